This is an optimization exercise on Yosys and OpenROAD, whose aim is small area, not a production implementation.
Where RTL was checked, it was by simulation tests only, not by an equivalence proof against the original.
The runs stand in the order in which they began. Some may have run side by side, so a run need not build on the results above it, and the first need not be the original design.
Not every run is shown, and edits may drop behaviour that the tests do not exercise.
Function not checked in run 4: the RTL went through the layout flow alone.
The clock cells of runs 11 to 18 come from the design's own scripts or RTL, not from TritonCTS.
The clock input has no modelled driver; a real chip could not lean on it and would need a root buffer or a full tree.

<file path="flow/config.mk">
export PLATFORM = sky130hd
export DESIGN_NAME = CounterUD
export DESIGN_NICKNAME = CounterUD
export VERILOG_FILES = /design/flow/design.v
export SDC_FILE = /design/flow/constraint.sdc
export NUM_CORES = 4
export LEC_CHECK = 0
export CAP_MARGIN = 20
export CORE_MARGIN = 2
export CORE_UTILIZATION = 40
export SLEW_MARGIN = 20
</file>
<file path="flow/design.v">
`timescale 1ns / 1ps
module chia8xung
#(parameter N= 30, M = 20000000) 
( input wire clk,reset,
 output wire [7:0]q );
reg [N-1:0] r_reg01H,r_reg1H,r_reg10H,r_reg100H,r_reg1000H,r_reg10000H,r_reg100000H,r_reg1000000H;
wire [N-1:0] 
r_next01H,r_next1H,r_next10H,r_next100H,r_next1000H,r_next10000H,r_next100000H,r_next1000000H;
always @(posedge clk,posedge reset)
if (reset)
begin
r_reg01H<=0;
r_reg1H<=0;
r_reg10H<=0;
r_reg100H<=0;
r_reg1000H<=0;
r_reg10000H<=0;
r_reg100000H<=0;
r_reg1000000H<=0;
end
else begin
r_reg01H<=r_next01H;
r_reg1H<=r_next1H;
r_reg10H<=r_next10H;
r_reg100H<=r_next100H;
r_reg1000H<=r_next1000H;
r_reg10000H<=r_next10000H;
r_reg100000H<=r_next100000H;
r_reg1000000H<=r_next1000000H; end
assign r_next01H = (r_reg01H==M)?0:r_reg01H + 1;
assign r_next1H = (r_reg1H==M/10)?0:r_reg1H + 1;
assign r_next10H = (r_reg10H==M/100)?0:r_reg10H + 1;
assign r_next100H = (r_reg100H==M/1000)?0:r_reg100H + 1;
assign r_next1000H = (r_reg1000H==M/10000)?0:r_reg1000H + 1;
assign r_next10000H = (r_reg10000H==M/100000)?0:r_reg10000H + 1;
assign r_next100000H = (r_reg100000H==M/1000000)?0:r_reg100000H + 1;
assign r_next1000000H = (r_reg1000000H==M/10000000)?0:r_reg1000000H + 1;
assign q[7]=(r_reg01H<M/2)?0:1;
assign q[6]=(r_reg1H<M/20)?0:1;
assign q[5]=(r_reg10H<M/200)?0:1;
assign q[4]=(r_reg100H<M/2000)?0:1;
assign q[3]=(r_reg1000H<M/20000)?0:1;
assign q[2]=(r_reg10000H<M/200000)?0:1;
assign q[1]=(r_reg100000H<M/2000000)?0:1;
assign q[0]=(r_reg1000000H<M/20000000)?0:1;
endmodule
`timescale 1ns / 1ps
module mux8to1(
input [7:0] d,
input [2:0] s,
input wire En,
output reg y);
always @(d, s, En)
if (En == 1)
case (s)
3'b000: y = d[0];
3'b001: y = d[1];
3'b010: y = d[2];
3'b011: y = d[3];
3'b100: y = d[4];
3'b101: y = d[5];
3'b110: y = d[6];
3'b111: y = d[7];
endcase
else y = 0;
endmodule
`timescale 1ns / 1ps
module dem8bit
#(parameter N= 8)
(input wire clk,reset,tick,ud,
output wire [7:0]q );
reg [N-1:0] r_reg;
reg t_prev;
wire [N-1:0] r_next;
always @(posedge clk, posedge reset) 
if (reset)
begin
r_reg<=0;
t_prev<=0;
end
else 
begin
t_prev<=tick;
if (tick & ~t_prev)
r_reg<=r_next;
end
assign r_next = (ud==0)?r_reg + 1:r_reg - 1;
assign q=r_reg;
endmodule
`timescale 1ns / 1ps
module CounterUD(
input wire clk, reset, En,
input wire [2:0] SW,
input wire UD,
output wire [7:0]LED,
output wire [7:0]Dao );
wire [7:0]f;
wire clk_o;
chia8xung a1 (clk, reset, f) ;
mux8to1 a2(f,SW,En,clk_o);
dem8bit a3 (clk,reset,clk_o,UD,LED);
assign Dao = ~LED;
endmodule
</file>
<file path="flow/run.sh">
#!/bin/bash
# synth_recipe.tcl (not shown) runs the flow's synth.tcl, then flattens the netlist and writes it again
# the make line also repeats each setting of config.mk as NAME=value (left out here)
make -C /OpenROAD-flow-scripts/flow DESIGN_CONFIG=/design/flow/config.mk WORK_HOME=/design/flow/orfs CLKGATE_MAP_FILE= SYNTH_SCRIPT=/design/flow/synth_recipe.tcl finish
</file>
<file path="flow/constraint.sdc">
create_clock -name core_clock -period 10.0 [get_ports {clk}]
set_input_delay 2.0000 -clock core_clock [delete_from_list [all_inputs] [get_ports {clk}]]
set_output_delay 2.0000 -clock core_clock [all_outputs]
set_load 0.01 [all_outputs]
</file>
==> run_results.csv, run 1 <==
group,metric,value,unit
worst_setup_path,cp.required,10.42,ns
cts,cts_tree,"yes",
route,viasPerCell,5.10,
timing,worst_slack,6.14,ns
placed_design,dp_hpwl,14800,um
worst_hold_path,worstHoldPathType,"reg2reg",
timing,finalHoldViolCount,0,
global_routing,grt_pass1_wl,38000,um
route,drt-initial-drc-count,445,
floorplanning,die_y,176,um
global_routing,gr-usage-all-layers,14.5,%
route,dr_total_vias,8147,
cells_and_area,drive_above_1_share,5.56,%
timing,slew_headroom,34.7,%
global_routing,grt-ovfl-total,0,
timing,layout_min_cycle_time,3.86,ns
synthesis,synth_top_area_share,52.5,%
worst_setup_path,crit_path_start,"SW[0]",
timing,worstMarginPinSlew,0.979,ns
worst_setup_path,crit_fanout,14,
cts,clockBufferDepth,3,
cts,cts-root-buf,"clkbuf_16",
cts,post_cts_resized,0,
cts,numCtsBuffers,29,
placed_design,portBuffers,22,
global_routing,busiest_layer,"met2",
run_status,outcome,"complete, no violations",
global_routing,grt_use_met1,20.1,%
cells_and_area,final_net_count,1217,
synthesis,synth_area,11900,um2
flow_run,maxCapViolCount,0,
floorplanning,die_area,31000,um2
synthesis,synthTopCellsByArea,"dfrtp_1, xnor2_1, xor2_1",
floorplanning,start_util,40.3,%
global_routing,grt_max_degree,141,
synthesis,async_reset_ff_share,100,%
synthesis,yosysUniqueCellTypes,54,
timing,rsz0062_at_grt,"false",
worst_setup_path,critical-path-max-stage-delay,0.71,ns
worst_hold_path,hp-start,"a1.r_reg10H[29]$_DFF_PP0_",
timing,period_share,38.6,%
floorplanning,io_pins,23,
worst_setup_path,r2r-end,"a3.r_reg[7]$_DFFE_PP0P_",
synthesis,ys_seq_area_share,52.5,%
cts,htree_levels,1,
worst_setup_path,r2r_cells,7,
cts,path_clk_slew,0.06,ns
global_routing,met2_usage,23.7,%
floorplanning,design.core.area,29400,um2
worst_setup_path,end_kind,"register",
timing,fmax,259,MHz
synthesis,syn_area_per_cell,10.4,um2
worst_setup_path,r2r-start,"a1.r_reg1H[13]$_DFF_PP0_",
cells_and_area,area_growth,14.2,%
cells_and_area,post-route-util,46.1,%
cts,hold_buffers,0,
cts,worstSkewPairLatency,0.54,ns
timing,setup_violations,0,
synthesis,syn_nets,1170,
global_routing,grt_pass1_vias,7982,
timing,slew_viol_final,0,
worst_setup_path,worst_setup_path_start_kind,"primary input",
worst_setup_path,criticalPathCategory,"in2reg",
cts,cts_sinks,249,
route,wl_per_cell,13.6,um
worst_setup_path,r2r_slack,7.43,ns
synthesis,ys_warn_count,3,
worst_setup_path,worstPathCellList,"clkdlybuf4s50_1, or4b_2, o41ai_1, nor4_1, o311ai_4, nor2_1, xnor2_1",
route,drc,0,
route,ant_nets,0,
timing,fin_skew,0.0173,ns
worst_setup_path,cp_slowest_cell,"or4b_2",
worst_hold_path,min_to,"a1.r_reg10H[29]$_DFF_PP0_",
floorplanning,die_x,176,um
synthesis,synth-edff-count,0,
worst_hold_path,hold_depth,1,
global_routing,grt_use_met3,2.67,%
floorplanning,num_rows,63,
worst_setup_path,critPathArrivalTime,4.28,ns
global_routing,antenna_found_initial,1,
synthesis,synth_seq_cells,249,
route,routed_wl,21700,um
synthesis,syn_inst,1139,
synthesis,synthFlopType,"dfrtp_1",
synthesis,post-synth-top-area-cell,"dfrtp_1",
route,dr.pass1.iters,5,
cts,postCtsSetupBuffers,0,
timing,tns,0,ns
placed_design,place.gp.congestion,0.774,
placed_design,post-place-ws,5.56,ns
metal layers:
metal	vias to the layer above	wire length [um]	share of wire, %
li1	4038	-	-
met3	27	853	3.9
met2	85	9740	45
met4	0	292	1.3
met5	-	0	0
met1	3997	10800	50
cells by family (layout without fill, tap and decap cells):
logic type	Yosys count	count (layout)	synth area share, %
XOR/XNOR	229	229	16.9
AO/OA/AOI/OAI	42	42	2.47
AND/OR/NAND/NOR	539	539	23.6
adder cells (fa/ha/maj)	24	24	2.60
buffers and inverters	56	123	1.90
flip-flops	249	249	52.5
other	0	1	0
through the flow:
step	std cells	area, um2	hold slack [ns]
after CTS	1596	13500	0.470
after global placement	1545	12600	0.460
after floorplan	1139	11900	0.443
final	1597	13500	0.469
after global routing	1596	13500	0.480
after detailed placement	1545	12600	0.459
worst max-delay path: cells and delay by family:
family,cells,cell delay [ns]
buf+inv,1,0.61
xor+xnor,1,0.15
simple gates,3,0.98
compound gates,2,0.54
worst max path at each step:
stage | to | slack, ns | depth (start not counted)
detailed placement | a3.r_reg[7]$_DFFE_PP0P_ | 5.56 | 7
global route | a3.r_reg[7]$_DFFE_PP0P_ | 5.94 | 7
CTS | a3.r_reg[7]$_DFFE_PP0P_ | 6.13 | 7
finish | a3.r_reg[7]$_DFFE_PP0P_ | 6.14 | 7
global placement | a3.r_reg[7]$_DFFE_PP0P_ | 5.69 | 9
floorplan | a1.r_reg01H[0]$_DFF_PP0_ | 1.16 | 1
cell usage after synthesis (2+ instances only):
cell       count
or3_1          6
a21o_1         2
nor4_1        41
nor2b_1        8
inv_1         44
nand3_1      108
and3_1        39
a211oi_1       3
nand2_1       91
nor3_1        28
and2_1         4
o21ai_1        6
xor2_1        72
xnor2_1      157
o41ai_1        2
nand2b_1       3
or4_1          5
o211ai_1       4
ha_1          23
o21ai_0        9
nor2_1       121
dfrtp_1      249
nor4b_1        3
buf_2          2
o31a_1         2
clkbuf_1       7
nand4bb_1      2
nand4b_1       5
nand4_1       48
and4_1        15
a21oi_1        7
cells in the final DEF (no fill, tap or decap), types with 39 or more instances in the layout:
cell type / netlist / routed
nand3_1: 108 / 108
xor2_1: 72 / 72
nor4_1: 41 / 39
nand2_1: 91 / 91
nand4_1: 48 / 48
xnor2_1: 157 / 157
dfrtp_1: 249 / 249
inv_1: 44 / 43
and3_1: 39 / 39
nor2_1: 121 / 121
cell type report:
class                      count  area [um2]
sequential                   249        6230
inverter                      44         173
tap                          390         488
multi-input combinational    834        5410
antenna                        1        2.50
fill                        2751       15900
clock buffer                  40         837
timing repair buffer          28         265
clock inverter                11         134
Power of run 1 is not shown: the default activity estimate is doubtful for this run.
==> inputs of run 2 (changes only) <==
==> flow/design.v (replaced) <==
module CounterUD(
input wire clk, reset, En,
input wire [2:0] SW,
input wire UD,
output wire [7:0] LED,
output wire [7:0] Dao );
reg ca, cb;  
reg [2:0] r7;
reg [6:0] r67;
reg [9:0] r667;
reg [12:0] r6667;
reg [16:0] r66667;
reg [19:0] r666667;
reg [19:0] r952381;
reg [7:1] fr;
reg p;
reg [7:0] cnt;
wire fb7 = ~(r7[2] ^ r7[1]);
wire e67 = (r67 == 7'd55);
wire fb67 = ~(r67[6] ^ r67[0]) ^ e67;
wire e667 = (r667 == 10'd587);
wire fb667 = ~(r667[9] ^ r667[6]) ^ e667;
wire e6667 = (r6667 == 13'd4920);
wire fb6667 = ~(r6667[12] ^ r6667[0] ^ r6667[1] ^ r6667[4]) ^ e6667;
wire e66667 = (r66667 == 17'd56286);
wire fb66667 = ~(r66667[16] ^ r66667[2]) ^ e66667;
wire e666667 = (r666667 == 20'd344611);
wire fb666667 = ~(r666667[19] ^ r666667[16]) ^ e666667;
wire e952381 = (r952381 == 20'd126811);
wire fb952381 = ~(r952381[19] ^ r952381[2]) ^ e952381;
wire set1 = ~ca & (r7 == 3'd3);
wire clr1 = cb & (r7 == 3'd4);
wire set2 = ~ca & (r67 == 7'd11);
wire clr2 = cb & e67;
wire set3 = ~ca & (r667 == 10'd594);
wire clr3 = cb & e667;
wire set4 = ~ca & (r6667 == 13'd8101);
wire clr4 = cb & e6667;
wire set5 = ~ca & (r66667 == 17'd40949);
wire clr5 = cb & e66667;
wire set6 = ~ca & (r666667 == 20'd485048);
wire clr6 = cb & e666667;
wire set7 = ~ca & (r7 == 3'd3) & (r952381 == 20'd704423);
wire clr7 = cb & (r7 == 3'd4) & e952381;
wire [7:0] f = {fr, ca};
wire s = En & f[SW];
always @(posedge clk, posedge reset)
if (reset) begin
  ca <= 1'b0; cb <= 1'b0;
  r7 <= 3'd0;
  r67 <= 7'd111;
  r667 <= 10'd150;
  r6667 <= 13'd1648;
  r66667 <= 17'd112573;
  r666667 <= 20'd689223;
  r952381 <= 20'd253622;
  fr <= 7'd0; p <= 1'b0; cnt <= 8'd0;
end else begin
  ca <= ~cb; cb <= ca & ~cb;
  r7 <= {r7[1:0], fb7};
  r67 <= {r67[5:0], fb67};
  r667 <= {r667[8:0], fb667};
  r6667 <= {r6667[11:0], fb6667};
  r66667 <= {r66667[15:0], fb66667};
  r666667 <= {r666667[18:0], fb666667};
  r952381 <= {r952381[18:0], fb952381};
  fr[1] <= set1 | (fr[1] & ~clr1);
  fr[2] <= set2 | (fr[2] & ~clr2);
  fr[3] <= set3 | (fr[3] & ~clr3);
  fr[4] <= set4 | (fr[4] & ~clr4);
  fr[5] <= set5 | (fr[5] & ~clr5);
  fr[6] <= set6 | (fr[6] & ~clr6);
  fr[7] <= set7 | (fr[7] & ~clr7);
  p <= s;
  if (s & ~p) cnt <= UD ? cnt - 8'd1 : cnt + 8'd1;
end
assign LED = cnt;
assign Dao = ~cnt;
endmodule
==> run_results.csv, run 2 <==
group,metric,value,unit
timing,fin_skew,0.0125,ns
synthesis,synthTopCellsByArea,"dfrtp_1, dfstp_2, ha_1",
global_routing,grt-ovfl-total,0,
cts,htree_levels,3,
global_routing,grt_pass1_wl,10300,um
floorplanning,num_rows,35,
synthesis,synth-edff-count,0,
timing,hold-worst-slack,0.366,ns
cells_and_area,num_antenna_cells,0,
synthesis,synth_area,3810,um2
synthesis,synth_top_area_share,38.8,%
floorplanning,die_area,10300,um2
cts,hold_buffers,0,
cts,path_clk_slew,0.11,ns
worst_setup_path,cp.required,10.27,ns
route,dr.pass1.iters,4,
route,drt-initial-drc-count,90,
cells_and_area,layout.cells.non_filler,429,
run_status,outcome,"complete, no violations",
synthesis,ys_warn_count,1,
worst_setup_path,crit_fanout,7,
timing,slew_viol_final,0,
global_routing,grt_max_degree,66,
floorplanning,design.core.area,9240,um2
timing,finalHoldViolCount,0,
route,ant_nets,0,
cells_and_area,fillCellCount,814,
synthesis,syn_inst,262,
cells_and_area,reg_top3,"r666667 x20, r952381 x20, r66667 x17",
global_routing,gr-usage-all-layers,13.0,%
synthesis,syn_area_per_cell,14.5,um2
timing,tns,0,ns
cts,worstSkewPairLatency,0.37,ns
cts,cts_sinks,108,
cts,numCtsBuffers,9,
timing,period_share,37.9,%
route,viasPerCell,4.87,
worst_setup_path,critPathArrivalTime,4.06,ns
synthesis,async_reset_ff_share,100,%
cells_and_area,drive_above_1_share,23.3,%
worst_setup_path,criticalPathCategory,"in2reg",
cells_and_area,design_area,4390,um2
floorplanning,die_x,102,um
route,drc,0,
synthesis,netlist_top_cells_count,"dfrtp_1, dfstp_2, nand2_1, nor2_1, o21ai_0",
worst_hold_path,worstHoldPathType,"reg2reg",
global_routing,grt_pass1_vias,2139,
cells_and_area,final_net_count,309,
synthesis,ys_seq_area_share,72.6,%
cts,cts_tree,"yes",
floorplanning,die_y,102,um
floorplanning,io_pins,23,
synthesis,syn_nets,276,
placed_design,place.gp.congestion,0.734,
placed_design,place_area,4190,um2
route,wl_per_cell,13.7,um
synthesis,post-synth-top-area-cell,"dfrtp_1",
placed_design,portBuffers,22,
cells_and_area,layout_common_cells,"dfrtp_1, dfstp_2, clkdlybuf4s50_1, nand2_1",
flow_run,maxCapViolCount,0,
route,dr_total_vias,2089,
floorplanning,start_util,41.2,%
cts,clockBufferDepth,2,
synthesis,yosysUniqueCellTypes,44,
route,routed_wl,5880,um
cts,postCtsSetupBuffers,0,
cells_and_area,area_growth,15.2,%
worst_setup_path,end_kind,"register",
timing,worstMarginPinSlew,0.777,ns
cts,cts-root-buf,"clkbuf_8",
timing,setup_violations,0,
global_routing,antenna_found_initial,0,
synthesis,yosys.cell_count.top_type,"dfrtp_1",
cts,post_cts_resized,0,
timing,fmax,264,MHz
timing,slew_headroom,47.9,%
timing,layout_min_cycle_time,3.79,ns
cells_and_area,layout_commonest_cell,"dfrtp_1",
placed_design,dp_hpwl,3980,um
timing,rsz0062_at_grt,"false",
synthesis,synth_seq_cells,108,
worst_setup_path,worst_setup_path_start_kind,"primary input",
placed_design,dp_cells,413,
synthesis,synthFlopType,"dfrtp_1",
## run 2: changes by cell type in the layout (fill, tap and decap cells not counted), sizes merged, moves of 37 or more
cell	before	now
dfstp	0	49
xor2	72	4
nor4	41	2
xnor2	157	7
nor2	121	14
nand2	91	15
and3	39	2
nand3	108	7
dfrtp	249	59
nand4	49	4
## run 2: logic make-up after synthesis
logic type                 after synthesis  share of synthesized area [%]
AOI/OAI and AO/OA                       34                           5.39
xor gates and xnor gates                11                           2.53
adders and majority gates                7                           2.50
buffers and inverters                   14                           1.58
DFF                                    108                           72.6
muxes                                    5                           2.17
and+or+nand+nor                         83                           13.2
## run 2: critical path, cell delays in order
cell             delay, ns
clkdlybuf4s50_1       0.65
inv_1                 0.15
fa_1                  0.47
nand2b_1              0.18
a21oi_1               0.18
o21a_1                0.14
o21ai_0               0.07
a31o_2                0.23
## run 2: layout make-up
type	instances	area [um2]	share of cell area [%]
Sequential cell	108	2760	63.0
Tap cell	129	161	3.68
Clock inverter	7	76.3	1.74
Timing Repair Buffer	23	228	5.19
Inverter	13	51.3	1.17
Multi-Input combinational cell	140	983	22.4
Clock buffer	9	124	2.82
## run 2: per-layer routing
metal	vias to the layer above	global-route usage, %	wire [um]
li1	994	-	-
met1	1063	18.3	2890
met2	25	19.0	2720
met3	7	4.83	224
met4	0	3.85	47
met5	-	0	0
## run 2: worst paths after layout
check,startpoint,end,cells past startpoint,slack (ns)
max in group asynchronous,reset,r6667[3]$_DFF_PP0_,3,6.80
max,UD,cnt[6]$_DFFE_PP0P_,8,6.21
max reg2reg,ca$_DFF_PP0_,cnt[7]$_DFFE_PP0P_,5,8.04
min reg2reg,r66667[15]$_DFF_PP1_,r66667[16]$_DFF_PP1_,0,0.37
min in group asynchronous,reset,r952381[13]$_DFF_PP0_,2,2.03
min,r66667[15]$_DFF_PP1_,r66667[16]$_DFF_PP1_,0,0.37
## run 2: metrics by stage
stage	setup slack, ns	utilization [%]
finish	6.21	47.5
global route	6.07	47.5
CTS	6.22	47.5
detailed placement	5.81	45.3
global placement	5.83	45.3
floorplan	5.24	-
Power of run 2 is not shown: the default activity estimate is doubtful for this run.
==> inputs of run 3 (changes only) <==
==> flow/design.v (replaced) <==
module CounterUD(
input wire clk, reset, En,
input wire [2:0] SW,
input wire UD,
output wire [7:0] LED,
output wire [7:0] Dao );
reg ca, cb;  
reg [2:0] r1;  
reg [6:0] r2;  
reg [9:0] r3;  
reg [12:0] r4;  
reg [16:0] r5;  
reg [19:0] r6;  
reg [19:0] r7;  
reg [7:1] fr;
reg p;
reg [7:0] cnt;
wire fb1 = ~(r1[2] ^ r1[1]);
wire e2 = ((r2 & 7'd101) == 7'd4);
wire e3 = ((r3 & 10'd863) == 10'd73);
wire e4 = ((r4 & 13'd8179) == 13'd7218);
wire e5 = ((r5 & 17'd98259) == 17'd18688);
wire e6 = ((r6 & 20'd491503) == 20'd279595);
wire e7 = ((r7 & 20'd1048559) == 20'd57610);
wire set1 = ~ca & ((r1 & 3'd1) == 3'd1);
wire clr1 = cb & ((r1 & 3'd7) == 3'd4);
wire set2 = ~ca & ((r2 & 7'd25) == 7'd1);
wire clr2 = cb & e2;
wire set3 = ~ca & ((r3 & 10'd821) == 10'd0);
wire clr3 = cb & e3;
wire set4 = ~ca & ((r4 & 13'd7918) == 13'd4236);
wire clr4 = cb & e4;
wire set5 = ~ca & ((r5 & 17'd40446) == 17'd38914);
wire clr5 = cb & e5;
wire set6 = ~ca & ((r6 & 20'd786382) == 20'd60166);
wire clr6 = cb & e6;
wire set7 = ~ca & ((r1 & 3'd3) == 3'd3) & ((r7 & 20'd753591) == 20'd218117);
wire clr7 = cb & e7 & ((r1 & 3'd5) == 3'd4);
wire [7:0] f = {fr, ca};
wire s = En & f[SW];
always @(posedge clk, posedge reset)
if (reset) begin
  ca <= 1'b0; cb <= 1'b0;
  r1 <= 3'd0;
  r2 <= 7'd9;
  r3 <= 10'd18;
  r4 <= 13'd4196;
  r5 <= 17'd70160;
  r6 <= 20'd559188;
  r7 <= 20'd49684;
  fr <= 7'd0; p <= 1'b0; cnt <= 8'd0;
end else begin
  ca <= ~cb; cb <= ca & ~cb;
  r1 <= {r1[1:0], fb1};
  r2 <= {r2[5], r2[4], r2[3], r2[2], r2[1], r2[0], (r2[6] ^ r2[5]) ^ e2};
  r3 <= {r3[8], r3[7], r3[6] ^ e3, r3[5], r3[4], r3[3], r3[2], r3[1], r3[0], ~(r3[9] ^ r3[6])};
  r4 <= {r4[11], r4[10] ^ e4, r4[9], r4[8], r4[7], r4[6], r4[5], r4[4], r4[3], r4[2], r4[1], r4[0], ~(r4[12] ^ r4[2])};
  r5 <= {r5[15], r5[14] ^ e5, r5[13], r5[12], r5[11], r5[10], r5[9], r5[8], r5[7], r5[6], r5[5], r5[4], r5[3], r5[2], r5[1], r5[0], (r5[16] ^ r5[2])};
  r6 <= {r6[18], r6[17], r6[16], r6[15], r6[14], r6[13], r6[12], r6[11], r6[10], r6[9], r6[8], r6[7], r6[6], r6[5], r6[4], r6[3], r6[2], r6[1], r6[0] ^ e6, ~(r6[19] ^ r6[2])};
  r7 <= {r7[18], r7[17], r7[16], r7[15] ^ e7, r7[14], r7[13], r7[12], r7[11], r7[10], r7[9], r7[8], r7[7], r7[6], r7[5], r7[4], r7[3], r7[2], r7[1], r7[0], (r7[19] ^ r7[2])};
  fr[1] <= set1 | (fr[1] & ~clr1);
  fr[2] <= set2 | (fr[2] & ~clr2);
  fr[3] <= set3 | (fr[3] & ~clr3);
  fr[4] <= set4 | (fr[4] & ~clr4);
  fr[5] <= set5 | (fr[5] & ~clr5);
  fr[6] <= set6 | (fr[6] & ~clr6);
  fr[7] <= set7 | (fr[7] & ~clr7);
  p <= s;
  if (s & ~p) cnt <= UD ? cnt - 8'd1 : cnt + 8'd1;
end
assign LED = cnt;
assign Dao = ~cnt;
endmodule
==> run_results.csv, run 3 <==
group,metric,value,unit
worst_setup_path,criticalPathCategory,"in2reg",
placed_design,dp_cells,380,
route,ant_nets,0,
route,wl_met1,2870,um
worst_hold_path,min_to,"r2[2]$_DFF_PP0_",
cells_and_area,layout_common_cells,"dfrtp_1, dfstp_2, clkdlybuf4s50_1, inv_1, nand2_1",
route,wl_per_cell,14.7,um
cells_and_area,layout_commonest_cell,"dfrtp_1",
timing,worstMarginPinSlew,0.726,ns
worst_hold_path,worstHoldPathType,"reg2reg",
route,dr.max_layer_used,"met4",
global_routing,gr-usage-all-layers,13.3,%
worst_setup_path,worstPathCellList,"clkdlybuf4s50_1, inv_1, fa_1, nand2b_1, a21oi_1, o21a_1, o21ai_0, a31o_2",
cells_and_area,design_area,4280,um2
cells_and_area,reg_top3,"r6 x20, r7 x20, r5 x17",
synthesis,ys_warn_count,1,
floorplanning,num_rows,35,
cts,post_cts_resized,0,
synthesis,synth_seq_cells,108,
placed_design,place_area,4070,um2
cts,hold_buffers,0,
worst_setup_path,critPathArrivalTime,4.08,ns
cells_and_area,layout.cells.non_filler,396,
worst_setup_path,r2r-end,"cnt[7]$_DFFE_PP0P_",
placed_design,dp_hpwl,3970,um
floorplanning,io_pins,23,
worst_setup_path,r2r-start,"ca$_DFF_PP0_",
global_routing,grt_max_degree,84,
synthesis,syn_inst,247,
synthesis,synth_top_area_share,57.4,%
placed_design,portBuffers,22,
route,drt-initial-drc-count,55,
global_routing,grt-ovfl-total,0,
timing,finalHoldViolCount,0,
synthesis,syn_area_per_cell,15.0,um2
cts,htree_levels,3,
run_status,outcome,"complete, no violations",
global_routing,grt_pass1_wl,10400,um
timing,layout_min_cycle_time,3.83,ns
worst_setup_path,r2r_cells,5,
cells_and_area,num_antenna_cells,0,
cts,cts_tree,"yes",
timing,slew_headroom,51.3,%
synthesis,yosysUniqueCellTypes,44,
cts,cts-root-buf,"clkbuf_8",
floorplanning,design.core.area,9110,um2
route,wl_met2,2670,um
synthesis,syn_nets,262,
placed_design,place.gp.congestion,0.739,
cts,cts_sinks,108,
synthesis,synthFlopType,"dfrtp_1",
route,dr_total_vias,1990,
global_routing,grt_pass1_vias,2056,
timing,fin_skew,0.00581,ns
cts,worstSkewPairLatency,0.36,ns
floorplanning,die_y,100,um
flow_run,maxCapViolCount,0,
synthesis,synthTopCellsByArea,"dfrtp_1, dfstp_2, ha_1",
cells_and_area,drive_above_1_share,15.1,%
worst_setup_path,end_kind,"register",
synthesis,yosys.cell_count.top_type,"dfrtp_1",
timing,slew_viol_final,0,
cts,numCtsBuffers,9,
worst_setup_path,r2r_slack,8.02,ns
worst_setup_path,cp_slowest_cell,"clkdlybuf4s50_1",
synthesis,netlist_top_cells_count,"dfrtp_1, dfstp_2, inv_1, nand2_1, o21ai_0",
cells_and_area,area_growth,15.6,%
timing,period_share,38.3,%
synthesis,async_reset_ff_share,100,%
route,dr.pass1.iters,4,
synthesis,synth_area,3710,um2
cells_and_area,final_net_count,295,
cts,clockBufferDepth,2,
worst_hold_path,hold_depth,0,
route,routed_wl,5810,um
floorplanning,start_util,40.7,%
worst_setup_path,worst_setup_path_start_kind,"primary input",
worst_hold_path,hp-start,"r2[1]$_DFF_PP0_",
timing,fmax,261,MHz
cells_and_area,fillCellCount,786,
synthesis,ys_seq_area_share,73.7,%
global_routing,antenna_found_initial,0,
worst_setup_path,cp.required,10.26,ns
timing,rsz0062_at_grt,"false",
worst_setup_path,critical-path-max-stage-delay,0.63,ns
timing,setup_violations,0,
route,viasPerCell,5.03,
route,wl_met3,201,um
timing,tns,0,ns
route,drc,0,
cts,postCtsSetupBuffers,0,
floorplanning,die_x,100,um
synthesis,synth-edff-count,0,
synthesis,post-synth-top-area-cell,"dfrtp_1",
worst_setup_path,crit_fanout,7,
floorplanning,die_area,10100,um2
cts,path_clk_slew,0.10,ns
[run 3: cell count changes in the layout (fill, tap and decap cells not counted), sizes merged, moves of 3 or more]
cell    before  now
nand4b       4    1
dfrtp       59   85
inv         14   20
nand2       15   12
o21ai       15   11
nor4b        4    7
nor4         2    5
nor2        14    6
and2         0    3
dfstp       49   23
clkinv       4    1
[run 3: worst max-delay path: cells and delay by family]
family | cells | cell delay (ns)
buf+inv | 2 | 0.77
compound gates | 4 | 0.63
simple gates | 1 | 0.18
fa+ha+maj | 1 | 0.48
[run 3: cell type report]
type	count	area, um2	area share, %
Clock inverter	7	91.3	2.13
Tap cell	111	139	3.24
Sequential cell	108	2730	63.8
Timing Repair Buffer	23	231	5.40
Multi-Input combinational cell	122	905	21.1
Clock buffer	9	124	2.89
Inverter	16	62.6	1.46
[run 3: cell families (layout without fill, tap and decap cells)]
kind of cell    count (synthesis)  count (layout)  synth area share (%)
flops                         108             108                  73.7
simple gates                   67              67                  11.4
compound gates                 32              32                  5.57
buf+inv                        17              55                  1.92
xor+xnor                       11              11                  2.60
fa+ha+maj                       8               8                  2.90
mux                             4               4                  1.96
[run 3: worst max-delay path by stage]
stage                from            endpoint  slack [ns]
finish                 UD  cnt[6]$_DFFE_PP0P_        6.17
global route           UD  cnt[6]$_DFFE_PP0P_        6.05
CTS                    UD  cnt[6]$_DFFE_PP0P_        6.19
detailed placement     UD  cnt[6]$_DFFE_PP0P_        5.80
global placement       UD  cnt[6]$_DFFE_PP0P_        5.89
floorplan           reset        ca$_DFF_PP0_        5.19
[run 3: metrics by stage]
step | setup slack [ns] | hold WS [ns] | util (%)
after floorplan | 5.19 | 0.331 | -
after global placement | 5.89 | 0.335 | 44.6
after detailed placement | 5.80 | 0.337 | 44.6
after CTS | 6.19 | 0.367 | 47.0
after global routing | 6.05 | 0.371 | 47.0
final | 6.17 | 0.360 | 47.0
[run 3: layer usage]
layer  vias to the layer above  global-route usage [%]
li1                        940                       -
met1                      1011                    19.1
met2                        32                    19.5
met3                         7                    3.83
met4                         0                    4.43
met5                         -                       0
Power of run 3 is not shown: the default activity estimate is doubtful for this run.
==> inputs of run 4 (changes only) <==
--- a/flow/design.v
+++ b/flow/design.v
@@ -39,4 +39,11 @@
 wire [7:0] f = {fr, ca};
 wire s = En & f[SW];
+wire [7:0] x = cnt ^ {8{UD}};
+wire [7:0] tg;
+assign tg[0] = s & ~p;
+genvar i;
+generate for (i = 1; i < 8; i = i + 1) begin : g_tg
+  assign tg[i] = tg[i-1] & x[i-1];
+end endgenerate
 always @(posedge clk, posedge reset)
 if (reset) begin
@@ -67,5 +74,5 @@
   fr[7] <= set7 | (fr[7] & ~clr7);
   p <= s;
-  if (s & ~p) cnt <= UD ? cnt - 8'd1 : cnt + 8'd1;
+  cnt <= cnt ^ tg;
 end
 assign LED = cnt;
==> flow/flow/run.sh (new file) <==
#!/bin/bash
# Standard ORFS layout (standard.sh), with two changes that only affect buffer choice:
# port buffers use buf_1 and CTS uses clkbuf_8 without dummy loads.
set -euo pipefail
export BUFFER_PORTS_ARGS="-buffer_cell sky130_fd_sc_hd__buf_1"
export CTS_ARGS="-sink_clustering_enable -repair_clock_nets -dont_use_dummy_load -buf_list sky130_fd_sc_hd__clkbuf_8"
bash standard.sh finish > run_standard.log 2>&1
==> flow/standard.sh (new file) <==
#!/bin/bash
# synth_recipe.tcl (not shown) runs the flow's synth.tcl, then flattens the netlist and writes it again
# the make line also repeats each setting of config.mk as NAME=value (left out here)
make -C /OpenROAD-flow-scripts/flow DESIGN_CONFIG=/design/flow/config.mk WORK_HOME=/design/flow/orfs CLKGATE_MAP_FILE= SYNTH_SCRIPT=/design/flow/synth_recipe.tcl "${@:-finish}"
removed: flow/run.sh
==> run_results.csv, run 4 <==
group,metric,value,unit
cells_and_area,regArea,2730,um2
placed_design,portBuffers,22,
timing,slew_viol_final,0,
synthesis,synth_compound_area_share,4.09,%
cts,htree_levels,3,
global_routing,grt_pass1_vias,1913,
cells_and_area,layout_commonest_cell,"dfrtp_1",
worst_setup_path,worstSetupPathDepth,2,
route,dr_total_vias,1876,
cells_and_area,drive_above_1_share,16.5,%
worst_setup_path,critPathBufInv,2,
timing,worstMarginPinSlew,0.793,ns
worst_setup_path,crit_family,"flip-flops",
synthesis,synth_seq_cells,108,
synthesis,post-synth-top-area-cell,"dfrtp_1",
timing,layout_min_cycle_time,3.10,ns
worst_setup_path,worstPathCellList,"inv_1, buf_1",
synthesis,netlist_top_cells_count,"dfrtp_1, dfstp_2, xnor2_1, inv_1",
synthesis,syn_inst,237,
route,routed_wl,5630,um
worst_setup_path,r2r_cells,4,
synthesis,synth-edff-count,0,
worst_hold_path,hold_depth,0,
global_routing,grt_max_degree,69,
floorplanning,die_y,99.8,um
cts,clockBufferDepth,2,
timing,worst_slack,6.90,ns
synthesis,synthFlopType,"dfrtp_1",
timing,fmax,323,MHz
global_routing,grt_pass1_wl,9740,um
route,dr.pass1.iters,5,
timing,rsz0062_at_grt,"false",
worst_setup_path,cp.required,8.00,ns
timing,slew_headroom,47.1,%
cts,hold_buffers,0,
placed_design,place.gp.congestion,0.736,
cells_and_area,num_antenna_cells,0,
synthesis,synth_top_family_by_area,"simple AND/OR/NAND/NOR gates",
cells_and_area,reg_top3,"r6 x20, r7 x20, r5 x17",
cts,post_cts_resized,0,
route,viasPerCell,5.00,
floorplanning,num_rows,34,
worst_setup_path,end_kind,"primary output",
floorplanning,die_area,9950,um2
flow_run,maxCapViolCount,0,
synthesis,synth_area,3670,um2
synthesis,yosys.cell_count.top_type,"dfrtp_1",
route,drt-initial-drc-count,63,
cts,worstSkewPairLatency,0.36,ns
floorplanning,die_x,99.8,um
floorplanning,io_pins,23,
cells_and_area,area_growth,9.08,%
floorplanning,start_util,41.6,%
synthesis,ys_warn_count,1,
timing,finalHoldViolCount,0,
worst_setup_path,criticalPathCategory,"reg2out",
cells_and_area,layout_common_cells,"dfrtp_1, dfstp_2, buf_1, xnor2_1, inv_1",
synthesis,async_reset_ff_share,100,%
cts,cts_tree,"yes",
cts,path_clk_slew,0.09,ns
worst_setup_path,worst_setup_path_start_kind,"register",
global_routing,antenna_found_initial,0,
worst_setup_path,cp_slowest_cell,"dfrtp_1",
cells_and_area,final_net_count,277,
timing,period_share,31.0,%
route,drc,0,
synthesis,yosysUniqueCellTypes,42,
floorplanning,design.core.area,8810,um2
placed_design,dp_hpwl,3720,um
synthesis,ys_seq_area_share,74.5,%
worst_setup_path,critical-path-max-stage-delay,0.46,ns
placed_design,post-place-ws,6.56,ns
route,wl_per_cell,15.0,um
timing,setup_violations,0,
synthesis,synth_mux_area_share,1.16,%
synthesis,synthXorXnorAreaFrac,4.06,%
worst_setup_path,crit_fanout,7,
cts,cts-root-buf,"clkbuf_8",
synthesis,synth_top_area_share,58.0,%
timing,tns,0,ns
synthesis,synthAdderAreaFrac,0.341,%
synthesis,syn_area_per_cell,15.5,um2
route,ant_nets,0,
global_routing,grt-ovfl-total,0,
synthesis,syn_nets,245,
cts,postCtsSetupBuffers,0,
cts,numCtsBuffers,9,
cells_and_area,fillCellCount,782,
worst_hold_path,worstHoldPathType,"reg2reg",
cells_and_area,multi_input_area,865,um2
timing,fin_skew,0.0290,ns
worst_setup_path,critPathArrivalTime,1.10,ns
global_routing,gr-usage-all-layers,12.7,%
cts,cts_sinks,108,
run_status,outcome,"complete, no violations",
synthesis,synthTopCellsByArea,"dfrtp_1, dfstp_2, xnor2_1",
synthesis,synthSimpleGateAreaFrac,13.9,%
-- run 4: cell type report --
cell class	count	area share (%)
flip-flops and latches	108	68.3
multi-input cells	113	21.6
well taps	108	3.38
clock buffers	9	3.10
repair buffers	23	2.25
inverters	14	1.38
-- run 4: per-stage QoR --
| stage | instances | area, um2 | hold slack, ns | util [%] |
|---|---|---|---|---|
| after global routing | 375 | 4000 | 0.348 | 45.4 |
| after detailed placement | 366 | 3880 | 0.336 | 44.0 |
| after CTS | 375 | 4000 | 0.332 | 45.4 |
| after global placement | 366 | 3880 | 0.334 | 44.0 |
| final | 375 | 4000 | 0.337 | 45.4 |
| after floorplan | 237 | 3670 | 0.331 | - |
-- run 4: final timing paths --
path                                        from                to  slack (ns)
worst max register to register      ca$_DFF_PP0_  cnt[7]$_DFF_PP0_        8.35
worst min register to register   r3[7]$_DFF_PP0_   r3[8]$_DFF_PP0_        0.34
max in group asynchronous                  reset   r6[7]$_DFF_PP0_        7.14
worst min-delay path             r3[7]$_DFF_PP0_   r3[8]$_DFF_PP0_        0.34
worst max-delay path            cnt[0]$_DFF_PP0_            Dao[0]        6.90
min in group asynchronous                  reset   r1[0]$_DFF_PP0_        1.65
-- run 4: cell families after synthesis --
family | after synthesis
DFF | 108
buffers and inverters | 16
muxes | 4
adders and majority gates | 1
AOI/OAI and AO/OA | 19
xor gates and xnor gates | 17
and+or+nand+nor | 72
-- run 4: per-layer routing --
layer  part of all wire (%)  track usage (%)
met4                    1.7             5.69
met2                     41             16.1
met3                    4.1             4.08
met1                     54             19.8
met5                      0                0
Power of run 4 is not shown: the default activity estimate is doubtful for this run.
==> inputs of run 5 (changes only) <==
--- a/flow/design.v
+++ b/flow/design.v
@@ -60,10 +60,10 @@
   ca <= ~cb; cb <= ca & ~cb;
   r1 <= {r1[1:0], fb1};
-  r2 <= {r2[5], r2[4], r2[3], r2[2], r2[1], r2[0], (r2[6] ^ r2[5]) ^ e2};
-  r3 <= {r3[8], r3[7], r3[6] ^ e3, r3[5], r3[4], r3[3], r3[2], r3[1], r3[0], ~(r3[9] ^ r3[6])};
-  r4 <= {r4[11], r4[10] ^ e4, r4[9], r4[8], r4[7], r4[6], r4[5], r4[4], r4[3], r4[2], r4[1], r4[0], ~(r4[12] ^ r4[2])};
-  r5 <= {r5[15], r5[14] ^ e5, r5[13], r5[12], r5[11], r5[10], r5[9], r5[8], r5[7], r5[6], r5[5], r5[4], r5[3], r5[2], r5[1], r5[0], (r5[16] ^ r5[2])};
-  r6 <= {r6[18], r6[17], r6[16], r6[15], r6[14], r6[13], r6[12], r6[11], r6[10], r6[9], r6[8], r6[7], r6[6], r6[5], r6[4], r6[3], r6[2], r6[1], r6[0] ^ e6, ~(r6[19] ^ r6[2])};
-  r7 <= {r7[18], r7[17], r7[16], r7[15] ^ e7, r7[14], r7[13], r7[12], r7[11], r7[10], r7[9], r7[8], r7[7], r7[6], r7[5], r7[4], r7[3], r7[2], r7[1], r7[0], (r7[19] ^ r7[2])};
+  r2 <= {r2[5], r2[4], r2[3], r2[2], r2[1], r2[0], ((r2[6] ^ r2[5]) | e2)};
+  r3 <= {r3[8], r3[7], (r3[6] & ~e3), r3[5], r3[4], r3[3], r3[2], r3[1], r3[0], ~(r3[9] ^ r3[6])};
+  r4 <= {r4[11], (r4[10] & ~e4), r4[9], r4[8], r4[7], r4[6], r4[5], r4[4], r4[3], r4[2], r4[1], r4[0], ~(r4[12] ^ r4[2])};
+  r5 <= {r5[15], (r5[14] & ~e5), r5[13], r5[12], r5[11], r5[10], r5[9], r5[8], r5[7], r5[6], r5[5], r5[4], r5[3], r5[2], r5[1], r5[0], (r5[16] ^ r5[2])};
+  r6 <= {r6[18], r6[17], r6[16], r6[15], r6[14], r6[13], r6[12], r6[11], r6[10], r6[9], r6[8], r6[7], r6[6], r6[5], r6[4], r6[3], r6[2], r6[1], (r6[0] & ~e6), ~(r6[19] ^ r6[2])};
+  r7 <= {r7[18], r7[17], r7[16], (r7[15] & ~e7), r7[14], r7[13], r7[12], r7[11], r7[10], r7[9], r7[8], r7[7], r7[6], r7[5], r7[4], r7[3], r7[2], r7[1], r7[0], (r7[19] ^ r7[2])};
   fr[1] <= set1 | (fr[1] & ~clr1);
   fr[2] <= set2 | (fr[2] & ~clr2);
==> run_results.csv, run 5 <==
group,metric,value,unit
synthesis,post-synth-top-area-cell,"dfrtp_1",
cells_and_area,design_area,3970,um2
cts,numCtsBuffers,9,
floorplanning,start_util,41.6,%
synthesis,synthFlopType,"dfrtp_1",
worst_hold_path,worstHoldPathType,"reg2reg",
cells_and_area,area_growth,9.03,%
placed_design,dp_cells,367,
cts,post_cts_resized,0,
global_routing,grt_max_degree,84,
timing,finalHoldViolCount,0,
timing,layout_min_cycle_time,3.23,ns
synthesis,synth_top_area_share,58.4,%
worst_setup_path,worst_setup_path_start_kind,"primary input",
cts,cts_tree,"yes",
route,drc,0,
synthesis,synth_seq_cells,108,
timing,fin_skew,0.0309,ns
route,viasPerCell,4.91,
timing,rsz0062_at_grt,"false",
global_routing,antenna_found_initial,0,
timing,fmax,310,MHz
floorplanning,die_y,99.5,um
placed_design,place_area,3850,um2
worst_setup_path,crit_fanout,9,
route,wl_per_cell,14.9,um
synthesis,synthAdderAreaFrac,0.343,%
placed_design,post-place-ws,6.43,ns
floorplanning,design.core.area,8760,um2
floorplanning,die_x,99.5,um
worst_setup_path,end_kind,"register",
cts,clockBufferDepth,2,
timing,worst_slack,6.77,ns
placed_design,place.gp.congestion,0.740,
synthesis,syn_nets,246,
global_routing,grt_pass1_wl,9390,um
timing,tns,0,ns
route,routed_wl,5610,um
timing,setup_violations,0,
synthesis,synthSimpleGateAreaFrac,13.6,%
floorplanning,num_rows,34,
timing,period_share,32.3,%
cells_and_area,reg_top3,"r6 x20, r7 x20, r5 x17",
worst_setup_path,criticalPathCategory,"in2reg",
timing,slew_viol_final,0,
synthesis,synthXorXnorAreaFrac,3.84,%
cells_and_area,final_net_count,278,
cells_and_area,num_antenna_cells,0,
synthesis,synth-edff-count,0,
synthesis,yosys.cell_count.top_type,"dfrtp_1",
route,dr_total_vias,1846,
worst_setup_path,critPathArrivalTime,3.45,ns
cts,path_clk_slew,0.10,ns
global_routing,grt_pass1_vias,1894,
synthesis,ys_seq_area_share,74.9,%
synthesis,async_reset_ff_share,100,%
cts,hold_buffers,0,
timing,worstMarginPinSlew,0.972,ns
cts,worstSkewPairLatency,0.35,ns
synthesis,netlist_top_cells_count,"dfrtp_1, dfstp_2, xnor2_1, inv_1",
worst_setup_path,cp.required,10.22,ns
floorplanning,io_pins,23,
cells_and_area,drive_above_1_share,16.0,%
synthesis,syn_area_per_cell,15.3,um2
global_routing,grt-ovfl-total,0,
flow_run,maxCapViolCount,0,
synthesis,synth_compound_area_share,4.19,%
run_status,outcome,"complete, no violations",
synthesis,ys_warn_count,1,
cells_and_area,layout.cells.non_filler,376,
cts,postCtsSetupBuffers,0,
placed_design,dp_hpwl,3760,um
synthesis,syn_inst,238,
synthesis,synthTopCellsByArea,"dfrtp_1, dfstp_2, xnor2_1",
cts,htree_levels,3,
synthesis,synth_mux_area_share,1.17,%
cells_and_area,layout_commonest_cell,"dfrtp_1",
cts,cts-root-buf,"clkbuf_8",
synthesis,yosysUniqueCellTypes,41,
placed_design,portBuffers,22,
cells_and_area,layout_common_cells,"dfrtp_1, dfstp_2, buf_1, xnor2_1, inv_1",
timing,slew_headroom,35.2,%
route,dr.pass1.iters,4,
floorplanning,die_area,9890,um2
synthesis,synth_area,3640,um2
global_routing,gr-usage-all-layers,12.3,%
route,ant_nets,0,
cts,cts_sinks,108,
synthesis,synth_top_family_by_area,"simple AND/OR/NAND/NOR gates",
route,drt-initial-drc-count,75,
## run 5: changes by cell type after synthesis, sizes merged, moves of 3 or more
cell,before,now
nand4b,1,4
nand3,3,8
nor4,10,7
o21ai,5,8
nor4b,9,6
## run 5: critical path, stage by stage
cell	delay (ns)
buf_1	0.29
or3b_2	0.47
o21ai_0	0.08
or4b_1	0.46
xnor2_1	0.14
## run 5: area by class of cell
type | instances | area, um2
clock buffer | 9 | 124
fill | 771 | 4790
inverter | 13 | 51.3
multi-input combinational | 115 | 842
sequential | 108 | 2730
tap | 108 | 135
timing repair buffer | 23 | 90.1
## run 5: per-layer routing
layer  up-vias  GRT usage (%)  routed length [um]
li1        895              -                   -
met1       917           18.0                2890
met2        27           17.5                2470
met3         7           3.79                 174
met4         0           4.11                  75
met5         -              0                   0
## run 5: stage by stage
stage               hold slack [ns]  utilization [%]
finish                        0.353             45.3
global placement              0.337             43.9
global route                  0.365             45.3
detailed placement            0.339             43.9
floorplan                     0.331                -
CTS                           0.358             45.3
## run 5: path summary, 6_finish.rpt
path / startpoint / slack [ns] / cells after the start / to
min reg2reg: r2[4]$_DFF_PP0_ / 0.35 / 0 / r2[5]$_DFF_PP0_
min in group asynchronous: reset / 1.59 / 2 / r7[7]$_DFF_PP0_
min: r2[4]$_DFF_PP0_ / 0.35 / 0 / r2[5]$_DFF_PP0_
max: UD / 6.77 / 5 / cnt[2]$_DFF_PP0_
max in group asynchronous: reset / 7.11 / 3 / r6[0]$_DFF_PP0_
max reg2reg: ca$_DFF_PP0_ / 8.17 / 4 / cnt[2]$_DFF_PP0_
## run 5: kinds of logic (layout without fill, tap and decap cells)
kind of cell    Yosys count  in the layout
compound gates           19             19
simple gates             75             75
flops                   108            108
fa+ha+maj                 1              1
mux                       4              4
xor+xnor                 16             16
buf+inv                  15             45
Power of run 5 is not shown: the default activity estimate is doubtful for this run.
==> inputs of run 6 (changes only) <==
==> flow/flow/run.sh (replaced) <==
#!/bin/bash
# Standard ORFS layout (standard.sh), with two changes that only affect buffer choice:
# port buffers use buf_1 and CTS uses clkbuf_8 without dummy loads.
set -euo pipefail
export BUFFER_PORTS_ARGS="-buffer_cell sky130_fd_sc_hd__buf_1"
export CTS_ARGS="-sink_clustering_enable -repair_clock_nets -dont_use_dummy_load -buf_list sky130_fd_sc_hd__clkbuf_16 -sink_clustering_size 100 -sink_clustering_max_diameter 500"
bash standard.sh finish > run_standard.log 2>&1
==> run_results.csv, run 6 <==
group,metric,value,unit
synthesis,synth_mux_area_share,1.17,%
route,dr_total_vias,1847,
floorplanning,die_y,99.5,um
global_routing,grt_max_degree,84,
worst_setup_path,r2r_slack,8.19,ns
floorplanning,design.core.area,8760,um2
cells_and_area,layout_common_cells,"dfrtp_1, dfstp_2, buf_1, xnor2_1, inv_1",
worst_setup_path,critPathArrivalTime,3.46,ns
worst_setup_path,end_kind,"register",
cts,htree_levels,3,
synthesis,synth_area,3640,um2
timing,worstMarginPinSlew,0.978,ns
cts,clockBufferDepth,2,
route,drt-initial-drc-count,62,
route,routed_wl,5730,um
worst_setup_path,r2r_cells,4,
cts,post_cts_resized,0,
timing,period_share,32.5,%
timing,layout_min_cycle_time,3.25,ns
placed_design,place.gp.congestion,0.740,
worst_hold_path,worstHoldPathType,"reg2reg",
timing,slew_viol_final,0,
cts,cts_tree,"yes",
placed_design,portBuffers,22,
synthesis,yosys.cell_count.top_type,"dfrtp_1",
cts,path_clk_slew,0.07,ns
global_routing,grt_use_met3,4.22,%
synthesis,synthFlopType,"dfrtp_1",
cells_and_area,drive_above_1_share,16.0,%
worst_setup_path,crit_path_start,"UD",
cells_and_area,fillCellCount,764,
worst_setup_path,crit_end,"cnt[2]$_DFF_PP0_",
timing,slew_headroom,34.8,%
worst_setup_path,worst_setup_path_start_kind,"primary input",
timing,fin_skew,0.0198,ns
global_routing,grt_use_met1,18.3,%
synthesis,ys_warn_count,1,
floorplanning,io_pins,23,
timing,rsz0062_at_grt,"false",
cts,hold_buffers,0,
worst_setup_path,cp_slowest_cell,"or3b_2",
route,drc,0,
run_status,outcome,"complete, no violations",
placed_design,post-place-ws,6.43,ns
global_routing,grt-ovfl-total,0,
timing,fmax,307,MHz
cts,postCtsSetupBuffers,0,
cts,worstSkewPairLatency,0.34,ns
cells_and_area,final_net_count,278,
route,dr.pass1.iters,4,
global_routing,antenna_found_initial,0,
cells_and_area,num_antenna_cells,0,
floorplanning,die_area,9890,um2
route,viasPerCell,4.91,
worst_setup_path,r2r-start,"ca$_DFF_PP0_",
synthesis,synth_seq_cells,108,
worst_setup_path,critPathBufInv,1,
synthesis,synthSimpleGateAreaFrac,13.6,%
synthesis,syn_area_per_cell,15.3,um2
floorplanning,start_util,41.6,%
synthesis,post-synth-top-area-cell,"dfrtp_1",
route,ant_nets,0,
global_routing,grt_pass1_vias,1910,
worst_setup_path,cp.required,10.21,ns
worst_setup_path,worstSetupPathDepth,5,
flow_run,maxCapViolCount,0,
global_routing,busiest_layer,"met1",
synthesis,synth_top_area_share,58.4,%
floorplanning,num_rows,34,
cells_and_area,reg_top3,"r6 x20, r7 x20, r5 x17",
timing,finalHoldViolCount,0,
cts,cts_sinks,108,
worst_setup_path,criticalPathCategory,"in2reg",
cts,numCtsBuffers,9,
worst_setup_path,worstPathCellList,"buf_1, or3b_2, o21ai_0, or4b_1, xnor2_1",
worst_setup_path,r2r-end,"cnt[2]$_DFF_PP0_",
route,wl_per_cell,15.2,um
cts,cts-root-buf,"clkbuf_16",
cells_and_area,layout_commonest_cell,"dfrtp_1",
synthesis,synthXorXnorAreaFrac,3.84,%
floorplanning,die_x,99.5,um
synthesis,synth_compound_area_share,4.19,%
placed_design,dp_hpwl,3760,um
synthesis,synthAdderAreaFrac,0.343,%
timing,setup_violations,0,
synthesis,synth-edff-count,0,
timing,worst_slack,6.75,ns
worst_setup_path,crit_family,"simple AND/OR/NAND/NOR gates",
synthesis,synthTopCellsByArea,"dfrtp_1, dfstp_2, xnor2_1",
synthesis,ys_seq_area_share,74.9,%
synthesis,syn_nets,246,
global_routing,met2_usage,17.7,%
synthesis,async_reset_ff_share,100,%
worst_setup_path,crit_fanout,9,
synthesis,syn_inst,238,
global_routing,grt_pass1_wl,9560,um
synthesis,synth_top_family_by_area,"simple AND/OR/NAND/NOR gates",
cells_and_area,post-route-util,46.5,%
synthesis,yosysUniqueCellTypes,41,
global_routing,gr-usage-all-layers,12.6,%
worst_setup_path,critical-path-max-stage-delay,0.48,ns
cells_and_area,area_growth,11.8,%
synthesis,netlist_top_cells_count,"dfrtp_1, dfstp_2, xnor2_1, inv_1",
timing,tns,0,ns
## run 6: cell counts after synthesis
Identical to the previous run, type by type.
## run 6: cell families after synthesis
| logic type | after synthesis |
|---|---|
| AOI/OAI and AO/OA | 19 |
| xor gates and xnor gates | 16 |
| adders and majority gates | 1 |
| buffers and inverters | 15 |
| muxes | 4 |
| DFF | 108 |
| and+or+nand+nor | 75 |
## run 6: worst min-delay path by stage
| stage | startpoint | to | slack, ns | cells after the start |
|---|---|---|---|---|
| after floorplan | r2[1]$_DFF_PP0_ | r2[2]$_DFF_PP0_ | 0.33 | 0 |
| after global placement | r2[1]$_DFF_PP0_ | r2[2]$_DFF_PP0_ | 0.34 | 0 |
| after detailed placement | r3[7]$_DFF_PP0_ | r3[8]$_DFF_PP0_ | 0.34 | 0 |
| after CTS | r2[1]$_DFF_PP0_ | r2[2]$_DFF_PP0_ | 0.36 | 0 |
| after global routing | r2[1]$_DFF_PP0_ | r2[2]$_DFF_PP0_ | 0.37 | 0 |
| final | r2[1]$_DFF_PP0_ | r2[2]$_DFF_PP0_ | 0.36 | 0 |
## run 6: metal layers
layer  vias up  share of wire (%)  routed length [um]
li1        893                  -                   -
met1       920                 52                3010
met2        24                 43                2470
met3        10                2.9                 168
met4         0                1.5                  87
met5         -                  0                   0
## run 6: area by class of cell
cell class	count	area (um2)	share of cell area [%]
sequential	108	2730	67.0
inverter	13	51.3	1.26
multi-input combinational	115	842	20.7
timing repair buffer	23	90.1	2.21
clock buffer	9	225	5.53
tap	108	135	3.32
## run 6: through the flow
| stage | hold WS [ns] | instances | instance area, um2 |
|---|---|---|---|
| after floorplan | 0.331 | 238 | 3640 |
| after global placement | 0.337 | 367 | 3850 |
| after detailed placement | 0.339 | 367 | 3850 |
| after CTS | 0.361 | 376 | 4080 |
| after global routing | 0.370 | 376 | 4080 |
| final | 0.358 | 376 | 4080 |
Power of run 6 is not shown: the default activity estimate is doubtful for this run.
==> inputs of run 7 (changes only) <==
==> flow/flow/run.sh (replaced) <==
#!/bin/bash
# Standard ORFS layout (standard.sh), with two changes that only affect buffer choice:
# port buffers use buf_1 and CTS uses clkbuf_8 without dummy loads.
set -euo pipefail
export BUFFER_PORTS_ARGS="-buffer_cell sky130_fd_sc_hd__buf_1"
export CTS_ARGS="-sink_clustering_enable -repair_clock_nets -dont_use_dummy_load -buf_list sky130_fd_sc_hd__clkbuf_8 -sink_clustering_size 30 -sink_clustering_max_diameter 300"
bash standard.sh finish > run_standard.log 2>&1
==> run_results.csv, run 7 <==
group,metric,value,unit
run_status,outcome,"complete, no violations",
synthesis,syn_area_per_cell,15.3,um2
timing,fmax,310,MHz
global_routing,grt_pass1_wl,9390,um
route,dr.pass1.iters,4,
synthesis,yosys.cell_count.top_type,"dfrtp_1",
synthesis,synth_top_area_share,58.4,%
timing,layout_min_cycle_time,3.23,ns
timing,fin_skew,0.0309,ns
cts,postCtsSetupBuffers,0,
synthesis,yosysUniqueCellTypes,41,
synthesis,async_reset_ff_share,100,%
global_routing,grt-ovfl-total,0,
timing,slew_headroom,35.2,%
cts,hold_buffers,0,
worst_setup_path,end_kind,"register",
worst_setup_path,critical-path-max-stage-delay,0.47,ns
cells_and_area,design_area,3970,um2
global_routing,grt_pass1_vias,1894,
cts,cts_tree,"yes",
synthesis,synthTopCellsByArea,"dfrtp_1, dfstp_2, xnor2_1",
worst_setup_path,worstPathCellList,"buf_1, or3b_2, o21ai_0, or4b_1, xnor2_1",
global_routing,antenna_found_initial,0,
timing,slew_viol_final,0,
synthesis,synth-edff-count,0,
worst_setup_path,crit_family,"simple AND/OR/NAND/NOR gates",
synthesis,syn_inst,238,
synthesis,netlist_top_cells_count,"dfrtp_1, dfstp_2, xnor2_1, inv_1",
cts,cts-root-buf,"clkbuf_8",
timing,tns,0,ns
synthesis,ys_seq_area_share,74.9,%
cells_and_area,area_growth,9.03,%
cts,cts_sinks,108,
route,viasPerCell,4.91,
timing,period_share,32.3,%
flow_run,maxCapViolCount,0,
floorplanning,die_x,99.5,um
floorplanning,die_area,9890,um2
cells_and_area,num_antenna_cells,0,
timing,worstMarginPinSlew,0.972,ns
placed_design,dp_hpwl,3760,um
cells_and_area,final_net_count,278,
cells_and_area,layout_common_cells,"dfrtp_1, dfstp_2, buf_1, xnor2_1, inv_1",
worst_setup_path,crit_fanout,9,
synthesis,ys_warn_count,1,
global_routing,gr-usage-all-layers,12.3,%
synthesis,syn_nets,246,
placed_design,portBuffers,22,
worst_setup_path,cp_slowest_cell,"or3b_2",
cts,worstSkewPairLatency,0.35,ns
worst_setup_path,crit_path_start,"UD",
worst_hold_path,worstHoldPathType,"reg2reg",
placed_design,post-place-ws,6.43,ns
cells_and_area,drive_above_1_share,16.0,%
worst_setup_path,cp.required,10.22,ns
placed_design,place_area,3850,um2
route,drt-initial-drc-count,75,
worst_setup_path,critPathArrivalTime,3.45,ns
synthesis,synth_area,3640,um2
floorplanning,num_rows,34,
synthesis,synth_seq_cells,108,
timing,finalHoldViolCount,0,
placed_design,place.gp.congestion,0.740,
timing,rsz0062_at_grt,"false",
floorplanning,io_pins,23,
floorplanning,die_y,99.5,um
route,ant_nets,0,
cts,path_clk_slew,0.10,ns
worst_setup_path,worst_setup_path_start_kind,"primary input",
floorplanning,start_util,41.6,%
cells_and_area,reg_top3,"r6 x20, r7 x20, r5 x17",
route,routed_wl,5610,um
synthesis,synthFlopType,"dfrtp_1",
worst_setup_path,critPathBufInv,1,
cts,post_cts_resized,0,
cells_and_area,layout_commonest_cell,"dfrtp_1",
timing,setup_violations,0,
worst_setup_path,r2r-start,"ca$_DFF_PP0_",
route,dr_total_vias,1846,
cts,htree_levels,3,
floorplanning,design.core.area,8760,um2
synthesis,post-synth-top-area-cell,"dfrtp_1",
timing,worst_slack,6.77,ns
worst_hold_path,hp-start,"r2[4]$_DFF_PP0_",
route,wl_per_cell,14.9,um
global_routing,grt_max_degree,84,
route,drc,0,
cts,numCtsBuffers,9,
worst_setup_path,criticalPathCategory,"in2reg",
cts,clockBufferDepth,2,
[run 7: cells by family (layout without fill, tap and decap cells)]
kind of cell    after synthesis  in the layout  synth area share [%]
simple gates                 75             75                  13.6
fa+ha+maj                     1              1                 0.343
mux                           4              4                  1.17
buf+inv                      15             45                  1.96
flops                       108            108                  74.9
xor+xnor                     16             16                  3.84
compound gates               19             19                  4.19
[run 7: path summary, 6_finish.rpt]
check	depth (start not counted)	to	slack, ns
worst max-delay path	5	cnt[2]$_DFF_PP0_	6.77
worst min-delay path	0	r2[5]$_DFF_PP0_	0.35
worst max register to register	4	cnt[2]$_DFF_PP0_	8.17
worst min register to register	0	r2[5]$_DFF_PP0_	0.35
max in group asynchronous	3	r6[0]$_DFF_PP0_	7.11
min in group asynchronous	2	r7[7]$_DFF_PP0_	1.59
[run 7: layer usage]
| metal | vias to the layer above | share of wire (%) | track usage [%] |
|---|---|---|---|
| li1 | 895 | - | - |
| met1 | 917 | 52 | 18.0 |
| met2 | 27 | 44 | 17.5 |
| met3 | 7 | 3.1 | 3.79 |
| met4 | 0 | 1.3 | 4.11 |
| met5 | - | 0 | 0 |
[run 7: metrics by stage]
stage | utilization [%] | cells | hold slack, ns
2_1_floorplan | - | 238 | 0.331
3_3_place_gp | 43.9 | 367 | 0.337
5_1_grt | 45.3 | 376 | 0.365
6_report | 45.3 | 376 | 0.353
4_1_cts | 45.3 | 376 | 0.358
3_5_place_dp | 43.9 | 367 | 0.339
[run 7: layout make-up]
class	count	area, um2
fill	771	4790
multi-input combinational	115	842
sequential	108	2730
tap	108	135
inverter	13	51.3
clock buffer	9	124
timing repair buffer	23	90.1
Power of run 7 is not shown: the default activity estimate is doubtful for this run.
==> inputs of run 8 (changes only) <==
==> flow/flow/run.sh (replaced) <==
#!/bin/bash
# Standard ORFS layout (standard.sh) with changes that only affect cell sizes and buffer choice:
# combinational cells downsized after synthesis (the later repair steps upsize where needed),
# port buffers use buf_1, and CTS uses clkbuf_8 without dummy loads.
set -euo pipefail
export BUFFER_PORTS_ARGS="-buffer_cell sky130_fd_sc_hd__buf_1"
export CTS_ARGS="-sink_clustering_enable -repair_clock_nets -dont_use_dummy_load -buf_list sky130_fd_sc_hd__clkbuf_8"
bash standard.sh synth > run_synth.log 2>&1
DOWNSIZE_ODB=orfs/results/sky130hd/CounterUD/base/1_synth.odb openroad -no_init -exit flow/downsize.tcl > run_downsize.log 2>&1
bash standard.sh finish > run_finish.log 2>&1
==> flow/flow/downsize.tcl (new file) <==
# Swap every combinational cell of the synthesized netlist to the smallest cell with the
# same function (same base name, other drive strength); registers and buffers are left alone.
set odb $::env(DOWNSIZE_ODB)
read_db $odb
set db [ord::get_db]
set block [ord::get_db_block]
set best [dict create]
foreach lib [$db getLibs] {
  foreach m [$lib getMasters] {
    set n [$m getName]
    if {[regexp {^(sky130_fd_sc_hd__[a-z0-9]+)_([0-9]+)$} $n -> base drive]} {
      set a [expr {[$m getWidth] * [$m getHeight]}]
      if {![dict exists $best $base] || $a < [lindex [dict get $best $base] 1]} {
        dict set best $base [list $m $a]
      }
    }
  }
}
set n 0
foreach inst [$block getInsts] {
  set m [$inst getMaster]
  set name [$m getName]
  if {![regexp {^(sky130_fd_sc_hd__[a-z0-9]+)_([0-9]+)$} $name -> base drive]} { continue }
  if {[regexp {__(df|dl|sdf|buf|clkbuf|inv|clkinv|conb|tap)} $name]} { continue }
  set nm [lindex [dict get $best $base] 0]
  if {[$nm getName] ne $name && [expr {[$nm getWidth]*[$nm getHeight]}] < [expr {[$m getWidth]*[$m getHeight]}]} {
    puts "downsize [$inst getName] $name -> [$nm getName]"
    $inst swapMaster $nm
    incr n
  }
}
puts "downsized $n cells"
write_db $odb
==> run_results.csv, run 8 <==
group,metric,value,unit
synthesis,yosysUniqueCellTypes,41,
synthesis,ys_seq_area_share,74.9,%
synthesis,synthXorXnorAreaFrac,3.84,%
timing,slew_viol_final,0,
cts,worstSkewPairLatency,0.36,ns
route,routed_wl,5460,um
floorplanning,die_y,99.1,um
timing,rsz0062_at_grt,"false",
synthesis,ys_area,3640,um2
global_routing,grt-ovfl-total,0,
cts,hold_buffers,0,
synthesis,synth_area,3610,um2
route,viasPerCell,5.02,
global_routing,grt_pass1_wl,9520,um
cells_and_area,drive_above_1_share,13.8,%
synthesis,syn_inst,238,
cells_and_area,reg_top3,"r6 x20, r7 x20, r5 x17",
worst_setup_path,r2r-end,"cnt[7]$_DFF_PP0_",
synthesis,synthTopCellsByArea,"dfrtp_1, dfstp_2, xnor2_1",
worst_setup_path,r2r-start,"cnt[1]$_DFF_PP0_",
worst_setup_path,r2r_cells,4,
flow_run,maxCapViolCount,0,
placed_design,place.gp.congestion,0.772,
global_routing,gr-usage-all-layers,12.5,%
worst_setup_path,crit_end,"cnt[7]$_DFF_PP0_",
cts,post_cts_resized,0,
synthesis,synthFlopType,"dfrtp_1",
cts,cts-root-buf,"clkbuf_8",
placed_design,dp_hpwl,3550,um
worst_setup_path,criticalPathCategory,"in2reg",
worst_setup_path,crit_fanout,9,
floorplanning,die_area,9810,um2
synthesis,synthAdderAreaFrac,0.343,%
route,dr.pass1.iters,4,
placed_design,portBuffers,22,
cells_and_area,layout_common_cells,"dfrtp_1, dfstp_2, buf_1, xnor2_1, inv_1",
worst_setup_path,worst_setup_path_start_kind,"primary input",
timing,setup_violations,0,
cells_and_area,num_antenna_cells,0,
worst_hold_path,worstHoldPathType,"reg2reg",
worst_setup_path,r2r_slack,8.11,ns
worst_setup_path,critPathArrivalTime,3.64,ns
floorplanning,die_x,99.1,um
synthesis,post-synth-top-area-cell,"dfrtp_1",
timing,fin_skew,0.0312,ns
route,drc,0,
synthesis,synth_mux_area_share,1.17,%
cells_and_area,layout_commonest_cell,"dfrtp_1",
route,drt-initial-drc-count,82,
floorplanning,io_pins,23,
route,wl_per_cell,14.5,um
cells_and_area,post-route-util,45.0,%
cts,clockBufferDepth,2,
worst_setup_path,end_kind,"register",
floorplanning,start_util,41.2,%
cts,cts_sinks,108,
timing,fmax,297,MHz
cts,htree_levels,3,
cts,postCtsSetupBuffers,0,
timing,worst_slack,6.63,ns
cts,numCtsBuffers,9,
synthesis,synth_compound_area_share,4.19,%
floorplanning,design.core.area,8760,um2
synthesis,synthSimpleGateAreaFrac,13.6,%
synthesis,ys_warn_count,1,
worst_setup_path,cp.required,10.27,ns
cts,path_clk_slew,0.09,ns
floorplanning,num_rows,34,
synthesis,syn_nets,246,
cells_and_area,final_net_count,278,
global_routing,grt_max_degree,90,
timing,hold-worst-slack,0.357,ns
global_routing,antenna_found_initial,0,
synthesis,syn_area_per_cell,15.2,um2
synthesis,synth_seq_cells,108,
route,ant_nets,0,
cts,cts_tree,"yes",
synthesis,netlist_top_cells_count,"dfrtp_1, dfstp_2, xnor2_1, inv_1",
synthesis,synth-edff-count,0,
timing,slew_headroom,48.0,%
synthesis,synth_top_family_by_area,"simple AND/OR/NAND/NOR gates",
timing,worstMarginPinSlew,0.780,ns
synthesis,async_reset_ff_share,100,%
route,dr_total_vias,1889,
run_status,outcome,"complete, no violations",
worst_setup_path,crit_path_start,"UD",
synthesis,synth_top_area_share,58.4,%
placed_design,post-place-ws,6.29,ns
global_routing,grt_pass1_vias,1933,
timing,tns,0,ns
synthesis,yosys.cell_count.top_type,"dfrtp_1",
cells_and_area,area_growth,9.21,%
timing,finalHoldViolCount,0,
timing,layout_min_cycle_time,3.37,ns
timing,period_share,33.7,%
==> run 8: cell counts after synthesis <==
No cell type changed its count.
==> run 8: per-stage QoR <==
stage | area [um2] | std cells
after floorplan | 3610 | 238
after global placement | 3820 | 367
after detailed placement | 3820 | 367
after CTS | 3940 | 376
after global routing | 3950 | 376
final | 3950 | 376
==> run 8: logic make-up (layout without fill, tap and decap cells) <==
group                      Yosys count  in the layout
DFF                                108            108
xor gates and xnor gates            16             16
muxes                                4              4
AOI/OAI and AO/OA                   19             19
and+or+nand+nor                     75             75
adders and majority gates            1              1
buffers and inverters               15             45
==> run 8: area by class of cell <==
type	count	area [um2]
multi-input cells	115	812
clock buffers	9	124
fillers	779	4820
inverters	13	51.3
flip-flops and latches	108	2730
repair buffers	23	93.8
well taps	108	135
==> run 8: critical path: stages <==
cell and delay (ns):
buf_1 0.30, nor4b_1 0.40, a22oi_1 0.23, a2111oi_0 0.53, xnor2_1 0.17
==> run 8: worst min-delay path by stage <==
stage,endpoint,depth (start not counted),slack [ns],startpoint
floorplan,r2[2]$_DFF_PP0_,0,0.33,r2[1]$_DFF_PP0_
global placement,r3[8]$_DFF_PP0_,0,0.33,r3[7]$_DFF_PP0_
detailed placement,r3[8]$_DFF_PP0_,0,0.34,r3[7]$_DFF_PP0_
CTS,r2[2]$_DFF_PP0_,0,0.36,r2[1]$_DFF_PP0_
global route,r2[2]$_DFF_PP0_,0,0.37,r2[1]$_DFF_PP0_
finish,r2[2]$_DFF_PP0_,0,0.36,r2[1]$_DFF_PP0_
==> run 8: metal layers <==
| layer | vias to the layer above | track usage, % | wire, um |
|---|---|---|---|
| li1 | 893 | - | - |
| met4 | 0 | 3.79 | 68 |
| met5 | - | 0 | 0 |
| met3 | 7 | 4.47 | 213 |
| met2 | 31 | 17.3 | 2330 |
| met1 | 958 | 18.6 | 2840 |
Power of run 8 is not shown: the default activity estimate is doubtful for this run.
==> inputs of run 9 (changes only) <==
--- a/flow/design.v
+++ b/flow/design.v
@@ -39,11 +39,16 @@
 wire [7:0] f = {fr, ca};
 wire s = En & f[SW];
-wire [7:0] x = cnt ^ {8{UD}};
-wire [7:0] tg;
-assign tg[0] = s & ~p;
+wire [7:0] nx;
+wire [7:0] c;  
+assign c[0] = s & ~p;
 genvar i;
-generate for (i = 1; i < 8; i = i + 1) begin : g_tg
-  assign tg[i] = tg[i-1] & x[i-1];
+generate for (i = 0; i < 7; i = i + 1) begin : g_ud
+  if (i % 2 == 0) begin : g_even
+    ud_even u (.ci(c[i]), .q(cnt[i]), .ud(UD), .co(c[i+1]), .qn(nx[i]));
+  end else begin : g_odd
+    ud_odd u (.ci(c[i]), .q(cnt[i]), .ud(UD), .co(c[i+1]), .qn(nx[i]));
+  end
 end endgenerate
+ud_last u7 (.ci(c[7]), .q(cnt[7]), .qn(nx[7]));
 always @(posedge clk, posedge reset)
 if (reset) begin
@@ -74,7 +79,18 @@
   fr[7] <= set7 | (fr[7] & ~clr7);
   p <= s;
-  cnt <= cnt ^ tg;
+  cnt <= nx;
 end
 assign LED = cnt;
 assign Dao = ~cnt;
 endmodule
+module ud_even(input wire ci, q, ud, output wire co, qn);
+assign co = ~(ci & (q ^ ud));
+assign qn = q ^ ci;
+endmodule
+module ud_odd(input wire ci, q, ud, output wire co, qn);
+assign co = ~(ci | ~(q ^ ud));
+assign qn = ~(q ^ ci);
+endmodule
+module ud_last(input wire ci, q, output wire qn);
+assign qn = ~(q ^ ci);
+endmodule
--- a/flow/config.mk
+++ b/flow/config.mk
@@ -10,2 +10,4 @@
 export CORE_UTILIZATION = 40
 export SLEW_MARGIN = 20
+export SYNTH_HIERARCHICAL = 1
+export SYNTH_MINIMUM_KEEP_SIZE = 0
==> run_results.csv, run 9 <==
group,metric,value,unit
worst_setup_path,criticalPathCategory,"in2reg",
global_routing,grt_max_degree,56,
timing,fin_skew,0.0192,ns
global_routing,grt-ovfl-total,0,
synthesis,synthTopCellsByArea,"dfrtp_1, dfstp_2, xnor2_1",
timing,worstMarginPinSlew,0.651,ns
floorplanning,die_x,97.5,um
route,wl_met1,2710,um
timing,rsz0062_at_grt,"false",
global_routing,antenna_found_initial,0,
cts,cts_sinks,108,
worst_setup_path,cp_slowest_cell,"mux4_2",
run_status,outcome,"complete, no violations",
synthesis,async_reset_ff_share,100,%
floorplanning,die_area,9500,um2
route,dr.pass1.iters,4,
worst_hold_path,worstHoldPathType,"reg2reg",
cells_and_area,layout_common_cells,"dfrtp_1, dfstp_2, buf_1, inv_1, xnor2_1",
route,wl_met2,2290,um
synthesis,syn_inst,217,
worst_setup_path,worstPathCellList,"buf_1, mux4_2, mux2i_1, nor2b_1, nor2b_1, nand2_1, nor2_1, nand2_1, nor2_1, nand2_1, nor2_1, nand2_1, xnor2_1",
worst_setup_path,critPathArrivalTime,3.95,ns
worst_hold_path,hp-start,"r3[7]$_DFF_PP0_",
placed_design,portBuffers,22,
cells_and_area,reg_top3,"r6 x20, r7 x20, r5 x17",
synthesis,yosysUniqueCellTypes,31,
worst_setup_path,r2r_slack,7.57,ns
worst_setup_path,critPathBufInv,1,
synthesis,syn_area_per_cell,16.1,um2
floorplanning,io_pins,23,
worst_setup_path,crit_family,"simple AND/OR/NAND/NOR gates",
route,dr_total_vias,1714,
global_routing,grt_pass1_vias,1746,
cts,post_cts_resized,0,
route,viasPerCell,4.80,
placed_design,place_area,3720,um2
route,ant_nets,0,
worst_setup_path,crit_fanout,2,
synthesis,synth-edff-count,0,
worst_setup_path,cp.required,10.24,ns
synthesis,ys_seq_area_share,77.9,%
worst_hold_path,min_to,"r3[8]$_DFF_PP0_",
floorplanning,die_y,97.5,um
cells_and_area,area_growth,10.1,%
route,dr.max_layer_used,"met4",
floorplanning,design.core.area,8590,um2
cts,path_clk_slew,0.08,ns
cts,hold_buffers,0,
timing,tns,0,ns
cts,clockBufferDepth,2,
cts,cts-root-buf,"clkbuf_8",
synthesis,synth_top_area_share,60.7,%
worst_setup_path,worst_setup_path_start_kind,"primary input",
route,wl_met3,255,um
placed_design,place.gp.congestion,0.706,
global_routing,grt_pass1_wl,9290,um
synthesis,yosys.cell_count.top_type,"dfrtp_1",
cells_and_area,drive_above_1_share,14.5,%
flow_run,maxCapViolCount,0,
route,drc,0,
synthesis,syn_nets,225,
synthesis,ys_area,3510,um2
floorplanning,start_util,40.7,%
worst_setup_path,r2r-end,"cnt[7]$_DFF_PP0_",
timing,period_share,37.2,%
timing,slew_headroom,56.6,%
route,routed_wl,5310,um
timing,setup_violations,0,
worst_setup_path,r2r-start,"ca$_DFF_PP0_",
timing,finalHoldViolCount,0,
worst_hold_path,hold_depth,0,
synthesis,ys_warn_count,7,
worst_setup_path,end_kind,"register",
cts,worstSkewPairLatency,0.36,ns
floorplanning,num_rows,34,
timing,layout_min_cycle_time,3.72,ns
route,wl_per_cell,14.9,um
timing,fmax,269,MHz
cts,numCtsBuffers,9,
cells_and_area,final_net_count,259,
synthesis,synth_seq_cells,108,
cells_and_area,design_area,3840,um2
timing,slew_viol_final,0,
worst_setup_path,critical-path-max-stage-delay,0.33,ns
worst_setup_path,path_common_cell,"nand2_1",
synthesis,netlist_top_cells_count,"dfrtp_1, dfstp_2, inv_1, xnor2_1, xor2_1",
placed_design,dp_hpwl,3550,um
synthesis,synthFlopType,"dfrtp_1",
global_routing,gr-usage-all-layers,12.5,%
cells_and_area,layout_commonest_cell,"dfrtp_1",
cts,htree_levels,3,
worst_setup_path,r2r_cells,12,
cts,cts_tree,"yes",
cts,postCtsSetupBuffers,0,
cells_and_area,num_antenna_cells,0,
cells_and_area,fillCellCount,779,
synthesis,post-synth-top-area-cell,"dfrtp_1",
route,drt-initial-drc-count,84,
synthesis,synth_area,3490,um2
==> run 9: changes by cell type in the layout (fill, tap and decap cells not counted), sizes merged, moves of 2 or more <==
| cell | delta |
|---|---|
| nand3 | -3 |
| xnor2 | -3 |
| nor4bb | +2 |
| xor2 | +8 |
| mux4 | +2 |
| o21ai | -2 |
| nor4 | -4 |
| nand4 | +2 |
| o31ai | +2 |
| nor3 | -3 |
| mux2 | -2 |
| o21a | +2 |
| nand4b | -2 |
==> run 9: worst max path at each step <==
| stage | startpoint | to | slack [ns] | cells past startpoint |
|---|---|---|---|---|
| detailed placement | SW[0] | cnt[7]$_DFF_PP0_ | 5.89 | 13 |
| floorplan | reset | ca$_DFF_PP0_ | 5.19 | 1 |
| global route | SW[0] | cnt[7]$_DFF_PP0_ | 6.00 | 13 |
| global placement | SW[0] | cnt[7]$_DFF_PP0_ | 5.97 | 13 |
| finish | SW[0] | cnt[7]$_DFF_PP0_ | 6.28 | 13 |
| CTS | SW[0] | cnt[7]$_DFF_PP0_ | 6.27 | 13 |
==> run 9: cells by family (layout without fill, tap and decap cells) <==
kind of cell / after synthesis / in the layout / share of synthesized area, %
compound gates: 15 / 15 / 3.21
flops: 108 / 108 / 77.9
fa+ha+maj: 1 / 1 / 0.357
mux: 3 / 3 / 1.57
xor+xnor: 21 / 21 / 5.25
buf+inv: 13 / 45 / 1.39
simple gates: 56 / 56 / 10.3
==> run 9: worst register-to-register path, stage by stage, from the launching register on <==
cell and delay, ns:
dfrtp_1 0.54, mux4_2 0.29, mux2i_1 0.06, nor2b_1 0.15, nor2b_1 0.21, nand2_1 0.12
nor2_1 0.19, nand2_1 0.11, nor2_1 0.18, nand2_1 0.10, nor2_1 0.17, nand2_1 0.09
xnor2_1 0.12
==> run 9: layout make-up <==
| cell class | count | area, um2 | share of cell area (%) |
|---|---|---|---|
| flip-flops and latches | 108 | 2730 | 71.0 |
| multi-input cells | 96 | 713 | 18.5 |
| well taps | 108 | 135 | 3.51 |
| clock buffers | 9 | 124 | 3.22 |
| repair buffers | 23 | 90.1 | 2.34 |
| inverters | 13 | 51.3 | 1.33 |
==> run 9: routing by layer <==
metal / global-route usage [%] / vias up
li1: - / 810
met1: 19.3 / 869
met2: 16.6 / 28
met3: 5.11 / 7
met4: 3.21 / 0
met5: 0 / -
==> run 9: modules after synthesis, one instance, submodules excluded <==
module	copies in the design	flip-flops and latches	area, um2
CounterUD	1	108	3350
ud_even	4	0	21.3
ud_last	1	0	8.76
ud_odd	3	0	21.3
==> run 9: stage by stage <==
step / worst slack, ns / instances / utilization (%) / hold WS (ns)
floorplan: 5.19 / 217 / - / 0.331
global placement: 5.97 / 348 / 43.3 / 0.333
detailed placement: 5.89 / 348 / 43.3 / 0.337
CTS: 6.27 / 357 / 44.7 / 0.357
global route: 6.00 / 357 / 44.7 / 0.372
finish: 6.28 / 357 / 44.7 / 0.352
Power of run 9 is not shown: the default activity estimate is doubtful for this run.
==> inputs of run 10 (changes only) <==
--- a/flow/config.mk
+++ b/flow/config.mk
@@ -8,5 +8,5 @@
 export CAP_MARGIN = 20
 export CORE_MARGIN = 2
-export CORE_UTILIZATION = 40
+export CORE_UTILIZATION = 65
 export SLEW_MARGIN = 20
 export SYNTH_HIERARCHICAL = 1
==> run_results.csv, run 10 <==
group,metric,value,unit
run_status,outcome,"complete, no violations",
synthesis,syn_inst,217,
cells_and_area,drive_above_1_share,14.5,%
timing,tns,0,ns
cts,postCtsSetupBuffers,0,
worst_setup_path,worst_setup_path_start_kind,"primary input",
worst_hold_path,hold_depth,0,
cells_and_area,regArea,2730,um2
route,viasPerCell,5.58,
floorplanning,design.core.area,5140,um2
worst_hold_path,worstHoldPathType,"reg2reg",
floorplanning,num_rows,26,
cts,numCtsBuffers,9,
placed_design,dp_hpwl,3580,um
synthesis,ys_seq_area_share,77.9,%
synthesis,synthTopCellsByArea,"dfrtp_1, dfstp_2, xnor2_1",
timing,setup_violations,0,
floorplanning,die_y,77.3,um
worst_setup_path,worstSetupPathDepth,13,
synthesis,synth_top_area_share,60.7,%
worst_setup_path,r2r-start,"ca$_DFF_PP0_",
worst_setup_path,criticalPathCategory,"in2reg",
global_routing,grt-ovfl-total,0,
floorplanning,die_x,77.3,um
floorplanning,die_area,5980,um2
route,drc,0,
timing,rsz0062_at_grt,"false",
worst_setup_path,r2r_cells,12,
synthesis,netlist_top_cells_count,"dfrtp_1, dfstp_2, inv_1, xnor2_1, xor2_1",
cells_and_area,area_growth,8.70,%
global_routing,gr-usage-all-layers,20.7,%
cells_and_area,design_area,3800,um2
synthesis,synth-edff-count,0,
cts,path_clk_slew,0.07,ns
cts,hold_buffers,0,
synthesis,async_reset_ff_share,100,%
global_routing,grt_pass1_wl,9320,um
route,ant_nets,0,
worst_setup_path,crit_family,"simple AND/OR/NAND/NOR gates",
cts,cts_tree,"yes",
worst_setup_path,end_kind,"register",
route,dr_total_vias,1781,
timing,worstMarginPinSlew,0.810,ns
timing,fmax,271,MHz
synthesis,yosys.cell_count.top_type,"dfrtp_1",
cells_and_area,layout_commonest_cell,"dfrtp_1",
worst_setup_path,r2r-end,"cnt[7]$_DFF_PP0_",
cts,post_cts_resized,0,
worst_setup_path,critPathArrivalTime,3.93,ns
worst_setup_path,cp_slowest_cell,"mux4_2",
synthesis,yosysUniqueCellTypes,31,
placed_design,portBuffers,22,
worst_setup_path,cp.required,10.23,ns
timing,slew_viol_final,0,
synthesis,ys_area,3510,um2
worst_setup_path,crit_fanout,2,
worst_setup_path,crit_end,"cnt[7]$_DFF_PP0_",
timing,slew_headroom,46.0,%
route,wl_per_cell,16.6,um
cells_and_area,reg_top3,"r6 x20, r7 x20, r5 x17",
route,dr.pass1.iters,4,
worst_setup_path,path_common_cell,"nand2_1",
worst_setup_path,critPathBufInv,1,
flow_run,maxCapViolCount,0,
synthesis,ys_warn_count,7,
placed_design,place.gp.congestion,0.790,
global_routing,antenna_found_initial,0,
cts,htree_levels,3,
cells_and_area,fillCellCount,353,
synthesis,syn_area_per_cell,16.1,um2
timing,fin_skew,0.0230,ns
worst_setup_path,crit_path_start,"SW[0]",
synthesis,syn_nets,225,
cts,cts_sinks,108,
floorplanning,io_pins,23,
synthesis,synth_seq_cells,108,
worst_setup_path,r2r_slack,7.57,ns
cells_and_area,num_antenna_cells,0,
timing,period_share,37.0,%
cts,worstSkewPairLatency,0.36,ns
worst_setup_path,worstPathCellList,"buf_1, mux4_2, mux2i_1, nor2b_1, nor2b_1, nand2_1, nor2_1, nand2_1, nor2_1, nand2_1, nor2_1, nand2_1, xnor2_1",
cells_and_area,layout_common_cells,"dfrtp_1, dfstp_2, buf_1, inv_1, xnor2_1",
synthesis,synthFlopType,"dfrtp_1",
route,drt-initial-drc-count,86,
worst_setup_path,critical-path-max-stage-delay,0.33,ns
timing,finalHoldViolCount,0,
global_routing,grt_max_degree,73,
global_routing,grt_pass1_vias,1892,
synthesis,post-synth-top-area-cell,"dfrtp_1",
timing,layout_min_cycle_time,3.70,ns
floorplanning,start_util,68.0,%
synthesis,synth_area,3490,um2
route,routed_wl,5290,um
cts,clockBufferDepth,2,
placed_design,place_area,3670,um2
cells_and_area,final_net_count,259,
cts,cts-root-buf,"clkbuf_8",
cells_and_area,post-route-util,73.9,%
cells_and_area,multi_input_area,713,um2
## run 10: cell counts after synthesis
Identical to the previous run, type by type.
## run 10: how the worst min path moves through the flow
stage | startpoint | slack [ns] | endpoint
final | r3[7]$_DFF_PP0_ | 0.35 | r3[8]$_DFF_PP0_
after global routing | r5[15]$_DFF_PP0_ | 0.36 | r5[16]$_DFF_PP1_
after CTS | r3[7]$_DFF_PP0_ | 0.36 | r3[8]$_DFF_PP0_
after detailed placement | r2[1]$_DFF_PP0_ | 0.34 | r2[2]$_DFF_PP0_
after global placement | r2[1]$_DFF_PP0_ | 0.34 | r2[2]$_DFF_PP0_
after floorplan | r2[1]$_DFF_PP0_ | 0.33 | r2[2]$_DFF_PP0_
## run 10: routing by layer
metal	global-route usage, %	wire (um)
met1	29.5	2430
met2	31.2	2580
met3	7.53	211
met4	5.36	65
met5	0	0
## run 10: layout make-up
type,count,area share (%)
Sequential cell,108,71.9
Multi-Input combinational cell,96,18.8
Clock buffer,9,3.26
Inverter,13,1.35
Timing Repair Buffer,23,2.37
Tap cell,70,2.31
## run 10: metrics by stage
step / hold slack [ns] / worst slack (ns) / std cells
2_1_floorplan: 0.331 / 5.19 / 217
3_3_place_gp: 0.337 / 6.01 / 310
3_5_place_dp: 0.343 / 5.92 / 310
4_1_cts: 0.356 / 6.29 / 319
5_1_grt: 0.364 / 6.10 / 319
6_report: 0.353 / 6.30 / 319
## run 10: kinds of logic (layout without fill, tap and decap cells)
group / after synthesis / in the layout / share of synthesized area, %
AOI/OAI and AO/OA: 15 / 15 / 3.21
xor gates and xnor gates: 21 / 21 / 5.25
adders and majority gates: 1 / 1 / 0.357
buffers and inverters: 13 / 45 / 1.39
DFF: 108 / 108 / 77.9
muxes: 3 / 3 / 1.57
and+or+nand+nor: 56 / 56 / 10.3
## run 10: modules after synthesis (local to each module, per instance)
module     cells  flip-flops and latches
CounterUD    195                     108
ud_last        1                       0
ud_odd         3                       0
ud_even        3                       0
Power of run 10 is not shown: the default activity estimate is doubtful for this run.
==> inputs of run 11 (changes only) <==
==> flow/design.v (replaced) <==
module CounterUD(
input wire clk, reset, En,
input wire [2:0] SW,
input wire UD,
output wire [7:0] LED,
output wire [7:0] Dao );
reg ca, cb;  
reg [2:0] r1;  
reg [6:0] r2;  
reg [9:0] r3;  
reg [12:0] r4;  
reg [16:0] r5;  
reg [19:0] r6;  
reg [19:0] r7;  
reg [7:1] fr;
reg p;
reg [7:0] cnt;
wire fb1 = ~(r1[2] ^ r1[1]);
wire e2 = ((r2 & 7'd115) == 7'd16);
wire e3 = ((r3 & 10'd943) == 10'd41);
wire e4 = ((r4 & 13'd8183) == 13'd1362);
wire e5 = ((r5 & 17'd128957) == 17'd16385);
wire e6 = ((r6 & 20'd491503) == 20'd279595);
wire e7 = ((r7 & 20'd1015807) == 20'd791585);
wire set1 = ~ca & ((r1 & 3'd1) == 3'd1);
wire clr1 = cb & ((r1 & 3'd7) == 3'd4);
wire set2 = ~ca & ((r2 & 7'd100) == 7'd4);
wire clr2 = cb & e2;
wire set3 = ~ca & ((r3 & 10'd415) == 10'd267);
wire clr3 = cb & e3;
wire set4 = ~ca & ((r4 & 13'd6775) == 13'd530);
wire clr4 = cb & e4;
wire set5 = ~ca & ((r5 & 17'd16363) == 17'd1);
wire clr5 = cb & e5;
wire set6 = ~ca & ((r6 & 20'd783867) == 20'd57651);
wire clr6 = cb & e6;
wire set7 = ~ca & ((r1 & 3'd3) == 3'd3) & ((r7 & 20'd1046491) == 20'd275457);
wire clr7 = cb & e7 & ((r1 & 3'd5) == 3'd4);
wire [7:0] f = {fr, ca};
wire s = En & f[SW];
wire [7:0] nx;
wire [7:0] c;  
assign c[0] = s & ~p;
genvar i;
generate for (i = 0; i < 7; i = i + 1) begin : g_ud
  if (i % 2 == 0) begin : g_even
    ud_even u (.ci(c[i]), .q(cnt[i]), .ud(UD), .co(c[i+1]), .qn(nx[i]));
  end else begin : g_odd
    ud_odd u (.ci(c[i]), .q(cnt[i]), .ud(UD), .co(c[i+1]), .qn(nx[i]));
  end
end endgenerate
ud_last u7 (.ci(c[7]), .q(cnt[7]), .qn(nx[7]));
always @(posedge clk, posedge reset)
if (reset) begin
  ca <= 1'b0; cb <= 1'b0;
  r1 <= 3'd0;
  r2 <= 7'd36;
  r3 <= 10'd66;
  r4 <= 13'd2736;
  r5 <= 17'd36996;
  r6 <= 20'd559188;
  r7 <= 20'd75843;
  fr <= 7'd0; p <= 1'b0; cnt <= 8'd0;
end else begin
  ca <= ~cb; cb <= ca & ~cb;
  r1 <= {r1[1:0], fb1};
  r2 <= {r2[5], r2[4], r2[3], r2[2], (r2[1] | e2), r2[0], (r2[6] ^ r2[5])};
  r3 <= {r3[8], r3[7], r3[6], r3[5], r3[4], (r3[3] & ~e3), r3[2], r3[1], r3[0], (r3[9] ^ r3[8])};
  r4 <= {r4[11], r4[10], r4[9], r4[8], r4[7], r4[6], r4[5], r4[4], r4[3], r4[2], (r4[1] & ~e4), r4[0], ~(r4[12] ^ r4[3])};
  r5 <= {r5[15], r5[14], r5[13], r5[12], r5[11], r5[10], r5[9], r5[8], r5[7], r5[6], r5[5], r5[4], r5[3], r5[2], r5[1], (r5[0] & ~e5), (r5[16] ^ r5[2])};
  r6 <= {r6[18], r6[17], r6[16], r6[15], r6[14], r6[13], r6[12], r6[11], r6[10], r6[9], r6[8], r6[7], r6[6], r6[5], r6[4], r6[3], r6[2], r6[1], (r6[0] & ~e6), ~(r6[19] ^ r6[2])};
  r7 <= {(r7[18] & ~e7), r7[17], r7[16], r7[15], r7[14], r7[13], r7[12], r7[11], r7[10], r7[9], r7[8], r7[7], r7[6], r7[5], r7[4], r7[3], r7[2], r7[1], r7[0], (r7[19] ^ r7[16])};
  fr[1] <= set1 | (fr[1] & ~clr1);
  fr[2] <= set2 | (fr[2] & ~clr2);
  fr[3] <= set3 | (fr[3] & ~clr3);
  fr[4] <= set4 | (fr[4] & ~clr4);
  fr[5] <= set5 | (fr[5] & ~clr5);
  fr[6] <= set6 | (fr[6] & ~clr6);
  fr[7] <= set7 | (fr[7] & ~clr7);
  p <= s;
  cnt <= nx;
end
assign LED = cnt;
assign Dao = ~cnt;
endmodule
module ud_even(input wire ci, q, ud, output wire co, qn);
assign co = ~(ci & (q ^ ud));
assign qn = q ^ ci;
endmodule
module ud_odd(input wire ci, q, ud, output wire co, qn);
assign co = ~(ci | ~(q ^ ud));
assign qn = ~(q ^ ci);
endmodule
module ud_last(input wire ci, q, output wire qn);
assign qn = ~(q ^ ci);
endmodule
==> flow/flow/run.sh (replaced) <==
#!/bin/bash
# Standard ORFS layout (standard.sh) with changes that only affect cell sizes and buffers:
# - combinational cells downsized after synthesis (later repair steps upsize where needed),
# - port buffers are buf_1,
# - CTS without dummy loads; its tree is then replaced by four leaf buffers driven from the
#   clock port (reclock_step.tcl), one per group of nearby registers.
set -euo pipefail
R=orfs/results/$FLOW_PLATFORM/CounterUD/base
export BUFFER_PORTS_ARGS="-buffer_cell sky130_fd_sc_hd__buf_1"
export CTS_ARGS="-sink_clustering_enable -repair_clock_nets -dont_use_dummy_load -buf_list sky130_fd_sc_hd__clkbuf_8"
bash standard.sh synth > run_synth.log 2>&1
DOWNSIZE_ODB=$R/1_synth.odb openroad -no_init -exit flow/downsize.tcl > run_downsize.log 2>&1
bash standard.sh cts > run_cts.log 2>&1
RECLOCK_ODB=$R/4_cts.odb RECLOCK_SDC=$R/4_cts.sdc RECLOCK_K=4 RECLOCK_BUF=sky130_fd_sc_hd__clkbuf_8 \
  RECLOCK_SIZES="sky130_fd_sc_hd__clkbuf_8 sky130_fd_sc_hd__clkbuf_16" RECLOCK_SLEW=0.105 \
  openroad -no_init -exit flow/reclock_step.tcl > run_reclock.log 2>&1
bash standard.sh finish > run_finish.log 2>&1
==> flow/flow/reclock.tcl (new file) <==
# Rebuild the clock tree that CTS made as K leaf buffers driven straight from the clock port.
# Sinks are split into K groups by k-means on their locations; each buffer sits at its
# group's centroid and is legalized by detailed placement.
set K $::env(RECLOCK_K)
set bufname $::env(RECLOCK_BUF)
set block [ord::get_db_block]
set db [ord::get_db]
set bt [$block findBTerm clk]
set clknet [$bt getNet]
set master [$db findMaster $bufname]
# walk the tree from the port: collect buffers and register clock pins
set sinks {}
set bufs {}
set front [list $clknet]
while {[llength $front]} {
  set net [lindex $front 0]; set front [lrange $front 1 end]
  foreach it [$net getITerms] {
    if {[$it isOutputSignal]} { continue }
    set inst [$it getInst]
    set mn [[$inst getMaster] getName]
    if {[string match *clkbuf* $mn] || [string match *clkinv* $mn] || [string match *__buf_* $mn]} {
      if {[string match *clkinv* $mn]} { error "inverter in clock tree" }
      lappend bufs $inst
      foreach o [$inst getITerms] { if {[$o isOutputSignal] && [$o getNet] ne "NULL"} { lappend front [$o getNet] } }
    } else {
      lappend sinks $it
    }
  }
}
puts "reclock: [llength $bufs] old buffers, [llength $sinks] sinks"
# sink locations
set pts {}
foreach it $sinks {
  set b [[$it getInst] getBBox]
  lappend pts [list [expr {([$b xMin]+[$b xMax])/2}] [expr {([$b yMin]+[$b yMax])/2}]]
}
# k-means, seeded along x sorted order
set n [llength $pts]
set sorted [lsort -real -index 0 $pts]
set cent {}
for {set k 0} {$k < $K} {incr k} { lappend cent [lindex $sorted [expr {int(($k+0.5)*$n/$K)}]] }
for {set iter 0} {$iter < 50} {incr iter} {
  set asg {}
  foreach p $pts {
    set bk 0; set bd 1e30
    for {set k 0} {$k < $K} {incr k} {
      set c [lindex $cent $k]
      set d [expr {abs([lindex $p 0]-[lindex $c 0]) + abs([lindex $p 1]-[lindex $c 1])}]
      if {$d < $bd} { set bd $d; set bk $k }
    }
    lappend asg $bk
  }
  set nc {}
  for {set k 0} {$k < $K} {incr k} {
    set sx 0; set sy 0; set cnt 0
    foreach p $pts a $asg { if {$a == $k} { set sx [expr {$sx+[lindex $p 0]}]; set sy [expr {$sy+[lindex $p 1]}]; incr cnt } }
    if {$cnt} { lappend nc [list [expr {$sx/$cnt}] [expr {$sy/$cnt}]] } else { lappend nc [lindex $cent $k] }
  }
  set cent $nc
}
# remove the old tree
foreach it $sinks { $it disconnect }
foreach inst $bufs {
  foreach o [$inst getITerms] {
    set nn [$o getNet]
    if {$nn ne "NULL" && [$o isOutputSignal]} { $o disconnect; odb::dbNet_destroy $nn } else { $o disconnect }
  }
  odb::dbInst_destroy $inst
}
# new leaf buffers
for {set k 0} {$k < $K} {incr k} {
  set inst [odb::dbInst_create $block $master "clkleaf_$k"]
  set net [odb::dbNet_create $block "clkleaf_net_$k"]
  $net setSigType CLOCK
  foreach it [$inst getITerms] {
    set mt [[$it getMTerm] getName]
    if {$mt eq "A"} { $it connect $clknet } elseif {$mt eq "X"} { $it connect $net }
  }
  set c [lindex $cent $k]
  $inst setLocation [expr {int([lindex $c 0])}] [expr {int([lindex $c 1])}]
  $inst setPlacementStatus PLACED
  set cnt 0
  foreach it $sinks a $asg { if {$a == $k} { $it connect $net; incr cnt } }
  puts "reclock: leaf $k at $c drives $cnt sinks"
}
==> flow/flow/reclock_step.tcl (new file) <==
# Replace the clock tree CTS built with RECLOCK_K leaf buffers driven straight from the clock
# port (k-means groups of registers, each buffer sized to keep clock-pin slew low), then
# legalize. Runs between ORFS's cts and global route steps.
set plat $::env(FLOW_HOME)/platforms/$::env(FLOW_PLATFORM)
read_liberty $plat/lib/sky130_fd_sc_hd__tt_025C_1v80.lib
read_db $::env(RECLOCK_ODB)
read_sdc $::env(RECLOCK_SDC)
source $plat/setRC.tcl
source [file dirname [info script]]/reclock.tcl
detailed_placement
estimate_parasitics -placement
source [file dirname [info script]]/sizeleaf.tcl
detailed_placement
check_placement -verbose
set_propagated_clock [all_clocks]
estimate_parasitics -placement
report_clock_skew
report_worst_slack -min
report_worst_slack -max
write_db $::env(RECLOCK_ODB)
==> flow/flow/sizeleaf.tcl (new file) <==
# After reclock.tcl: size each leaf buffer to the smallest of RECLOCK_SIZES whose sinks'
# clock slew stays under RECLOCK_SLEW (ns), by placement parasitics.
set_propagated_clock [all_clocks]
set sizes $::env(RECLOCK_SIZES)
set target $::env(RECLOCK_SLEW)
proc leaf_slew {k} {
  set net [[ord::get_db_block] findNet "clkleaf_net_$k"]
  set ms 0
  foreach it [$net getITerms] {
    if {[$it isOutputSignal]} { continue }
    set pin [get_pins [[$it getInst] getName]/[[$it getMTerm] getName]]
    foreach p {slew_max_rise slew_max_fall} { set s [get_property $pin $p]; if {$s > $ms} {set ms $s} }
  }
  return $ms
}
for {set k 0} {$k < $::env(RECLOCK_K)} {incr k} {
  set inst [[ord::get_db_block] findInst "clkleaf_$k"]
  foreach sz $sizes {
    replace_cell [get_cells clkleaf_$k] $sz
    estimate_parasitics -placement
    set s [leaf_slew $k]
    puts "reclock: leaf $k $sz slew $s"
    if {$s <= $target} { break }
  }
}
--- a/flow/config.mk
+++ b/flow/config.mk
@@ -8,5 +8,5 @@
 export CAP_MARGIN = 20
 export CORE_MARGIN = 2
-export CORE_UTILIZATION = 65
+export CORE_UTILIZATION = 55
 export SLEW_MARGIN = 20
 export SYNTH_HIERARCHICAL = 1
==> run_results.csv, run 11 <==
group,metric,value,unit
run_status,outcome,"complete, no violations",
floorplanning,design.core.area,6240,um2
timing,worstMarginPinSlew,0.782,ns
worst_hold_path,hp-start,"r2[3]$_DFF_PP0_",
synthesis,netlist_top_cells_count,"dfrtp_1, dfstp_2, inv_1, xor2_1",
placed_design,place.gp.congestion,0.784,
route,ant_nets,0,
worst_setup_path,critPathArrivalTime,3.93,ns
flow_run,maxCapViolCount,0,
synthesis,syn_area_per_cell,16.3,um2
synthesis,synth_top_area_share,59.6,%
timing,slew_viol_final,0,
route,viasPerCell,5.23,
worst_setup_path,r2r-end,"cnt[7]$_DFF_PP0_",
synthesis,synthAdderAreaFrac,0.359,%
global_routing,grt_pass1_wl,8710,um
worst_setup_path,worst_setup_path_start_kind,"primary input",
synthesis,syn_nets,222,
worst_setup_path,r2r-start,"ca$_DFF_PP0_",
global_routing,grt_use_met1,23.6,%
floorplanning,start_util,55.9,%
worst_setup_path,cp.required,10.05,ns
synthesis,post-synth-top-area-cell,"dfrtp_1",
global_routing,antenna_found_initial,0,
cells_and_area,layout_common_cells,"dfrtp_1, dfstp_2, buf_1, inv_1, xor2_1",
global_routing,grt_max_degree,93,
placed_design,portBuffers,22,
cells_and_area,layout_commonest_cell,"dfrtp_1",
floorplanning,die_y,83.6,um
cts,path_clk_slew,0.09,ns
timing,period_share,38.8,%
synthesis,synthSimpleGateAreaFrac,10.5,%
synthesis,syn_inst,214,
global_routing,met2_usage,23.9,%
synthesis,synth_compound_area_share,2.33,%
global_routing,gr-usage-all-layers,15.9,%
route,drt-initial-drc-count,70,
global_routing,grt_use_met3,4.55,%
synthesis,synth_mux_area_share,1.58,%
timing,finalHoldViolCount,0,
cells_and_area,regArea,2730,um2
worst_setup_path,criticalPathCategory,"in2reg",
worst_setup_path,r2r_slack,7.57,ns
synthesis,synthXorXnorAreaFrac,5.27,%
synthesis,synth_top_family_by_area,"simple AND/OR/NAND/NOR gates",
global_routing,grt-ovfl-total,0,
cts,cts_sinks,108,
cells_and_area,num_antenna_cells,0,
worst_hold_path,hold_depth,0,
cells_and_area,fillCellCount,490,
floorplanning,num_rows,29,
synthesis,ys_warn_count,7,
timing,setup_violations,0,
worst_hold_path,min_to,"r2[4]$_DFF_PP0_",
cells_and_area,final_net_count,251,
timing,layout_min_cycle_time,3.88,ns
global_routing,grt_pass1_vias,1707,
route,drc,0,
synthesis,async_reset_ff_share,100,%
worst_setup_path,r2r_cells,12,
route,routed_wl,5070,um
worst_hold_path,worstHoldPathType,"reg2reg",
cells_and_area,reg_top3,"r6 x20, r7 x20, r5 x17",
worst_setup_path,end_kind,"register",
route,dr.pass1.iters,4,
floorplanning,die_x,83.6,um
synthesis,yosys.cell_count.top_type,"dfrtp_1",
timing,fmax,258,MHz
floorplanning,die_area,6990,um2
worst_setup_path,crit_fanout,2,
cells_and_area,multi_input_area,701,um2
synthesis,synth_area,3490,um2
route,dr_total_vias,1664,
synthesis,yosysUniqueCellTypes,37,
synthesis,synth-edff-count,0,
timing,hold-worst-slack,0.362,ns
cells_and_area,area_growth,8.40,%
timing,fin_skew,0.0121,ns
timing,rsz0062_at_grt,"false",
route,wl_per_cell,15.9,um
cells_and_area,drive_above_1_share,14.5,%
synthesis,synthTopCellsByArea,"dfrtp_1, dfstp_2, xor2_1",
cts,post_cts_resized,0,
cts,worstSkewPairLatency,0.16,ns
synthesis,synthFlopType,"dfrtp_1",
cts,postCtsSetupBuffers,0,
placed_design,dp_hpwl,3360,um
timing,tns,0,ns
synthesis,ys_seq_area_share,78.4,%
timing,slew_headroom,47.9,%
cts,hold_buffers,0,
synthesis,synth_seq_cells,108,
floorplanning,io_pins,23,
global_routing,busiest_layer,"met2",
==> run 11: Yosys stat by module (local to each module, per instance) <==
module / flops+latches / cell area, um2
ud_odd: 0 / 21.3
ud_even: 0 / 21.3
CounterUD: 108 / 3330
ud_last: 0 / 8.76
==> run 11: worst max path at each step <==
stage               start          endpoint  slack (ns)  cells after the start
global route        SW[0]  cnt[7]$_DFF_PP0_        5.80                     13
finish              SW[0]  cnt[7]$_DFF_PP0_        6.12                     13
CTS                 SW[0]  cnt[7]$_DFF_PP0_        6.26                     13
detailed placement  SW[0]  cnt[7]$_DFF_PP0_        5.89                     13
floorplan           reset      ca$_DFF_PP0_        5.20                      1
global placement    SW[0]  cnt[7]$_DFF_PP0_        5.94                     13
==> run 11: layout make-up <==
class / instances / area share (%)
repair buffers: 23 / 2.48
well taps: 77 / 2.55
plain buffers: 4 / 2.65
multi-input cells: 92 / 18.5
flip-flops and latches: 108 / 72.3
inverters: 14 / 1.46
==> run 11: routing by layer <==
metal  share of wire (%)  vias to the layer above
met5                   0                        -
met3                 2.8                        4
li1                    -                      782
met1                  49                      862
met4                 1.0                        0
met2                  48                       16
==> run 11: logic make-up after synthesis <==
family	after synthesis
DFF	108
and+or+nand+nor	57
xor gates and xnor gates	21
buffers and inverters	14
AOI/OAI and AO/OA	10
muxes	3
adders and majority gates	1
==> run 11: critical path: stages <==
cell and delay [ns]:
buf_1 0.11, mux4_2 0.33, mux2i_1 0.07, nor2b_1 0.14
nor2b_1 0.21, nand2_1 0.12, nor2_1 0.17, nand2_1 0.11
nor2_1 0.17, nand2_1 0.10, nor2_1 0.17, nand2_1 0.09
xnor2_1 0.13
==> run 11: metrics by stage <==
step	cells	setup slack [ns]	instance area [um2]	utilization, %
global route	318	5.80	3780	60.6
floorplan	214	5.20	3490	-
finish	318	6.12	3780	60.6
global placement	314	5.94	3680	58.9
CTS	323	6.26	3800	60.9
detailed placement	314	5.89	3680	58.9
Power of run 11 is not shown: the default activity estimate is doubtful for this run.
==> inputs of run 12 (changes only) <==
--- a/flow/design.v
+++ b/flow/design.v
@@ -18,22 +18,22 @@
 wire fb1 = ~(r1[2] ^ r1[1]);
 wire e2 = ((r2 & 7'd115) == 7'd16);
-wire e3 = ((r3 & 10'd943) == 10'd41);
-wire e4 = ((r4 & 13'd8183) == 13'd1362);
+wire e3 = ((r3 & 10'd863) == 10'd73);
+wire e4 = ((r4 & 13'd8187) == 13'd681);
 wire e5 = ((r5 & 17'd128957) == 17'd16385);
-wire e6 = ((r6 & 20'd491503) == 20'd279595);
-wire e7 = ((r7 & 20'd1015807) == 20'd791585);
+wire e6 = ((r6 & 20'd983037) == 20'd567400);
+wire e7 = ((r7 & 20'd1040383) == 20'd984328);
 wire set1 = ~ca & ((r1 & 3'd1) == 3'd1);
 wire clr1 = cb & ((r1 & 3'd7) == 3'd4);
 wire set2 = ~ca & ((r2 & 7'd100) == 7'd4);
 wire clr2 = cb & e2;
-wire set3 = ~ca & ((r3 & 10'd415) == 10'd267);
+wire set3 = ~ca & ((r3 & 10'd821) == 10'd0);
 wire clr3 = cb & e3;
-wire set4 = ~ca & ((r4 & 13'd6775) == 13'd530);
+wire set4 = ~ca & ((r4 & 13'd7483) == 13'd265);
 wire clr4 = cb & e4;
 wire set5 = ~ca & ((r5 & 17'd16363) == 17'd1);
 wire clr5 = cb & e5;
-wire set6 = ~ca & ((r6 & 20'd783867) == 20'd57651);
+wire set6 = ~ca & ((r6 & 20'd704383) == 20'd557420);
 wire clr6 = cb & e6;
-wire set7 = ~ca & ((r1 & 3'd3) == 3'd3) & ((r7 & 20'd1046491) == 20'd275457);
+wire set7 = ~ca & ((r1 & 3'd3) == 3'd3) & ((r7 & 20'd1048054) == 20'd855296);
 wire clr7 = cb & e7 & ((r1 & 3'd5) == 3'd4);
 wire [7:0] f = {fr, ca};
@@ -56,9 +56,9 @@
   r1 <= 3'd0;
   r2 <= 7'd36;
-  r3 <= 10'd66;
-  r4 <= 13'd2736;
+  r3 <= 10'd18;
+  r4 <= 13'd1368;
   r5 <= 17'd36996;
-  r6 <= 20'd559188;
-  r7 <= 20'd75843;
+  r6 <= 20'd213200;
+  r7 <= 20'd805392;
   fr <= 7'd0; p <= 1'b0; cnt <= 8'd0;
 end else begin
@@ -66,9 +66,9 @@
   r1 <= {r1[1:0], fb1};
   r2 <= {r2[5], r2[4], r2[3], r2[2], (r2[1] | e2), r2[0], (r2[6] ^ r2[5])};
-  r3 <= {r3[8], r3[7], r3[6], r3[5], r3[4], (r3[3] & ~e3), r3[2], r3[1], r3[0], (r3[9] ^ r3[8])};
-  r4 <= {r4[11], r4[10], r4[9], r4[8], r4[7], r4[6], r4[5], r4[4], r4[3], r4[2], (r4[1] & ~e4), r4[0], ~(r4[12] ^ r4[3])};
+  r3 <= {r3[8], r3[7], (r3[6] & ~e3), r3[5], r3[4], r3[3], r3[2], r3[1], r3[0], ~(r3[9] ^ r3[6])};
+  r4 <= {r4[11], r4[10], r4[9], r4[8], r4[7], r4[6], r4[5], r4[4], r4[3], r4[2], r4[1], (r4[0] & ~e4), ~(r4[12] ^ r4[3])};
   r5 <= {r5[15], r5[14], r5[13], r5[12], r5[11], r5[10], r5[9], r5[8], r5[7], r5[6], r5[5], r5[4], r5[3], r5[2], r5[1], (r5[0] & ~e5), (r5[16] ^ r5[2])};
-  r6 <= {r6[18], r6[17], r6[16], r6[15], r6[14], r6[13], r6[12], r6[11], r6[10], r6[9], r6[8], r6[7], r6[6], r6[5], r6[4], r6[3], r6[2], r6[1], (r6[0] & ~e6), ~(r6[19] ^ r6[2])};
-  r7 <= {(r7[18] & ~e7), r7[17], r7[16], r7[15], r7[14], r7[13], r7[12], r7[11], r7[10], r7[9], r7[8], r7[7], r7[6], r7[5], r7[4], r7[3], r7[2], r7[1], r7[0], (r7[19] ^ r7[16])};
+  r6 <= {r6[18], r6[17], r6[16], r6[15], r6[14], r6[13], r6[12], (r6[11] & ~e6), r6[10], r6[9], r6[8], r6[7], r6[6], r6[5], r6[4], r6[3], r6[2], r6[1], r6[0], ~(r6[19] ^ r6[0])};
+  r7 <= {r7[18], r7[17], (r7[16] & ~e7), r7[15], r7[14], r7[13], r7[12], r7[11], r7[10], r7[9], r7[8], r7[7], r7[6], r7[5], r7[4], r7[3], r7[2], r7[1], r7[0], (r7[19] ^ r7[16])};
   fr[1] <= set1 | (fr[1] & ~clr1);
   fr[2] <= set2 | (fr[2] & ~clr2);
==> run_results.csv, run 12 <==
group,metric,value,unit
run_status,outcome,"complete, no violations",
global_routing,grt_pass1_vias,1764,
worst_setup_path,end_kind,"register",
worst_setup_path,r2r_cells,12,
route,viasPerCell,5.37,
placed_design,dp_hpwl,3310,um
route,drt-initial-drc-count,117,
cts,postCtsSetupBuffers,0,
placed_design,place.gp.congestion,0.786,
timing,setup_violations,0,
cts,post_cts_resized,0,
worst_setup_path,r2r-end,"cnt[7]$_DFF_PP0_",
floorplanning,die_x,83.4,um
synthesis,syn_inst,212,
route,dr_total_vias,1685,
floorplanning,start_util,57.9,%
synthesis,syn_nets,219,
synthesis,async_reset_ff_share,100,%
timing,fmax,255,MHz
placed_design,place_area,3650,um2
worst_setup_path,worst_setup_path_start_kind,"primary input",
cells_and_area,drive_above_1_share,14.6,%
worst_hold_path,hold_depth,0,
route,wl_per_cell,16.2,um
synthesis,synth_seq_cells,108,
worst_setup_path,crit_fanout,2,
timing,slew_headroom,46.0,%
route,ant_nets,0,
cts,hold_buffers,0,
worst_setup_path,cp_slowest_cell,"mux4_2",
worst_hold_path,hp-start,"r5[8]$_DFF_PP0_",
synthesis,netlist_top_cells_count,"dfrtp_1, dfstp_2, nor2_1",
cts,cts_sinks,108,
worst_setup_path,path_common_cell,"nand2_1",
timing,worstMarginPinSlew,0.810,ns
worst_setup_path,critical-path-max-stage-delay,0.34,ns
floorplanning,die_y,83.4,um
synthesis,syn_area_per_cell,16.3,um2
cells_and_area,regArea,2730,um2
cells_and_area,fillCellCount,446,
worst_setup_path,r2r_slack,7.52,ns
worst_setup_path,worstPathCellList,"buf_1, mux4_2, mux2i_1, nor2b_1, nor2b_1, nand2_1, nor2_1, nand2_1, nor2_1, nand2_1, nor2_1, nand2_1, xnor2_1",
cells_and_area,design_area,3760,um2
floorplanning,design.core.area,5990,um2
synthesis,synthTopCellsByArea,"dfrtp_1, dfstp_2, xnor2_1",
synthesis,synth_area,3470,um2
global_routing,grt-ovfl-total,0,
timing,fin_skew,0.0248,ns
cells_and_area,area_growth,8.38,%
floorplanning,io_pins,23,
global_routing,grt_pass1_wl,8750,um
synthesis,synth-edff-count,0,
timing,tns,0,ns
worst_setup_path,criticalPathCategory,"in2reg",
floorplanning,num_rows,28,
placed_design,post-place-ws,5.87,ns
cts,path_clk_slew,0.11,ns
timing,rsz0062_at_grt,"false",
cells_and_area,final_net_count,248,
worst_setup_path,r2r-start,"ca$_DFF_PP0_",
worst_hold_path,min_to,"r5[9]$_DFF_PP0_",
cells_and_area,multi_input_area,691,um2
route,dr.pass1.iters,3,
floorplanning,die_area,6950,um2
timing,finalHoldViolCount,0,
global_routing,antenna_found_initial,0,
synthesis,synthFlopType,"dfrtp_1",
synthesis,yosys.cell_count.top_type,"dfrtp_1",
synthesis,yosysUniqueCellTypes,38,
cells_and_area,num_antenna_cells,0,
timing,layout_min_cycle_time,3.93,ns
synthesis,ys_area,3480,um2
cells_and_area,layout_common_cells,"dfrtp_1, dfstp_2, buf_1, nor2_1",
flow_run,maxCapViolCount,0,
cts,worstSkewPairLatency,0.17,ns
timing,period_share,39.3,%
synthesis,ys_seq_area_share,78.6,%
cells_and_area,reg_top3,"r6 x20, r7 x20, r5 x17",
worst_setup_path,critPathArrivalTime,3.99,ns
synthesis,ys_warn_count,7,
worst_setup_path,cp.required,10.07,ns
timing,slew_viol_final,0,
synthesis,synth_top_area_share,59.7,%
global_routing,gr-usage-all-layers,16.0,%
timing,worst_slack,6.07,ns
timing,hold-worst-slack,0.359,ns
cells_and_area,layout_commonest_cell,"dfrtp_1",
worst_setup_path,crit_path_start,"SW[0]",
placed_design,portBuffers,22,
route,routed_wl,5100,um
synthesis,post-synth-top-area-cell,"dfrtp_1",
global_routing,grt_max_degree,96,
route,drc,0,
worst_hold_path,worstHoldPathType,"reg2reg",
==> run 12: layout make-up <==
cell class | count | area share, %
multi-input cells | 93 | 18.4
plain buffers | 4 | 2.66
repair buffers | 23 | 2.50
inverters | 11 | 1.17
well taps | 75 | 2.50
flip-flops and latches | 108 | 72.8
==> run 12: worst max path at each step <==
stage	to	slack, ns	depth (start not counted)
after detailed placement	cnt[7]$_DFF_PP0_	5.87	13
after CTS	cnt[7]$_DFF_PP0_	6.23	13
after global routing	cnt[7]$_DFF_PP0_	5.84	13
final	cnt[7]$_DFF_PP0_	6.07	13
after floorplan	ca$_DFF_PP0_	5.20	1
after global placement	cnt[7]$_DFF_PP0_	6.01	13
==> run 12: through the flow <==
| stage | std cells | utilization, % |
|---|---|---|
| 2_1_floorplan | 212 | - |
| 3_3_place_gp | 310 | 61.0 |
| 3_5_place_dp | 310 | 61.0 |
| 4_1_cts | 319 | 63.0 |
| 5_1_grt | 314 | 62.7 |
| 6_report | 314 | 62.7 |
==> run 12: critical path: cells and delay by family <==
family	cells	cell delay, ns
and+or+nand+nor	9	1.33
muxes	2	0.41
xor gates and xnor gates	1	0.13
buffers and inverters	1	0.11
==> run 12: kinds of logic after synthesis <==
family	after synthesis	synth area share, %
XOR/XNOR	22	5.54
flip-flops	108	78.6
multiplexers	3	1.58
AND/OR/NAND/NOR	55	9.93
AO/OA/AOI/OAI	13	3.13
buffers and inverters	11	1.19
==> run 12: modules after synthesis, one instance, submodules excluded <==
module,area [um2],flops+latches,times used,cells
ud_odd,21.3,0,3,3
ud_last,8.76,0,1,1
ud_even,21.3,0,4,3
CounterUD,3320,108,1,190
==> run 12: layer usage <==
metal | track usage, % | share of wire [%] | routed length [um]
met5 | 0 | 0 | 0
met1 | 24.0 | 51 | 2580
met3 | 3.88 | 3.4 | 172
met4 | 5.37 | 2.0 | 100
met2 | 23.4 | 44 | 2240
Power of run 12 is not shown: the default activity estimate is doubtful for this run.
==> inputs of run 13 (changes only) <==
==> flow/design.v: back to that of run 11 <==
--- a/flow/config.mk
+++ b/flow/config.mk
@@ -6,8 +6,8 @@
 export NUM_CORES = 4
 export LEC_CHECK = 0
-export CAP_MARGIN = 20
+export CAP_MARGIN = 5
 export CORE_MARGIN = 2
 export CORE_UTILIZATION = 55
-export SLEW_MARGIN = 20
+export SLEW_MARGIN = 5
 export SYNTH_HIERARCHICAL = 1
 export SYNTH_MINIMUM_KEEP_SIZE = 0
==> run_results.csv, run 13 <==
group,metric,value,unit
global_routing,grt_pass1_vias,1707,
route,routed_wl,5080,um
worst_setup_path,critical-path-max-stage-delay,0.33,ns
timing,slew_viol_final,0,
worst_setup_path,end_kind,"register",
worst_setup_path,cp_slowest_cell,"mux4_2",
placed_design,place_area,3680,um2
floorplanning,start_util,55.9,%
route,dr.max_layer_used,"met4",
route,wl_met3,141,um
timing,tns,0,ns
route,wl_met2,2420,um
cts,cts_sinks,108,
floorplanning,die_x,83.6,um
synthesis,yosysUniqueCellTypes,37,
cells_and_area,num_antenna_cells,0,
worst_setup_path,crit_path_start,"SW[0]",
timing,hold-worst-slack,0.362,ns
synthesis,syn_area_per_cell,16.3,um2
cts,worstSkewPairLatency,0.16,ns
synthesis,syn_inst,214,
cells_and_area,drive_above_1_share,14.5,%
cells_and_area,design_area,3780,um2
route,wl_met1,2470,um
cts,postCtsSetupBuffers,0,
route,viasPerCell,5.23,
synthesis,synth_area,3490,um2
placed_design,portBuffers,22,
worst_setup_path,critPathBufInv,1,
floorplanning,die_y,83.6,um
worst_hold_path,worstHoldPathType,"reg2reg",
synthesis,synthFlopType,"dfrtp_1",
timing,fmax,258,MHz
cts,post_cts_resized,0,
worst_setup_path,r2r-start,"ca$_DFF_PP0_",
worst_setup_path,path_common_cell,"nand2_1",
synthesis,synth_top_area_share,59.6,%
worst_setup_path,crit_fanout,2,
global_routing,antenna_found_initial,0,
synthesis,synth-edff-count,0,
worst_setup_path,crit_end,"cnt[7]$_DFF_PP0_",
run_status,outcome,"complete, no violations",
route,drt-initial-drc-count,70,
timing,slew_headroom,27.4,%
cells_and_area,reg_top3,"r6 x20, r7 x20, r5 x17",
floorplanning,num_rows,29,
synthesis,synth_seq_cells,108,
worst_setup_path,worstPathCellList,"buf_1, mux4_2, mux2i_1, nor2b_1, nor2b_1, nand2_1, nor2_1, nand2_1, nor2_1, nand2_1, nor2_1, nand2_1, xnor2_1",
timing,fin_skew,0.0121,ns
timing,finalHoldViolCount,0,
timing,setup_violations,0,
route,dr.pass1.iters,4,
floorplanning,die_area,6990,um2
synthesis,synthTopCellsByArea,"dfrtp_1, dfstp_2, xor2_1",
global_routing,grt_pass1_wl,8710,um
cells_and_area,final_net_count,251,
placed_design,place.gp.congestion,0.784,
cells_and_area,layout_common_cells,"dfrtp_1, dfstp_2, buf_1, inv_1, xor2_1",
global_routing,grt-ovfl-total,0,
cts,path_clk_slew,0.09,ns
worst_setup_path,worstSetupPathDepth,13,
floorplanning,io_pins,23,
synthesis,async_reset_ff_share,100,%
global_routing,grt_max_degree,93,
route,ant_nets,0,
timing,worstMarginPinSlew,1.09,ns
timing,rsz0062_at_grt,"false",
worst_setup_path,worst_setup_path_start_kind,"primary input",
worst_setup_path,r2r_cells,12,
synthesis,ys_seq_area_share,78.4,%
synthesis,yosys.cell_count.top_type,"dfrtp_1",
timing,period_share,38.8,%
worst_setup_path,r2r-end,"cnt[7]$_DFF_PP0_",
worst_setup_path,cp.required,10.05,ns
route,wl_per_cell,16.0,um
worst_setup_path,critPathArrivalTime,3.93,ns
route,drc,0,
synthesis,netlist_top_cells_count,"dfrtp_1, dfstp_2, inv_1, xor2_1",
synthesis,post-synth-top-area-cell,"dfrtp_1",
cells_and_area,layout_commonest_cell,"dfrtp_1",
timing,layout_min_cycle_time,3.88,ns
synthesis,syn_nets,222,
cells_and_area,area_growth,8.29,%
floorplanning,design.core.area,6240,um2
flow_run,maxCapViolCount,0,
route,dr_total_vias,1663,
worst_setup_path,r2r_slack,7.57,ns
global_routing,gr-usage-all-layers,15.9,%
worst_setup_path,criticalPathCategory,"in2reg",
worst_setup_path,crit_family,"simple AND/OR/NAND/NOR gates",
placed_design,dp_hpwl,3360,um
cts,hold_buffers,0,
synthesis,ys_warn_count,7,
run 13: cell types whose count changed after synthesis, moves of 2 or more:
cell       change
nor4b_1        +2
nor2_1         -5
nand4bb_1      +3
nor4_1         +2
inv_1          +3
o41ai_1        -2
run 13: area by class of cell:
type,instances,area [um2]
sequential,108,2730
multi-input combinational,92,701
fill,489,2460
tap,77,96.3
timing repair buffer,23,90.1
buffer,4,100
inverter,14,55.1
run 13: worst min-delay path by stage:
stage | from | endpoint | slack [ns] | cells past startpoint
2_1_floorplan | r2[3]$_DFF_PP0_ | r2[4]$_DFF_PP0_ | 0.33 | 0
3_3_place_gp | r2[3]$_DFF_PP0_ | r2[4]$_DFF_PP0_ | 0.34 | 0
3_5_place_dp | r2[3]$_DFF_PP0_ | r2[4]$_DFF_PP0_ | 0.34 | 0
4_1_cts | r2[3]$_DFF_PP0_ | r2[4]$_DFF_PP0_ | 0.36 | 0
5_1_grt | r7[0]$_DFF_PP1_ | r7[1]$_DFF_PP1_ | 0.38 | 0
6_report | r2[3]$_DFF_PP0_ | r2[4]$_DFF_PP0_ | 0.36 | 0
run 13: layer usage:
metal	vias to the layer above	GRT usage, %
met2	16	23.9
met5	-	0
met4	0	3.52
met3	4	4.55
li1	782	-
met1	861	23.6
run 13: metrics by stage:
stage	cells	utilization [%]	worst slack [ns]
floorplan	214	-	5.20
global placement	314	58.9	5.94
detailed placement	314	58.9	5.89
CTS	323	60.9	6.26
global route	318	60.5	5.80
finish	318	60.5	6.12
run 13: cells by family after synthesis:
family          Yosys count  synth area share (%)
fa+ha+maj                 1                 0.359
compound gates           10                  2.33
buf+inv                  14                  1.51
mux                       3                  1.58
xor+xnor                 21                  5.27
simple gates             57                  10.5
flops                   108                  78.4
run 13: modules after synthesis (local to each module, per instance):
module     cells inside  times used  area [um2]
ud_even               3           4        21.3
CounterUD           192           1        3330
ud_last               1           1        8.76
ud_odd                3           3        21.3
Power of run 13 is not shown: the default activity estimate is doubtful for this run.
==> inputs of run 14 (changes only) <==
==> flow/design.v: back to that of run 12 <==
==> run_results.csv, run 14 <==
group,metric,value,unit
cts,path_clk_slew,0.11,ns
worst_setup_path,worst_setup_path_start_kind,"primary input",
timing,tns,0,ns
cells_and_area,area_growth,8.27,%
flow_run,maxCapViolCount,0,
worst_setup_path,r2r_slack,7.52,ns
placed_design,dp_hpwl,3310,um
synthesis,synthFlopType,"dfrtp_1",
worst_setup_path,criticalPathCategory,"in2reg",
worst_setup_path,r2r-start,"ca$_DFF_PP0_",
global_routing,grt_pass1_vias,1764,
floorplanning,io_pins,23,
synthesis,synthTopCellsByArea,"dfrtp_1, dfstp_2, xnor2_1",
placed_design,dp_cells,310,
floorplanning,start_util,57.9,%
floorplanning,die_x,83.4,um
global_routing,grt_max_degree,96,
synthesis,yosys.cell_count.top_type,"dfrtp_1",
timing,hold-worst-slack,0.359,ns
placed_design,post-place-ws,5.87,ns
cells_and_area,layout_common_cells,"dfrtp_1, dfstp_2, buf_1, nor2_1",
run_status,outcome,"complete, no violations",
route,dr.pass1.iters,3,
worst_setup_path,crit_fanout,2,
synthesis,ys_warn_count,7,
route,drc,0,
cells_and_area,reg_top3,"r6 x20, r7 x20, r5 x17",
synthesis,synth-edff-count,0,
route,wl_per_cell,16.3,um
cts,post_cts_resized,0,
route,drt-initial-drc-count,113,
cells_and_area,drive_above_1_share,14.6,%
synthesis,synth_seq_cells,108,
worst_setup_path,critPathArrivalTime,3.99,ns
synthesis,yosysUniqueCellTypes,38,
synthesis,syn_nets,219,
timing,rsz0062_at_grt,"false",
timing,layout_min_cycle_time,3.93,ns
synthesis,syn_inst,212,
timing,worstMarginPinSlew,1.13,ns
worst_hold_path,min_to,"r5[9]$_DFF_PP0_",
cts,hold_buffers,0,
cells_and_area,layout.cells.non_filler,314,
synthesis,async_reset_ff_share,100,%
global_routing,grt_pass1_wl,8750,um
worst_hold_path,hp-start,"r5[8]$_DFF_PP0_",
cts,cts_sinks,108,
cts,worstSkewPairLatency,0.17,ns
route,dr_total_vias,1688,
floorplanning,num_rows,28,
cells_and_area,layout_commonest_cell,"dfrtp_1",
cells_and_area,num_antenna_cells,0,
floorplanning,design.core.area,5990,um2
synthesis,synth_area,3470,um2
cells_and_area,final_net_count,248,
route,routed_wl,5110,um
synthesis,syn_area_per_cell,16.3,um2
synthesis,netlist_top_cells_count,"dfrtp_1, dfstp_2, nor2_1",
route,viasPerCell,5.38,
global_routing,gr-usage-all-layers,16.0,%
worst_hold_path,worstHoldPathType,"reg2reg",
route,ant_nets,0,
floorplanning,die_y,83.4,um
timing,slew_viol_final,0,
timing,slew_headroom,24.9,%
worst_setup_path,r2r-end,"cnt[7]$_DFF_PP0_",
placed_design,portBuffers,22,
placed_design,place.gp.congestion,0.786,
worst_hold_path,hold_depth,0,
timing,setup_violations,0,
timing,worst_slack,6.07,ns
timing,fmax,255,MHz
worst_setup_path,r2r_cells,12,
synthesis,ys_area,3480,um2
global_routing,antenna_found_initial,0,
cts,postCtsSetupBuffers,0,
floorplanning,die_area,6950,um2
timing,fin_skew,0.0248,ns
timing,period_share,39.3,%
timing,finalHoldViolCount,0,
worst_setup_path,end_kind,"register",
worst_setup_path,cp.required,10.07,ns
global_routing,grt-ovfl-total,0,
synthesis,synth_top_area_share,59.7,%
synthesis,post-synth-top-area-cell,"dfrtp_1",
synthesis,ys_seq_area_share,78.6,%
## run 14: cell types whose count changed in the layout (fill, tap and decap cells not counted), moves of 2 or more
cell	change
nand4bb_1	-3
nor4b_1	-2
nor2_1	+5
o41ai_1	+2
inv_1	-3
## run 14: how the worst max path moves through the flow
stage | from | to | slack (ns) | cells past startpoint
6_report | SW[0] | cnt[7]$_DFF_PP0_ | 6.07 | 13
5_1_grt | SW[0] | cnt[7]$_DFF_PP0_ | 5.84 | 13
4_1_cts | SW[0] | cnt[7]$_DFF_PP0_ | 6.23 | 13
3_5_place_dp | SW[0] | cnt[7]$_DFF_PP0_ | 5.87 | 13
3_3_place_gp | SW[0] | cnt[7]$_DFF_PP0_ | 6.01 | 13
2_1_floorplan | reset | ca$_DFF_PP0_ | 5.20 | 1
## run 14: critical path: stages
cell and delay, ns:
buf_1 0.11, mux4_2 0.34, mux2i_1 0.07, nor2b_1 0.13, nor2b_1 0.21, nand2_1 0.11
nor2_1 0.19, nand2_1 0.11, nor2_1 0.19, nand2_1 0.11, nor2_1 0.19, nand2_1 0.09
xnor2_1 0.13
## run 14: routing by layer
layer	up-vias	GRT usage (%)	wire (um)
li1	772	-	-
met1	879	24.0	2590
met4	0	5.37	100
met5	-	0	0
met2	28	23.4	2240
met3	9	3.88	172
## run 14: per-stage QoR
step / utilization [%] / instance area (um2)
final: 62.6 / 3750
after global routing: 62.6 / 3750
after CTS: 63.0 / 3780
after detailed placement: 61.0 / 3650
after global placement: 61.0 / 3650
after floorplan: - / 3470
## run 14: per-module statistics from Yosys (local to each module, per instance)
module | flops+latches | area (um2) | cells
CounterUD | 108 | 3320 | 190
ud_last | 0 | 8.76 | 1
ud_even | 0 | 21.3 | 3
ud_odd | 0 | 21.3 | 3
## run 14: kinds of logic after synthesis
group	count (synthesis)	synth area share (%)
flip-flops	108	78.6
AND/OR/NAND/NOR	55	9.93
XOR/XNOR	22	5.54
AO/OA/AOI/OAI	13	3.13
buffers and inverters	11	1.19
multiplexers	3	1.58
## run 14: cell type report
cell class | instances | area (um2)
flip-flops and latches | 108 | 2730
inverters | 11 | 43.8
plain buffers | 4 | 100
multi-input cells | 93 | 691
fillers | 448 | 2240
repair buffers | 23 | 90.1
well taps | 75 | 93.8
Power of run 14 is not shown: the default activity estimate is doubtful for this run.
==> inputs of run 15 (changes only) <==
--- a/flow/flow/run.sh
+++ b/flow/flow/run.sh
@@ -4,5 +4,6 @@
 # - port buffers are buf_1,
 # - CTS without dummy loads; its tree is then replaced by four leaf buffers driven from the
-#   clock port (reclock_step.tcl), one per group of nearby registers.
+#   clock port (reclock_step.tcl), one per group of nearby registers (one group kept
+#   small so a smaller buffer can drive it).
 set -euo pipefail
 R=orfs/results/$FLOW_PLATFORM/CounterUD/base
@@ -12,5 +13,5 @@
 DOWNSIZE_ODB=$R/1_synth.odb openroad -no_init -exit flow/downsize.tcl > run_downsize.log 2>&1
 bash standard.sh cts > run_cts.log 2>&1
-RECLOCK_ODB=$R/4_cts.odb RECLOCK_SDC=$R/4_cts.sdc RECLOCK_K=4 RECLOCK_BUF=sky130_fd_sc_hd__clkbuf_8 \
+RECLOCK_ODB=$R/4_cts.odb RECLOCK_SDC=$R/4_cts.sdc RECLOCK_K=4 RECLOCK_SMALL=18 RECLOCK_BUF=sky130_fd_sc_hd__clkbuf_8 \
   RECLOCK_SIZES="sky130_fd_sc_hd__clkbuf_8 sky130_fd_sc_hd__clkbuf_16" RECLOCK_SLEW=0.105 \
   openroad -no_init -exit flow/reclock_step.tcl > run_reclock.log 2>&1
--- a/flow/flow/reclock.tcl
+++ b/flow/flow/reclock.tcl
@@ -59,4 +59,37 @@
   set cent $nc
 }
+# optionally shrink the smallest group to RECLOCK_SMALL sinks (so a smaller buffer can drive it),
+# moving its farthest sinks to the nearest other group
+if {[info exists ::env(RECLOCK_SMALL)] && $K > 1} {
+  set small $::env(RECLOCK_SMALL)
+  set cnts {}
+  for {set k 0} {$k < $K} {incr k} { lappend cnts [llength [lsearch -all -exact $asg $k]] }
+  set ks [lsearch -exact $cnts [tcl::mathfunc::min {*}$cnts]]
+  set c [lindex $cent $ks]
+  while {[llength [lsearch -all -exact $asg $ks]] > $small} {
+    set far -1; set fd -1
+    foreach i [lsearch -all -exact $asg $ks] {
+      set p [lindex $pts $i]
+      set d [expr {abs([lindex $p 0]-[lindex $c 0]) + abs([lindex $p 1]-[lindex $c 1])}]
+      if {$d > $fd} { set fd $d; set far $i }
+    }
+    set p [lindex $pts $far]; set bk -1; set bd 1e30
+    for {set k 0} {$k < $K} {incr k} {
+      if {$k == $ks} { continue }
+      set cc [lindex $cent $k]
+      set d [expr {abs([lindex $p 0]-[lindex $cc 0]) + abs([lindex $p 1]-[lindex $cc 1])}]
+      if {$d < $bd} { set bd $d; set bk $k }
+    }
+    lset asg $far $bk
+  }
+  # recompute centroids
+  set nc {}
+  for {set k 0} {$k < $K} {incr k} {
+    set sx 0; set sy 0; set cnt 0
+    foreach p $pts a $asg { if {$a == $k} { set sx [expr {$sx+[lindex $p 0]}]; set sy [expr {$sy+[lindex $p 1]}]; incr cnt } }
+    if {$cnt} { lappend nc [list [expr {$sx/$cnt}] [expr {$sy/$cnt}]] } else { lappend nc [lindex $cent $k] }
+  }
+  set cent $nc
+}
 # remove the old tree
 foreach it $sinks { $it disconnect }
==> run_results.csv, run 15 <==
group,metric,value,unit
synthesis,synth-edff-count,0,
timing,period_share,39.1,%
timing,layout_min_cycle_time,3.91,ns
cells_and_area,reg_top3,"r6 x20, r7 x20, r5 x17",
synthesis,synth_area,3470,um2
cells_and_area,drive_above_1_share,14.6,%
synthesis,ys_seq_area_share,78.6,%
timing,slew_headroom,25.0,%
floorplanning,die_y,83.4,um
cells_and_area,area_growth,7.94,%
timing,tns,0,ns
worst_setup_path,crit_family,"simple AND/OR/NAND/NOR gates",
worst_setup_path,cp.required,10.08,ns
synthesis,synthFlopType,"dfrtp_1",
timing,finalHoldViolCount,0,
cells_and_area,num_antenna_cells,0,
timing,setup_violations,0,
worst_setup_path,end_kind,"register",
global_routing,grt-ovfl-total,0,
global_routing,grt_max_degree,96,
cts,path_clk_slew,0.12,ns
worst_setup_path,critPathBufInv,1,
global_routing,antenna_found_initial,0,
worst_setup_path,worst_setup_path_start_kind,"primary input",
synthesis,synth_top_area_share,59.7,%
worst_setup_path,path_common_cell,"nand2_1",
route,ant_nets,0,
cts,worstSkewPairLatency,0.17,ns
worst_setup_path,cp_slowest_cell,"mux4_2",
floorplanning,die_area,6950,um2
route,routed_wl,5050,um
placed_design,place.gp.congestion,0.786,
timing,fin_skew,0.0226,ns
cells_and_area,post-route-util,62.4,%
synthesis,synth_seq_cells,108,
cts,postCtsSetupBuffers,0,
timing,slew_viol_final,0,
route,wl_per_cell,16.1,um
global_routing,gr-usage-all-layers,16.1,%
worst_setup_path,criticalPathCategory,"in2reg",
synthesis,async_reset_ff_share,100,%
cts,cts_sinks,108,
cells_and_area,layout_common_cells,"dfrtp_1, dfstp_2, buf_1, nor2_1",
synthesis,post-synth-top-area-cell,"dfrtp_1",
worst_setup_path,critPathArrivalTime,3.99,ns
synthesis,yosysUniqueCellTypes,38,
synthesis,ys_area,3480,um2
placed_design,dp_hpwl,3310,um
flow_run,maxCapViolCount,0,
route,wl_met2,2220,um
floorplanning,io_pins,23,
route,dr_total_vias,1697,
synthesis,ys_warn_count,7,
synthesis,syn_area_per_cell,16.3,um2
placed_design,portBuffers,22,
route,wl_met3,172,um
timing,rsz0062_at_grt,"false",
worst_hold_path,worstHoldPathType,"reg2reg",
route,dr.pass1.iters,3,
synthesis,syn_nets,219,
route,drc,0,
global_routing,grt_pass1_wl,8750,um
synthesis,netlist_top_cells_count,"dfrtp_1, dfstp_2, nor2_1",
floorplanning,die_x,83.4,um
floorplanning,num_rows,28,
floorplanning,design.core.area,5990,um2
route,viasPerCell,5.40,
synthesis,syn_inst,212,
worst_setup_path,critical-path-max-stage-delay,0.34,ns
cells_and_area,layout_commonest_cell,"dfrtp_1",
timing,worstMarginPinSlew,1.13,ns
floorplanning,start_util,57.9,%
route,wl_met1,2550,um
cells_and_area,final_net_count,248,
worst_setup_path,crit_fanout,2,
synthesis,yosys.cell_count.top_type,"dfrtp_1",
worst_setup_path,worstPathCellList,"buf_1, mux4_2, mux2i_1, nor2b_1, nor2b_1, nand2_1, nor2_1, nand2_1, nor2_1, nand2_1, nor2_1, nand2_1, xnor2_1",
run_status,outcome,"complete, no violations",
synthesis,synthTopCellsByArea,"dfrtp_1, dfstp_2, xnor2_1",
timing,fmax,255,MHz
cts,post_cts_resized,0,
route,dr.max_layer_used,"met4",
global_routing,grt_pass1_vias,1751,
route,drt-initial-drc-count,121,
cts,hold_buffers,0,
run 15: cell counts after synthesis:
Identical to the previous run, type by type.
run 15: worst paths after layout:
path / slack [ns] / to / depth (start not counted) / start
setup / recovery: 6.09 / cnt[7]$_DFF_PP0_ / 13 / SW[0]
hold reg to reg: 0.34 / r6[17]$_DFF_PP1_ / 0 / r6[16]$_DFF_PP1_
min in group asynchronous: 1.73 / r7[16]$_DFF_PP0_ / 2 / reset
hold / removal: 0.34 / r6[17]$_DFF_PP1_ / 0 / r6[16]$_DFF_PP1_
max in group asynchronous: 6.93 / r1[1]$_DFF_PP0_ / 3 / reset
setup reg to reg: 7.52 / cnt[7]$_DFF_PP0_ / 12 / ca$_DFF_PP0_
run 15: routing by layer:
layer,global-route usage [%],up-vias
li1,-,771
met1,24.6,890
met2,22.9,27
met3,3.88,9
met4,5.37,0
met5,0,-
run 15: worst reg2reg max path: stages, from the launching register on:
cell and delay [ns]:
dfrtp_1 0.55, mux4_2 0.30, mux2i_1 0.07, nor2b_1 0.13
nor2b_1 0.21, nand2_1 0.11, nor2_1 0.19, nand2_1 0.11
nor2_1 0.19, nand2_1 0.11, nor2_1 0.19, nand2_1 0.09
xnor2_1 0.13
run 15: area by class of cell:
type,count,area (um2)
Sequential cell,108,2730
Multi-Input combinational cell,93,691
Buffer,4,88.8
Fill cell,451,2250
Tap cell,75,93.8
Inverter,11,43.8
Timing Repair Buffer,23,90.1
run 15: Yosys stat by module, one instance, submodules excluded:
module / cell area, um2 / cells
ud_odd: 21.3 / 3
ud_even: 21.3 / 3
CounterUD: 3320 / 190
ud_last: 8.76 / 1
run 15: logic make-up (layout without fill, tap and decap cells):
group / Yosys count / in the layout / share of synthesized area [%]
AND/OR/NAND/NOR: 55 / 55 / 9.93
buffers and inverters: 11 / 38 / 1.19
multiplexers: 3 / 3 / 1.58
XOR/XNOR: 22 / 22 / 5.54
AO/OA/AOI/OAI: 13 / 13 / 3.13
flip-flops: 108 / 108 / 78.6
run 15: per-stage QoR:
step           worst slack, ns  area (um2)  std cells  hold slack (ns)
2_1_floorplan             5.20        3470        212            0.331
3_3_place_gp              6.01        3650        310            0.334
3_5_place_dp              5.87        3650        310            0.336
4_1_cts                   6.23        3780        319            0.344
5_1_grt                   5.85        3740        314            0.349
6_report                  6.09        3740        314            0.339
Power of run 15 is not shown: the default activity estimate is doubtful for this run.
==> inputs of run 16 (changes only) <==
--- a/flow/flow/run.sh
+++ b/flow/flow/run.sh
@@ -13,5 +13,5 @@
 DOWNSIZE_ODB=$R/1_synth.odb openroad -no_init -exit flow/downsize.tcl > run_downsize.log 2>&1
 bash standard.sh cts > run_cts.log 2>&1
-RECLOCK_ODB=$R/4_cts.odb RECLOCK_SDC=$R/4_cts.sdc RECLOCK_K=4 RECLOCK_SMALL=18 RECLOCK_BUF=sky130_fd_sc_hd__clkbuf_8 \
+RECLOCK_ODB=$R/4_cts.odb RECLOCK_SDC=$R/4_cts.sdc RECLOCK_K=4 RECLOCK_SMALL=18 RECLOCK_CAP=31 RECLOCK_BUF=sky130_fd_sc_hd__clkbuf_8 \
   RECLOCK_SIZES="sky130_fd_sc_hd__clkbuf_8 sky130_fd_sc_hd__clkbuf_16" RECLOCK_SLEW=0.105 \
   openroad -no_init -exit flow/reclock_step.tcl > run_reclock.log 2>&1
--- a/flow/flow/reclock.tcl
+++ b/flow/flow/reclock.tcl
@@ -77,4 +77,5 @@
     for {set k 0} {$k < $K} {incr k} {
       if {$k == $ks} { continue }
+      if {[llength [lsearch -all -exact $asg $k]] >= $::env(RECLOCK_CAP)} { continue }
       set cc [lindex $cent $k]
       set d [expr {abs([lindex $p 0]-[lindex $cc 0]) + abs([lindex $p 1]-[lindex $cc 1])}]
==> run_results.csv, run 16 <==
group,metric,value,unit
worst_setup_path,critPathArrivalTime,4.00,ns
synthesis,async_reset_ff_share,100,%
cts,worstSkewPairLatency,0.17,ns
worst_hold_path,worstHoldPathType,"reg2reg",
worst_setup_path,worst_setup_path_start_kind,"primary input",
synthesis,syn_nets,219,
route,routed_wl,5100,um
cells_and_area,layout.cells.non_filler,314,
synthesis,yosysUniqueCellTypes,38,
route,wl_per_cell,16.3,um
synthesis,synth_top_area_share,59.7,%
placed_design,dp_cells,310,
timing,setup_violations,0,
placed_design,place.gp.congestion,0.786,
cells_and_area,layout_common_cells,"dfrtp_1, dfstp_2, buf_1, nor2_1",
synthesis,synth_top_family_by_area,"simple AND/OR/NAND/NOR gates",
global_routing,grt_pass1_vias,1742,
floorplanning,start_util,57.9,%
global_routing,grt_max_degree,96,
synthesis,synthTopCellsByArea,"dfrtp_1, dfstp_2, xnor2_1",
timing,rsz0062_at_grt,"false",
synthesis,syn_inst,212,
cells_and_area,drive_above_1_share,14.6,%
global_routing,grt-ovfl-total,0,
worst_setup_path,crit_fanout,2,
global_routing,grt_pass1_wl,8770,um
floorplanning,num_rows,28,
cells_and_area,num_antenna_cells,0,
timing,period_share,39.3,%
synthesis,synth_seq_cells,108,
cts,postCtsSetupBuffers,0,
synthesis,synthFlopType,"dfrtp_1",
placed_design,post-place-ws,5.87,ns
synthesis,synth-edff-count,0,
worst_setup_path,cp.required,10.07,ns
timing,tns,0,ns
synthesis,synth_area,3470,um2
synthesis,synth_compound_area_share,3.13,%
synthesis,ys_seq_area_share,78.6,%
cells_and_area,layout_commonest_cell,"dfrtp_1",
route,drc,0,
timing,slew_viol_final,0,
synthesis,netlist_top_cells_count,"dfrtp_1, dfstp_2, nor2_1",
route,dr.pass1.iters,3,
timing,fin_skew,0.0173,ns
floorplanning,die_y,83.4,um
synthesis,ys_area,3480,um2
synthesis,post-synth-top-area-cell,"dfrtp_1",
cts,path_clk_slew,0.11,ns
global_routing,grt_use_met1,25.0,%
global_routing,gr-usage-all-layers,16.1,%
global_routing,grt_use_met3,2.68,%
timing,worst_slack,6.07,ns
timing,finalHoldViolCount,0,
timing,layout_min_cycle_time,3.93,ns
timing,fmax,255,MHz
timing,worstMarginPinSlew,1.12,ns
route,ant_nets,0,
floorplanning,io_pins,23,
placed_design,dp_hpwl,3310,um
synthesis,synthXorXnorAreaFrac,5.54,%
global_routing,met2_usage,22.9,%
placed_design,portBuffers,22,
cts,cts_sinks,108,
floorplanning,design.core.area,5990,um2
flow_run,maxCapViolCount,0,
synthesis,syn_area_per_cell,16.3,um2
worst_setup_path,criticalPathCategory,"in2reg",
synthesis,ys_warn_count,7,
global_routing,busiest_layer,"met1",
route,drt-initial-drc-count,106,
cells_and_area,area_growth,7.94,%
route,dr_total_vias,1693,
route,viasPerCell,5.39,
floorplanning,die_area,6950,um2
timing,slew_headroom,25.2,%
worst_setup_path,end_kind,"register",
synthesis,synthSimpleGateAreaFrac,9.93,%
synthesis,synthAdderAreaFrac,0,%
cts,hold_buffers,0,
synthesis,synth_mux_area_share,1.58,%
global_routing,antenna_found_initial,0,
synthesis,yosys.cell_count.top_type,"dfrtp_1",
run_status,outcome,"complete, no violations",
cts,post_cts_resized,0,
cells_and_area,final_net_count,248,
floorplanning,die_x,83.4,um
cells_and_area,reg_top3,"r6 x20, r7 x20, r5 x17",
run 16: cell counts after synthesis:
Identical to the previous run, type by type.
run 16: per-module statistics from Yosys, one instance, submodules excluded:
module / cells inside / flip-flops and latches
ud_even: 3 / 0
CounterUD: 190 / 108
ud_odd: 3 / 0
ud_last: 1 / 0
run 16: cells by family after synthesis:
logic type / Yosys count
compound gates: 13
buf+inv: 11
simple gates: 55
xor+xnor: 22
mux: 3
flops: 108
run 16: stage by stage:
stage / instance area, um2 / hold WS (ns) / util (%)
detailed placement: 3650 / 0.336 / 61.0
global placement: 3650 / 0.334 / 61.0
CTS: 3780 / 0.344 / 63.0
floorplan: 3470 / 0.331 / -
finish: 3740 / 0.348 / 62.4
global route: 3740 / 0.358 / 62.4
run 16: per-layer routing:
metal	share of wire (%)	vias to the layer above
li1	-	770
met1	50	885
met2	45	27
met3	2.8	11
met4	2.3	0
met5	0	-
run 16: area by class of cell:
cell class                 count  area [um2]
timing repair buffer          23        90.1
tap                           75        93.8
inverter                      11        43.8
fill                         451        2250
buffer                         4        88.8
multi-input combinational     93         691
sequential                   108        2730
run 16: final timing paths:
kind | startpoint | slack [ns] | cells past startpoint | end
worst max-delay path | SW[0] | 6.07 | 13 | cnt[7]$_DFF_PP0_
worst min-delay path | r6[16]$_DFF_PP1_ | 0.35 | 0 | r6[17]$_DFF_PP1_
worst max register to register | ca$_DFF_PP0_ | 7.51 | 12 | cnt[7]$_DFF_PP0_
worst min register to register | r6[16]$_DFF_PP1_ | 0.35 | 0 | r6[17]$_DFF_PP1_
max in group asynchronous | reset | 6.95 | 3 | r4[1]$_DFF_PP0_
min in group asynchronous | reset | 1.71 | 2 | r7[16]$_DFF_PP0_
run 16: critical path: stages:
cell and delay [ns]:
buf_1 0.11, mux4_2 0.34, mux2i_1 0.07, nor2b_1 0.14
nor2b_1 0.21, nand2_1 0.11, nor2_1 0.19, nand2_1 0.11
nor2_1 0.19, nand2_1 0.11, nor2_1 0.19, nand2_1 0.09
xnor2_1 0.13
Power of run 16 is not shown: the default activity estimate is doubtful for this run.
==> inputs of run 17 (changes only) <==
--- a/flow/flow/run.sh
+++ b/flow/flow/run.sh
@@ -13,5 +13,5 @@
 DOWNSIZE_ODB=$R/1_synth.odb openroad -no_init -exit flow/downsize.tcl > run_downsize.log 2>&1
 bash standard.sh cts > run_cts.log 2>&1
-RECLOCK_ODB=$R/4_cts.odb RECLOCK_SDC=$R/4_cts.sdc RECLOCK_K=4 RECLOCK_SMALL=18 RECLOCK_CAP=31 RECLOCK_BUF=sky130_fd_sc_hd__clkbuf_8 \
+RECLOCK_ODB=$R/4_cts.odb RECLOCK_SDC=$R/4_cts.sdc RECLOCK_K=4 RECLOCK_SMALL=20 RECLOCK_NSMALL=2 RECLOCK_CAP=34 RECLOCK_BUF=sky130_fd_sc_hd__clkbuf_8 \
   RECLOCK_SIZES="sky130_fd_sc_hd__clkbuf_8 sky130_fd_sc_hd__clkbuf_16" RECLOCK_SLEW=0.105 \
   openroad -no_init -exit flow/reclock_step.tcl > run_reclock.log 2>&1
--- a/flow/flow/reclock.tcl
+++ b/flow/flow/reclock.tcl
@@ -61,9 +61,15 @@
 # optionally shrink the smallest group to RECLOCK_SMALL sinks (so a smaller buffer can drive it),
 # moving its farthest sinks to the nearest other group
+set nsmall [expr {[info exists ::env(RECLOCK_NSMALL)] ? $::env(RECLOCK_NSMALL) : 1}]
+set shrunk {}
+for {set si 0} {$si < $nsmall} {incr si} {
 if {[info exists ::env(RECLOCK_SMALL)] && $K > 1} {
   set small $::env(RECLOCK_SMALL)
   set cnts {}
-  for {set k 0} {$k < $K} {incr k} { lappend cnts [llength [lsearch -all -exact $asg $k]] }
+  for {set k 0} {$k < $K} {incr k} {
+    if {[lsearch -exact $shrunk $k] >= 0} { lappend cnts 1000000 } else { lappend cnts [llength [lsearch -all -exact $asg $k]] }
+  }
   set ks [lsearch -exact $cnts [tcl::mathfunc::min {*}$cnts]]
+  lappend shrunk $ks
   set c [lindex $cent $ks]
   while {[llength [lsearch -all -exact $asg $ks]] > $small} {
@@ -76,5 +82,5 @@
     set p [lindex $pts $far]; set bk -1; set bd 1e30
     for {set k 0} {$k < $K} {incr k} {
-      if {$k == $ks} { continue }
+      if {[lsearch -exact $shrunk $k] >= 0} { continue }
       if {[llength [lsearch -all -exact $asg $k]] >= $::env(RECLOCK_CAP)} { continue }
       set cc [lindex $cent $k]
@@ -92,4 +98,5 @@
   }
   set cent $nc
+}
 }
 # remove the old tree
--- a/flow/config.mk
+++ b/flow/config.mk
@@ -8,5 +8,5 @@
 export CAP_MARGIN = 5
 export CORE_MARGIN = 2
-export CORE_UTILIZATION = 55
+export CORE_UTILIZATION = 70
 export SLEW_MARGIN = 5
 export SYNTH_HIERARCHICAL = 1
==> run_results.csv, run 17 <==
group,metric,value,unit
worst_setup_path,crit_path_start,"SW[0]",
synthesis,post-synth-top-area-cell,"dfrtp_1",
timing,setup_violations,0,
route,dr.pass1.iters,4,
cts,path_clk_slew,0.11,ns
worst_setup_path,path_common_cell,"nand2_1",
synthesis,syn_nets,219,
cells_and_area,layout_common_cells,"dfrtp_1, dfstp_2, buf_1, nor2_1",
global_routing,grt_max_degree,86,
floorplanning,die_x,74.4,um
synthesis,syn_inst,212,
cells_and_area,num_antenna_cells,0,
timing,slew_viol_final,0,
timing,fin_skew,0.0329,ns
timing,finalHoldViolCount,0,
worst_hold_path,min_to,"r5[4]$_DFF_PP0_",
worst_setup_path,r2r_cells,12,
worst_hold_path,worstHoldPathType,"reg2reg",
cts,postCtsSetupBuffers,0,
cells_and_area,layout_commonest_cell,"dfrtp_1",
floorplanning,design.core.area,4750,um2
cts,cts_sinks,108,
worst_setup_path,cp.required,10.07,ns
worst_setup_path,r2r_slack,7.67,ns
worst_hold_path,hold_depth,0,
timing,layout_min_cycle_time,3.86,ns
cells_and_area,final_net_count,248,
synthesis,ys_area,3480,um2
route,wl_per_cell,16.7,um
cells_and_area,reg_top3,"r6 x20, r7 x20, r5 x17",
route,routed_wl,5110,um
synthesis,synth_seq_cells,108,
timing,tns,0,ns
worst_setup_path,crit_fanout,2,
worst_setup_path,end_kind,"register",
global_routing,grt_pass1_wl,8600,um
synthesis,synth_area,3470,um2
cells_and_area,drive_above_1_share,14.6,%
floorplanning,die_y,74.4,um
synthesis,synthTopCellsByArea,"dfrtp_1, dfstp_2, xnor2_1",
worst_setup_path,worstPathCellList,"buf_1, mux4_2, mux2i_1, nor2b_1, nor2b_1, nand2_1, nor2_1, nand2_1, nor2_1, nand2_1, nor2_1, nand2_1, xnor2_1",
synthesis,async_reset_ff_share,100,%
synthesis,synthFlopType,"dfrtp_1",
flow_run,maxCapViolCount,0,
placed_design,portBuffers,22,
cts,hold_buffers,0,
worst_setup_path,critical-path-max-stage-delay,0.34,ns
floorplanning,io_pins,23,
placed_design,place.gp.congestion,0.766,
synthesis,synth-edff-count,0,
worst_hold_path,hp-start,"r5[3]$_DFF_PP0_",
run_status,outcome,"complete, no violations",
synthesis,synth_top_area_share,59.7,%
cells_and_area,area_growth,7.98,%
worst_setup_path,r2r-end,"cnt[7]$_DFF_PP0_",
route,viasPerCell,5.59,
floorplanning,num_rows,25,
synthesis,yosys.cell_count.top_type,"dfrtp_1",
placed_design,dp_hpwl,3460,um
timing,worstMarginPinSlew,0.977,ns
floorplanning,start_util,72.9,%
synthesis,syn_area_per_cell,16.3,um2
global_routing,grt-ovfl-total,0,
synthesis,yosysUniqueCellTypes,38,
route,dr_total_vias,1711,
floorplanning,die_area,5530,um2
synthesis,netlist_top_cells_count,"dfrtp_1, dfstp_2, nor2_1",
global_routing,grt_pass1_vias,1750,
timing,period_share,38.6,%
global_routing,antenna_found_initial,0,
worst_setup_path,cp_slowest_cell,"mux4_2",
worst_setup_path,r2r-start,"ca$_DFF_PP0_",
worst_setup_path,critPathArrivalTime,3.93,ns
global_routing,gr-usage-all-layers,21.2,%
synthesis,ys_warn_count,7,
worst_setup_path,worst_setup_path_start_kind,"primary input",
cts,worstSkewPairLatency,0.17,ns
route,drc,0,
route,ant_nets,0,
timing,slew_headroom,34.9,%
timing,fmax,259,MHz
worst_setup_path,criticalPathCategory,"in2reg",
timing,rsz0062_at_grt,"false",
route,drt-initial-drc-count,63,
cts,post_cts_resized,0,
synthesis,ys_seq_area_share,78.6,%
run 17: cells by family (layout without fill, tap and decap cells):
group                     Yosys count  after routing  synth area share [%]
buffers and inverters              11             38                  1.19
AOI/OAI and AO/OA                  13             13                  3.13
and+or+nand+nor                    55             55                  9.93
xor gates and xnor gates           22             22                  5.54
muxes                               3              3                  1.58
DFF                               108            108                  78.6
run 17: per-module statistics from Yosys, one instance, submodules excluded:
module	cells	area [um2]
ud_last	1	8.76
ud_odd	3	21.3
ud_even	3	21.3
CounterUD	190	3320
run 17: area by class of cell:
| type | count | area, um2 |
|---|---|---|
| timing repair buffer | 23 | 90.1 |
| multi-input combinational | 93 | 691 |
| buffer | 4 | 100 |
| inverter | 11 | 43.8 |
| tap | 67 | 83.8 |
| sequential | 108 | 2730 |
| fill | 269 | 1010 |
run 17: worst max-delay path by stage:
stage	to	slack [ns]	cells past startpoint
floorplan	ca$_DFF_PP0_	5.20	1
global placement	cnt[7]$_DFF_PP0_	5.99	13
detailed placement	cnt[7]$_DFF_PP0_	5.92	13
CTS	cnt[7]$_DFF_PP0_	6.30	13
global route	cnt[7]$_DFF_PP0_	5.90	13
finish	cnt[7]$_DFF_PP0_	6.14	13
run 17: through the flow:
stage / util (%) / cells / hold WS [ns] / area, um2 / setup WS (ns)
finish: 78.7 / 306 / 0.350 / 3740 / 6.14
global route: 78.7 / 306 / 0.374 / 3740 / 5.90
CTS: 79.2 / 311 / 0.357 / 3770 / 6.30
detailed placement: 76.6 / 302 / 0.339 / 3640 / 5.92
global placement: 76.6 / 302 / 0.335 / 3640 / 5.99
floorplan: - / 212 / 0.331 / 3470 / 5.20
run 17: routing by layer:
layer / GRT usage (%) / part of all wire, % / up-vias
met5: 0 / 0 / -
met4: 5.36 / 1.2 / 0
met3: 4.88 / 2.7 / 6
met2: 33.4 / 49 / 22
met1: 30.8 / 47 / 903
li1: - / - / 780
run 17: worst max-delay path: cells and delay by family:
kind	cells	cell delay (ns)
and+or+nand+nor	9	1.30
xor gates and xnor gates	1	0.13
muxes	2	0.40
buffers and inverters	1	0.11
Power of run 17 is not shown: the default activity estimate is doubtful for this run.
==> inputs of run 18 (changes only) <==
--- a/flow/flow/run.sh
+++ b/flow/flow/run.sh
@@ -14,5 +14,5 @@
 bash standard.sh cts > run_cts.log 2>&1
 RECLOCK_ODB=$R/4_cts.odb RECLOCK_SDC=$R/4_cts.sdc RECLOCK_K=4 RECLOCK_SMALL=20 RECLOCK_NSMALL=2 RECLOCK_CAP=34 RECLOCK_BUF=sky130_fd_sc_hd__clkbuf_8 \
-  RECLOCK_SIZES="sky130_fd_sc_hd__clkbuf_8 sky130_fd_sc_hd__clkbuf_16" RECLOCK_SLEW=0.105 \
+  RECLOCK_SIZES="sky130_fd_sc_hd__clkbuf_8 sky130_fd_sc_hd__clkbuf_16" RECLOCK_SLEW=0.118 \
   openroad -no_init -exit flow/reclock_step.tcl > run_reclock.log 2>&1
 bash standard.sh finish > run_finish.log 2>&1
==> run_results.csv, run 18 <==
group,metric,value,unit
worst_setup_path,r2r_cells,12,
flow_run,maxCapViolCount,0,
worst_setup_path,critPathArrivalTime,3.93,ns
worst_setup_path,path_common_cell,"nand2_1",
cells_and_area,fillCellCount,271,
route,wl_per_cell,16.8,um
timing,hold-worst-slack,0.368,ns
cts,path_clk_slew,0.12,ns
cts,postCtsSetupBuffers,0,
synthesis,synth_top_area_share,59.7,%
cells_and_area,layout_common_cells,"dfrtp_1, dfstp_2, buf_1, nor2_1",
synthesis,synth_seq_cells,108,
timing,setup_violations,0,
placed_design,place.gp.congestion,0.766,
cells_and_area,num_antenna_cells,0,
floorplanning,die_x,74.4,um
global_routing,grt-ovfl-total,0,
timing,finalHoldViolCount,0,
cts,hold_buffers,0,
floorplanning,num_rows,25,
route,viasPerCell,5.61,
global_routing,grt_pass1_wl,8590,um
synthesis,syn_area_per_cell,16.3,um2
synthesis,synthTopCellsByArea,"dfrtp_1, dfstp_2, xnor2_1",
synthesis,syn_inst,212,
synthesis,synth_area,3470,um2
synthesis,synth-edff-count,0,
synthesis,yosys.cell_count.top_type,"dfrtp_1",
synthesis,netlist_top_cells_count,"dfrtp_1, dfstp_2, nor2_1",
floorplanning,io_pins,23,
synthesis,ys_area,3480,um2
global_routing,grt_max_degree,86,
synthesis,ys_warn_count,7,
timing,fin_skew,0.0119,ns
worst_setup_path,criticalPathCategory,"in2reg",
placed_design,dp_hpwl,3460,um
timing,fmax,260,MHz
cells_and_area,final_net_count,248,
timing,period_share,38.5,%
worst_setup_path,end_kind,"register",
global_routing,grt_pass1_vias,1749,
cells_and_area,reg_top3,"r6 x20, r7 x20, r5 x17",
worst_hold_path,worstHoldPathType,"reg2reg",
worst_setup_path,worst_setup_path_start_kind,"primary input",
global_routing,gr-usage-all-layers,21.0,%
synthesis,ys_seq_area_share,78.6,%
route,ant_nets,0,
cells_and_area,drive_above_1_share,14.6,%
worst_hold_path,hold_depth,0,
timing,worstMarginPinSlew,0.979,ns
cells_and_area,area_growth,7.33,%
timing,layout_min_cycle_time,3.85,ns
timing,slew_headroom,34.7,%
route,dr_total_vias,1717,
synthesis,post-synth-top-area-cell,"dfrtp_1",
worst_setup_path,worstPathCellList,"buf_1, mux4_2, mux2i_1, nor2b_1, nor2b_1, nand2_1, nor2_1, nand2_1, nor2_1, nand2_1, nor2_1, nand2_1, xnor2_1",
cells_and_area,post-route-util,78.2,%
worst_setup_path,cp_slowest_cell,"mux4_2",
synthesis,yosysUniqueCellTypes,38,
floorplanning,start_util,72.9,%
synthesis,syn_nets,219,
cells_and_area,design_area,3720,um2
worst_setup_path,critical-path-max-stage-delay,0.34,ns
timing,rsz0062_at_grt,"false",
timing,slew_viol_final,0,
route,drt-initial-drc-count,65,
cts,cts_sinks,108,
worst_setup_path,cp.required,10.07,ns
floorplanning,die_area,5530,um2
placed_design,place_area,3640,um2
synthesis,async_reset_ff_share,100,%
cts,post_cts_resized,0,
run_status,outcome,"complete, no violations",
cts,worstSkewPairLatency,0.17,ns
synthesis,synthFlopType,"dfrtp_1",
route,routed_wl,5140,um
cells_and_area,layout_commonest_cell,"dfrtp_1",
route,drc,0,
floorplanning,design.core.area,4750,um2
global_routing,antenna_found_initial,0,
worst_setup_path,crit_fanout,2,
placed_design,portBuffers,22,
timing,tns,0,ns
route,dr.pass1.iters,4,
floorplanning,die_y,74.4,um
[run 18: cell counts after synthesis]
No cell type changed its count.
[run 18: modules after synthesis (local to each module, per instance)]
| module | area (um2) | copies in the design | flip-flops and latches |
|---|---|---|---|
| CounterUD | 3320 | 1 | 108 |
| ud_even | 21.3 | 4 | 0 |
| ud_odd | 21.3 | 3 | 0 |
| ud_last | 8.76 | 1 | 0 |
[run 18: worst max-delay path: cells and delay by family]
family / cells / cell delay [ns]
xor+xnor: 1 / 0.13
buf+inv: 1 / 0.11
mux: 2 / 0.40
simple gates: 9 / 1.30
[run 18: cells by family after synthesis]
group / count (synthesis) / synth area share, %
flops: 108 / 78.6
simple gates: 55 / 9.93
xor+xnor: 22 / 5.54
compound gates: 13 / 3.13
buf+inv: 11 / 1.19
mux: 3 / 1.58
[run 18: cell type report]
type | instances | area [um2] | share of cell area (%)
Sequential cell | 108 | 2730 | 73.5
Multi-Input combinational cell | 93 | 691 | 18.6
Timing Repair Buffer | 23 | 90.1 | 2.42
Tap cell | 67 | 83.8 | 2.25
Buffer | 4 | 77.6 | 2.09
Inverter | 11 | 43.8 | 1.18
[run 18: path summary, 6_finish.rpt]
check	endpoint	start	slack (ns)
min in group asynchronous	r7[3]$_DFF_PP0_	reset	1.76
max in group asynchronous	r5[3]$_DFF_PP0_	reset	6.98
min	r6[17]$_DFF_PP1_	r6[16]$_DFF_PP1_	0.37
min reg2reg	r6[17]$_DFF_PP1_	r6[16]$_DFF_PP1_	0.37
max	cnt[7]$_DFF_PP0_	SW[0]	6.15
max reg2reg	cnt[7]$_DFF_PP0_	ca$_DFF_PP0_	7.64
[run 18: layer usage]
layer,track usage (%),wire length [um]
met2,33.4,2550
met3,3.66,125
met5,0,0
met1,30.8,2390
met4,5.95,70
[run 18: through the flow]
stage               std cells  setup WS (ns)
floorplan                 212           5.20
global placement          302           5.99
detailed placement        302           5.92
CTS                       311           6.30
global route              306           5.90
finish                    306           6.15
Power of run 18 is not shown: the default activity estimate is doubtful for this run.

==> re-timing with driven ports <==
In the flow no input, the clock included, has a driving cell. The finished layouts below were timed again as built, in two steps.
Step 1 (the two cells are an assumption about what drives the block):
set clk [get_ports {clk}]
set_driving_cell -lib_cell sky130_fd_sc_hd__clkbuf_16 $clk
set_driving_cell -lib_cell sky130_fd_sc_hd__buf_2 [delete_from_list [all_inputs] $clk]
Step 2 adds t to the input delays and takes it off the output delays; t is the mean of the earliest and latest rising clock arrival at the registers after step 1. Input paths then give back, and output paths get back, about the clock's delay inside the block.
Slacks: ideal ports / drivers / drivers and shift; pairs: ideal ports / drivers.
| run | t, ns | slack for setup (ns) | worst setup path after step 2 | worst register clock-pin slew, ns |
|---|---|---|---|---|
| run 1 | 0.584 | 6.137 / 6.165 / 5.581 | input to register | 0.06 / 0.06 |
| run 2 | 0.391 | 6.207 / 6.205 / 5.814 | input to register | 0.11 / 0.11 |
| run 3 | 0.386 | 6.174 / 6.177 / 5.791 | input to register | 0.10 / 0.10 |
| run 4 | 0.376 | 6.900 / 6.871 / 6.565 | input to register | 0.10 / 0.10 |
| run 5 | 0.367 | 6.770 / 6.774 / 6.407 | input to register | 0.10 / 0.10 |
| run 6 | 0.365 | 6.747 / 6.760 / 6.395 | input to register | 0.07 / 0.07 |
| run 7 | 0.367 | 6.770 / 6.774 / 6.407 | input to register | 0.10 / 0.10 |
| run 8 | 0.373 | 6.628 / 6.632 / 6.259 | input to register | 0.10 / 0.10 |
| run 9 | 0.376 | 6.283 / 6.279 / 5.903 | input to register | 0.09 / 0.09 |
| run 10 | 0.373 | 6.304 / 6.307 / 5.934 | input to register | 0.10 / 0.10 |
| run 11 | 0.228 | 6.119 / 6.167 / 5.939 | input to register | 0.10 / 0.10 |
| run 12 | 0.230 | 6.072 / 6.123 / 5.892 | input to register | 0.11 / 0.11 |
| run 13 | 0.228 | 6.119 / 6.167 / 5.939 | input to register | 0.10 / 0.10 |
| run 14 | 0.230 | 6.072 / 6.123 / 5.892 | input to register | 0.11 / 0.11 |
| run 15 | 0.233 | 6.085 / 6.133 / 5.900 | input to register | 0.12 / 0.12 |
| run 16 | 0.229 | 6.074 / 6.120 / 5.890 | input to register | 0.11 / 0.11 |
| run 17 | 0.230 | 6.143 / 6.187 / 5.956 | input to register | 0.11 / 0.11 |
| run 18 | 0.234 | 6.147 / 6.183 / 5.948 | input to register | 0.12 / 0.12 |
After both steps setup and hold are still met in every run listed. The setup slack of run 1, which loses most, moves by +0.028 ns with the drivers and by -0.556 ns with both steps.
